Background: an optimization exercise with open tools, aiming at small area. Do not read the settings as production practice. The RTL was checked by simulation tests, not by an equivalence proof against the original design. Order is by start time. A run may have started before the one above it ended, and the first run may already hold edits. The series may have gaps, and a smaller design here may also do less where the tests do not look. Power and IR drop assume default switching activity.

[config.mk]
export PLATFORM = sky130hd
export DESIGN_NAME = top
export DESIGN_NICKNAME = top
export VERILOG_FILES = /design/flow/design.v
export SDC_FILE = /design/flow/constraint.sdc
export NUM_CORES = 4
export LEC_CHECK = 0
export CAP_MARGIN = 20
export CORE_MARGIN = 2
export CORE_UTILIZATION = 40
export SLEW_MARGIN = 20
[constraint.sdc]
create_clock -name core_clock -period 6.5 [get_ports {clk}]
set_input_delay 1.3000 -clock core_clock [delete_from_list [all_inputs] [get_ports {clk}]]
set_output_delay 1.3000 -clock core_clock [all_outputs]
set_load 0.01 [all_outputs]
[design.v]
`timescale 1ns / 1ps
module one_bit_comparator(prev_less, prev_greater, prev_eq, a, b,
                          this_less, this_greater, this_eq);
	input prev_less, prev_greater, prev_eq, a, b;
	output this_less, this_greater, this_eq;
	wire this_less, this_greater, this_eq;
	assign this_less = prev_less | (prev_eq & ~a & b);
	assign this_greater = prev_greater | (prev_eq & a & ~b);
	assign this_eq = prev_eq & ((~a & ~b) | (a & b));
endmodule
module comp( A,B,out
    );
	 input [15:0] A,B;
    output wire [15:0] out;
	 wire less, greater, equality;
	 wire [14:0] less_array;
	 wire [14:0] greater_array;
	 wire [14:0] equality_array;
	 assign out[15:1] = 0;
	 one_bit_comparator COMP15 (1'b0, 1'b0, 1'b1, A[15], B[15],
						less_array[14], greater_array[14], equality_array[14]);
	 one_bit_comparator COMP14 (less_array[14], greater_array[14], equality_array[14],
						A[14], B[14], less_array[13], greater_array[13], equality_array[13]);
	 one_bit_comparator COMP13 (less_array[13], greater_array[13], equality_array[13],
						A[13], B[13], less_array[12], greater_array[12], equality_array[12]);
	 one_bit_comparator COMP12 (less_array[12], greater_array[12], equality_array[12],
						A[12], B[12], less_array[11], greater_array[11], equality_array[11]);
	 one_bit_comparator COMP11 (less_array[11], greater_array[11], equality_array[11],
						A[11], B[11], less_array[10], greater_array[10], equality_array[10]);
	 one_bit_comparator COMP10 (less_array[10], greater_array[10], equality_array[10],
						A[10], B[10], less_array[9], greater_array[9], equality_array[9]);
	 one_bit_comparator COMP9 (less_array[9], greater_array[9], equality_array[9],
						A[9], B[9], less_array[8], greater_array[8], equality_array[8]);
	 one_bit_comparator COMP8 (less_array[8], greater_array[8], equality_array[8],
						A[8], B[8], less_array[7], greater_array[7], equality_array[7]);
	 one_bit_comparator COMP7 (less_array[7], greater_array[7], equality_array[7],
						A[7], B[7], less_array[6], greater_array[6], equality_array[6]);
	 one_bit_comparator COMP6 (less_array[6], greater_array[6], equality_array[6],
						A[6], B[6], less_array[5], greater_array[5], equality_array[5]);
	 one_bit_comparator COMP5 (less_array[5], greater_array[5], equality_array[5],
						A[5], B[5], less_array[4], greater_array[4], equality_array[4]);
	 one_bit_comparator COMP4 (less_array[4], greater_array[4], equality_array[4],
						A[4], B[4], less_array[3], greater_array[3], equality_array[3]);
	 one_bit_comparator COMP3 (less_array[3], greater_array[3], equality_array[3],
						A[3], B[3], less_array[2], greater_array[2], equality_array[2]);
	 one_bit_comparator COMP2 (less_array[2], greater_array[2], equality_array[2],
						A[2], B[2], less_array[1], greater_array[1], equality_array[1]);
	 one_bit_comparator COMP1 (less_array[1], greater_array[1], equality_array[1],
						A[1], B[1], less_array[0], greater_array[0], equality_array[0]);
	 one_bit_comparator COMP0 (less_array[0], greater_array[0], equality_array[0],
						A[0], B[0], less, greater, equality);	 
    assign out[0]=less;
endmodule
`timescale 1ns / 1ps
module calc_xor(data1,data2,out
    );
	 input [15:0] data1,data2;
	 output wire [15:0]out;
	 assign out[0] = data1[0]^data2[0];
	 assign out[1] = data1[1]^data2[1];
	 assign out[2] = data1[2]^data2[2];
	 assign out[3] = data1[3]^data2[3];
	 assign out[4] = data1[4]^data2[4];
	 assign out[5] = data1[5]^data2[5];
	 assign out[6] = data1[6]^data2[6];
	 assign out[7] = data1[7]^data2[7];
	 assign out[8] = data1[8]^data2[8];
	 assign out[9] = data1[9]^data2[9];
	 assign out[10] = data1[10]^data2[10];
	 assign out[11] = data1[11]^data2[11];
	 assign out[12] = data1[12]^data2[12];
	 assign out[13] = data1[13]^data2[13];
	 assign out[14] = data1[14]^data2[14];
	 assign out[15] = data1[15]^data2[15];
endmodule
`timescale 1ns / 1ps
module right_shift(clk,A,shift,R
    );
        input clk; 
        input [15:0]A;
        input [3:0]shift;
        output [15:0]R;
        reg [15:0]R;
        always@(posedge clk) begin
                if(shift==0) begin
                        R<=A;
                end
                else if(shift==1) begin
                        R[14:0]<=A[15:1];
                        R[15]<=A[15];
                end
                else if(shift==2) begin
                        R[13:0]<=A[15:2];
                        R[15:14]<= {2{A[15]}};
                end
                else if(shift==3) begin
                        R[12:0]<=A[15:3];
                        R[15:13]<={3{A[15]}};
                end
                else if(shift==4) begin
                        R[11:0]<=A[15:4];
                        R[15:12]<={4{A[15]}};
                end
                else if(shift==5) begin
                        R[10:0]<=A[15:5];
                        R[15:11]<={5{A[15]}};
                end
                else if(shift==6) begin
                        R[9:0]<=A[15:6];
                        R[15:10]<={6{A[15]}};
                end
                else if(shift==7) begin
                        R[8:0]<=A[15:7];
                        R[15:9]<={7{A[15]}};
                end
                else if(shift==8) begin
                        R[7:0]<=A[15:8];
                        R[15:8]<={2{A[15]}};
                end
                else if(shift==9) begin
                        R[6:0]<=A[15:9];
                        R[15:7]<={8{A[15]}};
                end
                else if(shift==10) begin
                        R[5:0]<=A[15:10];
                        R[15:6]<={9{A[15]}};
                end
                else if(shift==11) begin
                        R[4:0]<=A[15:11];
                        R[15:5]<={10{A[15]}};
                end
                else if(shift==12) begin
                        R[3:0]<=A[15:12];
                        R[15:4]<={11{A[15]}};
                end
                else if(shift==13) begin
                        R[2:0]<=A[15:13];
                        R[15:3]<={12{A[15]}};
                end
                else if(shift==14) begin
                        R[1:0]<=A[15:14];
                        R[15:2]<={13{A[15]}};
                end
                else if(shift==15) begin
                        R[0]<=A[15];
                        R[15:1]<={14{A[15]}};
                end
        end
endmodule
`timescale 1ns / 1ps
module lcd_driver(line_a, line_b, clk, rst, LCD_RS, LCD_W, LCD_E, databits
    );
    input [127:0] line_a;
    input [127:0] line_b;
    input clk;
    input rst;
    output LCD_E;
    output LCD_W;
    output LCD_RS;
    output reg[3:0] databits;
    reg LCD_E;
    reg LCD_W;
    reg LCD_RS;
    reg [19:0] counter;
    reg [15:0] state;
    always @(posedge clk) begin
      if(rst) begin
        counter<=0;
        state<=0;
        LCD_E<=0;
        LCD_W<=0;
        LCD_RS<=0;
        databits<=0;
      end
      else begin
        if(counter==31) begin
            case(state)
                16'h0000: begin
                    LCD_E<=0;
                end
                16'h0001: begin
                    LCD_RS<=0;
                    LCD_W<=0;
                    databits <= 4'b0011;
                end
                16'h0002: begin
                    LCD_E<=1;
                end
                16'h0003: begin
                    LCD_E<=0;
                end
                16'h0004: begin
                    LCD_RS<=0;
                    LCD_W<=0;
                    databits <= 4'b0011;
                end
                16'h0005: begin
                    LCD_E<=1;
                end
                16'h0006: begin
                    LCD_E<=0;
                end
                16'h0007: begin
                    LCD_RS<=0;
                    LCD_W<=0;
                    databits <= 4'b0011;
                end
                16'h0008: begin
                    LCD_E<=1;
                end
                16'h0009: begin
                    LCD_E<=0;
                end
                16'h000A: begin
                    LCD_RS<=0;
                    LCD_W<=0;
                    databits <= 4'b0010;
                end
                16'h000B: begin
                    LCD_E<=1;
                end
                16'h000C: begin
                    LCD_E<=0;
                end
                16'h000D: begin
                    LCD_RS<=0;
                    LCD_W<=0;
                    databits <= 4'b0010;
                end
                16'h000E: begin
                    LCD_E<=1;
                end
                16'h000F: begin
                    LCD_E<=0;
                end
                16'h0010: begin
                    LCD_RS<=0;
                    LCD_W<=0;
                    databits <= 4'b1000;
                end
                16'h0011: begin
                    LCD_E<=1;
                end
                16'h0012: begin
                    LCD_E<=0;
                end
                16'h0013: begin
                    LCD_RS<=0;
                    LCD_W<=0;
                    databits <= 4'b0000;
                end
                16'h0014: begin
                    LCD_E<=1;
                end
                16'h0015: begin
                    LCD_E<=0;
                end
                16'h0016: begin
                    LCD_RS<=0;
                    LCD_W<=0;
                    databits <= 4'b0110;
                end
                16'h0017: begin
                    LCD_E<=1;
                end
                16'h0018: begin
                    LCD_E<=0;
                end
                16'h0019: begin
                    LCD_RS<=0;
                    LCD_W<=0;
                    databits <= 4'b0000;
                end
                16'h001A: begin
                    LCD_E<=1;
                end
                16'h001B: begin
                    LCD_E<=0;
                end
                16'h001C: begin
                    LCD_RS<=0;
                    LCD_W<=0;
                    databits <= 4'b1100;
                end
                16'h001D: begin
                    LCD_E<=1;
                end               
                16'h001E: begin
                    LCD_E<=0;
                end
                16'h001F: begin
                    LCD_RS<=0;
                    LCD_W<=0;
                    databits <= 4'b0000;
                end
                16'h0020: begin
                    LCD_E<=1;
                end
                16'h0021: begin
                    LCD_E<=0;
                end
                16'h0022: begin
                    LCD_RS<=0;
                    LCD_W<=0;
                    databits <= 4'b0001;
                end
                16'h0023: begin
                    LCD_E<=1;
                end     
                16'h0024: begin
                    LCD_E<=0;
                end
                16'h0025: begin
                    LCD_RS<=0;
                    LCD_W<=0;
                    databits <= 4'b1000;
                end
                16'h0026: begin
                    LCD_E<=1;
                end
                16'h0027: begin
                    LCD_E<=0;
                end
                16'h0028: begin
                    LCD_RS<=0;
                    LCD_W<=0;
                    databits <= 4'b0000;
                end
                16'h0029: begin
                    LCD_E<=1;
                end                
                16'h002A: begin
                    LCD_E<=0;
                end
                16'h002B: begin
                    LCD_RS<=1;
                    LCD_W<=0;
                    databits <= line_a[127:124];
                end
                16'h002C: begin
                    LCD_E<=1;
                end
                16'h002D: begin
                    LCD_E<=0;
                end
                16'h002E: begin
                    LCD_RS<=1;
                    LCD_W<=0;
                    databits <= line_a[123:120];
                end
                16'h002F: begin
                    LCD_E<=1;
                end
                16'h0030: begin
                    LCD_E<=0;
                end
                16'h0031: begin
                    LCD_RS<=1;
                    LCD_W<=0;
                    databits <= line_a[119:116];
                end
                16'h0032: begin
                    LCD_E<=1;
                end
                16'h0033: begin
                    LCD_E<=0;
                end
                16'h0034: begin
                    LCD_RS<=1;
                    LCD_W<=0;
                    databits <= line_a[115:112];
                end
                16'h0035: begin
                    LCD_E<=1;
                end
                16'h0036: begin
                    LCD_E<=0;
                end
                16'h0037: begin
                    LCD_RS<=1;
                    LCD_W<=0;
                    databits <= line_a[111:108];
                end
                16'h0038: begin
                    LCD_E<=1;
                end
                16'h0039: begin
                    LCD_E<=0;
                end
                16'h003A: begin
                    LCD_RS<=1;
                    LCD_W<=0;
                    databits <= line_a[107:104];
                end
                16'h003B: begin
                    LCD_E<=1;
                end
                16'h003C: begin
                    LCD_E<=0;
                end
                16'h003D: begin
                    LCD_RS<=1;
                    LCD_W<=0;
                    databits <= line_a[103:100];
                end
                16'h003E: begin
                    LCD_E<=1;
                end
                16'h003F: begin
                    LCD_E<=0;
                end
                16'h0040: begin
                    LCD_RS<=1;
                    LCD_W<=0;
                    databits <= line_a[99:96];
                end
                16'h0041: begin
                    LCD_E<=1;
                end  
                16'h0042: begin
                    LCD_E<=0;
                end
                16'h0043: begin
                    LCD_RS<=1;
                    LCD_W<=0;
                    databits <= line_a[95:92];
                end
                16'h0044: begin
                    LCD_E<=1;
                end
                16'h0045: begin
                    LCD_E<=0;
                end
                16'h0046: begin
                    LCD_RS<=1;
                    LCD_W<=0;
                    databits <= line_a[91:88];
                end
                16'h0047: begin
                    LCD_E<=1;
                end 
                16'h0048: begin
                    LCD_E<=0;
                end
                16'h0049: begin
                    LCD_RS<=1;
                    LCD_W<=0;
                    databits <= line_a[87:84];
                end
                16'h004A: begin
                    LCD_E<=1;
                end
                16'h004B: begin
                    LCD_E<=0;
                end
                16'h004C: begin
                    LCD_RS<=1;
                    LCD_W<=0;
                    databits <= line_a[83:80];
                end
                16'h004D: begin
                    LCD_E<=1;
                end 
                16'h004E: begin
                    LCD_E<=0;
                end
                16'h004F: begin
                    LCD_RS<=1;
                    LCD_W<=0;
                    databits <= line_a[79:76];
                end
                16'h0050: begin
                    LCD_E<=1;
                end
                16'h0051: begin
                    LCD_E<=0;
                end
                16'h0052: begin
                    LCD_RS<=1;
                    LCD_W<=0;
                    databits <= line_a[75:72];
                end
                16'h0053: begin
                    LCD_E<=1;
                end 
                16'h0054: begin
                    LCD_E<=0;
                end
                16'h0055: begin
                    LCD_RS<=1;
                    LCD_W<=0;
                    databits <= line_a[71:68];
                end
                16'h0056: begin
                    LCD_E<=1;
                end
                16'h0057: begin
                    LCD_E<=0;
                end
                16'h0058: begin
                    LCD_RS<=1;
                    LCD_W<=0;
                    databits <= line_a[67:64];
                end
                16'h0059: begin
                    LCD_E<=1;
                end 
                16'h005A: begin
                    LCD_E<=0;
                end
                16'h005B: begin
                    LCD_RS<=1;
                    LCD_W<=0;
                    databits <= line_a[63:60];
                end
                16'h005C: begin
                    LCD_E<=1;
                end
                16'h005D: begin
                    LCD_E<=0;
                end
                16'h005E: begin
                    LCD_RS<=1;
                    LCD_W<=0;
                    databits <= line_a[59:56];
                end
                16'h005F: begin
                    LCD_E<=1;
                end 
                16'h0060: begin
                    LCD_E<=0;
                end
                16'h0061: begin
                    LCD_RS<=1;
                    LCD_W<=0;
                    databits <= line_a[55:52];
                end
                16'h0062: begin
                    LCD_E<=1;
                end
                16'h0063: begin
                    LCD_E<=0;
                end
                16'h0064: begin
                    LCD_RS<=1;
                    LCD_W<=0;
                    databits <= line_a[51:48];
                end
                16'h0065: begin
                    LCD_E<=1;
                end 
                16'h0066: begin
                    LCD_E<=0;
                end
                16'h0067: begin
                    LCD_RS<=1;
                    LCD_W<=0;
                    databits <= line_a[47:44];
                end
                16'h0068: begin
                    LCD_E<=1;
                end
                16'h0069: begin
                    LCD_E<=0;
                end
                16'h006A: begin
                    LCD_RS<=1;
                    LCD_W<=0;
                    databits <= line_a[43:40];
                end
                16'h006B: begin
                    LCD_E<=1;
                end 
                16'h006C: begin
                    LCD_E<=0;
                end
                16'h006D: begin
                    LCD_RS<=1;
                    LCD_W<=0;
                    databits <= line_a[39:36];
                end
                16'h006E: begin
                    LCD_E<=1;
                end
                16'h006F: begin
                    LCD_E<=0;
                end
                16'h0070: begin
                    LCD_RS<=1;
                    LCD_W<=0;
                    databits <= line_a[35:32];
                end
                16'h0071: begin
                    LCD_E<=1;
                end
                16'h0072: begin
                    LCD_E<=0;
                end
                16'h0073: begin
                    LCD_RS<=1;
                    LCD_W<=0;
                    databits <= line_a[31:28];
                end
                16'h0074: begin
                    LCD_E<=1;
                end
                16'h0075: begin
                    LCD_E<=0;
                end
                16'h0076: begin
                    LCD_RS<=1;
                    LCD_W<=0;
                    databits <= line_a[27:24];
                end
                16'h0077: begin
                    LCD_E<=1;
                end
                16'h0078: begin
                    LCD_E<=0;
                end
                16'h0079: begin
                    LCD_RS<=1;
                    LCD_W<=0;
                    databits <= line_a[23:20];
                end
                16'h007A: begin
                    LCD_E<=1;
                end
                16'h007B: begin
                    LCD_E<=0;
                end
                16'h007C: begin
                    LCD_RS<=1;
                    LCD_W<=0;
                    databits <= line_a[19:16];
                end
                16'h007D: begin
                    LCD_E<=1;
                end
                16'h007E: begin
                    LCD_E<=0;
                end
                16'h007F: begin
                    LCD_RS<=1;
                    LCD_W<=0;
                    databits <= line_a[15:12];
                end
                16'h0080: begin
                    LCD_E<=1;
                end
                16'h0081: begin
                    LCD_E<=0;
                end
                16'h0082: begin
                    LCD_RS<=1;
                    LCD_W<=0;
                    databits <= line_a[11:8];
                end
                16'h0083: begin
                    LCD_E<=1;
                end
                16'h0084: begin
                    LCD_E<=0;
                end
                16'h0085: begin
                    LCD_RS<=1;
                    LCD_W<=0;
                    databits <= line_a[7:4];
                end
                16'h0086: begin
                    LCD_E<=1;
                end
                16'h0087: begin
                    LCD_E<=0;
                end
                16'h0088: begin
                    LCD_RS<=1;
                    LCD_W<=0;
                    databits <= line_a[3:0];
                end
                16'h0089: begin
                    LCD_E<=1;
                end
                16'h008A: begin
                    LCD_E<=0;
                end
                16'h008B: begin
                    LCD_RS<=0;
                    LCD_W<=0;
                    databits <= 4'b1100;
                end
                16'h008C: begin
                    LCD_E<=1;
                end
                16'h008D: begin
                    LCD_E<=0;
                end
                16'h008E: begin
                    LCD_RS<=0;
                    LCD_W<=0;
                    databits <= 4'b0000;
                end
                16'h008F: begin
                    LCD_E<=1;
                end      
                16'h0090: begin
                    LCD_E<=0;
                end
                16'h0091: begin
                    LCD_RS<=1;
                    LCD_W<=0;
                    databits <= line_b[127:124];
                end
                16'h0092: begin
                    LCD_E<=1;
                end
                16'h0093: begin
                    LCD_E<=0;
                end
                16'h0094: begin
                    LCD_RS<=1;
                    LCD_W<=0;
                    databits <= line_b[123:120];
                end
                16'h0095: begin
                    LCD_E<=1;
                end
                16'h0096: begin
                    LCD_E<=0;
                end
                16'h0097: begin
                    LCD_RS<=1;
                    LCD_W<=0;
                    databits <= line_b[119:116];
                end
                16'h0098: begin
                    LCD_E<=1;
                end
                16'h0099: begin
                    LCD_E<=0;
                end
                16'h009A: begin
                    LCD_RS<=1;
                    LCD_W<=0;
                    databits <= line_b[115:112];
                end
                16'h009B: begin
                    LCD_E<=1;
                end
                16'h009C: begin
                    LCD_E<=0;
                end
                16'h009D: begin
                    LCD_RS<=1;
                    LCD_W<=0;
                    databits <= line_b[111:108];
                end
                16'h009E: begin
                    LCD_E<=1;
                end
                16'h009F: begin
                    LCD_E<=0;
                end
                16'h00A0: begin
                    LCD_RS<=1;
                    LCD_W<=0;
                    databits <= line_b[107:104];
                end
                16'h00A1: begin
                    LCD_E<=1;
                end
                16'h00A2: begin
                    LCD_E<=0;
                end
                16'h00A3: begin
                    LCD_RS<=1;
                    LCD_W<=0;
                    databits <= line_b[103:100];
                end
                16'h00A4: begin
                    LCD_E<=1;
                end
                16'h00A5: begin
                    LCD_E<=0;
                end
                16'h00A6: begin
                    LCD_RS<=1;
                    LCD_W<=0;
                    databits <= line_b[99:96];
                end
                16'h00A7: begin
                    LCD_E<=1;
                end  
                16'h00A8: begin
                    LCD_E<=0;
                end
                16'h00A9: begin
                    LCD_RS<=1;
                    LCD_W<=0;
                    databits <= line_b[95:92];
                end
                16'h00AA: begin
                    LCD_E<=1;
                end
                16'h00AB: begin
                    LCD_E<=0;
                end
                16'h00AC: begin
                    LCD_RS<=1;
                    LCD_W<=0;
                    databits <= line_b[91:88];
                end
                16'h00AD: begin
                    LCD_E<=1;
                end 
                16'h00AE: begin
                    LCD_E<=0;
                end
                16'h00AF: begin
                    LCD_RS<=1;
                    LCD_W<=0;
                    databits <= line_b[87:84];
                end
                16'h00B0: begin
                    LCD_E<=1;
                end
                16'h00B1: begin
                    LCD_E<=0;
                end
                16'h00B2: begin
                    LCD_RS<=1;
                    LCD_W<=0;
                    databits <= line_b[83:80];
                end
                16'h00B3: begin
                    LCD_E<=1;
                end 
                16'h00B4: begin
                    LCD_E<=0;
                end
                16'h00B5: begin
                    LCD_RS<=1;
                    LCD_W<=0;
                    databits <= line_b[79:76];
                end
                16'h00B6: begin
                    LCD_E<=1;
                end
                16'h00B7: begin
                    LCD_E<=0;
                end
                16'h00B8: begin
                    LCD_RS<=1;
                    LCD_W<=0;
                    databits <= line_b[75:72];
                end
                16'h00B9: begin
                    LCD_E<=1;
                end 
                16'h00BA: begin
                    LCD_E<=0;
                end
                16'h00BB: begin
                    LCD_RS<=1;
                    LCD_W<=0;
                    databits <= line_b[71:68];
                end
                16'h00BC: begin
                    LCD_E<=1;
                end
                16'h00BD: begin
                    LCD_E<=0;
                end
                16'h00BE: begin
                    LCD_RS<=1;
                    LCD_W<=0;
                    databits <= line_b[67:64];
                end
                16'h00BF: begin
                    LCD_E<=1;
                end 
                16'h00C0: begin
                    LCD_E<=0;
                end
                16'h00C1: begin
                    LCD_RS<=1;
                    LCD_W<=0;
                    databits <= line_b[63:60];
                end
                16'h00C2: begin
                    LCD_E<=1;
                end
                16'h00C3: begin
                    LCD_E<=0;
                end
                16'h00C4: begin
                    LCD_RS<=1;
                    LCD_W<=0;
                    databits <= line_b[59:56];
                end
                16'h00C5: begin
                    LCD_E<=1;
                end 
                16'h00C6: begin
                    LCD_E<=0;
                end
                16'h00C7: begin
                    LCD_RS<=1;
                    LCD_W<=0;
                    databits <= line_b[55:52];
                end
                16'h00C8: begin
                    LCD_E<=1;
                end
                16'h00C9: begin
                    LCD_E<=0;
                end
                16'h00CA: begin
                    LCD_RS<=1;
                    LCD_W<=0;
                    databits <= line_b[51:48];
                end
                16'h00CB: begin
                    LCD_E<=1;
                end 
                16'h00CC: begin
                    LCD_E<=0;
                end
                16'h00CD: begin
                    LCD_RS<=1;
                    LCD_W<=0;
                    databits <= line_b[47:44];
                end
                16'h00CE: begin
                    LCD_E<=1;
                end
                16'h00CF: begin
                    LCD_E<=0;
                end
                16'h00D0: begin
                    LCD_RS<=1;
                    LCD_W<=0;
                    databits <= line_b[43:40];
                end
                16'h00D1: begin
                    LCD_E<=1;
                end 
                16'h00D2: begin
                    LCD_E<=0;
                end
                16'h00D3: begin
                    LCD_RS<=1;
                    LCD_W<=0;
                    databits <= line_b[39:36];
                end
                16'h00D4: begin
                    LCD_E<=1;
                end
                16'h00D5: begin
                    LCD_E<=0;
                end
                16'h00D6: begin
                    LCD_RS<=1;
                    LCD_W<=0;
                    databits <= line_b[35:32];
                end
                16'h00D7: begin
                    LCD_E<=1;
                end
                16'h00D8: begin
                    LCD_E<=0;
                end
                16'h00D9: begin
                    LCD_RS<=1;
                    LCD_W<=0;
                    databits <= line_b[31:28];
                end
                16'h00DA: begin
                    LCD_E<=1;
                end
                16'h00DB: begin
                    LCD_E<=0;
                end
                16'h00DC: begin
                    LCD_RS<=1;
                    LCD_W<=0;
                    databits <= line_b[27:24];
                end
                16'h00DD: begin
                    LCD_E<=1;
                end
                16'h00DE: begin
                    LCD_E<=0;
                end
                16'h00DF: begin
                    LCD_RS<=1;
                    LCD_W<=0;
                    databits <= line_b[23:20];
                end
                16'h00E0: begin
                    LCD_E<=1;
                end
                16'h00E1: begin
                    LCD_E<=0;
                end
                16'h00E2: begin
                    LCD_RS<=1;
                    LCD_W<=0;
                    databits <= line_b[19:16];
                end
                16'h00E3: begin
                    LCD_E<=1;
                end
                16'h00E4: begin
                    LCD_E<=0;
                end
                16'h00E5: begin
                    LCD_RS<=1;
                    LCD_W<=0;
                    databits <= line_b[15:12];
                end
                16'h00E6: begin
                    LCD_E<=1;
                end
                16'h00E7: begin
                    LCD_E<=0;
                end
                16'h00E8: begin
                    LCD_RS<=1;
                    LCD_W<=0;
                    databits <= line_b[11:8];
                end
                16'h00E9: begin
                    LCD_E<=1;
                end
                16'h00EA: begin
                    LCD_E<=0;
                end
                16'h00EB: begin
                    LCD_RS<=1;
                    LCD_W<=0;
                    databits <= line_b[7:4];
                end
                16'h00EC: begin
                    LCD_E<=1;
                end
                16'h00ED: begin
                    LCD_E<=0;
                end
                16'h00EE: begin
                    LCD_RS<=1;
                    LCD_W<=0;
                    databits <= line_b[3:0];
                end
                16'h00EF: begin
                    LCD_E<=1;
                end
					 endcase
            if(state == 16'h00EF) begin
					state <= 0;
				end
				else begin
					state<=state+1;
				end  
            counter<=0;
        end
        else begin
            counter <=counter+1;
        end
      end
    end
endmodule
`timescale 1ns / 1ps
module calc_interface(bits,clk,rst,rot,reset,line1,line2
    );
        input [3:0]bits;
        input clk,rst,rot,reset;
        output [127:0]line1;
        output [127:0]line2;
        reg [127:0]line1;
        reg [127:0]line2;
        reg prev;
        reg [4:0]state;
        reg [3:0]count;
        reg [15:0]r_data1;
        reg [15:0]r_data2;
        reg [15:0]w_data;
        reg [4:0]r_addr1;
        reg [4:0]r_addr2;
        reg [4:0]w_addr;
        reg [3:0]shift;
        reg [15:0]mem_block[0:31];
        wire [15:0]comp_res;
		  wire [15:0]xor_res;
        wire [15:0]s_result;
        integer k;
        always@(posedge clk) begin
            if(rst) begin
                prev<=1;
                state<=0;
                count<=0;
                r_data1<=0;
                r_data2<=0;
                w_data<=0;
                r_addr1<=0;
                r_addr2<=0;
                w_addr<=0;
                shift<=0;
                line1<=0;
                line2<=0;
                for(k=0;k<32;k=k+1) mem_block[k]<=0;
            end
            else begin
                prev<=rot;
                if(reset==1) begin
                        count<=0;
                        state<=0;
                end
                if(prev==0 & rot==1) begin
                        if(state==0) begin
                                if(bits[2:0]==0) begin
                                        state<=1;
                                end
                                else if(bits[2:0]==1) begin
                                        state<=2;
                                end
                                else if(bits[2:0]==2) begin
                                        state<=3;
                                end
                                else if(bits[2:0]==3) begin
                                        state<=4;
                                end
                                else if(bits[2:0]==4) begin
                                        state<=5;
                                end
                                else if(bits[2:0]==5) begin
                                        state<=6;
                                end
                                else if(bits[2:0]==6) begin
                                        state<=7;
                                end
                                else if(bits[2:0]==7) begin
                                        state<=8;
                                end
                        end
                        else if(state==1) begin
                                if(count==0) begin
                                        w_addr[3:0]<=bits[3:0];
                                        count<=1;
                                end
                                else if(count==1) begin
                                        w_addr[4]<=bits[0];
                                        count<=2;
                                end
                                else if(count==2) begin
                                        w_data[3:0]<=bits[3:0];
                                        count<=3;
                                end
                                else if(count==3) begin
                                        w_data[7:4]<=bits[3:0];
                                        count<=4;
                                end
                                else if(count==4) begin
                                        w_data[11:8]<=bits[3:0];
                                        count<=5;
                                end
                                else if(count==5) begin
                                        w_data[15:12]<=bits[3:0];
                                        count<=0;
                                        state<=9;
                                end
                        end
                        else if(state==2) begin
                                if(count==0) begin
                                        r_addr1[3:0]<=bits[3:0];
                                        count<=1;
                                end
                                if(count==1) begin
                                        r_addr1[4]<=bits[0];
                                        count<=0;
                                        state<=10;
                                end
                        end
                        else if(state==3) begin
                                if(count==0) begin
                                        r_addr1[3:0]<=bits[3:0];
                                        count<=1;
                                end
                                if(count==1) begin
                                        r_addr1[4]<=bits[0];
                                        count<=2;
                                end
                                if(count==2) begin
                                        r_addr2[3:0]<=bits[3:0];
                                        count<=3;
                                end
                                if(count==3) begin
                                        r_addr2[4]<=bits[0];
                                        count<=0;
                                        state<=11;
                                end
                        end
                        else if(state==4) begin
                                if(count==0) begin
                                        r_addr1[3:0]<=bits[3:0];
                                        count<=1;
                                end
                                if(count==1) begin
                                        r_addr1[4]<=bits[0];
                                        count<=2;
                                end
                                if(count==2) begin
                                        w_addr[3:0]<=bits[3:0];
                                        count<=3;
                                end
                                if(count==3) begin
                                        w_addr[4]<=bits[0];
                                        count<=4;
                                end
                                if(count==4) begin
                                        w_data[3:0]<=bits[3:0];
                                        count<=5;
                                end
                                if(count==5) begin
                                        w_data[7:4]<=bits[3:0];
                                        count<=6;
                                end
                                if(count==6) begin
                                        w_data[11:8]<=bits[3:0];
                                        count<=7;
                                end
                                if(count==7) begin
                                        w_data[15:12]<=bits[3:0];
                                        count<=0;
                                        state<=12;
                                end
                        end
                        else if(state==5) begin
                                if(count==0) begin
                                        r_addr1[3:0]<=bits[3:0];
                                        count<=1;
                                end
                                if(count==1) begin
                                        r_addr1[4]<=bits[0];
                                        count<=2;
                                end
                                if(count==2) begin
                                        r_addr2[3:0]<=bits[3:0];
                                        count<=3;
                                end
                                if(count==3) begin
                                        r_addr2[4]<=bits[0];
                                        count<=4;
                                end
                                if(count==4) begin
                                        w_addr[3:0]<=bits[3:0];
                                        count<=5;
                                end
                                if(count==5) begin
                                        w_addr[4]<=bits[0];
                                        count<=6;
                                end
                                if(count==6) begin
                                        w_data[3:0]<=bits[3:0];
                                        count<=7;
                                end
                                if(count==7) begin
                                        w_data[7:4]<=bits[3:0];
                                        count<=8;
                                end
                                if(count==8) begin
                                        w_data[11:8]<=bits[3:0];
                                        count<=9;
                                end
                                if(count==9) begin
                                        w_data[15:12]<=bits[3:0];
                                        count<=0;
                                        state<=13;
                                end
                        end
                        else if(state==6) begin
                                if(count==0) begin
                                        r_addr1[3:0]<=bits[3:0];
                                        count<=1;
                                end
                                if(count==1) begin
                                        r_addr1[4]<=bits[0];
                                        count<=2;
                                end
                                if(count==2) begin
                                        r_addr2[3:0]<=bits[3:0];
                                        count<=3;
                                end
                                if(count==3) begin
                                        r_addr2[4]<=bits[0];
                                        count<=4;
                                end
                                if(count==4) begin
                                        w_addr[3:0]<=bits[3:0];
                                        count<=5;
                                end
                                if(count==5) begin
                                        w_addr[4]<=bits[0];
                                        count<=0;
                                        state<=14;
                                end
                        end
                        else if(state==7) begin
                                if(count==0) begin
                                        r_addr1[3:0]<=bits[3:0];
                                        count<=1;
                                end
                                if(count==1) begin
                                        r_addr1[4]<=bits[0];
                                        count<=2;
                                end
                                if(count==2) begin
                                        r_addr2[3:0]<=bits[3:0];
                                        count<=3;
                                end
                                if(count==3) begin
                                        r_addr2[4]<=bits[0];
                                        count<=4;
                                end
                                if(count==4) begin
                                        w_addr[3:0]<=bits[3:0];
                                        count<=5;
                                end
                                if(count==5) begin
                                        w_addr[4]<=bits[0];
                                        count<=0;
                                        state<=15;
                                end
                        end
                        else if(state==8) begin
                                if(count==0) begin
                                        r_addr1[3:0]<=bits[3:0];
                                        count<=1;
                                end
                                if(count==1) begin
                                        r_addr1[4]<=bits[0];
                                        count<=2;
                                end
                                if(count==2) begin
                                        w_addr[3:0]<=bits[3:0];
                                        count<=3;
                                end
                                if(count==3) begin
                                        w_addr[4]<=bits[0];
                                        count<=4;
                                end
                                if(count==4) begin
                                        shift[3:0]<=bits[3:0];
                                        count<=0;
                                        state<=16;
                                end
                        end
                        else if(state==9) begin
                                mem_block[w_addr]<=w_data;
                                state<=17;
                        end
                        else if(state==10) begin
                                r_data1<=mem_block[r_addr1];
                                state<=18;
                        end
                        else if(state==11) begin
                                r_data1<=mem_block[r_addr1];
                                r_data2<=mem_block[r_addr2];
                                state<=19;
                        end
                        else if(state==12) begin
                                r_data1<=mem_block[r_addr1];
                                mem_block[w_addr]<=w_data;
                                state<=20;
                        end
                        else if(state==13) begin
                                r_data1<=mem_block[r_addr1];
                                r_data2<=mem_block[r_addr2];
                                mem_block[w_addr]<=w_data;
                                state<=21;
                        end
                        else if(state==14) begin
                                r_data1<=mem_block[r_addr1];
                                r_data2<=mem_block[r_addr2];
                                state<=22;
                        end
                        else if(state==15) begin
                                r_data1<=mem_block[r_addr1];
                                r_data2<=mem_block[r_addr2];
                                state<=23;
                        end
                        else if(state==16) begin
                                r_data1<=mem_block[r_addr1];
                                state<=24;
                        end
                        else if(state==17) begin
                                line1[127:40]<=88'h3030303030303030303030;
                                line1[39:32]<=w_addr[4]?8'b00110001:8'b00110000;
                                line1[31:24]<=w_addr[3]?8'b00110001:8'b00110000;
                                line1[23:16]<=w_addr[2]?8'b00110001:8'b00110000;
                                line1[15:8]<=w_addr[1]?8'b00110001:8'b00110000;
                                line1[7:0]<=w_addr[0]?8'b00110001:8'b00110000;
                                line2[127:120]<=w_data[15]?8'b00110001:8'b00110000;
                                line2[119:112]<=w_data[14]?8'b00110001:8'b00110000;
                                line2[111:104]<=w_data[13]?8'b00110001:8'b00110000;
                                line2[103:96]<=w_data[12]?8'b00110001:8'b00110000;
                                line2[95:88]<=w_data[11]?8'b00110001:8'b00110000;
                                line2[87:80]<=w_data[10]?8'b00110001:8'b00110000;
                                line2[79:72]<=w_data[9]?8'b00110001:8'b00110000;
                                line2[71:64]<=w_data[8]?8'b00110001:8'b00110000;
                                line2[63:56]<=w_data[7]?8'b00110001:8'b00110000;
                                line2[55:48]<=w_data[6]?8'b00110001:8'b00110000;
                                line2[47:40]<=w_data[5]?8'b00110001:8'b00110000;
                                line2[39:32]<=w_data[4]?8'b00110001:8'b00110000;
                                line2[31:24]<=w_data[3]?8'b00110001:8'b00110000;
                                line2[23:16]<=w_data[2]?8'b00110001:8'b00110000;
                                line2[15:8]<=w_data[1]?8'b00110001:8'b00110000;
                                line2[7:0]<=w_data[0]?8'b00110001:8'b00110000;
                                state<=0;
                        end
                        else if(state==18) begin
                                line1[127:40]<=88'h3030303030303030303030;
                                line1[39:32]<=r_addr1[4]?8'b00110001:8'b00110000;
                                line1[31:24]<=r_addr1[3]?8'b00110001:8'b00110000;
                                line1[23:16]<=r_addr1[2]?8'b00110001:8'b00110000;
                                line1[15:8]<=r_addr1[1]?8'b00110001:8'b00110000;
                                line1[7:0]<=r_addr1[0]?8'b00110001:8'b00110000;
                                line2[127:120]<=r_data1[15]?8'b00110001:8'b00110000;
                                line2[119:112]<=r_data1[14]?8'b00110001:8'b00110000;
                                line2[111:104]<=r_data1[13]?8'b00110001:8'b00110000;
                                line2[103:96]<=r_data1[12]?8'b00110001:8'b00110000;
                                line2[95:88]<=r_data1[11]?8'b00110001:8'b00110000;
                                line2[87:80]<=r_data1[10]?8'b00110001:8'b00110000;
                                line2[79:72]<=r_data1[9]?8'b00110001:8'b00110000;
                                line2[71:64]<=r_data1[8]?8'b00110001:8'b00110000;
                                line2[63:56]<=r_data1[7]?8'b00110001:8'b00110000;
                                line2[55:48]<=r_data1[6]?8'b00110001:8'b00110000;
                                line2[47:40]<=r_data1[5]?8'b00110001:8'b00110000;
                                line2[39:32]<=r_data1[4]?8'b00110001:8'b00110000;
                                line2[31:24]<=r_data1[3]?8'b00110001:8'b00110000;
                                line2[23:16]<=r_data1[2]?8'b00110001:8'b00110000;
                                line2[15:8]<=r_data1[1]?8'b00110001:8'b00110000;
                                line2[7:0]<=r_data1[0]?8'b00110001:8'b00110000;
                                state<=0;
                        end
                        else if(state==19) begin
                                line1[127:120]<=r_data1[15]?8'b00110001:8'b00110000;
                                line1[119:112]<=r_data1[14]?8'b00110001:8'b00110000;
                                line1[111:104]<=r_data1[13]?8'b00110001:8'b00110000;
                                line1[103:96]<=r_data1[12]?8'b00110001:8'b00110000;
                                line1[95:88]<=r_data1[11]?8'b00110001:8'b00110000;
                                line1[87:80]<=r_data1[10]?8'b00110001:8'b00110000;
                                line1[79:72]<=r_data1[9]?8'b00110001:8'b00110000;
                                line1[71:64]<=r_data1[8]?8'b00110001:8'b00110000;
                                line1[63:56]<=r_data1[7]?8'b00110001:8'b00110000;
                                line1[55:48]<=r_data1[6]?8'b00110001:8'b00110000;
                                line1[47:40]<=r_data1[5]?8'b00110001:8'b00110000;
                                line1[39:32]<=r_data1[4]?8'b00110001:8'b00110000;
                                line1[31:24]<=r_data1[3]?8'b00110001:8'b00110000;
                                line1[23:16]<=r_data1[2]?8'b00110001:8'b00110000;
                                line1[15:8]<=r_data1[1]?8'b00110001:8'b00110000;
                                line1[7:0]<=r_data1[0]?8'b00110001:8'b00110000;
                                line2[127:120]<=r_data2[15]?8'b00110001:8'b00110000;
                                line2[119:112]<=r_data2[14]?8'b00110001:8'b00110000;
                                line2[111:104]<=r_data2[13]?8'b00110001:8'b00110000;
                                line2[103:96]<=r_data2[12]?8'b00110001:8'b00110000;
                                line2[95:88]<=r_data2[11]?8'b00110001:8'b00110000;
                                line2[87:80]<=r_data2[10]?8'b00110001:8'b00110000;
                                line2[79:72]<=r_data2[9]?8'b00110001:8'b00110000;
                                line2[71:64]<=r_data2[8]?8'b00110001:8'b00110000;
                                line2[63:56]<=r_data2[7]?8'b00110001:8'b00110000;
                                line2[55:48]<=r_data2[6]?8'b00110001:8'b00110000;
                                line2[47:40]<=r_data2[5]?8'b00110001:8'b00110000;
                                line2[39:32]<=r_data2[4]?8'b00110001:8'b00110000;
                                line2[31:24]<=r_data2[3]?8'b00110001:8'b00110000;
                                line2[23:16]<=r_data2[2]?8'b00110001:8'b00110000;
                                line2[15:8]<=r_data2[1]?8'b00110001:8'b00110000;
                                line2[7:0]<=r_data2[0]?8'b00110001:8'b00110000;
                                state<=0;
                        end
                        else if(state==20) begin
                                line1[127:40]<=88'h3030303030303030303030;
                                line1[39:32]<=r_addr1[4]?8'b00110001:8'b00110000;
                                line1[31:24]<=r_addr1[3]?8'b00110001:8'b00110000;
                                line1[23:16]<=r_addr1[2]?8'b00110001:8'b00110000;
                                line1[15:8]<=r_addr1[1]?8'b00110001:8'b00110000;
                                line1[7:0]<=r_addr1[0]?8'b00110001:8'b00110000;
                                line2[127:120]<=r_data1[15]?8'b00110001:8'b00110000;
                                line2[119:112]<=r_data1[14]?8'b00110001:8'b00110000;
                                line2[111:104]<=r_data1[13]?8'b00110001:8'b00110000;
                                line2[103:96]<=r_data1[12]?8'b00110001:8'b00110000;
                                line2[95:88]<=r_data1[11]?8'b00110001:8'b00110000;
                                line2[87:80]<=r_data1[10]?8'b00110001:8'b00110000;
                                line2[79:72]<=r_data1[9]?8'b00110001:8'b00110000;
                                line2[71:64]<=r_data1[8]?8'b00110001:8'b00110000;
                                line2[63:56]<=r_data1[7]?8'b00110001:8'b00110000;
                                line2[55:48]<=r_data1[6]?8'b00110001:8'b00110000;
                                line2[47:40]<=r_data1[5]?8'b00110001:8'b00110000;
                                line2[39:32]<=r_data1[4]?8'b00110001:8'b00110000;
                                line2[31:24]<=r_data1[3]?8'b00110001:8'b00110000;
                                line2[23:16]<=r_data1[2]?8'b00110001:8'b00110000;
                                line2[15:8]<=r_data1[1]?8'b00110001:8'b00110000;
                                line2[7:0]<=r_data1[0]?8'b00110001:8'b00110000;
                                state<=0;
                        end
                        else if(state==21) begin
                                line1[127:120]<=r_data1[15]?8'b00110001:8'b00110000;
                                line1[119:112]<=r_data1[14]?8'b00110001:8'b00110000;
                                line1[111:104]<=r_data1[13]?8'b00110001:8'b00110000;
                                line1[103:96]<=r_data1[12]?8'b00110001:8'b00110000;
                                line1[95:88]<=r_data1[11]?8'b00110001:8'b00110000;
                                line1[87:80]<=r_data1[10]?8'b00110001:8'b00110000;
                                line1[79:72]<=r_data1[9]?8'b00110001:8'b00110000;
                                line1[71:64]<=r_data1[8]?8'b00110001:8'b00110000;
                                line1[63:56]<=r_data1[7]?8'b00110001:8'b00110000;
                                line1[55:48]<=r_data1[6]?8'b00110001:8'b00110000;
                                line1[47:40]<=r_data1[5]?8'b00110001:8'b00110000;
                                line1[39:32]<=r_data1[4]?8'b00110001:8'b00110000;
                                line1[31:24]<=r_data1[3]?8'b00110001:8'b00110000;
                                line1[23:16]<=r_data1[2]?8'b00110001:8'b00110000;
                                line1[15:8]<=r_data1[1]?8'b00110001:8'b00110000;
                                line1[7:0]<=r_data1[0]?8'b00110001:8'b00110000;
                                line2[127:120]<=r_data2[15]?8'b00110001:8'b00110000;
                                line2[119:112]<=r_data2[14]?8'b00110001:8'b00110000;
                                line2[111:104]<=r_data2[13]?8'b00110001:8'b00110000;
                                line2[103:96]<=r_data2[12]?8'b00110001:8'b00110000;
                                line2[95:88]<=r_data2[11]?8'b00110001:8'b00110000;
                                line2[87:80]<=r_data2[10]?8'b00110001:8'b00110000;
                                line2[79:72]<=r_data2[9]?8'b00110001:8'b00110000;
                                line2[71:64]<=r_data2[8]?8'b00110001:8'b00110000;
                                line2[63:56]<=r_data2[7]?8'b00110001:8'b00110000;
                                line2[55:48]<=r_data2[6]?8'b00110001:8'b00110000;
                                line2[47:40]<=r_data2[5]?8'b00110001:8'b00110000;
                                line2[39:32]<=r_data2[4]?8'b00110001:8'b00110000;
                                line2[31:24]<=r_data2[3]?8'b00110001:8'b00110000;
                                line2[23:16]<=r_data2[2]?8'b00110001:8'b00110000;
                                line2[15:8]<=r_data2[1]?8'b00110001:8'b00110000;
                                line2[7:0]<=r_data2[0]?8'b00110001:8'b00110000;
                                state<=0;
                        end
                        else if(state==22) begin
                                mem_block[w_addr]<=comp_res;
                                line1[127:40]<=88'h3030303030303030303030;
                                line1[39:32]<=w_addr[4]?8'b00110001:8'b00110000;
                                line1[31:24]<=w_addr[3]?8'b00110001:8'b00110000;
                                line1[23:16]<=w_addr[2]?8'b00110001:8'b00110000;
                                line1[15:8]<=w_addr[1]?8'b00110001:8'b00110000;
                                line1[7:0]<=w_addr[0]?8'b00110001:8'b00110000;
                                line2[127:120]<=comp_res[15]?8'b00110001:8'b00110000;
                                line2[119:112]<=comp_res[14]?8'b00110001:8'b00110000;
                                line2[111:104]<=comp_res[13]?8'b00110001:8'b00110000;
                                line2[103:96]<=comp_res[12]?8'b00110001:8'b00110000;
                                line2[95:88]<=comp_res[11]?8'b00110001:8'b00110000;
                                line2[87:80]<=comp_res[10]?8'b00110001:8'b00110000;
                                line2[79:72]<=comp_res[9]?8'b00110001:8'b00110000;
                                line2[71:64]<=comp_res[8]?8'b00110001:8'b00110000;
                                line2[63:56]<=comp_res[7]?8'b00110001:8'b00110000;
                                line2[55:48]<=comp_res[6]?8'b00110001:8'b00110000;
                                line2[47:40]<=comp_res[5]?8'b00110001:8'b00110000;
                                line2[39:32]<=comp_res[4]?8'b00110001:8'b00110000;
                                line2[31:24]<=comp_res[3]?8'b00110001:8'b00110000;
                                line2[23:16]<=comp_res[2]?8'b00110001:8'b00110000;
                                line2[15:8]<=comp_res[1]?8'b00110001:8'b00110000;
                                line2[7:0]<=comp_res[0]?8'b00110001:8'b00110000;
                                state<=0;
                        end
                        else if(state==23) begin
                                mem_block[w_addr]<=xor_res;
                                line1[127:40]<=88'h3030303030303030303030;
                                line1[39:32]<=w_addr[4]?8'b00110001:8'b00110000;
                                line1[31:24]<=w_addr[3]?8'b00110001:8'b00110000;
                                line1[23:16]<=w_addr[2]?8'b00110001:8'b00110000;
                                line1[15:8]<=w_addr[1]?8'b00110001:8'b00110000;
                                line1[7:0]<=w_addr[0]?8'b00110001:8'b00110000;
                                line2[127:120]<=xor_res[15]?8'b00110001:8'b00110000;
                                line2[119:112]<=xor_res[14]?8'b00110001:8'b00110000;
                                line2[111:104]<=xor_res[13]?8'b00110001:8'b00110000;
                                line2[103:96]<=xor_res[12]?8'b00110001:8'b00110000;
                                line2[95:88]<=xor_res[11]?8'b00110001:8'b00110000;
                                line2[87:80]<=xor_res[10]?8'b00110001:8'b00110000;
                                line2[79:72]<=xor_res[9]?8'b00110001:8'b00110000;
                                line2[71:64]<=xor_res[8]?8'b00110001:8'b00110000;
                                line2[63:56]<=xor_res[7]?8'b00110001:8'b00110000;
                                line2[55:48]<=xor_res[6]?8'b00110001:8'b00110000;
                                line2[47:40]<=xor_res[5]?8'b00110001:8'b00110000;
                                line2[39:32]<=xor_res[4]?8'b00110001:8'b00110000;
                                line2[31:24]<=xor_res[3]?8'b00110001:8'b00110000;
                                line2[23:16]<=xor_res[2]?8'b00110001:8'b00110000;
                                line2[15:8]<=xor_res[1]?8'b00110001:8'b00110000;
                                line2[7:0]<=xor_res[0]?8'b00110001:8'b00110000;
                                state<=0;
                        end
                        else if(state==24) begin
                                mem_block[w_addr]<=s_result;
                                line1[127:40]<=88'h3030303030303030303030;
                                line1[39:32]<=w_addr[4]?8'b00110001:8'b00110000;
                                line1[31:24]<=w_addr[3]?8'b00110001:8'b00110000;
                                line1[23:16]<=w_addr[2]?8'b00110001:8'b00110000;
                                line1[15:8]<=w_addr[1]?8'b00110001:8'b00110000;
                                line1[7:0]<=w_addr[0]?8'b00110001:8'b00110000;
                                line2[127:120]<=s_result[15]?8'b00110001:8'b00110000;
                                line2[119:112]<=s_result[14]?8'b00110001:8'b00110000;
                                line2[111:104]<=s_result[13]?8'b00110001:8'b00110000;
                                line2[103:96]<=s_result[12]?8'b00110001:8'b00110000;
                                line2[95:88]<=s_result[11]?8'b00110001:8'b00110000;
                                line2[87:80]<=s_result[10]?8'b00110001:8'b00110000;
                                line2[79:72]<=s_result[9]?8'b00110001:8'b00110000;
                                line2[71:64]<=s_result[8]?8'b00110001:8'b00110000;
                                line2[63:56]<=s_result[7]?8'b00110001:8'b00110000;
                                line2[55:48]<=s_result[6]?8'b00110001:8'b00110000;
                                line2[47:40]<=s_result[5]?8'b00110001:8'b00110000;
                                line2[39:32]<=s_result[4]?8'b00110001:8'b00110000;
                                line2[31:24]<=s_result[3]?8'b00110001:8'b00110000;
                                line2[23:16]<=s_result[2]?8'b00110001:8'b00110000;
                                line2[15:8]<=s_result[1]?8'b00110001:8'b00110000;
                                line2[7:0]<=s_result[0]?8'b00110001:8'b00110000;
                                state<=0;
                        end
                end
        end
            end
        comp  COMP(r_data1,r_data2,comp_res); 
		  calc_xor C_XOR(r_data1,r_data2,xor_res);
        right_shift RIGHT(clk,r_data1,shift,s_result);
endmodule
`timescale 1ns / 1ps
module detector(clk,rst,rot_a,rot_b,rot
    );
        input clk,rst,rot_a,rot_b;
        output rot;
        reg rot;
        always@(posedge clk) begin
                if(rst) begin
                        rot <= 1'b0;
                end
                else if(rot_a==1'b1 & rot_b==1'b1) begin
                        rot <= 1'b1;
                end
                else if(rot_a==1'b0 & rot_b==1'b0)      begin
                        rot <= 1'b0;
                end
        end
endmodule
`timescale 1ns / 1ps
module top(bits,clk,rst,rot_a,rot_b,reset,lcd_rs,lcd_w,lcd_e,databits
    );
        input [3:0]bits;
        input clk,rot_a,rot_b,reset;
        input rst;  
        output lcd_rs,lcd_w,lcd_e;
        output [3:0]databits;
        wire lcd_rs,lcd_w,lcd_e;
        wire [3:0]databits;
        wire rot;
        wire [127:0]line1;
        wire [127:0]line2;
        detector D0(clk,rst,rot_a,rot_b,rot);
        calc_interface I0(bits,clk,rst,rot,reset,line1,line2);
        lcd_driver L0(line1,line2,clk,rst,lcd_rs,lcd_w,lcd_e,databits);
endmodule
[run.sh]
#!/bin/bash
# synth_recipe.tcl (not shown) runs the flow's synth.tcl, then flattens the netlist and writes it again
# the make line also repeats each setting of config.mk as NAME=value (left out here)
make -C /OpenROAD-flow-scripts/flow DESIGN_CONFIG=/design/flow/config.mk WORK_HOME=/design/flow/orfs CLKGATE_MAP_FILE= SYNTH_SCRIPT=/design/flow/synth_recipe.tcl finish
==> flow_metrics.env, run 1 <==
export IMPL_hold_end="I0.line1[88]$_SDFFE_PP0P_"
export IMPL_synth_edf_count=528
export IMPL_max_slew_margin_rel_pct=24.49
export IMPL_nets=3189
export IMPL_hp_start="I0.line1[88]$_SDFFE_PP0P_"
export IMPL_start_util_pct=40.17
export IMPL_cts_root_buf="clkbuf_16"
export IMPL_post_route_period_util_pct=67.93
export IMPL_final_layout_size_suffix_gt1_share_pct=17.49
export IMPL_r2r_end="I0.mem_block[7][12]$_SDFFCE_PN0P_"
export IMPL_die_x_um=314.9
export IMPL_die_area_mm2=0.09919
export IMPL_grt_pass1_vias=26760
export IMPL_required_ns=6.79
export IMPL_cts_buffers=78
export IMPL_place_congestion=1.021
export IMPL_cts_tree="yes"
export IMPL_cap_violations=0
export IMPL_grt_setup_unrepaired="false"
export IMPL_grt_pass1_wl_mm=181.5
export IMPL_tns_ns=0
export IMPL_area_growth_pct=9.230
export IMPL_ios=16
export IMPL_worst_slack_ns=2.085
export IMPL_grt_overflow=0
export IMPL_num_vias=28490
export IMPL_ys_flop_type="edfxtp_1"
export IMPL_whs_path_depth=2
export IMPL_cts_setup_buffers=0
export IMPL_place_ws_ns=1.897
export IMPL_htreeDepth=3
export IMPL_grt_usage_pct=24.65
export IMPL_synth_cells=3324
export IMPL_r2r_cells=8
export IMPL_drc=0
export IMPL_worst_setup_path_end_kind="flip-flop"
export IMPL_antenna_found_initial=6
export IMPL_slew_violations=0
export IMPL_dpl_hpwl_mm=81.73
export IMPL_syn_area_per_cell_um2=11.63
export IMPL_cts_buffer_depth=3
export IMPL_drtIter0Drc=4231
export IMPL_clock_sinks=691
export IMPL_synthArstFlopShare_pct=0
export IMPL_hold_violations=0
export IMPL_cts_resized=0
export IMPL_yosysUniqueCellTypes=95
export IMPL_clkTransAtPathRegs_ns=0.06
export IMPL_path_class="reg -> reg"
export IMPL_finalSetupViolCount=0
export IMPL_clkLatencyLatePin_ns=0.68
export IMPL_fin_skew_ns=0.05851
export IMPL_max_freq_mhz=226.5
export IMPL_synthesis_area_mm2=0.03867
export IMPL_coreArea_mm2=0.09628
export IMPL_fillCellCount=8811
export IMPL_timing_reg2reg_setup_slack_ns=2.08
export IMPL_cp_start_kind="flip-flop"
export IMPL_grt_start_max_net_pins=95
export IMPL_worst_pin_slew_ns=1.130
export IMPL_seq_area_frac_synth_pct=49.44
export IMPL_p_per_area_mw_per_mm2=229.0
export IMPL_drtAntennaViolNets=0
export IMPL_hp_class="reg -> reg"
export IMPL_yosys_warnings=4
export IMPL_drt_first_pass_iters=6
export IMPL_rows=114
export IMPL_ys_ff_latch=691
export IMPL_ir_drop_mv=0.1761
export IMPL_viasPerCell=6.320
export IMPL_ctsHoldBuffers=0
export IMPL_status="no timing/DRC/antenna violations"
export IMPL_totalWireLength_mm=122.3
export IMPL_portBuffers=14
export IMPL_critPathArrivalTime_ns=4.70
export IMPL_finalCriticalPeriod_ns=4.415
export IMPL_worstReg2RegStart="I0.state[0]$_SDFF_PP0_"
export IMPL_leakage_nw=13.08
export IMPL_crit_fanout=21
export IMPL_route_detailed_wl_per_inst_um=27.12
export IMPL_fp_dieH_um=314.9
-- worst max-delay path, stage by stage (launching register included) --
cell	delay [ns]
dfxtp_1	0.57
buf_4	0.35
nor2_1	0.11
nor3_1	0.14
a22oi_1	0.14
nor3_1	0.34
and3_1	0.89
nand2_1	0.67
nand2b_1	0.85
-- registers in the layout (all words and copies together) (netlist names), named ones only --
signal        count
I0.mem_block    512
L0.counter       20
I0.line2         17
I0.RIGHT.R       16
I0.line1         16
I0.r_data1       16
I0.r_data2       16
I0.w_data        16
L0.state         16
I0.r_addr1        5
I0.r_addr2        5
I0.state          5
I0.w_addr         5
I0.count          4
I0.shift          4
L0.databits       4
D0.rot            1
I0.prev           1
L0.LCD_E          1
L0.LCD_RS         1
-- power breakdown --
part	switching, W	internal, W
logic	0.000201	0.000125
clock network	0.00188	0.00252
registers	0.0000820	0.00487
total	0.00216	0.00751
-- placed cells by master (no fill, tap or decap), types with 9 or more instances in the layout --
master / instances
nor4_1: 34
clkbuf_1: 18
conb_1: 17
nand4_1: 20
xnor2_1: 15
nand3b_1: 9
nand2b_1: 61
nor3b_1: 14
mux4_2: 322
a21oi_1: 129
a221o_1: 13
nor2_1: 745
a21o_1: 12
a31oi_1: 9
nor2b_1: 37
a22oi_1: 19
dfxtp_1: 153
a221oi_1: 31
o21ai_4: 10
and2_1: 9
o22ai_1: 14
buf_4: 65
xor2_1: 31
o221ai_1: 10
a2111oi_0: 9
edfxtp_1: 528
inv_1: 35
a211oi_1: 32
nand2_1: 165
and3_1: 27
mux2i_1: 86
o21ai_0: 107
clkinv_1: 10
o211ai_1: 17
or3_1: 9
clkdlybuf4s50_1: 13
clkinv_2: 11
clkbuf_16: 81
nor3_1: 50
nand3_1: 61
-- how the worst max path moves through the flow --
| stage | slack [ns] | from | end | cells past startpoint |
|---|---|---|---|---|
| after floorplan | 3.43 | rst | I0.mem_block[16][0]$_SDFFCE_PN0P_ | 6 |
| after global placement | 1.98 | rst | I0.mem_block[1][0]$_SDFFCE_PN0P_ | 8 |
| after detailed placement | 1.90 | rst | I0.mem_block[6][0]$_SDFFCE_PN0P_ | 8 |
| after CTS | 2.26 | I0.state[0]$_SDFF_PP0_ | I0.mem_block[2][0]$_SDFFCE_PN0P_ | 8 |
| after global routing | 1.93 | I0.state[0]$_SDFF_PP0_ | I0.mem_block[7][13]$_SDFFCE_PN0P_ | 8 |
| final | 2.08 | I0.state[0]$_SDFF_PP0_ | I0.mem_block[7][12]$_SDFFCE_PN0P_ | 8 |
-- synthesized netlist by cell type, types with 50 or more instances --
| master | n | area share (%) |
|---|---|---|
| a21oi_1 | 129 | 1.7 |
| buf_2 | 117 | 1.5 |
| clkbuf_1 | 178 | 1.7 |
| dfxtp_1 | 163 | 8.4 |
| edfxtp_1 | 528 | 41 |
| mux2i_1 | 86 | 2.2 |
| mux4_2 | 322 | 19 |
| nand2_1 | 165 | 1.6 |
| nand2b_1 | 61 | 0.99 |
| nand3_1 | 61 | 0.79 |
| nor2_1 | 746 | 7.2 |
| nor3_1 | 50 | 0.65 |
| o21ai_0 | 107 | 1.4 |
-- cells by family (layout without fill, tap and decap cells) --
kind of cell             after synthesis  in the layout  synth area share, %
AND/OR/NAND/NOR                     1298           1298                15.36
flip-flops                           691            691                49.44
AO/OA/AOI/OAI                        502            502                8.642
multiplexers                         413            413                21.12
buffers and inverters                364            256                4.125
XOR/XNOR                              46             46                1.042
adder cells (fa/ha/maj)                8              8               0.2523
other                                  2             18              0.01942
-- routing by layer --
layer | share of wire [%] | GRT usage, % | up-vias | routed length [um]
met1 | 41 | 35.92 | 14350 | 49820
met4 | 3.9 | 9.026 | 6 | 4796
met3 | 12 | 5.624 | 215 | 14130
li1 | - | - | 12260 | -
met2 | 44 | 35.93 | 1660 | 53480
met5 | 0.032 | 0 | - | 39
-- through the flow --
stage	total power [W]	instance area (um2)	std cells	utilization [%]	hold WS (ns)
2_1_floorplan	0.005205	38730	3339	-	0.4271
3_3_place_gp	0.005347	39680	4368	41.21	0.4413
3_5_place_dp	0.005357	39690	4368	41.22	0.4504
4_1_cts	0.009705	42190	4506	43.82	0.4594
5_1_grt	0.009920	42240	4507	43.87	0.4761
6_report	0.009675	42240	4508	43.88	0.4522
-- area by class of cell --
class                           count  area [um2]  share of cell area, %
Multi-Input combinational cell   2284       18160                  43.00
Sequential cell                   691       19140                  45.31
Clock buffer                      101        2122                  5.023
Antenna cell                        1       2.502               0.005924
Inverter                           36       135.1                 0.3199
Timing Repair Buffer               82       696.9                  1.650
Clock inverter                     37       385.4                 0.9123
Tap cell                         1276        1597                  3.779
==> run 2, diff against run 1 <==
==> design.v (replaced) <==
module comp(A,B,lt);
        input [15:0] A,B;
        output lt;
        assign lt = A < B;
endmodule
module calc_xor(data1,data2,out);
        input [15:0] data1,data2;
        output [15:0] out;
        assign out = data1 ^ data2;
endmodule
module right_shift(A,shift,R);
        input [15:0] A;
        input [3:0] shift;
        output [15:0] R;
        wire [15:0] lo = A >> shift;
        wire [15:0] fill = ~(16'hffff >> shift);
        wire [15:0] mask = (shift == 4'd8) ? 16'h0300 : shift[3] ? 16'h7fff : 16'hffff;
        assign R = lo | (fill & mask & {16{A[15]}});
endmodule
module lcd_driver(l1,l2,shown,clk,rst,LCD_RS,LCD_W,LCD_E,databits);
    input [15:0] l1, l2;
    input shown, clk, rst;
    output reg LCD_E, LCD_RS;
    output LCD_W;
    output reg [3:0] databits;
    assign LCD_W = 1'b0;
    reg [4:0] counter;
    reg [1:0] sub;
    reg [6:0] nib;
    reg [3:0] cmd;
    reg iscmd, hi, bitv;
    wire [6:0] k1 = nib - 7'd14;
    wire [6:0] k2 = nib - 7'd48;
    always @* begin
        iscmd = 1'b1; cmd = 4'h0; hi = 1'b0; bitv = 1'b0;
        case (nib)
          7'd0: cmd = 4'h3; 7'd1: cmd = 4'h3; 7'd2: cmd = 4'h3; 7'd3: cmd = 4'h2;
          7'd4: cmd = 4'h2; 7'd5: cmd = 4'h8; 7'd6: cmd = 4'h0; 7'd7: cmd = 4'h6;
          7'd8: cmd = 4'h0; 7'd9: cmd = 4'hC; 7'd10: cmd = 4'h0; 7'd11: cmd = 4'h1;
          7'd12: cmd = 4'h8; 7'd13: cmd = 4'h0; 7'd46: cmd = 4'hC; 7'd47: cmd = 4'h0;
          default: iscmd = 1'b0;
        endcase
        if (nib < 7'd48) begin hi = ~k1[0]; bitv = l1[~k1[4:1]]; end
        else begin hi = ~k2[0]; bitv = l2[~k2[4:1]]; end
    end
    always @(posedge clk) begin
      if (rst) begin
        counter <= 0; sub <= 0; nib <= 0;
        LCD_E <= 0; LCD_RS <= 0; databits <= 0;
      end else begin
        counter <= counter + 1'b1;
        if (counter == 5'd31) begin
            if (sub == 2'd0) LCD_E <= 1'b0;
            if (sub == 2'd2) LCD_E <= 1'b1;
            if (sub == 2'd1) begin
                LCD_RS <= ~iscmd;
                databits <= iscmd ? cmd : hi ? {2'b00, shown, shown} : {3'b000, bitv};
            end
            if (sub == 2'd2) begin
                sub <= 2'd0;
                nib <= (nib == 7'd79) ? 7'd0 : nib + 1'b1;
            end else sub <= sub + 1'b1;
        end
      end
    end
endmodule
module calc_interface(bits,clk,rst,rot,reset,l1,l2,shown);
        input [3:0]bits;
        input clk,rst,rot,reset;
        output reg [15:0] l1, l2;
        output reg shown;
        reg prev;
        reg [4:0]state;
        reg [3:0]count;
        reg [15:0]w_data;
        reg [4:0]r_addr1, r_addr2, w_addr;
        reg [3:0]shift;
        reg [15:0] rb;
        reg [15:0] mem [0:31];
        wire click = ~prev & rot;
        wire [15:0] ra = mem[click ? r_addr1 : r_addr2];
        wire [15:0] cmp_res, xor_res, s_res;
        comp C0(ra, rb, cmp_res[0]);
        assign cmp_res[15:1] = 15'd0;
        calc_xor X0(ra, rb, xor_res);
        right_shift S0(ra, shift, s_res);
        always@(posedge clk) rb <= ra;
        reg [15:0] n1, n2;
        always @* begin
            n1 = {11'd0, w_addr};
            n2 = w_data;
            case (state)
              5'd18, 5'd20: begin n1 = {11'd0, r_addr1}; n2 = ra; end
              5'd19, 5'd21: begin n1 = ra; n2 = rb; end
              5'd22: n2 = cmp_res;
              5'd23: n2 = xor_res;
              5'd24: n2 = s_res;
              default: ;
            endcase
        end
        wire disp = click & (state >= 5'd17);
        always @(posedge clk) begin
            if (rst) begin l1 <= 0; l2 <= 0; shown <= 0; end
            else if (disp) begin l1 <= n1; l2 <= n2; shown <= 1'b1; end
        end
        wire we = (click & ((state == 5'd9) | (state >= 5'd22))) |
                  ((click | reset) & ((state == 5'd20) | (state == 5'd21)));
        wire [15:0] wd = (state >= 5'd22) ? n2 : w_data;
        integer k;
        always @(posedge clk) begin
            for (k = 0; k < 32; k = k + 1)
                if (rst | (we & (w_addr == k))) mem[k] <= rst ? 16'd0 : wd;
        end
        always@(posedge clk) begin
            if(rst) begin
                prev<=1; state<=0; count<=0; w_data<=0;
                r_addr1<=0; r_addr2<=0; w_addr<=0; shift<=0;
            end
            else begin
                prev<=rot;
                if(reset) begin count<=0; state<=0; end
                if(click) begin
                    case (state)
                      5'd0: state <= {2'b00, bits[2:0]} + 5'd1;
                      5'd1: case (count)
                              4'd0: begin w_addr[3:0]<=bits; count<=1; end
                              4'd1: begin w_addr[4]<=bits[0]; count<=2; end
                              4'd2: begin w_data[3:0]<=bits; count<=3; end
                              4'd3: begin w_data[7:4]<=bits; count<=4; end
                              4'd4: begin w_data[11:8]<=bits; count<=5; end
                              4'd5: begin w_data[15:12]<=bits; count<=0; state<=9; end
                              default: ;
                            endcase
                      5'd2: case (count)
                              4'd0: begin r_addr1[3:0]<=bits; count<=1; end
                              4'd1: begin r_addr1[4]<=bits[0]; count<=0; state<=10; end
                              default: ;
                            endcase
                      5'd3: case (count)
                              4'd0: begin r_addr1[3:0]<=bits; count<=1; end
                              4'd1: begin r_addr1[4]<=bits[0]; count<=2; end
                              4'd2: begin r_addr2[3:0]<=bits; count<=3; end
                              4'd3: begin r_addr2[4]<=bits[0]; count<=0; state<=11; end
                              default: ;
                            endcase
                      5'd4: case (count)
                              4'd0: begin r_addr1[3:0]<=bits; count<=1; end
                              4'd1: begin r_addr1[4]<=bits[0]; count<=2; end
                              4'd2: begin w_addr[3:0]<=bits; count<=3; end
                              4'd3: begin w_addr[4]<=bits[0]; count<=4; end
                              4'd4: begin w_data[3:0]<=bits; count<=5; end
                              4'd5: begin w_data[7:4]<=bits; count<=6; end
                              4'd6: begin w_data[11:8]<=bits; count<=7; end
                              4'd7: begin w_data[15:12]<=bits; count<=0; state<=12; end
                              default: ;
                            endcase
                      5'd5: case (count)
                              4'd0: begin r_addr1[3:0]<=bits; count<=1; end
                              4'd1: begin r_addr1[4]<=bits[0]; count<=2; end
                              4'd2: begin r_addr2[3:0]<=bits; count<=3; end
                              4'd3: begin r_addr2[4]<=bits[0]; count<=4; end
                              4'd4: begin w_addr[3:0]<=bits; count<=5; end
                              4'd5: begin w_addr[4]<=bits[0]; count<=6; end
                              4'd6: begin w_data[3:0]<=bits; count<=7; end
                              4'd7: begin w_data[7:4]<=bits; count<=8; end
                              4'd8: begin w_data[11:8]<=bits; count<=9; end
                              4'd9: begin w_data[15:12]<=bits; count<=0; state<=13; end
                              default: ;
                            endcase
                      5'd6, 5'd7: case (count)
                              4'd0: begin r_addr1[3:0]<=bits; count<=1; end
                              4'd1: begin r_addr1[4]<=bits[0]; count<=2; end
                              4'd2: begin r_addr2[3:0]<=bits; count<=3; end
                              4'd3: begin r_addr2[4]<=bits[0]; count<=4; end
                              4'd4: begin w_addr[3:0]<=bits; count<=5; end
                              4'd5: begin w_addr[4]<=bits[0]; count<=0; state<=state+5'd8; end
                              default: ;
                            endcase
                      5'd8: case (count)
                              4'd0: begin r_addr1[3:0]<=bits; count<=1; end
                              4'd1: begin r_addr1[4]<=bits[0]; count<=2; end
                              4'd2: begin w_addr[3:0]<=bits; count<=3; end
                              4'd3: begin w_addr[4]<=bits[0]; count<=4; end
                              4'd4: begin shift<=bits; count<=0; state<=16; end
                              default: ;
                            endcase
                      default: state <= (state >= 5'd17) ? 5'd0 : state + 5'd8;
                    endcase
                end
            end
        end
endmodule
module detector(clk,rst,rot_a,rot_b,rot);
        input clk,rst,rot_a,rot_b;
        output reg rot;
        always@(posedge clk) begin
                if(rst) rot <= 1'b0;
                else if(rot_a & rot_b) rot <= 1'b1;
                else if(~rot_a & ~rot_b) rot <= 1'b0;
        end
endmodule
module top(bits,clk,rst,rot_a,rot_b,reset,lcd_rs,lcd_w,lcd_e,databits);
        input [3:0]bits;
        input clk,rot_a,rot_b,reset;
        input rst;  
        output lcd_rs,lcd_w,lcd_e;
        output [3:0]databits;
        wire rot;
        wire [15:0] l1, l2;
        wire shown;
        detector D0(clk,rst,rot_a,rot_b,rot);
        calc_interface I0(bits,clk,rst,rot,reset,l1,l2,shown);
        lcd_driver L0(l1,l2,shown,clk,rst,lcd_rs,lcd_w,lcd_e,databits);
endmodule
--- a/config.mk
+++ b/config.mk
@@ -6,6 +6,7 @@
 export NUM_CORES = 4
 export LEC_CHECK = 0
+export ABC_AREA = 1
 export CAP_MARGIN = 20
 export CORE_MARGIN = 2
-export CORE_UTILIZATION = 40
+export CORE_UTILIZATION = 55
 export SLEW_MARGIN = 20
==> flow_metrics.env, run 2 <==
export IMPL_switching_power_w=0.002063
export IMPL_ys_flop_type="edfxtp_1"
export IMPL_rows=82
export IMPL_power_frac_seq_pct=50.6
export IMPL_ios=16
export IMPL_cpPeakStageDelay_ns=0.68
export IMPL_nets=2930
export IMPL_syn_area_per_cell_um2=9.858
export IMPL_viasPerCell=5.794
export IMPL_area_growth_pct=12.32
export IMPL_synth_largest_area_cell="edfxtp_1"
export IMPL_place_congestion=0.9931
export IMPL_synthTopCellsByArea="edfxtp_1 (55%), nand2_1 (12%), dfxtp_1 (8.5%)"
export IMPL_synth_cells=2859
export IMPL_top_register="I0.mem"
export IMPL_instances_no_fill=3615
export IMPL_final_common_cell="nand2_1"
export IMPL_path_class="reg -> reg"
export IMPL_coreArea_mm2=0.05038
export IMPL_hp_class="reg -> reg"
export IMPL_finalSetupViolCount=0
export IMPL_cts_buffer_depth=3
export IMPL_fillCellCount=4127
export IMPL_cap_violations=0
export IMPL_worst_pin_slew_ns=1.119
export IMPL_cpMostUsedCell="nand2_1"
export IMPL_clkTransAtPathRegs_ns=0.06
export IMPL_grt_pass1_vias=19760
export IMPL_cts_buffers=67
export IMPL_cts_root_buf="clkbuf_16"
export IMPL_ctsHoldBuffers=0
export IMPL_yosys_warnings=4
export IMPL_crit_fanout=32
export IMPL_synthesis_area_mm2=0.02818
export IMPL_power_clock_fraction_pct=43.0
export IMPL_cts_tree="yes"
export IMPL_grt_usage_pct=31.35
export IMPL_worst_setup_path_end_kind="flip-flop"
export IMPL_fp_dieH_um=230.4
export IMPL_ir_drop_mv=0.2425
export IMPL_num_vias=20940
export IMPL_required_ns=6.80
export IMPL_p_comb_share_pct=6.4
export IMPL_largest_reg_flops=512
export IMPL_sw_frac_of_total_pct=22.96
export IMPL_clkLatencyLatePin_ns=0.62
export IMPL_finalCriticalPeriod_ns=5.268
export IMPL_grt_overflow=0
export IMPL_totalWireLength_mm=82.28
export IMPL_synthTopCellsByCount="nand2_1 (873), edfxtp_1 (512), nor2_1 (294), nand3_1 (222), inv_1 (176)"
export IMPL_synth_top_area_share_pct=54.55
export IMPL_tns_ns=0
export IMPL_yosysUniqueCellTypes=57
export IMPL_post_route_period_util_pct=81.05
export IMPL_p_int_w=0.006924
export IMPL_slowest_stage="nor2_2"
export IMPL_leakage_nw=12.80
export IMPL_hold_violations=0
export IMPL_status="no timing/DRC/antenna violations"
export IMPL_seq_area_mm2=0.01778
export IMPL_antenna_found_initial=4
export IMPL_placed_cells=3494
export IMPL_n_antenna_cell=0
export IMPL_portBuffers=14
export IMPL_max_freq_mhz=189.8
export IMPL_drtIter0Drc=2300
export IMPL_critPathArrivalTime_ns=5.57
export IMPL_hold_slack_ns=0.4503
export IMPL_clock_sinks=632
export IMPL_multiInputGateArea_mm2=0.009564
export IMPL_drt_first_pass_iters=6
export IMPL_grt_pass1_wl_mm=123.6
export IMPL_synthArstFlopShare_pct=0
export IMPL_grt_start_max_net_pins=78
export IMPL_grt_setup_unrepaired="false"
export IMPL_synth_edf_count=512
export IMPL_htreeDepth=3
export IMPL_mostFrequentLayoutCells="nand2_1 (873), edfxtp_1 (512), nor2_1 (294)"
export IMPL_synth_most_common_cell="nand2_1"
export IMPL_cts_setup_buffers=0
export IMPL_slew_violations=0
export IMPL_seq_area_frac_synth_pct=63.07
export IMPL_crit_chain="nand2_4 > nand2_1 > nand2_2 > nor2_4 > nand2_4 > nor2_2 > nand2_1 > nand4_1 > nor2_1 > nand4_1 > o21ai_0 > ha_1 > o21bai_1 > nand3_1 > a2111oi_0 > o21ai_0 > o211ai_1 > a21oi_1 > nor4_1 > nand2_1 > nand2_1 > a21oi_2 > buf_4"
export IMPL_final_layout_size_suffix_gt1_share_pct=9.956
export IMPL_fin_skew_ns=0.03278
export IMPL_dpl_hpwl_mm=53.66
export IMPL_cts_resized=0
export IMPL_drtAntennaViolNets=0
export IMPL_ys_ff_latch=632
export IMPL_max_slew_margin_rel_pct=25.25
export IMPL_start_util_pct=55.95
export IMPL_drc=0
export IMPL_die_x_um=230.4
export IMPL_route_detailed_wl_per_inst_um=22.76
export IMPL_p_per_area_mw_per_mm2=283.9
export IMPL_cp_start_kind="flip-flop"
export IMPL_timing_reg2reg_setup_slack_ns=1.23
export IMPL_die_area_mm2=0.05307
-- run 2: through the flow --
step                total power (W)  utilization, %  cell area, um2  setup WS, ns
finish                     0.008988           62.84           31660         1.232
global placement           0.005183           58.38           29410         1.482
CTS                        0.009008           62.77           31620         1.379
detailed placement         0.005189           58.39           29420         1.385
floorplan                  0.004985               -           28180         2.365
global route               0.009250           62.84           31660        0.9477
-- run 2: power by group through the flow --
stage	Clock [W]	Combinational, W	Sequential [W]
3_3_place_gp	0	0.000554	0.00463
3_5_place_dp	0	0.000556	0.00463
2_1_floorplan	0	0.000361	0.00462
5_1_grt	0.00406	0.000626	0.00456
4_1_cts	0.00390	0.000560	0.00455
6_report	0.00387	0.000572	0.00455
-- run 2: path summary, 6_finish.rpt --
| check | start | to | depth (start not counted) |
|---|---|---|---|
| setup / recovery | D0.rot$_SDFFE_PP0P_ | I0.mem[27][0]$_DFFE_PP_ | 23 |
| setup reg to reg | D0.rot$_SDFFE_PP0P_ | I0.mem[27][0]$_DFFE_PP_ | 23 |
| hold / removal | L0.counter[0]$_SDFF_PP0_ | L0.counter[0]$_SDFF_PP0_ | 1 |
| hold reg to reg | L0.counter[0]$_SDFF_PP0_ | L0.counter[0]$_SDFF_PP0_ | 1 |
-- run 2: final cells by class --
type	count	share of cell area, %
tap	672	2.656
sequential	632	56.16
timing repair buffer	67	1.763
multi-input combinational	1936	30.21
clock inverter	35	1.237
inverter	189	2.245
clock buffer	84	5.731
-- run 2: per-layer routing --
layer | up-vias | part of all wire (%) | track usage, %
met5 | - | 0 | 0
met4 | 0 | 3.2 | 10.65
met3 | 153 | 8.9 | 5.459
met2 | 989 | 45 | 48.04
met1 | 9978 | 43 | 45.51
li1 | 9824 | - | -
-- run 2: logic make-up (layout without fill, tap and decap cells) --
family          count (synthesis)  in the layout  share of synthesized area [%]
mux                             2              2                        0.07103
other cells                     1              1                        0.01331
simple gates                 1517           1517                          23.01
buf+inv                       291            375                          4.417
compound gates                383            383                          8.017
xor+xnor                        5              5                         0.1554
fa+ha+maj                      28             28                          1.243
flops                         632            632                          63.07
-- run 2: worst max-delay path: cells and delay by family, from the launching register on --
kind                       cells  cell delay [ns]
adders and majority gates      1             0.27
AOI/OAI and AO/OA              7             1.28
DFF                            1             0.51
and+or+nand+nor               14             2.64
buffers and inverters          1             0.26
==> run 3, diff against run 2 <==
--- a/design.v
+++ b/design.v
@@ -18,7 +18,8 @@
         assign R = lo | (fill & mask & {16{A[15]}});
 endmodule
-module lcd_driver(l1,l2,shown,clk,rst,LCD_RS,LCD_W,LCD_E,databits);
+module lcd_driver(l1,l2,shown,clk,rst,ph,LCD_RS,LCD_W,LCD_E,databits);
     input [15:0] l1, l2;
     input shown, clk, rst;
+    output [1:0] ph;
     output reg LCD_E, LCD_RS;
     output LCD_W;
@@ -26,4 +27,5 @@
     assign LCD_W = 1'b0;
     reg [4:0] counter;
+    assign ph = counter[1:0];
     reg [1:0] sub;
     reg [6:0] nib;
@@ -65,7 +67,8 @@
     end
 endmodule
-module calc_interface(bits,clk,rst,rot,reset,l1,l2,shown);
+module calc_interface(bits,clk,rst,rot,reset,ph,l1,l2,shown);
         input [3:0]bits;
         input clk,rst,rot,reset;
+        input [1:0] ph;
         output reg [15:0] l1, l2;
         output reg shown;
@@ -76,8 +79,45 @@
         reg [4:0]r_addr1, r_addr2, w_addr;
         reg [3:0]shift;
-        reg [15:0] rb;
-        reg [15:0] mem [0:31];
         wire click = ~prev & rot;
-        wire [15:0] ra = mem[click ? r_addr1 : r_addr2];
+        reg [15:0] word [0:31];
+        reg clr;                  
+        reg wact, wsel;           
+        reg [1:0] wcnt;
+        wire trig_a = (click & (state == 5'd9)) |
+                      ((click | reset) & ((state == 5'd20) | (state == 5'd21)));
+        wire trig_b = click & (state >= 5'd22);
+        wire wr = trig_a | wact;
+        wire [15:0] wsrc = (wsel & ~trig_a) ? l2 : w_data;
+        wire [3:0] wnib = (rst | clr) ? 4'd0 : wsrc[{ph, 2'b00} +: 4];
+        integer k;
+        always @(posedge clk) begin
+            for (k = 0; k < 32; k = k + 1)
+                word[k] <= {((rst | clr | (wr & (w_addr == k))) ? wnib : word[k][3:0]), word[k][15:4]};
+        end
+        always @(posedge clk) begin
+            if (rst) begin clr <= 1'b1; wact <= 1'b0; wsel <= 1'b0; wcnt <= 2'd0; end
+            else begin
+                if (ph == 2'd3) clr <= 1'b0;
+                if (trig_a) begin wact <= 1'b1; wsel <= 1'b0; wcnt <= 2'd2; end
+                else if (trig_b) begin wact <= 1'b1; wsel <= 1'b1; wcnt <= 2'd3; end
+                else if (wact) begin
+                    if (wcnt == 2'd0) wact <= 1'b0;
+                    wcnt <= wcnt - 1'b1;
+                end
+            end
+        end
+        wire [3:0] a_cur = word[r_addr1][3:0];
+        wire [3:0] b_cur = word[r_addr2][3:0];
+        reg [11:0] a_cap, b_cap;
+        always @(posedge clk) begin
+            a_cap <= {a_cur, a_cap[11:4]};
+            b_cap <= {b_cur, b_cap[11:4]};
+        end
+        wire [15:0] a_raw = {a_cur, a_cap};
+        wire [15:0] b_raw = {b_cur, b_cap};
+        wire [31:0] a_dbl = {a_raw, a_raw} << {ph, 2'b00};
+        wire [31:0] b_dbl = {b_raw, b_raw} << {ph, 2'b00};
+        wire [15:0] ra = a_dbl[27:12];
+        wire [15:0] rb = b_dbl[27:12];
         wire [15:0] cmp_res, xor_res, s_res;
         comp C0(ra, rb, cmp_res[0]);
@@ -85,5 +125,4 @@
         calc_xor X0(ra, rb, xor_res);
         right_shift S0(ra, shift, s_res);
-        always@(posedge clk) rb <= ra;
         reg [15:0] n1, n2;
         always @* begin
@@ -103,12 +142,4 @@
             if (rst) begin l1 <= 0; l2 <= 0; shown <= 0; end
             else if (disp) begin l1 <= n1; l2 <= n2; shown <= 1'b1; end
-        end
-        wire we = (click & ((state == 5'd9) | (state >= 5'd22))) |
-                  ((click | reset) & ((state == 5'd20) | (state == 5'd21)));
-        wire [15:0] wd = (state >= 5'd22) ? n2 : w_data;
-        integer k;
-        always @(posedge clk) begin
-            for (k = 0; k < 32; k = k + 1)
-                if (rst | (we & (w_addr == k))) mem[k] <= rst ? 16'd0 : wd;
         end
         always@(posedge clk) begin
@@ -210,5 +241,6 @@
         wire shown;
         detector D0(clk,rst,rot_a,rot_b,rot);
-        calc_interface I0(bits,clk,rst,rot,reset,l1,l2,shown);
-        lcd_driver L0(l1,l2,shown,clk,rst,lcd_rs,lcd_w,lcd_e,databits);
-endmodule
+        wire [1:0] ph;
+        calc_interface I0(bits,clk,rst,rot,reset,ph,l1,l2,shown);
+        lcd_driver L0(l1,l2,shown,clk,rst,ph,lcd_rs,lcd_w,lcd_e,databits);
+endmodule
==> flow_metrics.env, run 3 <==
export IMPL_clkLatencyLatePin_ns=0.65
export IMPL_yosys_warnings=4
export IMPL_cp_start_kind="flip-flop"
export IMPL_coreArea_mm2=0.04176
export IMPL_max_freq_mhz=223.9
export IMPL_seq_area_frac_synth_pct=55.64
export IMPL_tns_ns=0
export IMPL_cts_resized=0
export IMPL_synthTopCellsByArea="dfxtp_1 (56%), nand2_1 (10%), nand3_1 (5.0%)"
export IMPL_ys_flop_type="dfxtp_1"
export IMPL_start_util_pct=55.58
export IMPL_ir_drop_mv=0.2735
export IMPL_p_comb_share_pct=4.5
export IMPL_drc=0
export IMPL_portBuffers=14
export IMPL_die_area_mm2=0.04386
export IMPL_grt_pass1_vias=18870
export IMPL_clock_sinks=645
export IMPL_rows=75
export IMPL_area_growth_pct=12.17
export IMPL_grt_overflow=0
export IMPL_ios=16
export IMPL_cap_violations=0
export IMPL_antenna_found_initial=2
export IMPL_final_common_cell="nand2_1"
export IMPL_drt_first_pass_iters=6
export IMPL_power_frac_seq_pct=49.5
export IMPL_hold_violations=0
export IMPL_leakage_nw=10.45
export IMPL_hp_class="reg -> reg"
export IMPL_cts_setup_buffers=0
export IMPL_synthTopCellsByCount="nand2_1 (646), dfxtp_1 (645), inv_1 (271), nor2_1 (252), nand3_1 (232)"
export IMPL_placed_cells=3314
export IMPL_cts_buffer_depth=3
export IMPL_worst_pin_slew_ns=1.057
export IMPL_power_clock_fraction_pct=46.0
export IMPL_top_register="I0.word"
export IMPL_syn_area_per_cell_um2=8.204
export IMPL_power_w=0.008106
export IMPL_grt_setup_unrepaired="false"
export IMPL_yosysUniqueCellTypes=48
export IMPL_place_congestion=1.064
export IMPL_cts_root_buf="clkbuf_16"
export IMPL_fin_skew_ns=0.03890
export IMPL_switching_power_w=0.001822
export IMPL_synth_edf_count=0
export IMPL_required_ns=7.05
export IMPL_p_per_area_mw_per_mm2=311.4
export IMPL_num_vias=20090
export IMPL_synth_largest_area_cell="dfxtp_1"
export IMPL_max_slew_margin_rel_pct=29.11
export IMPL_drtAntennaViolNets=0
export IMPL_synth_top_area_share_pct=55.64
export IMPL_grt_pass1_wl_mm=115.2
export IMPL_route_detailed_wl_per_inst_um=22.66
export IMPL_clkTransAtPathRegs_ns=0.06
export IMPL_fillCellCount=3618
export IMPL_dpl_hpwl_mm=56.14
export IMPL_grt_start_max_net_pins=58
export IMPL_grt_usage_pct=35.02
export IMPL_instances_no_fill=3428
export IMPL_synthesis_area_mm2=0.02321
export IMPL_cts_tree="yes"
export IMPL_path_class="reg -> reg"
export IMPL_synth_cells=2829
export IMPL_slew_violations=0
export IMPL_fp_dieH_um=209.4
export IMPL_viasPerCell=5.861
export IMPL_p_int_w=0.006284
export IMPL_totalWireLength_mm=77.68
export IMPL_post_route_period_util_pct=68.71
export IMPL_nets=2875
export IMPL_worst_setup_path_end_kind="flip-flop"
export IMPL_sw_frac_of_total_pct=22.48
export IMPL_synthArstFlopShare_pct=0
export IMPL_finalCriticalPeriod_ns=4.466
export IMPL_status="no timing/DRC/antenna violations"
export IMPL_final_util_pct=62.34
export IMPL_cts_buffers=60
export IMPL_finalSetupViolCount=0
export IMPL_mostFrequentLayoutCells="nand2_1 (646), dfxtp_1 (643), inv_1 (271)"
export IMPL_critPathArrivalTime_ns=5.02
export IMPL_ctsHoldBuffers=0
export IMPL_final_layout_size_suffix_gt1_share_pct=6.960
export IMPL_synth_most_common_cell="nand2_1"
export IMPL_drtIter0Drc=2478
export IMPL_crit_fanout=6
export IMPL_htreeDepth=2
export IMPL_ys_ff_latch=645
export IMPL_die_x_um=209.4
export IMPL_largest_reg_flops=512
run 3: metal layers:
metal	vias up	GRT usage [%]	part of all wire [%]
met5	-	0	0
met4	0	14.61	4.2
met3	206	6.928	9.0
met2	1062	53.86	44
met1	9472	48.35	43
li1	9351	-	-
run 3: cell type report:
cell class	instances	area, um2	share of cell area (%)
diodes	1	2.502	0.009613
clock buffers	81	1720	6.609
clock inverters	32	424.2	1.629
inverters	282	1059	4.066
multi-input cells	1809	8915	34.24
flip-flops and latches	645	12910	49.61
well taps	539	674.4	2.591
repair buffers	39	322.8	1.240
run 3: worst paths after layout:
| check | endpoint | slack [ns] | from | depth (start not counted) |
|---|---|---|---|---|
| hold reg to reg | I0.word[1][8]$_DFF_P_ | 0.30 | I0.word[1][12]$_DFF_P_ | 0 |
| setup / recovery | I0.l2[0]$_SDFFE_PP0P_ | 2.03 | I0.r_addr1[0]$_SDFFE_PP0P_ | 25 |
| setup reg to reg | I0.l2[0]$_SDFFE_PP0P_ | 2.03 | I0.r_addr1[0]$_SDFFE_PP0P_ | 25 |
| hold / removal | I0.word[1][8]$_DFF_P_ | 0.30 | I0.word[1][12]$_DFF_P_ | 0 |
run 3: logic make-up after synthesis:
logic type               share of synthesized area, %
other                                         0.01616
buffers and inverters                           6.211
flip-flops                                      55.64
multiplexers                                    1.741
adder cells (fa/ha/maj)                         1.563
XOR/XNOR                                       0.2264
AND/OR/NAND/NOR                                 22.90
AO/OA/AOI/OAI                                   11.70
run 3: power groups by stage:
stage / clock, W / combinational [W] / sequential, W
floorplan: 0 / 0.000240 / 0.00409
global placement: 0 / 0.000350 / 0.00410
detailed placement: 0 / 0.000352 / 0.00410
CTS: 0.00377 / 0.000354 / 0.00402
global route: 0.00392 / 0.000399 / 0.00402
finish: 0.00373 / 0.000362 / 0.00402
run 3: critical path, stage by stage (launching register included):
cell and delay (ns):
dfxtp_1 0.38, nor2_1 0.50, nand2_1 0.29, nor2_1 0.46, nand2_1 0.22, nand2_1 0.10, nor2_1 0.08, nand2_1 0.11
nor2_1 0.08, nand2_1 0.19, nand3_1 0.14, nand3_1 0.15, nand2_1 0.16, inv_1 0.12, ha_1 0.26, a21oi_1 0.14
a211oi_1 0.09, a211oi_1 0.20, o21ai_0 0.11, nand4_1 0.07, a21oi_1 0.07, nor3_1 0.15, nor2_1 0.06, nand2_1 0.07
nand2_1 0.05, a21oi_1 0.11
run 3: metrics by stage:
stage | hold WS (ns) | worst slack (ns) | cell area [um2]
2_1_floorplan | 0.3096 | 3.308 | 23210
5_1_grt | 0.3029 | 1.761 | 26030
3_3_place_gp | 0.3097 | 1.842 | 23870
6_report | 0.3001 | 2.034 | 26030
4_1_cts | 0.2884 | 2.254 | 26030
3_5_place_dp | 0.3121 | 1.810 | 23880
==> run 4, diff against run 3 <==
--- a/config.mk
+++ b/config.mk
@@ -10,3 +10,6 @@
 export CORE_MARGIN = 2
 export CORE_UTILIZATION = 55
+export CTS_BUF_LIST = sky130_fd_sc_hd__clkbuf_16
+export CTS_CLUSTER_DIAMETER = 100
+export CTS_CLUSTER_SIZE = 30
 export SLEW_MARGIN = 20
==> flow_metrics.env, run 4 <==
export IMPL_status="no timing/DRC/antenna violations"
export IMPL_synth_edf_count=0
export IMPL_clkLatencyLatePin_ns=0.61
export IMPL_cts_resized=0
export IMPL_rows=75
export IMPL_synthArstFlopShare_pct=0
export IMPL_power_clock_fraction_pct=30.1
export IMPL_final_common_cell="nand2_1"
export IMPL_dpl_hpwl_mm=56.14
export IMPL_cpPeakStageDelay_ns=0.50
export IMPL_ys_ff_latch=645
export IMPL_place_congestion=1.064
export IMPL_coreArea_mm2=0.04176
export IMPL_max_slew_margin_rel_pct=12.29
export IMPL_fp_dieH_um=209.4
export IMPL_sw_frac_of_total_pct=22.76
export IMPL_grt_start_max_net_pins=58
export IMPL_mostFrequentLayoutCells="nand2_1 (646), dfxtp_1 (643), inv_1 (272)"
export IMPL_start_util_pct=55.58
export IMPL_clkTransAtPathRegs_ns=0.12
export IMPL_synth_cells=2829
export IMPL_tns_ns=0
export IMPL_grt_usage_pct=33.76
export IMPL_worst_pin_slew_ns=1.311
export IMPL_synth_top_area_share_pct=55.64
export IMPL_synthesis_area_mm2=0.02321
export IMPL_muxShareOfSynthArea_pct=1.741
export IMPL_antenna_found_initial=0
export IMPL_drt_first_pass_iters=6
export IMPL_top_register="I0.word"
export IMPL_finalSetupViolCount=0
export IMPL_clock_sinks=645
export IMPL_cts_buffers=25
export IMPL_path_class="reg -> reg"
export IMPL_ctsHoldBuffers=0
export IMPL_yosysUniqueCellTypes=48
export IMPL_synth_top_family_by_area="simple AND/OR/NAND/NOR gates"
export IMPL_synth_largest_area_cell="dfxtp_1"
export IMPL_cap_violations=0
export IMPL_cts_setup_buffers=0
export IMPL_die_x_um=209.4
export IMPL_slowest_stage="nor2_1"
export IMPL_ios=16
export IMPL_cp_start_kind="flip-flop"
export IMPL_largest_reg_flops=512
export IMPL_hp_class="reg -> reg"
export IMPL_route_detailed_wl_per_inst_um=22.59
export IMPL_synth_most_common_cell="nand2_1"
export IMPL_drtAntennaViolNets=0
export IMPL_power_frac_seq_pct=64.1
export IMPL_grt_setup_unrepaired="false"
export IMPL_hold_violations=0
export IMPL_synthTopCellsByCount="nand2_1 (646), dfxtp_1 (645), inv_1 (271), nor2_1 (252), nand3_1 (232)"
export IMPL_max_freq_mhz=224.3
export IMPL_synth_xor_area_share_pct=0.2264
export IMPL_worst_setup_path_end_kind="flip-flop"
export IMPL_required_ns=7.04
export IMPL_worst_slack_ns=2.042
export IMPL_p_comb_share_pct=5.8
export IMPL_totalWireLength_mm=75.49
export IMPL_fillCellCount=3803
export IMPL_grt_overflow=0
export IMPL_die_area_mm2=0.04386
export IMPL_nets=2840
export IMPL_crit_fanout=6
export IMPL_p_per_area_mw_per_mm2=255.0
export IMPL_place_ws_ns=1.810
export IMPL_cts_buffer_depth=3
export IMPL_grt_pass1_vias=18070
export IMPL_grt_pass1_wl_mm=111.6
export IMPL_n_antenna_cell=0
export IMPL_p_int_w=0.004837
export IMPL_drtIter0Drc=2412
export IMPL_synth_compound_area_share_pct=11.70
export IMPL_area_growth_pct=5.795
export IMPL_seq_area_frac_synth_pct=55.64
export IMPL_cpMostUsedCell="nand2_1"
export IMPL_yosys_warnings=4
export IMPL_finalCriticalPeriod_ns=4.458
export IMPL_crit_family="simple AND/OR/NAND/NOR gates"
export IMPL_htreeDepth=1
export IMPL_num_vias=19710
export IMPL_path_buf_inv=1
export IMPL_slew_violations=0
export IMPL_switching_power_w=0.001425
export IMPL_instances_no_fill=3342
export IMPL_ir_drop_mv=0.3155
export IMPL_portBuffers=14
export IMPL_cts_root_buf="clkbuf_16"
export IMPL_power_w=0.006262
export IMPL_viasPerCell=5.898
export IMPL_cts_tree="yes"
export IMPL_fin_skew_ns=0.04238
export IMPL_final_layout_size_suffix_gt1_share_pct=4.317
export IMPL_synthTopCellsByArea="dfxtp_1 (56%), nand2_1 (10%), nand3_1 (5.0%)"
export IMPL_drc=0
export IMPL_synthSimpleGateAreaFrac_pct=22.90
export IMPL_leakage_nw=9.735
export IMPL_post_route_period_util_pct=68.58
export IMPL_placed_cells=3314
export IMPL_synthAdderAreaFrac_pct=1.563
export IMPL_syn_area_per_cell_um2=8.204
export IMPL_ys_flop_type="dfxtp_1"
export IMPL_critPathArrivalTime_ns=4.99
## run 4: cell types whose count changed in the layout (fill, tap and decap cells not counted), moves of 2 or more
cell | before | now
clkinv_4 | 5 | 0
clkinvlp_4 | 5 | 0
inv_6 | 2 | 0
clkbuf_8 | 14 | 0
clkbuf_16 | 60 | 25
clkinv_2 | 11 | 0
bufinv_16 | 8 | 1
clkbuf_1 | 7 | 0
## run 4: cell families after synthesis
| kind of cell | Yosys count |
|---|---|
| and+or+nand+nor | 1258 |
| AOI/OAI and AO/OA | 478 |
| muxes | 37 |
| other | 1 |
| adders and majority gates | 29 |
| DFF | 645 |
| xor gates and xnor gates | 6 |
| buffers and inverters | 375 |
## run 4: final timing paths
| path | from | to | slack, ns | cells after the start |
|---|---|---|---|---|
| max | I0.r_addr1[0]$_SDFFE_PP0P_ | I0.l2[0]$_SDFFE_PP0P_ | 2.04 | 25 |
| min | I0.word[27][11]$_DFF_P_ | I0.word[27][7]$_DFF_P_ | 0.32 | 0 |
| max reg2reg | I0.r_addr1[0]$_SDFFE_PP0P_ | I0.l2[0]$_SDFFE_PP0P_ | 2.04 | 25 |
| min reg2reg | I0.word[27][11]$_DFF_P_ | I0.word[27][7]$_DFF_P_ | 0.32 | 0 |
## run 4: metrics by stage
stage / instance area (um2) / util [%] / hold WS [ns]
after floorplan: 23210 / - / 0.3096
after global placement: 23870 / 57.16 / 0.3097
after detailed placement: 23880 / 57.19 / 0.3121
after CTS: 24550 / 58.80 / 0.3205
after global routing: 24550 / 58.80 / 0.3321
final: 24550 / 58.80 / 0.3151
## run 4: area by class of cell
| type | count | area [um2] | area share (%) |
|---|---|---|---|
| Inverter | 282 | 1059 | 4.311 |
| Sequential cell | 645 | 12910 | 52.60 |
| Clock inverter | 3 | 45.04 | 0.1834 |
| Clock buffer | 25 | 625.6 | 2.548 |
| Tap cell | 539 | 674.4 | 2.747 |
| Timing Repair Buffer | 39 | 322.8 | 1.315 |
| Multi-Input combinational cell | 1809 | 8912 | 36.30 |
## run 4: routing by layer
metal  track usage, %  part of all wire (%)  vias to the layer above  wire [um]
met3            5.043                   8.9                      194       6755
met4            12.66                   4.4                        0       3338
met2            51.46                    43                     1050      32130
li1                 -                     -                     9228          -
met5                0                     0                        -          0
met1            48.64                    44                     9238      33260
## run 4: power by group through the flow
stage / Clock [W] / Combinational (W) / Sequential [W]
floorplan: 0 / 0.000240 / 0.00409
detailed placement: 0 / 0.000352 / 0.00410
global placement: 0 / 0.000350 / 0.00410
finish: 0.00189 / 0.000361 / 0.00401
global route: 0.00204 / 0.000398 / 0.00402
CTS: 0.00191 / 0.000353 / 0.00401
==> run 5, diff against run 4 <==
--- a/config.mk
+++ b/config.mk
@@ -10,6 +10,6 @@
 export CORE_MARGIN = 2
 export CORE_UTILIZATION = 55
-export CTS_BUF_LIST = sky130_fd_sc_hd__clkbuf_16
-export CTS_CLUSTER_DIAMETER = 100
-export CTS_CLUSTER_SIZE = 30
+export CTS_BUF_LIST = sky130_fd_sc_hd__clkbuf_8
+export CTS_CLUSTER_DIAMETER = 60
+export CTS_CLUSTER_SIZE = 20
 export SLEW_MARGIN = 20
==> flow_metrics.env, run 5 <==
export IMPL_final_layout_size_suffix_gt1_share_pct=5.497
export IMPL_yosysUniqueCellTypes=48
export IMPL_fin_skew_ns=0.05570
export IMPL_max_slew_margin_rel_pct=31.44
export IMPL_route_detailed_wl_per_inst_um=22.35
export IMPL_nets=2861
export IMPL_hold_end="I0.word[22][10]$_DFF_P_"
export IMPL_max_freq_mhz=221.4
export IMPL_cpMostUsedCell="nand2_1"
export IMPL_hp_start="I0.word[22][14]$_DFF_P_"
export IMPL_synthArstFlopShare_pct=0
export IMPL_seq_area_frac_synth_pct=55.64
export IMPL_drc=0
export IMPL_clkTransAtPathRegs_ns=0.11
export IMPL_worst_setup_path_end_kind="flip-flop"
export IMPL_leakage_nw=9.843
export IMPL_place_ws_ns=1.810
export IMPL_htreeDepth=2
export IMPL_clkLatencyLatePin_ns=0.71
export IMPL_synth_top_area_share_pct=55.64
export IMPL_synth_edf_count=0
export IMPL_grt_pass1_wl_mm=111.9
export IMPL_ctsHoldBuffers=0
export IMPL_rows=75
export IMPL_crit_family="simple AND/OR/NAND/NOR gates"
export IMPL_mostFrequentLayoutCells="nand2_1 (646), dfxtp_1 (643), inv_1 (272)"
export IMPL_n_antenna_cell=0
export IMPL_drt_first_pass_iters=8
export IMPL_grt_usage_pct=34.03
export IMPL_finalSetupViolCount=0
export IMPL_grt_pass1_vias=18150
export IMPL_cts_root_buf="clkbuf_8"
export IMPL_timing_reg2reg_setup_slack_ns=1.98
export IMPL_synth_cells=2829
export IMPL_dpl_hpwl_mm=56.14
export IMPL_fillCellCount=3792
export IMPL_p_per_area_mw_per_mm2=260.4
export IMPL_totalWireLength_mm=75.47
export IMPL_ir_drop_mv=0.2508
export IMPL_synthesis_area_mm2=0.02321
export IMPL_hp_class="reg -> reg"
export IMPL_clock_sinks=645
export IMPL_whs_path_depth=0
export IMPL_area_growth_pct=6.610
export IMPL_worst_pin_slew_ns=1.022
export IMPL_synth_most_common_cell="nand2_1"
export IMPL_cts_buffer_depth=3
export IMPL_ys_ff_latch=645
export IMPL_drtIter0Drc=2436
export IMPL_path_buf_inv=1
export IMPL_hold_violations=0
export IMPL_cts_tree="yes"
export IMPL_slowest_stage="nor2_1"
export IMPL_worst_slack_ns=1.983
export IMPL_crit_fanout=6
export IMPL_fp_dieH_um=209.4
export IMPL_cap_violations=0
export IMPL_post_route_period_util_pct=69.49
export IMPL_worstReg2RegStart="I0.r_addr1[0]$_SDFFE_PP0P_"
export IMPL_cts_buffers=45
export IMPL_grt_overflow=0
export IMPL_status="no timing/DRC/antenna violations"
export IMPL_synthTopCellsByCount="nand2_1 (646), dfxtp_1 (645), inv_1 (271), nor2_1 (252), nand3_1 (232)"
export IMPL_cpPeakStageDelay_ns=0.53
export IMPL_start_util_pct=55.58
export IMPL_antenna_found_initial=1
export IMPL_finalCriticalPeriod_ns=4.517
export IMPL_hold_slack_ns=0.3090
export IMPL_coreArea_mm2=0.04176
export IMPL_drtAntennaViolNets=0
export IMPL_die_x_um=209.4
export IMPL_top_register="I0.word"
export IMPL_cp_start_kind="flip-flop"
export IMPL_final_common_cell="nand2_1"
export IMPL_grt_setup_unrepaired="false"
export IMPL_slew_violations=0
export IMPL_path_class="reg -> reg"
export IMPL_cts_setup_buffers=0
export IMPL_final_util_pct=59.25
export IMPL_synthTopCellsByArea="dfxtp_1 (56%), nand2_1 (10%), nand3_1 (5.0%)"
export IMPL_grt_start_max_net_pins=58
export IMPL_syn_area_per_cell_um2=8.204
export IMPL_num_vias=19800
export IMPL_place_congestion=1.064
export IMPL_yosys_warnings=4
export IMPL_synth_largest_area_cell="dfxtp_1"
export IMPL_cts_resized=0
export IMPL_critPathArrivalTime_ns=5.13
export IMPL_required_ns=7.11
export IMPL_ios=16
export IMPL_largest_reg_flops=512
export IMPL_portBuffers=14
export IMPL_r2r_end="I0.l2[0]$_SDFFE_PP0P_"
export IMPL_die_area_mm2=0.04386
export IMPL_tns_ns=0
export IMPL_viasPerCell=5.863
export IMPL_ys_flop_type="dfxtp_1"
export IMPL_r2r_cells=25
## run 5: stage by stage
| step | cell area [um2] | std cells | power, W |
|---|---|---|---|
| finish | 24740 | 3377 | 0.006442 |
| global route | 24740 | 3377 | 0.006639 |
| CTS | 24740 | 3376 | 0.006456 |
| detailed placement | 23880 | 3314 | 0.004455 |
| global placement | 23870 | 3313 | 0.004451 |
| floorplan | 23210 | 2829 | 0.004333 |
## run 5: final cells by class
class | instances | area (um2) | share of cell area [%]
Sequential cell | 645 | 12910 | 52.20
Tap cell | 539 | 674.4 | 2.726
Multi-Input combinational cell | 1809 | 8912 | 36.02
Inverter | 282 | 1059 | 4.278
Clock buffer | 47 | 646.9 | 2.614
Clock inverter | 15 | 205.2 | 0.8293
Timing Repair Buffer | 40 | 330.3 | 1.335
## run 5: worst max-delay path by stage
stage,start,endpoint,slack (ns),cells after the start
finish,I0.r_addr1[0]$_SDFFE_PP0P_,I0.l2[0]$_SDFFE_PP0P_,1.98,25
global route,I0.r_addr1[4]$_SDFFE_PP0P_,I0.l2[0]$_SDFFE_PP0P_,1.79,25
CTS,I0.r_addr1[0]$_SDFFE_PP0P_,I0.l2[0]$_SDFFE_PP0P_,2.27,25
detailed placement,reset,I0.word[4][12]$_DFF_P_,1.81,14
global placement,reset,I0.word[17][12]$_DFF_P_,1.84,13
floorplan,reset,I0.word[17][15]$_DFF_P_,3.31,14
## run 5: cells by family (layout without fill, tap and decap cells)
| kind of cell | Yosys count | in the layout | share of synthesized area [%] |
|---|---|---|---|
| buffers and inverters | 375 | 384 | 6.211 |
| adder cells (fa/ha/maj) | 29 | 29 | 1.563 |
| XOR/XNOR | 6 | 6 | 0.2264 |
| AND/OR/NAND/NOR | 1258 | 1258 | 22.90 |
| AO/OA/AOI/OAI | 478 | 478 | 11.70 |
| other | 1 | 1 | 0.01616 |
| multiplexers | 37 | 37 | 1.741 |
| flip-flops | 645 | 645 | 55.64 |
## run 5: per-layer routing
layer / part of all wire [%] / track usage (%)
met4: 4.3 / 13.57
met5: 0 / 0
met2: 43 / 51.75
met3: 9.1 / 5.432
met1: 44 / 48.58
## run 5: worst reg2reg max path, delay by kind of cell (launching register included)
| family | cells | cell delay, ns |
|---|---|---|
| and+or+nand+nor | 17 | 2.92 |
| AOI/OAI and AO/OA | 6 | 0.70 |
| DFF | 1 | 0.39 |
| adders and majority gates | 1 | 0.26 |
| buffers and inverters | 1 | 0.12 |
## run 5: where the power goes
part | switching [W] | internal (W) | leakage, nW
combinational | 0.000256 | 0.000104 | 4.21
clock | 0.00131 | 0.000754 | 0.437
sequential | 0.0000214 | 0.00399 | 5.20
==> run 6, diff against run 5 <==
==> design.v (replaced) <==
module comp(A,B,lt);
        input [15:0] A,B;
        output lt;
        assign lt = A < B;
endmodule
module calc_xor(data1,data2,out);
        input [15:0] data1,data2;
        output [15:0] out;
        assign out = data1 ^ data2;
endmodule
module right_shift(A,shift,R);
        input [15:0] A;
        input [3:0] shift;
        output [15:0] R;
        wire [15:0] lo = A >> shift;
        wire [15:0] fill = ~(16'hffff >> shift);
        wire [15:0] mask = (shift == 4'd8) ? 16'h0300 : shift[3] ? 16'h7fff : 16'hffff;
        assign R = lo | (fill & mask & {16{A[15]}});
endmodule
module lcd_driver(l1,l2,shown,clk,rst,ph,LCD_RS,LCD_W,LCD_E,databits);
    input [15:0] l1, l2;
    input shown, clk, rst;
    output [1:0] ph;
    output reg LCD_E, LCD_RS;
    output LCD_W;
    output reg [3:0] databits;
    assign LCD_W = 1'b0;
    reg [4:0] counter;
    reg [1:0] sub;
    reg [6:0] m;
    assign ph = counter[1:0];
    wire ischar = m[5];
    wire [31:0] lbits = {l2, l1};
    wire bitv = lbits[{m[6], ~m[4:1]}];
    reg [3:0] cmd;
    always @* begin
        case ({m[6], m[3:0]})
          5'd0, 5'd1, 5'd2: cmd = 4'h3;
          5'd3, 5'd4: cmd = 4'h2;
          5'd5, 5'd12: cmd = 4'h8;
          5'd7: cmd = 4'h6;
          5'd9: cmd = 4'hC;
          5'd11: cmd = 4'h1;
          5'd16: cmd = 4'hC;
          default: cmd = 4'h0;
        endcase
    end
    wire [6:0] m_next = (m == 7'd13) ? 7'd32 : (m == 7'd65) ? 7'd96 : m + 1'b1;
    always @(posedge clk) begin
      if (rst) begin
        counter <= 0; sub <= 0; m <= 0;
        LCD_E <= 0; LCD_RS <= 0; databits <= 0;
      end else begin
        counter <= counter + 1'b1;
        if (counter == 5'd31) begin
            if (sub == 2'd0) LCD_E <= 1'b0;
            if (sub == 2'd2) LCD_E <= 1'b1;
            if (sub == 2'd1) begin
                LCD_RS <= ischar;
                databits <= ~ischar ? cmd : m[0] ? {3'b000, bitv & shown} : {2'b00, shown, shown};
            end
            if (sub == 2'd2) begin
                sub <= 2'd0;
                m <= m_next;
            end else sub <= sub + 1'b1;
        end
      end
    end
endmodule
module calc_interface(bits,clk,rst,rot,reset,ph,l1,l2,shown);
        input [3:0]bits;
        input clk,rst,rot,reset;
        input [1:0] ph;
        output reg [15:0] l1, l2;
        output reg shown;
        reg prev;
        reg [1:0] phs;
        reg [2:0] op;
        reg [3:0] count;
        reg [15:0] w_data;
        reg [4:0] r_addr1, r_addr2, w_addr;
        reg [3:0] shift;
        wire click = ~prev & rot;
        wire idle = (phs == 2'd0), opnd = (phs == 2'd1), exec = (phs == 2'd2), disp = (phs == 2'd3);
        reg [15:0] word [0:31];
        reg clr;                  
        reg wact, wsel;           
        reg [1:0] wcnt;
        wire trig_a = (click & exec & (op == 3'd0)) |
                      ((click | reset) & disp & ((op == 3'd3) | (op == 3'd4)));
        wire trig_b = click & disp & (op >= 3'd5);
        wire wr = trig_a | wact;
        wire [15:0] wsrc = (wsel & ~trig_a) ? l2 : w_data;
        wire [3:0] wnib = (rst | clr) ? 4'd0 : wsrc[{ph, 2'b00} +: 4];
        integer k;
        always @(posedge clk) begin
            for (k = 0; k < 32; k = k + 1)
                word[k] <= {((rst | clr | (wr & (w_addr == k))) ? wnib : word[k][3:0]), word[k][15:4]};
        end
        always @(posedge clk) begin
            if (rst) begin clr <= 1'b1; wact <= 1'b0; wsel <= 1'b0; wcnt <= 2'd0; end
            else begin
                if (ph == 2'd3) clr <= 1'b0;
                if (trig_a) begin wact <= 1'b1; wsel <= 1'b0; wcnt <= 2'd2; end
                else if (trig_b) begin wact <= 1'b1; wsel <= 1'b1; wcnt <= 2'd3; end
                else if (wact) begin
                    if (wcnt == 2'd0) wact <= 1'b0;
                    wcnt <= wcnt - 1'b1;
                end
            end
        end
        wire selb = (exec | disp) & ((op == 3'd2) | (op == 3'd4) | (op == 3'd5) | (op == 3'd6));
        wire [3:0] cur = word[selb ? r_addr2 : r_addr1][3:0];
        reg [15:0] a_hold;
        reg [11:0] b_cap;
        always @(posedge clk) begin
            if (~selb) a_hold[{ph, 2'b00} +: 4] <= cur;
            b_cap <= {cur, b_cap[11:4]};
        end
        reg [15:0] ra;
        always @* begin
            ra = a_hold;
            if (~selb) ra[{ph, 2'b00} +: 4] = cur;
        end
        wire [15:0] b_raw = {cur, b_cap};
        wire [31:0] b_dbl = {b_raw, b_raw} << {ph, 2'b00};
        wire [15:0] rb = b_dbl[27:12];
        wire [15:0] cmp_res, xor_res, s_res;
        comp C0(ra, rb, cmp_res[0]);
        assign cmp_res[15:1] = 15'd0;
        calc_xor X0(ra, rb, xor_res);
        right_shift S0(ra, shift, s_res);
        reg [15:0] n1, n2;
        always @* begin
            n1 = {11'd0, w_addr};
            n2 = w_data;
            case (op)
              3'd1, 3'd3: begin n1 = {11'd0, r_addr1}; n2 = ra; end
              3'd2, 3'd4: begin n1 = ra; n2 = rb; end
              3'd5: n2 = cmp_res;
              3'd6: n2 = xor_res;
              3'd7: n2 = s_res;
              default: ;
            endcase
        end
        wire show = click & disp;
        always @(posedge clk) begin
            if (show) begin l1 <= n1; l2 <= n2; end
            if (rst) shown <= 1'b0; else if (show) shown <= 1'b1;
        end
        reg f_r1lo, f_r1hi, f_r2lo, f_r2hi, f_wlo, f_whi, f_sh, fin;
        reg [3:0] f_d;    
        reg valid;
        always @* begin
            {f_r1lo, f_r1hi, f_r2lo, f_r2hi, f_wlo, f_whi, f_sh, fin} = 8'd0;
            f_d = 4'd0; valid = 1'b1;
            case (op)
              3'd0: case (count)
                      4'd0: f_wlo = 1'b1; 4'd1: f_whi = 1'b1;
                      4'd2: f_d[0] = 1'b1; 4'd3: f_d[1] = 1'b1; 4'd4: f_d[2] = 1'b1;
                      4'd5: begin f_d[3] = 1'b1; fin = 1'b1; end
                      default: valid = 1'b0;
                    endcase
              3'd1: case (count)
                      4'd0: f_r1lo = 1'b1;
                      4'd1: begin f_r1hi = 1'b1; fin = 1'b1; end
                      default: valid = 1'b0;
                    endcase
              3'd2: case (count)
                      4'd0: f_r1lo = 1'b1; 4'd1: f_r1hi = 1'b1; 4'd2: f_r2lo = 1'b1;
                      4'd3: begin f_r2hi = 1'b1; fin = 1'b1; end
                      default: valid = 1'b0;
                    endcase
              3'd3: case (count)
                      4'd0: f_r1lo = 1'b1; 4'd1: f_r1hi = 1'b1;
                      4'd2: f_wlo = 1'b1; 4'd3: f_whi = 1'b1;
                      4'd4: f_d[0] = 1'b1; 4'd5: f_d[1] = 1'b1; 4'd6: f_d[2] = 1'b1;
                      4'd7: begin f_d[3] = 1'b1; fin = 1'b1; end
                      default: valid = 1'b0;
                    endcase
              3'd4: case (count)
                      4'd0: f_r1lo = 1'b1; 4'd1: f_r1hi = 1'b1;
                      4'd2: f_r2lo = 1'b1; 4'd3: f_r2hi = 1'b1;
                      4'd4: f_wlo = 1'b1; 4'd5: f_whi = 1'b1;
                      4'd6: f_d[0] = 1'b1; 4'd7: f_d[1] = 1'b1; 4'd8: f_d[2] = 1'b1;
                      4'd9: begin f_d[3] = 1'b1; fin = 1'b1; end
                      default: valid = 1'b0;
                    endcase
              3'd5, 3'd6: case (count)
                      4'd0: f_r1lo = 1'b1; 4'd1: f_r1hi = 1'b1;
                      4'd2: f_r2lo = 1'b1; 4'd3: f_r2hi = 1'b1;
                      4'd4: f_wlo = 1'b1;
                      4'd5: begin f_whi = 1'b1; fin = 1'b1; end
                      default: valid = 1'b0;
                    endcase
              default: case (count)
                      4'd0: f_r1lo = 1'b1; 4'd1: f_r1hi = 1'b1;
                      4'd2: f_wlo = 1'b1; 4'd3: f_whi = 1'b1;
                      4'd4: begin f_sh = 1'b1; fin = 1'b1; end
                      default: valid = 1'b0;
                    endcase
            endcase
        end
        wire oc = click & opnd;           
        wire [3:0] bz = bits & {4{~rst}};
        wire ld_r1lo = rst | (oc & f_r1lo), ld_r1hi = rst | (oc & f_r1hi);
        wire ld_r2lo = rst | (oc & f_r2lo), ld_r2hi = rst | (oc & f_r2hi);
        wire ld_wlo = rst | (oc & f_wlo), ld_whi = rst | (oc & f_whi);
        wire [3:0] ld_d = {4{rst}} | ({4{oc}} & f_d);
        always @(posedge clk) begin
            if (ld_r1lo) r_addr1[3:0] <= bz;
            if (ld_r1hi) r_addr1[4] <= bz[0];
            if (ld_r2lo) r_addr2[3:0] <= bz;
            if (ld_r2hi) r_addr2[4] <= bz[0];
            if (ld_wlo) w_addr[3:0] <= bz;
            if (ld_whi) w_addr[4] <= bz[0];
            if (ld_d[0]) w_data[3:0] <= bz;
            if (ld_d[1]) w_data[7:4] <= bz;
            if (ld_d[2]) w_data[11:8] <= bz;
            if (ld_d[3]) w_data[15:12] <= bz;
            if (oc & f_sh) shift <= bits;   
        end
        always @(posedge clk) begin
            if (rst) begin
                prev <= 1'b1; phs <= 2'd0; count <= 4'd0;
            end else begin
                prev <= rot;
                if (reset) begin count <= 4'd0; phs <= 2'd0; end
                if (click) begin
                    if (idle) begin phs <= 2'd1; op <= bits[2:0]; end
                    else if (opnd) begin
                        if (valid) begin
                            count <= fin ? 4'd0 : count + 4'd1;
                            if (fin) phs <= 2'd2;
                        end
                    end
                    else if (exec) phs <= 2'd3;
                    else phs <= 2'd0;
                end
            end
        end
endmodule
module detector(clk,rst,rot_a,rot_b,rot);
        input clk,rst,rot_a,rot_b;
        output reg rot;
        always@(posedge clk) begin
                if(rst) rot <= 1'b0;
                else if(rot_a & rot_b) rot <= 1'b1;
                else if(~rot_a & ~rot_b) rot <= 1'b0;
        end
endmodule
module top(bits,clk,rst,rot_a,rot_b,reset,lcd_rs,lcd_w,lcd_e,databits);
        input [3:0]bits;
        input clk,rot_a,rot_b,reset;
        input rst;  
        output lcd_rs,lcd_w,lcd_e;
        output [3:0]databits;
        wire rot;
        wire [15:0] l1, l2;
        wire shown;
        detector D0(clk,rst,rot_a,rot_b,rot);
        wire [1:0] ph;
        calc_interface I0(bits,clk,rst,rot,reset,ph,l1,l2,shown);
        lcd_driver L0(l1,l2,shown,clk,rst,ph,lcd_rs,lcd_w,lcd_e,databits);
endmodule
--- a/config.mk
+++ b/config.mk
@@ -10,6 +10,6 @@
 export CORE_MARGIN = 2
 export CORE_UTILIZATION = 55
-export CTS_BUF_LIST = sky130_fd_sc_hd__clkbuf_8
-export CTS_CLUSTER_DIAMETER = 60
-export CTS_CLUSTER_SIZE = 20
+export CTS_BUF_LIST = sky130_fd_sc_hd__clkbuf_16
+export CTS_CLUSTER_DIAMETER = 100
+export CTS_CLUSTER_SIZE = 30
 export SLEW_MARGIN = 20
==> flow_metrics.env, run 6 <==
export IMPL_path_buf_inv=0
export IMPL_die_area_mm2=0.04250
export IMPL_synth_top_family_by_area="simple AND/OR/NAND/NOR gates"
export IMPL_cts_setup_buffers=0
export IMPL_final_layout_size_suffix_gt1_share_pct=11.27
export IMPL_antenna_found_initial=0
export IMPL_synth_compound_area_share_pct=6.937
export IMPL_grt_setup_unrepaired="false"
export IMPL_drc=0
export IMPL_multiInputGateArea_mm2=0.007430
export IMPL_synthArstFlopShare_pct=0
export IMPL_ios=16
export IMPL_clock_sinks=667
export IMPL_synthesis_area_mm2=0.02247
export IMPL_muxShareOfSynthArea_pct=6.302
export IMPL_use_met2_pct=39.63
export IMPL_grt_usage_pct=26.13
export IMPL_top_register="I0.word"
export IMPL_synthSimpleGateAreaFrac_pct=17.58
export IMPL_yosysUniqueCellTypes=58
export IMPL_grt_start_max_net_pins=40
export IMPL_final_common_cell="dfxtp_1"
export IMPL_ir_drop_mv=0.2588
export IMPL_grt_busiest_layer="met1"
export IMPL_rows=74
export IMPL_hold_violations=0
export IMPL_drtAntennaViolNets=0
export IMPL_hold_slack_ns=0.3285
export IMPL_num_vias=15010
export IMPL_cpMostUsedCell="nand2_1"
export IMPL_met3_usage_pct=2.759
export IMPL_seq_area_frac_synth_pct=62.53
export IMPL_cpPeakStageDelay_ns=0.68
export IMPL_place_congestion=0.9335
export IMPL_slowest_stage="nor2_4"
export IMPL_totalWireLength_mm=55.29
export IMPL_fin_skew_ns=0.02442
export IMPL_fillCellCount=3534
export IMPL_nets=2209
export IMPL_synthTopCellsByCount="dfxtp_1 (597), nand2_1 (339), nand3_1 (216), nor2_1 (200), inv_1 (145)"
export IMPL_largest_reg_flops=512
export IMPL_p_per_area_mw_per_mm2=282.7
export IMPL_seq_area_mm2=0.01405
export IMPL_grt_pass1_wl_mm=84.23
export IMPL_synth_most_common_cell="dfxtp_1"
export IMPL_cts_buffers=26
export IMPL_crit_fanout=32
export IMPL_finalCriticalPeriod_ns=5.058
export IMPL_ys_ff_latch=667
export IMPL_coreArea_mm2=0.04055
export IMPL_portBuffers=14
export IMPL_cts_root_buf="clkbuf_16"
export IMPL_cts_resized=0
export IMPL_worst_pin_slew_ns=1.154
export IMPL_critPathArrivalTime_ns=5.42
export IMPL_synth_largest_area_cell="dfxtp_1"
export IMPL_cp_start_kind="flip-flop"
export IMPL_post_route_period_util_pct=77.81
export IMPL_synth_top_area_share_pct=53.18
export IMPL_start_util_pct=55.42
export IMPL_clkTransAtPathRegs_ns=0.12
export IMPL_slew_violations=0
export IMPL_max_slew_margin_rel_pct=22.76
export IMPL_synth_xor_area_share_pct=0.07794
export IMPL_cts_tree="yes"
export IMPL_max_freq_mhz=197.7
export IMPL_status="no timing/DRC/antenna violations"
export IMPL_cts_buffer_depth=3
export IMPL_drt_first_pass_iters=6
export IMPL_yosys_warnings=4
export IMPL_die_x_um=206.1
export IMPL_fp_dieH_um=206.1
export IMPL_area_growth_pct=5.829
export IMPL_synthAdderAreaFrac_pct=1.837
export IMPL_dpl_hpwl_mm=39.10
export IMPL_worst_setup_path_end_kind="flip-flop"
export IMPL_synth_edf_count=70
export IMPL_hp_class="reg -> reg"
export IMPL_syn_area_per_cell_um2=10.22
export IMPL_synthTopCellsByArea="dfxtp_1 (53%), edfxtp_1 (9.4%), mux2_2 (6.2%)"
export IMPL_route_detailed_wl_per_inst_um=20.44
export IMPL_ctsHoldBuffers=0
export IMPL_leakage_nw=9.840
export IMPL_ys_flop_type="dfxtp_1"
export IMPL_drtIter0Drc=1619
export IMPL_grt_pass1_vias=14010
export IMPL_n_antenna_cell=0
export IMPL_required_ns=6.87
export IMPL_mostFrequentLayoutCells="dfxtp_1 (597), nand2_1 (339), nand3_1 (216)"
export IMPL_viasPerCell=5.548
export IMPL_tns_ns=0
export IMPL_clkLatencyLatePin_ns=0.60
export IMPL_global_route_usage_met1_pct=39.86
export IMPL_path_class="reg -> reg"
export IMPL_cap_violations=0
export IMPL_htreeDepth=1
export IMPL_crit_family="simple AND/OR/NAND/NOR gates"
export IMPL_synth_cells=2199
export IMPL_finalSetupViolCount=0
export IMPL_grt_overflow=0
run 6: cell types whose count changed after synthesis, moves of 16 or more:
cell / before / now
a21oi_1: 100 / 52
dfxtp_1: 645 / 597
edfxtp_1: 0 / 70
inv_1: 271 / 145
mux2_2: 27 / 124
nand2_1: 646 / 339
nand2_2: 1 / 21
nand3_1: 232 / 216
nand4_1: 67 / 41
nor2_1: 252 / 200
nor2_4: 0 / 17
o21ai_0: 223 / 93
o22ai_1: 49 / 11
run 6: path summary, 6_finish.rpt:
check | start | to | slack, ns | cells after the start
max reg2reg | I0.op[1]$_DFFE_PP_ | I0.l2[0]$_DFFE_PP_ | 1.44 | 30
min reg2reg | I0.word[10][5]$_DFF_P_ | I0.word[10][1]$_DFF_P_ | 0.33 | 0
max | I0.op[1]$_DFFE_PP_ | I0.l2[0]$_DFFE_PP_ | 1.44 | 30
min | I0.word[10][5]$_DFF_P_ | I0.word[10][1]$_DFF_P_ | 0.33 | 0
run 6: stage by stage:
stage | power (W) | util [%] | cells | worst slack [ns] | instance area [um2]
6_report | 0.006723 | 58.65 | 2705 | 1.442 | 23780
5_1_grt | 0.006954 | 58.65 | 2705 | 0.9898 | 23780
4_1_cts | 0.006759 | 58.58 | 2704 | 1.530 | 23760
3_5_place_dp | 0.004837 | 56.77 | 2670 | 1.569 | 23020
3_3_place_gp | 0.004833 | 56.64 | 2668 | 1.748 | 22970
2_1_floorplan | 0.004691 | - | 2199 | 2.796 | 22470
run 6: area by class of cell:
| cell class | count | area share (%) |
|---|---|---|
| clock inverter | 7 | 0.2420 |
| clock buffer | 27 | 2.841 |
| inverter | 157 | 2.478 |
| sequential | 667 | 59.09 |
| tap | 532 | 2.799 |
| timing repair buffer | 29 | 1.315 |
| multi-input combinational | 1286 | 31.24 |
run 6: power by group:
part | switching, W | internal (W)
Sequential | 0.0000462 | 0.00427
Combinational | 0.000311 | 0.000129
Clock | 0.00119 | 0.000781
Total | 0.00155 | 0.00518
run 6: layer usage:
| metal | routed length (um) | vias to the layer above |
|---|---|---|
| li1 | - | 7297 |
| met1 | 26850 | 7133 |
| met2 | 23640 | 497 |
| met3 | 3377 | 80 |
| met4 | 1415 | 0 |
| met5 | 0 | - |
run 6: cell families (layout without fill, tap and decap cells):
logic type / Yosys count / after routing
compound gates: 253 / 253
xor+xnor: 2 / 2
fa+ha+maj: 33 / 33
buf+inv: 246 / 220
flops: 667 / 667
mux: 126 / 126
other cells: 1 / 1
simple gates: 871 / 871
==> run 7, diff against run 6 <==
--- a/config.mk
+++ b/config.mk
@@ -9,5 +9,5 @@
 export CAP_MARGIN = 20
 export CORE_MARGIN = 2
-export CORE_UTILIZATION = 55
+export CORE_UTILIZATION = 70
 export CTS_BUF_LIST = sky130_fd_sc_hd__clkbuf_16
 export CTS_CLUSTER_DIAMETER = 100
==> flow_metrics.env, run 7 <==
export IMPL_totalWireLength_mm=55.30
export IMPL_r2r_end="I0.l2[0]$_DFFE_PP_"
export IMPL_antenna_found_initial=2
export IMPL_viasPerCell=6.022
export IMPL_power_frac_seq_pct=64.3
export IMPL_ir_drop_mv=0.2986
export IMPL_ys_ff_latch=667
export IMPL_yosysUniqueCellTypes=58
export IMPL_drtAntennaViolNets=0
export IMPL_dpl_hpwl_mm=37.77
export IMPL_synthAdderAreaFrac_pct=1.837
export IMPL_cpMostUsedCell="nand2_1"
export IMPL_synthTopCellsByArea="dfxtp_1 (53%), edfxtp_1 (9.4%), mux2_2 (6.2%)"
export IMPL_place_ws_ns=1.316
export IMPL_synthTopCellsByCount="dfxtp_1 (597), nand2_1 (339), nand3_1 (216), nor2_1 (200), inv_1 (145)"
export IMPL_r2r_cells=31
export IMPL_n_antenna_cell=0
export IMPL_synth_cells=2199
export IMPL_max_freq_mhz=196.6
export IMPL_area_growth_pct=4.977
export IMPL_ys_flop_type="dfxtp_1"
export IMPL_final_layout_size_suffix_gt1_share_pct=11.14
export IMPL_muxShareOfSynthArea_pct=6.302
export IMPL_start_util_pct=71.22
export IMPL_largest_reg_flops=512
export IMPL_timing_reg2reg_setup_slack_ns=1.41
export IMPL_post_route_period_util_pct=78.24
export IMPL_path_class="reg -> reg"
export IMPL_fin_skew_ns=0.03414
export IMPL_synth_xor_area_share_pct=0.07794
export IMPL_cap_violations=0
export IMPL_mostFrequentLayoutCells="dfxtp_1 (597), nand2_1 (339), nand3_1 (216)"
export IMPL_synthSimpleGateAreaFrac_pct=17.58
export IMPL_synth_edf_count=70
export IMPL_top_register="I0.word"
export IMPL_cts_buffer_depth=3
export IMPL_portBuffers=14
export IMPL_grt_pass1_wl_mm=85.19
export IMPL_hold_violations=0
export IMPL_cts_root_buf="clkbuf_16"
export IMPL_required_ns=6.86
export IMPL_ios=16
export IMPL_hp_start="I0.word[12][12]$_DFF_P_"
export IMPL_grt_setup_unrepaired="false"
export IMPL_synth_top_family_by_area="simple AND/OR/NAND/NOR gates"
export IMPL_num_vias=15500
export IMPL_worst_setup_path_end_kind="flip-flop"
export IMPL_sw_frac_of_total_pct=23.18
export IMPL_nets=2206
export IMPL_worst_pin_slew_ns=1.140
export IMPL_cp_start_kind="flip-flop"
export IMPL_grt_overflow=0
export IMPL_cts_setup_buffers=0
export IMPL_status="no timing/DRC/antenna violations"
export IMPL_coreArea_mm2=0.03156
export IMPL_finalSetupViolCount=0
export IMPL_route_detailed_wl_per_inst_um=21.48
export IMPL_slowest_stage="nor2_4"
export IMPL_synth_largest_area_cell="dfxtp_1"
export IMPL_yosys_warnings=4
export IMPL_max_slew_margin_rel_pct=24.01
export IMPL_cts_tree="yes"
export IMPL_power_clock_fraction_pct=29.2
export IMPL_cts_buffers=26
export IMPL_switching_power_w=0.001556
export IMPL_synth_top_area_share_pct=53.18
export IMPL_htreeDepth=1
export IMPL_hold_end="I0.word[12][8]$_DFF_P_"
export IMPL_drtIter0Drc=1728
export IMPL_clock_sinks=667
export IMPL_synth_compound_area_share_pct=6.937
export IMPL_grt_start_max_net_pins=41
export IMPL_synth_most_common_cell="dfxtp_1"
export IMPL_worst_slack_ns=1.414
export IMPL_grt_usage_pct=32.89
export IMPL_rows=65
export IMPL_grt_pass1_vias=15020
export IMPL_place_congestion=0.9837
export IMPL_final_util_pct=74.77
export IMPL_synthesis_area_mm2=0.02247
export IMPL_drc=0
export IMPL_p_per_area_mw_per_mm2=284.6
export IMPL_ctsHoldBuffers=0
export IMPL_p_int_w=0.005158
export IMPL_p_comb_share_pct=6.5
export IMPL_drt_first_pass_iters=6
export IMPL_clkLatencyLatePin_ns=0.59
export IMPL_die_area_mm2=0.03355
export IMPL_syn_area_per_cell_um2=10.22
export IMPL_whs_path_depth=0
export IMPL_finalCriticalPeriod_ns=5.086
export IMPL_leakage_nw=9.831
export IMPL_crit_fanout=29
export IMPL_clkTransAtPathRegs_ns=0.12
export IMPL_tns_ns=0
export IMPL_cts_resized=0
export IMPL_hp_class="reg -> reg"
export IMPL_cpPeakStageDelay_ns=0.65
export IMPL_worstReg2RegStart="I0.op[2]$_DFFE_PP_"
export IMPL_slew_violations=0
export IMPL_synthArstFlopShare_pct=0
export IMPL_die_x_um=183.2
export IMPL_critPathArrivalTime_ns=5.45
export IMPL_seq_area_frac_synth_pct=62.53
export IMPL_fp_dieH_um=183.2
export IMPL_final_common_cell="dfxtp_1"
-- run 7: through the flow --
| step | instances | total power (W) | instance area (um2) | hold slack [ns] |
|---|---|---|---|---|
| final | 2574 | 0.006715 | 23590 | 0.3214 |
| after global routing | 2574 | 0.006912 | 23590 | 0.3319 |
| after CTS | 2571 | 0.006707 | 23510 | 0.3291 |
| after detailed placement | 2535 | 0.004827 | 22780 | 0.3121 |
| after global placement | 2535 | 0.004816 | 22780 | 0.3096 |
| after floorplan | 2199 | 0.004691 | 22470 | 0.3096 |
-- run 7: per-layer routing --
layer / routed length, um / global-route usage [%]
met1: 23870 / 47.17
met2: 25290 / 52.56
met3: 4629 / 4.607
met4: 1477 / 9.440
met5: 38 / 0
-- run 7: worst max path at each step --
stage                        from                endpoint  slack (ns)
3_5_place_dp                reset  I0.word[8][13]$_DFF_P_        1.32
4_1_cts        I0.op[1]$_DFFE_PP_      I0.l2[0]$_DFFE_PP_        1.50
5_1_grt        I0.op[1]$_DFFE_PP_      I0.l2[0]$_DFFE_PP_        0.91
6_report       I0.op[2]$_DFFE_PP_      I0.l2[0]$_DFFE_PP_        1.41
2_1_floorplan  I0.op[1]$_DFFE_PP_      I0.l2[0]$_DFFE_PP_        2.80
3_3_place_gp                reset  I0.word[1][13]$_DFF_P_        1.37
-- run 7: cell type report --
cell class / count / area [um2]
Sequential cell: 667 / 14050
Fill cell: 2195 / 7963
Multi-Input combinational cell: 1286 / 7430
Clock buffer: 27 / 675.6
Inverter: 157 / 589.3
Tap cell: 402 / 503.0
Timing Repair Buffer: 26 / 290.3
Clock inverter: 9 / 51.30
-- run 7: power by group through the flow --
stage	registers (W)	clock network (W)	logic, W
after global routing	0.00433	0.00211	0.000470
final	0.00432	0.00196	0.000435
after floorplan	0.00439	0	0.000305
after detailed placement	0.00441	0	0.000417
after CTS	0.00432	0.00197	0.000420
after global placement	0.00440	0	0.000413
-- run 7: cell families after synthesis --
group,count (synthesis)
AOI/OAI and AO/OA,253
muxes,126
other,1
buffers and inverters,246
and+or+nand+nor,871
DFF,667
adders and majority gates,33
xor gates and xnor gates,2
-- run 7: critical path: cells and delay by family, from the launching register on --
| family | cells | cell delay [ns] |
|---|---|---|
| simple gates | 19 | 2.75 |
| compound gates | 10 | 1.13 |
| flops | 1 | 0.49 |
| fa+ha+maj | 1 | 0.36 |
| buf+inv | 1 | 0.11 |
==> run 8, diff against run 7 <==
--- a/design.v
+++ b/design.v
@@ -33,17 +33,10 @@
     wire [31:0] lbits = {l2, l1};
     wire bitv = lbits[{m[6], ~m[4:1]}];
-    reg [3:0] cmd;
-    always @* begin
-        case ({m[6], m[3:0]})
-          5'd0, 5'd1, 5'd2: cmd = 4'h3;
-          5'd3, 5'd4: cmd = 4'h2;
-          5'd5, 5'd12: cmd = 4'h8;
-          5'd7: cmd = 4'h6;
-          5'd9: cmd = 4'hC;
-          5'd11: cmd = 4'h1;
-          5'd16: cmd = 4'hC;
-          default: cmd = 4'h0;
-        endcase
-    end
+    wire [3:0] ci = m[3:0];
+    wire [3:0] cmd;
+    assign cmd[3] = m[6] ? (ci == 4'd0) : ((ci == 4'd5) | (ci == 4'd9) | (ci == 4'd12));
+    assign cmd[2] = m[6] ? (ci == 4'd0) : ((ci == 4'd7) | (ci == 4'd9));
+    assign cmd[1] = ~m[6] & ((ci <= 4'd4) | (ci == 4'd7));
+    assign cmd[0] = ~m[6] & ((ci <= 4'd2) | (ci == 4'd11));
     wire [6:0] m_next = (m == 7'd13) ? 7'd32 : (m == 7'd65) ? 7'd96 : m + 1'b1;
     always @(posedge clk) begin
@@ -149,57 +142,21 @@
             if (rst) shown <= 1'b0; else if (show) shown <= 1'b1;
         end
-        reg f_r1lo, f_r1hi, f_r2lo, f_r2hi, f_wlo, f_whi, f_sh, fin;
-        reg [3:0] f_d;    
-        reg valid;
-        always @* begin
-            {f_r1lo, f_r1hi, f_r2lo, f_r2hi, f_wlo, f_whi, f_sh, fin} = 8'd0;
-            f_d = 4'd0; valid = 1'b1;
-            case (op)
-              3'd0: case (count)
-                      4'd0: f_wlo = 1'b1; 4'd1: f_whi = 1'b1;
-                      4'd2: f_d[0] = 1'b1; 4'd3: f_d[1] = 1'b1; 4'd4: f_d[2] = 1'b1;
-                      4'd5: begin f_d[3] = 1'b1; fin = 1'b1; end
-                      default: valid = 1'b0;
-                    endcase
-              3'd1: case (count)
-                      4'd0: f_r1lo = 1'b1;
-                      4'd1: begin f_r1hi = 1'b1; fin = 1'b1; end
-                      default: valid = 1'b0;
-                    endcase
-              3'd2: case (count)
-                      4'd0: f_r1lo = 1'b1; 4'd1: f_r1hi = 1'b1; 4'd2: f_r2lo = 1'b1;
-                      4'd3: begin f_r2hi = 1'b1; fin = 1'b1; end
-                      default: valid = 1'b0;
-                    endcase
-              3'd3: case (count)
-                      4'd0: f_r1lo = 1'b1; 4'd1: f_r1hi = 1'b1;
-                      4'd2: f_wlo = 1'b1; 4'd3: f_whi = 1'b1;
-                      4'd4: f_d[0] = 1'b1; 4'd5: f_d[1] = 1'b1; 4'd6: f_d[2] = 1'b1;
-                      4'd7: begin f_d[3] = 1'b1; fin = 1'b1; end
-                      default: valid = 1'b0;
-                    endcase
-              3'd4: case (count)
-                      4'd0: f_r1lo = 1'b1; 4'd1: f_r1hi = 1'b1;
-                      4'd2: f_r2lo = 1'b1; 4'd3: f_r2hi = 1'b1;
-                      4'd4: f_wlo = 1'b1; 4'd5: f_whi = 1'b1;
-                      4'd6: f_d[0] = 1'b1; 4'd7: f_d[1] = 1'b1; 4'd8: f_d[2] = 1'b1;
-                      4'd9: begin f_d[3] = 1'b1; fin = 1'b1; end
-                      default: valid = 1'b0;
-                    endcase
-              3'd5, 3'd6: case (count)
-                      4'd0: f_r1lo = 1'b1; 4'd1: f_r1hi = 1'b1;
-                      4'd2: f_r2lo = 1'b1; 4'd3: f_r2hi = 1'b1;
-                      4'd4: f_wlo = 1'b1;
-                      4'd5: begin f_whi = 1'b1; fin = 1'b1; end
-                      default: valid = 1'b0;
-                    endcase
-              default: case (count)
-                      4'd0: f_r1lo = 1'b1; 4'd1: f_r1hi = 1'b1;
-                      4'd2: f_wlo = 1'b1; 4'd3: f_whi = 1'b1;
-                      4'd4: begin f_sh = 1'b1; fin = 1'b1; end
-                      default: valid = 1'b0;
-                    endcase
-            endcase
-        end
+        wire c0 = (count == 4'd0), c1 = (count == 4'd1), c2 = (count == 4'd2), c3 = (count == 4'd3),
+             c4 = (count == 4'd4), c5 = (count == 4'd5), c6 = (count == 4'd6), c7 = (count == 4'd7),
+             c8 = (count == 4'd8), c9 = (count == 4'd9);
+        wire o0 = (op == 3'd0), o1 = (op == 3'd1), o2 = (op == 3'd2), o3 = (op == 3'd3),
+             o4 = (op == 3'd4), o56 = (op == 3'd5) | (op == 3'd6), o7 = (op == 3'd7);
+        wire f_r1lo = ~o0 & c0;
+        wire f_r1hi = ~o0 & c1;
+        wire f_r2lo = (o2 | o4 | o56) & c2;
+        wire f_r2hi = (o2 | o4 | o56) & c3;
+        wire f_wlo = (o0 & c0) | ((o3 | o7) & c2) | ((o4 | o56) & c4);
+        wire f_whi = (o0 & c1) | ((o3 | o7) & c3) | ((o4 | o56) & c5);
+        wire f_sh = o7 & c4;
+        wire [3:0] f_d = o0 ? {c5, c4, c3, c2} : o3 ? {c7, c6, c5, c4} : o4 ? {c9, c8, c7, c6} : 4'd0;
+        wire fin = (o0 & c5) | (o1 & c1) | (o2 & c3) | (o3 & c7) | (o4 & c9) | (o56 & c5) | (o7 & c4);
+        wire valid = (o0 & (count <= 4'd5)) | (o1 & (count <= 4'd1)) | (o2 & (count <= 4'd3)) |
+                     (o3 & (count <= 4'd7)) | (o4 & (count <= 4'd9)) | (o56 & (count <= 4'd5)) |
+                     (o7 & (count <= 4'd4));
         wire oc = click & opnd;           
         wire [3:0] bz = bits & {4{~rst}};
--- a/config.mk
+++ b/config.mk
@@ -9,7 +9,7 @@
 export CAP_MARGIN = 20
 export CORE_MARGIN = 2
-export CORE_UTILIZATION = 70
+export CORE_UTILIZATION = 55
 export CTS_BUF_LIST = sky130_fd_sc_hd__clkbuf_16
-export CTS_CLUSTER_DIAMETER = 100
+export CTS_CLUSTER_DIAMETER = 60
 export CTS_CLUSTER_SIZE = 30
 export SLEW_MARGIN = 20
==> flow_metrics.env, run 8 <==
export IMPL_yosys_warnings=4
export IMPL_portBuffers=14
export IMPL_hold_violations=0
export IMPL_finalCriticalPeriod_ns=4.949
export IMPL_cp_start_kind="flip-flop"
export IMPL_grt_pass1_wl_mm=81.81
export IMPL_ys_flop_type="dfxtp_1"
export IMPL_worst_slack_ns=1.551
export IMPL_synthTopCellsByArea="dfxtp_1 (53%), edfxtp_1 (9.7%), nand2_1 (6.5%)"
export IMPL_mostFrequentLayoutCells="dfxtp_1 (574), nand2_1 (373), nand3_1 (199)"
export IMPL_clkLatencyLatePin_ns=0.59
export IMPL_drtIter0Drc=1261
export IMPL_num_vias=14700
export IMPL_area_growth_pct=8.753
export IMPL_power_clock_fraction_pct=36.8
export IMPL_die_x_um=202.9
export IMPL_coreArea_mm2=0.03883
export IMPL_whs_path_depth=0
export IMPL_synth_largest_area_cell="dfxtp_1"
export IMPL_p_comb_share_pct=5.7
export IMPL_synthesis_area_mm2=0.02175
export IMPL_cts_root_buf="clkbuf_16"
export IMPL_largest_reg_flops=512
export IMPL_grt_usage_pct=25.92
export IMPL_drt_first_pass_iters=6
export IMPL_p_per_area_mw_per_mm2=306.7
export IMPL_ctsHoldBuffers=0
export IMPL_cpMostUsedCell="nand2_1"
export IMPL_max_slew_margin_rel_pct=29.90
export IMPL_crit_fanout=11
export IMPL_hold_end="I0.word[2][11]$_DFF_P_"
export IMPL_grt_pass1_vias=14130
export IMPL_grt_overflow=0
export IMPL_die_area_mm2=0.04116
export IMPL_place_ws_ns=1.667
export IMPL_tns_ns=0
export IMPL_syn_area_per_cell_um2=10.16
export IMPL_clock_sinks=644
export IMPL_synth_top_area_share_pct=52.82
export IMPL_leakage_nw=9.847
export IMPL_slowest_stage="nor2_1"
export IMPL_ys_ff_latch=644
export IMPL_worstReg2RegStart="I0.op[1]$_DFFE_PP_"
export IMPL_status="no timing/DRC/antenna violations"
export IMPL_yosysUniqueCellTypes=57
export IMPL_hp_start="I0.word[2][15]$_DFF_P_"
export IMPL_cts_buffers=37
export IMPL_critPathArrivalTime_ns=5.26
export IMPL_path_class="reg -> reg"
export IMPL_nets=2173
export IMPL_ir_drop_mv=0.3170
export IMPL_finalSetupViolCount=0
export IMPL_start_util_pct=56.03
export IMPL_hp_class="reg -> reg"
export IMPL_worst_setup_path_end_kind="flip-flop"
export IMPL_fillCellCount=3296
export IMPL_r2r_end="I0.l2[0]$_DFFE_PP_"
export IMPL_placed_cells=2611
export IMPL_cts_tree="yes"
export IMPL_synth_cells=2141
export IMPL_grt_setup_unrepaired="false"
export IMPL_drc=0
export IMPL_synth_most_common_cell="dfxtp_1"
export IMPL_final_common_cell="dfxtp_1"
export IMPL_seq_area_frac_synth_pct=62.48
export IMPL_n_antenna_cell=0
export IMPL_place_congestion=0.9453
export IMPL_final_util_pct=60.93
export IMPL_multiInputGateArea_mm2=0.007254
export IMPL_clkTransAtPathRegs_ns=0.11
export IMPL_cts_buffer_depth=3
export IMPL_fin_skew_ns=0.04506
export IMPL_htreeDepth=2
export IMPL_cpPeakStageDelay_ns=0.66
export IMPL_dpl_hpwl_mm=37.22
export IMPL_slew_violations=0
export IMPL_grt_start_max_net_pins=41
export IMPL_sw_frac_of_total_pct=24.65
export IMPL_fp_dieH_um=202.9
export IMPL_cts_resized=0
export IMPL_antenna_found_initial=2
export IMPL_seq_area_mm2=0.01359
export IMPL_rows=72
export IMPL_r2r_cells=25
export IMPL_cts_setup_buffers=0
export IMPL_synthArstFlopShare_pct=0
export IMPL_worst_pin_slew_ns=1.048
export IMPL_final_layout_size_suffix_gt1_share_pct=12.33
export IMPL_required_ns=6.81
export IMPL_power_frac_seq_pct=57.5
export IMPL_timing_reg2reg_setup_slack_ns=1.55
export IMPL_synthTopCellsByCount="dfxtp_1 (574), nand2_1 (374), nand3_1 (199), nor2_1 (162), inv_1 (151)"
export IMPL_route_detailed_wl_per_inst_um=19.66
export IMPL_post_route_period_util_pct=76.14
export IMPL_instances_no_fill=2676
export IMPL_path_buf_inv=2
export IMPL_totalWireLength_mm=52.62
export IMPL_viasPerCell=5.493
export IMPL_drtAntennaViolNets=0
export IMPL_cap_violations=0
export IMPL_ios=16
export IMPL_p_int_w=0.005468
export IMPL_top_register="I0.word"
export IMPL_crit_family="simple AND/OR/NAND/NOR gates"
export IMPL_switching_power_w=0.001789
export IMPL_synth_edf_count=70
export IMPL_max_freq_mhz=202.0
==> run 8: changes by cell type in the layout (fill, tap and decap cells not counted), sizes merged, moves of 6 or more <==
cell and delta:
nand2 +30, clkbuf +10, nand4 +7, nor2 -40, a21oi +12, nand3 -19, o221ai -8, mux2 -6
dfxtp -23, o21ai -8, or2 +6, clkinv +8, inv +13
==> run 8: logic make-up after synthesis <==
kind of cell / share of synthesized area, %
DFF: 62.48
AOI/OAI and AO/OA: 6.810
and+or+nand+nor: 18.03
xor gates and xnor gates: 0.04027
buffers and inverters: 4.492
adders and majority gates: 1.840
other: 0.01724
muxes: 6.292
==> run 8: per-stage QoR <==
stage	cell area, um2	hold WS [ns]	total power [W]
5_1_grt	23660	0.2960	0.007530
4_1_cts	23660	0.2940	0.007309
3_3_place_gp	22350	0.3098	0.004666
6_report	23660	0.2995	0.007257
2_1_floorplan	21750	0.3096	0.004531
3_5_place_dp	22350	0.3121	0.004672
==> run 8: how the worst max path moves through the flow <==
stage / slack, ns / from / end / depth (start not counted)
6_report: 1.55 / I0.op[1]$_DFFE_PP_ / I0.l2[0]$_DFFE_PP_ / 25
3_5_place_dp: 1.67 / I0.op[2]$_DFFE_PP_ / I0.l2[0]$_DFFE_PP_ / 25
5_1_grt: 1.15 / I0.op[2]$_DFFE_PP_ / I0.l2[0]$_DFFE_PP_ / 25
3_3_place_gp: 1.79 / reset / I0.word[25][13]$_DFF_P_ / 14
4_1_cts: 1.64 / I0.op[2]$_DFFE_PP_ / I0.l2[0]$_DFFE_PP_ / 25
2_1_floorplan: 2.83 / I0.op[1]$_DFFE_PP_ / I0.l2[0]$_DFFE_PP_ / 26
==> run 8: power groups by stage <==
stage	combinational (W)	sequential [W]	clock (W)
floorplan	0.000292	0.00424	0
global route	0.000459	0.00419	0.00288
detailed placement	0.000407	0.00426	0
finish	0.000416	0.00417	0.00267
CTS	0.000409	0.00417	0.00273
global placement	0.000405	0.00426	0
==> run 8: per-layer routing <==
layer  vias up  routed length (um)  global-route usage (%)
li1       7162                   -                       -
met1      6970               25120                   37.93
met2       480               22740                   38.98
met3        83                3503                   4.831
met4         4                1227                   8.107
met5         -                  23                       0
==> run 8: final cells by class <==
| cell class | instances | area share, % |
|---|---|---|
| tap | 518 | 2.739 |
| clock buffer | 37 | 3.913 |
| clock inverter | 28 | 1.608 |
| inverter | 161 | 2.554 |
| sequential | 644 | 57.45 |
| timing repair buffer | 29 | 1.068 |
| multi-input combinational | 1259 | 30.66 |
==> run 8: worst register-to-register path: cells and delay by family (launching register included) <==
family	cells	cell delay, ns
compound gates	6	0.88
fa+ha+maj	1	0.38
buf+inv	2	0.21
flops	1	0.52
simple gates	16	2.70
==> run 9, diff against run 8 <==
--- a/config.mk
+++ b/config.mk
@@ -11,5 +11,5 @@
 export CORE_UTILIZATION = 55
 export CTS_BUF_LIST = sky130_fd_sc_hd__clkbuf_16
-export CTS_CLUSTER_DIAMETER = 60
-export CTS_CLUSTER_SIZE = 30
+export CTS_CLUSTER_DIAMETER = 100
+export CTS_CLUSTER_SIZE = 24
 export SLEW_MARGIN = 20
==> flow_metrics.env, run 9 <==
export IMPL_syn_area_per_cell_um2=10.16
export IMPL_ys_flop_type="dfxtp_1"
export IMPL_drc=0
export IMPL_drtIter0Drc=1439
export IMPL_yosysUniqueCellTypes=57
export IMPL_switching_power_w=0.001501
export IMPL_ys_ff_latch=644
export IMPL_path_buf_inv=2
export IMPL_grt_start_max_net_pins=41
export IMPL_max_slew_margin_rel_pct=29.67
export IMPL_r2r_end="I0.l2[0]$_DFFE_PP_"
export IMPL_status="no timing/DRC/antenna violations"
export IMPL_cts_root_buf="clkbuf_16"
export IMPL_max_freq_mhz=204.6
export IMPL_htreeDepth=1
export IMPL_area_growth_pct=6.442
export IMPL_synth_largest_area_cell="dfxtp_1"
export IMPL_synth_cells=2141
export IMPL_hp_class="reg -> reg"
export IMPL_p_comb_share_pct=6.3
export IMPL_grt_setup_unrepaired="false"
export IMPL_fp_dieH_um=202.9
export IMPL_cts_buffer_depth=3
export IMPL_cpPeakStageDelay_ns=0.65
export IMPL_p_per_area_mw_per_mm2=285.0
export IMPL_viasPerCell=5.507
export IMPL_portBuffers=14
export IMPL_dpl_hpwl_mm=37.22
export IMPL_slowest_stage="nor2_1"
export IMPL_synthArstFlopShare_pct=0
export IMPL_slew_violations=0
export IMPL_hold_violations=0
export IMPL_worst_setup_path_end_kind="flip-flop"
export IMPL_grt_pass1_vias=14000
export IMPL_die_area_mm2=0.04116
export IMPL_nets=2166
export IMPL_cts_buffers=30
export IMPL_cts_setup_buffers=0
export IMPL_tns_ns=0
export IMPL_finalCriticalPeriod_ns=4.888
export IMPL_cpMostUsedCell="nand2_1"
export IMPL_route_detailed_wl_per_inst_um=19.74
export IMPL_ios=16
export IMPL_clkLatencyLatePin_ns=0.62
export IMPL_drtAntennaViolNets=0
export IMPL_worstReg2RegStart="I0.op[1]$_DFFE_PP_"
export IMPL_start_util_pct=56.03
export IMPL_cp_start_kind="flip-flop"
export IMPL_seq_area_frac_synth_pct=62.48
export IMPL_largest_reg_flops=512
export IMPL_synth_most_common_cell="dfxtp_1"
export IMPL_crit_fanout=11
export IMPL_worst_pin_slew_ns=1.055
export IMPL_hold_end="I0.word[26][7]$_DFF_P_"
export IMPL_power_clock_fraction_pct=30.5
export IMPL_r2r_cells=25
export IMPL_crit_family="simple AND/OR/NAND/NOR gates"
export IMPL_synthTopCellsByCount="dfxtp_1 (574), nand2_1 (374), nand3_1 (199), nor2_1 (162), inv_1 (151)"
export IMPL_top_register="I0.word"
export IMPL_place_congestion=0.9453
export IMPL_power_frac_seq_pct=63.2
export IMPL_clkTransAtPathRegs_ns=0.11
export IMPL_mostFrequentLayoutCells="dfxtp_1 (574), nand2_1 (373), nand3_1 (199)"
export IMPL_synthesis_area_mm2=0.02175
export IMPL_cap_violations=0
export IMPL_leakage_nw=9.624
export IMPL_finalSetupViolCount=0
export IMPL_sw_frac_of_total_pct=22.74
export IMPL_p_int_w=0.005098
export IMPL_cts_resized=0
export IMPL_n_antenna_cell=0
export IMPL_ctsHoldBuffers=0
export IMPL_ir_drop_mv=0.2795
export IMPL_grt_overflow=0
export IMPL_die_x_um=202.9
export IMPL_final_common_cell="dfxtp_1"
export IMPL_synth_edf_count=70
export IMPL_totalWireLength_mm=52.28
export IMPL_critPathArrivalTime_ns=5.27
export IMPL_path_class="reg -> reg"
export IMPL_synth_top_area_share_pct=52.82
export IMPL_yosys_warnings=4
export IMPL_post_route_period_util_pct=75.20
export IMPL_antenna_found_initial=1
export IMPL_drt_first_pass_iters=5
export IMPL_grt_usage_pct=25.53
export IMPL_num_vias=14590
export IMPL_cts_tree="yes"
export IMPL_power_w=0.006599
export IMPL_grt_pass1_wl_mm=81.13
export IMPL_synthTopCellsByArea="dfxtp_1 (53%), edfxtp_1 (9.7%), nand2_1 (6.5%)"
export IMPL_whs_path_depth=0
export IMPL_hp_start="I0.word[26][11]$_DFF_P_"
export IMPL_timing_reg2reg_setup_slack_ns=1.61
export IMPL_final_layout_size_suffix_gt1_share_pct=11.07
export IMPL_coreArea_mm2=0.03883
export IMPL_required_ns=6.88
export IMPL_rows=72
export IMPL_fin_skew_ns=0.03610
export IMPL_clock_sinks=644
==> run 9: cell counts after synthesis <==
Identical to the previous run, type by type.
==> run 9: layout make-up <==
type                            count  area [um2]
Clock inverter                      7       27.53
Clock buffer                       31       775.7
Tap cell                          518       648.1
Fill cell                        3351       15670
Timing Repair Buffer               29       252.7
Multi-Input combinational cell   1259        7254
Sequential cell                   644       13590
Inverter                          161       604.3
==> run 9: how the worst max path moves through the flow <==
| stage | startpoint | end | slack, ns | cells after the start |
|---|---|---|---|---|
| floorplan | I0.op[1]$_DFFE_PP_ | I0.l2[0]$_DFFE_PP_ | 2.83 | 26 |
| global placement | reset | I0.word[25][13]$_DFF_P_ | 1.79 | 14 |
| detailed placement | I0.op[2]$_DFFE_PP_ | I0.l2[0]$_DFFE_PP_ | 1.67 | 25 |
| CTS | I0.op[2]$_DFFE_PP_ | I0.l2[0]$_DFFE_PP_ | 1.67 | 25 |
| global route | I0.op[2]$_DFFE_PP_ | I0.l2[0]$_DFFE_PP_ | 1.19 | 28 |
| finish | I0.op[1]$_DFFE_PP_ | I0.l2[0]$_DFFE_PP_ | 1.61 | 25 |
==> run 9: cell families after synthesis <==
group	count (synthesis)	synth area share (%)
compound gates	248	6.810
xor+xnor	1	0.04027
fa+ha+maj	32	1.840
buf+inv	238	4.492
flops	644	62.48
mux	122	6.292
other cells	1	0.01724
simple gates	855	18.03
==> run 9: through the flow <==
stage	hold WS (ns)	cells	setup slack (ns)	utilization, %	cell area (um2)
floorplan	0.3096	2141	2.832	-	21750
finish	0.3158	2649	1.612	59.64	23160
global placement	0.3098	2611	1.786	57.56	22350
detailed placement	0.3121	2611	1.667	57.57	22350
global route	0.3276	2649	1.189	59.64	23160
CTS	0.3194	2649	1.668	59.64	23160
==> run 9: routing by layer <==
metal | global-route usage, % | up-vias | wire length [um]
li1 | - | 7124 | -
met5 | 0 | - | 11
met3 | 4.157 | 91 | 3470
met2 | 39.07 | 471 | 22670
met4 | 6.700 | 2 | 1266
met1 | 37.67 | 6900 | 24860
==> run 9: power by group through the flow <==
stage	logic (W)	registers [W]	clock network, W
floorplan	0.000292	0.00424	0
global placement	0.000405	0.00426	0
detailed placement	0.000407	0.00426	0
CTS	0.000409	0.00417	0.00207
global route	0.000459	0.00419	0.00221
finish	0.000415	0.00417	0.00201
==> run 10, diff against run 9 <==
--- a/design.v
+++ b/design.v
@@ -2,5 +2,11 @@
         input [15:0] A,B;
         output lt;
-        assign lt = A < B;
+        wire [16:0] c;
+        assign c[0] = 1'b0;
+        genvar i;
+        generate for (i = 0; i < 16; i = i + 1) begin : g
+            assign c[i+1] = (~A[i] & B[i]) | (~A[i] & c[i]) | (B[i] & c[i]);
+        end endgenerate
+        assign lt = c[16];
 endmodule
 module calc_xor(data1,data2,out);
@@ -9,12 +15,17 @@
         assign out = data1 ^ data2;
 endmodule
-module right_shift(A,shift,R);
-        input [15:0] A;
+module right_shift(X,shift,a15,R);
+        input [15:0] X;
         input [3:0] shift;
+        input a15;
         output [15:0] R;
-        wire [15:0] lo = A >> shift;
-        wire [15:0] fill = ~(16'hffff >> shift);
-        wire [15:0] mask = (shift == 4'd8) ? 16'h0300 : shift[3] ? 16'h7fff : 16'hffff;
-        assign R = lo | (fill & mask & {16{A[15]}});
+        wire [3:0] top = {shift[3] | shift[2], shift[3], shift[3] & shift[2], 1'b0};   
+        wire [15:0] xs = {top[3] ? {4{a15}} : X[15:12], top[2] ? {4{a15}} : X[11:8],
+                          top[1] ? {4{a15}} : X[7:4], X[3:0]};
+        wire s = xs[15];
+        wire [15:0] asr = shift[1] ? (shift[0] ? {{3{s}}, xs[15:3]} : {{2{s}}, xs[15:2]})
+                                   : (shift[0] ? {s, xs[15:1]} : xs);
+        wire [15:0] z = (shift == 4'd8) ? 16'hfc00 : shift[3] ? 16'h8000 : 16'h0000;
+        assign R = asr & ~z;
 endmodule
 module lcd_driver(l1,l2,shown,clk,rst,ph,LCD_RS,LCD_W,LCD_E,databits);
@@ -105,23 +116,25 @@
         wire selb = (exec | disp) & ((op == 3'd2) | (op == 3'd4) | (op == 3'd5) | (op == 3'd6));
         wire [3:0] cur = word[selb ? r_addr2 : r_addr1][3:0];
-        reg [15:0] a_hold;
-        reg [11:0] b_cap;
-        always @(posedge clk) begin
-            if (~selb) a_hold[{ph, 2'b00} +: 4] <= cur;
-            b_cap <= {cur, b_cap[11:4]};
-        end
-        reg [15:0] ra;
+        wire [1:0] noff = ((op == 3'd7) & ~idle) ? shift[3:2] : 2'd0;
+        wire [1:0] q = ph - noff;
+        reg [15:0] a_hold, b_hold;
+        always @(posedge clk) begin
+            if (~selb) a_hold[{q, 2'b00} +: 4] <= cur;
+            if (selb) b_hold[{ph, 2'b00} +: 4] <= cur;
+        end
+        reg [15:0] ra, rb;
         always @* begin
             ra = a_hold;
-            if (~selb) ra[{ph, 2'b00} +: 4] = cur;
-        end
-        wire [15:0] b_raw = {cur, b_cap};
-        wire [31:0] b_dbl = {b_raw, b_raw} << {ph, 2'b00};
-        wire [15:0] rb = b_dbl[27:12];
+            if (~selb) ra[{q, 2'b00} +: 4] = cur;
+            rb = b_hold;
+            if (selb) rb[{ph, 2'b00} +: 4] = cur;
+        end
+        wire [1:0] s3 = 2'd3 - noff;      
+        wire a15 = ra[{s3, 2'b11}];
         wire [15:0] cmp_res, xor_res, s_res;
         comp C0(ra, rb, cmp_res[0]);
         assign cmp_res[15:1] = 15'd0;
         calc_xor X0(ra, rb, xor_res);
-        right_shift S0(ra, shift, s_res);
+        right_shift S0(ra, shift, a15, s_res);
         reg [15:0] n1, n2;
         always @* begin
==> flow_metrics.env, run 10 <==
export IMPL_required_ns=6.94
export IMPL_yosysUniqueCellTypes=56
export IMPL_start_util_pct=55.87
export IMPL_cts_setup_buffers=0
export IMPL_yosys_warnings=4
export IMPL_ios=16
export IMPL_fillCellCount=3321
export IMPL_cts_root_buf="clkbuf_16"
export IMPL_hp_class="reg -> reg"
export IMPL_crit_fanout=23
export IMPL_cts_buffers=30
export IMPL_hp_start="I0.word[19][6]$_DFF_P_"
export IMPL_mostFrequentLayoutCells="dfxtp_1 (578), nand2_1 (545), inv_1 (223)"
export IMPL_coreArea_mm2=0.03776
export IMPL_viasPerCell=5.438
export IMPL_worst_setup_path_end_kind="flip-flop"
export IMPL_synth_edf_count=70
export IMPL_synthTopCellsByArea="dfxtp_1 (55%), edfxtp_1 (10%), nand2_1 (9.7%)"
export IMPL_leakage_nw=9.303
export IMPL_power_clock_fraction_pct=30.4
export IMPL_cpPeakStageDelay_ns=0.61
export IMPL_fp_dieH_um=199.8
export IMPL_area_growth_pct=7.065
export IMPL_critPathArrivalTime_ns=6.13
export IMPL_path_class="reg -> reg"
export IMPL_cpMostUsedCell="nand2_1"
export IMPL_num_vias=15000
export IMPL_cts_buffer_depth=3
export IMPL_final_layout_size_suffix_gt1_share_pct=3.872
export IMPL_nets=2288
export IMPL_clkTransAtPathRegs_ns=0.11
export IMPL_cap_violations=0
export IMPL_portBuffers=14
export IMPL_ir_drop_mv=0.2918
export IMPL_route_detailed_wl_per_inst_um=20.06
export IMPL_grt_start_max_net_pins=47
export IMPL_antenna_found_initial=1
export IMPL_synth_most_common_cell="dfxtp_1"
export IMPL_syn_area_per_cell_um2=9.425
export IMPL_clock_sinks=648
export IMPL_ctsHoldBuffers=0
export IMPL_post_route_period_util_pct=87.61
export IMPL_largest_reg_flops=512
export IMPL_ys_flop_type="dfxtp_1"
export IMPL_clkLatencyLatePin_ns=0.61
export IMPL_seq_area_frac_synth_pct=64.82
export IMPL_grt_pass1_vias=13730
export IMPL_grt_usage_pct=27.94
export IMPL_hold_end="I0.word[19][2]$_DFF_P_"
export IMPL_synth_cells=2238
export IMPL_grt_setup_unrepaired="false"
export IMPL_path_buf_inv=2
export IMPL_slew_violations=0
export IMPL_worst_pin_slew_ns=1.119
export IMPL_totalWireLength_mm=55.33
export IMPL_finalSetupViolCount=0
export IMPL_synthTopCellsByCount="dfxtp_1 (578), nand2_1 (545), inv_1 (216), o21ai_0 (185), nor2_1 (179)"
export IMPL_p_per_area_mw_per_mm2=289.1
export IMPL_synth_largest_area_cell="dfxtp_1"
export IMPL_synthArstFlopShare_pct=0
export IMPL_final_util_pct=59.81
export IMPL_worst_slack_ns=0.8051
export IMPL_cts_resized=0
export IMPL_r2r_end="I0.l2[0]$_DFFE_PP_"
export IMPL_ys_ff_latch=648
export IMPL_top_register="I0.word"
export IMPL_place_ws_ns=0.8335
export IMPL_r2r_cells=50
export IMPL_timing_reg2reg_setup_slack_ns=0.81
export IMPL_cp_start_kind="flip-flop"
export IMPL_worstReg2RegStart="I0.op[1]$_DFFE_PP_"
export IMPL_slowest_stage="a211oi_1"
export IMPL_synthesis_area_mm2=0.02109
export IMPL_final_common_cell="dfxtp_1"
export IMPL_place_congestion=0.9602
export IMPL_grt_pass1_wl_mm=83.26
export IMPL_fin_skew_ns=0.03986
export IMPL_drc=0
export IMPL_drtAntennaViolNets=0
export IMPL_cts_tree="yes"
export IMPL_htreeDepth=1
export IMPL_p_comb_share_pct=5.3
export IMPL_drtIter0Drc=1429
export IMPL_hold_violations=0
export IMPL_p_int_w=0.005072
export IMPL_die_x_um=199.8
export IMPL_drt_first_pass_iters=5
export IMPL_whs_path_depth=0
export IMPL_dpl_hpwl_mm=40.58
export IMPL_synth_top_area_share_pct=54.86
export IMPL_switching_power_w=0.001456
export IMPL_grt_overflow=0
export IMPL_max_freq_mhz=175.6
export IMPL_rows=71
export IMPL_sw_frac_of_total_pct=22.30
export IMPL_tns_ns=0
export IMPL_max_slew_margin_rel_pct=25.12
export IMPL_die_area_mm2=0.03993
export IMPL_finalCriticalPeriod_ns=5.695
export IMPL_n_antenna_cell=0
export IMPL_crit_family="simple AND/OR/NAND/NOR gates"
export IMPL_power_w=0.006528
export IMPL_status="no timing/DRC/antenna violations"
export IMPL_power_frac_seq_pct=64.4
## run 10: layout make-up
class                           instances  area, um2  area share (%)
Multi-Input combinational cell       1312       6394           28.31
Timing Repair Buffer                   27      250.2           1.108
Clock inverter                          8      42.54          0.1884
Clock buffer                           30      750.7           3.324
Sequential cell                       648      13670           60.55
Tap cell                              511      639.4           2.831
Inverter                              222      833.3           3.690
## run 10: worst max-delay path by stage
stage / endpoint / depth (start not counted) / startpoint
3_5_place_dp: I0.l2[0]$_DFFE_PP_ / 51 / I0.op[1]$_DFFE_PP_
3_3_place_gp: I0.l2[0]$_DFFE_PP_ / 51 / I0.op[1]$_DFFE_PP_
5_1_grt: I0.l2[0]$_DFFE_PP_ / 51 / I0.op[1]$_DFFE_PP_
6_report: I0.l2[0]$_DFFE_PP_ / 50 / I0.op[1]$_DFFE_PP_
2_1_floorplan: I0.l2[0]$_DFFE_PP_ / 48 / I0.op[1]$_DFFE_PP_
4_1_cts: I0.l2[0]$_DFFE_PP_ / 51 / I0.op[1]$_DFFE_PP_
## run 10: cell families (layout without fill, tap and decap cells)
group | count (synthesis) | count (layout) | share of synthesized area (%)
XOR/XNOR | 4 | 4 | 0.1661
adder cells (fa/ha/maj) | 38 | 38 | 2.254
other | 1 | 1 | 0.01778
AND/OR/NAND/NOR | 903 | 903 | 17.53
AO/OA/AOI/OAI | 354 | 354 | 9.556
flip-flops | 648 | 648 | 64.82
buffers and inverters | 278 | 287 | 5.030
multiplexers | 12 | 12 | 0.6169
## run 10: power groups by stage
stage | combinational [W] | clock (W) | sequential [W]
after detailed placement | 0.000334 | 0 | 0.00429
after global placement | 0.000333 | 0 | 0.00429
after floorplan | 0.000225 | 0 | 0.00427
final | 0.000345 | 0.00198 | 0.00420
after global routing | 0.000385 | 0.00216 | 0.00421
after CTS | 0.000336 | 0.00203 | 0.00420
## run 10: metal layers
| metal | track usage (%) | share of wire, % | vias to the layer above | wire length (um) |
|---|---|---|---|---|
| li1 | - | - | 7244 | - |
| met1 | 44.55 | 50 | 7135 | 27440 |
| met2 | 40.03 | 41 | 549 | 22530 |
| met3 | 4.368 | 7.9 | 71 | 4374 |
| met4 | 5.185 | 1.8 | 0 | 987 |
| met5 | 0 | 0 | - | 0 |
## run 10: through the flow
step / hold WS [ns] / cell area (um2) / std cells
floorplan: 0.3096 / 21090 / 2238
global placement: 0.3095 / 21780 / 2720
detailed placement: 0.3121 / 21780 / 2720
CTS: 0.3232 / 22570 / 2758
global route: 0.3359 / 22580 / 2758
finish: 0.3242 / 22580 / 2758
==> run 11, diff against run 10 <==
--- a/config.mk
+++ b/config.mk
@@ -10,5 +10,5 @@
 export CORE_MARGIN = 2
 export CORE_UTILIZATION = 55
-export CTS_BUF_LIST = sky130_fd_sc_hd__clkbuf_16
+export CTS_BUF_LIST = sky130_fd_sc_hd__clkbuf_8 sky130_fd_sc_hd__clkbuf_16
 export CTS_CLUSTER_DIAMETER = 100
 export CTS_CLUSTER_SIZE = 24
==> flow_metrics.env, run 11 <==
export IMPL_worst_pin_slew_ns=1.119
export IMPL_die_x_um=199.8
export IMPL_slew_violations=0
export IMPL_post_route_period_util_pct=87.61
export IMPL_crit_fanout=23
export IMPL_synthTopCellsByArea="dfxtp_1 (55%), edfxtp_1 (10%), nand2_1 (9.7%)"
export IMPL_start_util_pct=55.87
export IMPL_grt_pass1_vias=13730
export IMPL_coreArea_mm2=0.03776
export IMPL_clkLatencyLatePin_ns=0.61
export IMPL_clkTransAtPathRegs_ns=0.11
export IMPL_syn_area_per_cell_um2=9.425
export IMPL_grt_overflow=0
export IMPL_top_register="I0.word"
export IMPL_cts_root_buf="clkbuf_16"
export IMPL_sw_frac_of_total_pct=22.30
export IMPL_required_ns=6.94
export IMPL_n_antenna_cell=0
export IMPL_drtIter0Drc=1429
export IMPL_critPathArrivalTime_ns=6.13
export IMPL_hold_slack_ns=0.3242
export IMPL_cap_violations=0
export IMPL_totalWireLength_mm=55.33
export IMPL_status="no timing/DRC/antenna violations"
export IMPL_grt_setup_unrepaired="false"
export IMPL_rows=71
export IMPL_synth_compound_area_share_pct=9.556
export IMPL_mostFrequentLayoutCells="dfxtp_1 (578), nand2_1 (545), inv_1 (223)"
export IMPL_hp_class="reg -> reg"
export IMPL_finalCriticalPeriod_ns=5.695
export IMPL_power_frac_seq_pct=64.4
export IMPL_synthArstFlopShare_pct=0
export IMPL_max_freq_mhz=175.6
export IMPL_ys_flop_type="dfxtp_1"
export IMPL_p_int_w=0.005072
export IMPL_yosysUniqueCellTypes=56
export IMPL_synthTopCellsByCount="dfxtp_1 (578), nand2_1 (545), inv_1 (216), o21ai_0 (185), nor2_1 (179)"
export IMPL_synth_cells=2238
export IMPL_viasPerCell=5.438
export IMPL_seq_area_frac_synth_pct=64.82
export IMPL_synth_edf_count=70
export IMPL_synth_top_family_by_area="simple AND/OR/NAND/NOR gates"
export IMPL_switching_power_w=0.001456
export IMPL_cp_start_kind="flip-flop"
export IMPL_nets=2288
export IMPL_cts_setup_buffers=0
export IMPL_cts_buffer_depth=3
export IMPL_route_detailed_wl_per_inst_um=20.06
export IMPL_antenna_found_initial=1
export IMPL_dpl_hpwl_mm=40.58
export IMPL_drtAntennaViolNets=0
export IMPL_final_layout_size_suffix_gt1_share_pct=3.872
export IMPL_place_congestion=0.9602
export IMPL_p_per_area_mw_per_mm2=289.1
export IMPL_hold_violations=0
export IMPL_htreeDepth=1
export IMPL_synthAdderAreaFrac_pct=2.254
export IMPL_cts_buffers=30
export IMPL_finalSetupViolCount=0
export IMPL_ir_drop_mv=0.2918
export IMPL_drc=0
export IMPL_ys_ff_latch=648
export IMPL_slowest_stage="a211oi_1"
export IMPL_final_common_cell="dfxtp_1"
export IMPL_fp_dieH_um=199.8
export IMPL_power_clock_fraction_pct=30.4
export IMPL_synth_most_common_cell="dfxtp_1"
export IMPL_synth_xor_area_share_pct=0.1661
export IMPL_yosys_warnings=4
export IMPL_synthSimpleGateAreaFrac_pct=17.53
export IMPL_num_vias=15000
export IMPL_largest_reg_flops=512
export IMPL_cpMostUsedCell="nand2_1"
export IMPL_synthesis_area_mm2=0.02109
export IMPL_cts_tree="yes"
export IMPL_drt_first_pass_iters=5
export IMPL_muxShareOfSynthArea_pct=0.6169
export IMPL_fin_skew_ns=0.03986
export IMPL_leakage_nw=9.303
export IMPL_ios=16
export IMPL_synth_top_area_share_pct=54.86
export IMPL_area_growth_pct=7.065
export IMPL_cpPeakStageDelay_ns=0.61
export IMPL_clock_sinks=648
export IMPL_grt_start_max_net_pins=47
export IMPL_grt_usage_pct=27.94
export IMPL_p_comb_share_pct=5.3
export IMPL_final_util_pct=59.81
export IMPL_grt_pass1_wl_mm=83.26
export IMPL_worst_setup_path_end_kind="flip-flop"
export IMPL_max_slew_margin_rel_pct=25.12
export IMPL_path_class="reg -> reg"
export IMPL_portBuffers=14
export IMPL_tns_ns=0
export IMPL_die_area_mm2=0.03993
export IMPL_synth_largest_area_cell="dfxtp_1"
==> run 11: cell counts after synthesis <==
No cell type changed its count.
==> run 11: routing by layer <==
| metal | track usage (%) | wire length (um) | up-vias |
|---|---|---|---|
| met5 | 0 | 0 | - |
| li1 | - | - | 7244 |
| met4 | 5.185 | 987 | 0 |
| met3 | 4.368 | 4374 | 71 |
| met2 | 40.03 | 22530 | 549 |
| met1 | 44.55 | 27440 | 7135 |
==> run 11: cell families after synthesis <==
family	Yosys count
and+or+nand+nor	903
DFF	648
AOI/OAI and AO/OA	354
buffers and inverters	278
adders and majority gates	38
muxes	12
xor gates and xnor gates	4
other	1
==> run 11: critical path: cells and delay by family, from the launching register on <==
| family | cells | cell delay, ns |
|---|---|---|
| compound gates | 3 | 0.86 |
| flops | 1 | 0.46 |
| simple gates | 44 | 3.77 |
| fa+ha+maj | 1 | 0.18 |
| buf+inv | 2 | 0.23 |
==> run 11: per-stage QoR <==
step           setup WS (ns)  power [W]  cells  area [um2]
4_1_cts               0.7883   0.006566   2758       22570
2_1_floorplan          1.905   0.004492   2238       21090
3_3_place_gp          0.9646   0.004624   2720       21780
6_report              0.8051   0.006528   2758       22580
3_5_place_dp          0.8335   0.004629   2720       21780
5_1_grt               0.1062   0.006756   2758       22580
==> run 11: power by group through the flow <==
stage | Sequential [W] | Clock [W] | Combinational [W]
2_1_floorplan | 0.00427 | 0 | 0.000225
3_3_place_gp | 0.00429 | 0 | 0.000333
3_5_place_dp | 0.00429 | 0 | 0.000334
4_1_cts | 0.00420 | 0.00203 | 0.000336
5_1_grt | 0.00421 | 0.00216 | 0.000385
6_report | 0.00420 | 0.00198 | 0.000345
==> run 11: area by class of cell <==
cell class	instances	area, um2
fillers	3321	15170
flip-flops and latches	648	13670
multi-input cells	1312	6394
inverters	222	833.3
clock buffers	30	750.7
well taps	511	639.4
repair buffers	27	250.2
clock inverters	8	42.54
==> run 11: repair_timing <==
item,CTS,global route
endpoints found under the setup margin,0,1
endpoints found under the hold margin,0,0
resized for setup,0,2
hold buffers,0,0
==> run 11: final timing paths <==
| kind | start | endpoint | slack (ns) | depth (start not counted) |
|---|---|---|---|---|
| worst max register to register | I0.op[1]$_DFFE_PP_ | I0.l2[0]$_DFFE_PP_ | 0.81 | 50 |
| worst min register to register | I0.word[19][6]$_DFF_P_ | I0.word[19][2]$_DFF_P_ | 0.32 | 0 |
| worst min-delay path | I0.word[19][6]$_DFF_P_ | I0.word[19][2]$_DFF_P_ | 0.32 | 0 |
| worst max-delay path | I0.op[1]$_DFFE_PP_ | I0.l2[0]$_DFFE_PP_ | 0.81 | 50 |
==> run 12, diff against run 11 <==
--- a/config.mk
+++ b/config.mk
@@ -10,6 +10,7 @@
 export CORE_MARGIN = 2
 export CORE_UTILIZATION = 55
-export CTS_BUF_LIST = sky130_fd_sc_hd__clkbuf_8 sky130_fd_sc_hd__clkbuf_16
+export CTS_BUF_LIST = sky130_fd_sc_hd__clkbuf_8
 export CTS_CLUSTER_DIAMETER = 100
-export CTS_CLUSTER_SIZE = 24
+export CTS_CLUSTER_SIZE = 16
+export GPL_TIMING_DRIVEN = 0
 export SLEW_MARGIN = 20
==> flow_metrics.env, run 12 <==
export IMPL_final_util_pct=59.90
export IMPL_die_area_mm2=0.03993
export IMPL_cts_root_buf="clkbuf_8"
export IMPL_place_congestion=0.9437
export IMPL_p_per_area_mw_per_mm2=284.4
export IMPL_fp_dieH_um=199.8
export IMPL_cp_start_kind="flip-flop"
export IMPL_ys_flop_type="dfxtp_1"
export IMPL_cts_buffers=46
export IMPL_required_ns=6.91
export IMPL_drtAntennaViolNets=0
export IMPL_start_util_pct=55.87
export IMPL_grt_setup_unrepaired="false"
export IMPL_slew_violations=0
export IMPL_slowest_stage="nor2_1"
export IMPL_cap_violations=0
export IMPL_finalCriticalPeriod_ns=5.957
export IMPL_antenna_found_initial=2
export IMPL_grt_usage_pct=29.25
export IMPL_post_route_period_util_pct=91.65
export IMPL_rows=71
export IMPL_clkTransAtPathRegs_ns=0.11
export IMPL_viasPerCell=5.414
export IMPL_die_x_um=199.8
export IMPL_drtIter0Drc=1665
export IMPL_nets=2347
export IMPL_whs_path_depth=0
export IMPL_drt_first_pass_iters=6
export IMPL_status="no timing/DRC/antenna violations"
export IMPL_final_layout_size_suffix_gt1_share_pct=4.459
export IMPL_area_growth_pct=7.219
export IMPL_met3_usage_pct=5.612
export IMPL_fillCellCount=3314
export IMPL_portBuffers=13
export IMPL_use_met2_pct=41.13
export IMPL_instances_no_fill=2822
export IMPL_leakage_nw=9.312
export IMPL_clkLatencyLatePin_ns=0.67
export IMPL_worst_setup_path_end_kind="flip-flop"
export IMPL_cpMostUsedCell="nand2_1"
export IMPL_cts_setup_buffers=0
export IMPL_ctsHoldBuffers=0
export IMPL_ir_drop_mv=0.2425
export IMPL_cts_tree="yes"
export IMPL_multiInputGateArea_mm2=0.006385
export IMPL_clock_sinks=648
export IMPL_ios=16
export IMPL_seq_area_mm2=0.01367
export IMPL_top_register="I0.word"
export IMPL_synthArstFlopShare_pct=0
export IMPL_num_vias=15280
export IMPL_max_slew_margin_rel_pct=31.61
export IMPL_placed_cells=2763
export IMPL_worst_pin_slew_ns=1.026
export IMPL_cpPeakStageDelay_ns=0.62
export IMPL_synth_top_area_share_pct=54.86
export IMPL_path_class="reg -> reg"
export IMPL_synth_cells=2238
export IMPL_drc=0
export IMPL_finalSetupViolCount=0
export IMPL_synthTopCellsByArea="dfxtp_1 (55%), edfxtp_1 (10%), nand2_1 (9.7%)"
export IMPL_seq_area_frac_synth_pct=64.82
export IMPL_cts_buffer_depth=3
export IMPL_totalWireLength_mm=57.74
export IMPL_grt_busiest_layer="met1"
export IMPL_max_freq_mhz=167.9
export IMPL_grt_pass1_vias=14220
export IMPL_synthTopCellsByCount="dfxtp_1 (578), nand2_1 (545), inv_1 (216), o21ai_0 (185), nor2_1 (179)"
export IMPL_syn_area_per_cell_um2=9.425
export IMPL_yosys_warnings=4
export IMPL_synth_most_common_cell="dfxtp_1"
export IMPL_global_route_usage_met1_pct=45.20
export IMPL_synth_largest_area_cell="dfxtp_1"
export IMPL_coreArea_mm2=0.03776
export IMPL_grt_start_max_net_pins=28
export IMPL_hp_class="reg -> reg"
export IMPL_hold_violations=0
export IMPL_fin_skew_ns=0.05177
export IMPL_tns_ns=0
export IMPL_synthesis_area_mm2=0.02109
export IMPL_largest_reg_flops=512
export IMPL_grt_pass1_wl_mm=85.27
export IMPL_synth_edf_count=70
export IMPL_critPathArrivalTime_ns=6.37
export IMPL_htreeDepth=2
export IMPL_r2r_cells=53
export IMPL_route_detailed_wl_per_inst_um=20.46
export IMPL_dpl_hpwl_mm=43.25
export IMPL_mostFrequentLayoutCells="dfxtp_1 (578), nand2_1 (545), inv_1 (224)"
export IMPL_crit_fanout=9
export IMPL_ys_ff_latch=648
export IMPL_final_common_cell="dfxtp_1"
export IMPL_yosysUniqueCellTypes=56
export IMPL_grt_overflow=0
export IMPL_hold_slack_ns=0.2889
==> run 12: cell counts after synthesis <==
Identical to the previous run, type by type.
==> run 12: cells by family after synthesis <==
kind of cell / count (synthesis) / share of synthesized area, %
XOR/XNOR: 4 / 0.1661
AND/OR/NAND/NOR: 903 / 17.53
adder cells (fa/ha/maj): 38 / 2.254
flip-flops: 648 / 64.82
multiplexers: 12 / 0.6169
buffers and inverters: 278 / 5.030
AO/OA/AOI/OAI: 354 / 9.556
other: 1 / 0.01778
==> run 12: path summary, 6_finish.rpt <==
path	startpoint	to	slack (ns)
hold reg to reg	I0.word[29][7]$_DFF_P_	I0.word[29][3]$_DFF_P_	0.29
hold / removal	I0.word[29][7]$_DFF_P_	I0.word[29][3]$_DFF_P_	0.29
setup / recovery	I0.op[2]$_DFFE_PP_	I0.l2[0]$_DFFE_PP_	0.54
setup reg to reg	I0.op[2]$_DFFE_PP_	I0.l2[0]$_DFFE_PP_	0.54
==> run 12: power breakdown <==
part	internal (W)	total, W	switching (W)	leakage, nW
clock	0.000665	0.00187	0.00120	0.394
combinational	0.0000893	0.000369	0.000279	3.58
sequential	0.00415	0.00420	0.0000455	5.34
==> run 12: critical path: cells and delay by family, from the launching register on <==
kind | cells | cell delay, ns
and+or+nand+nor | 44 | 4.01
buffers and inverters | 6 | 0.86
DFF | 1 | 0.34
adders and majority gates | 1 | 0.24
AOI/OAI and AO/OA | 2 | 0.19
==> run 12: layout make-up <==
class	instances	area share, %
multi-input combinational	1312	28.23
tap	511	2.827
timing repair buffer	14	0.6639
clock buffer	47	2.860
antenna	1	0.01107
sequential	648	60.46
clock inverter	11	0.2490
inverter	222	3.685
buffer	56	1.012
==> run 12: per-stage QoR <==
stage | setup WS (ns) | area [um2] | total power (W)
floorplan | 1.905 | 21090 | 0.004492
global placement | 0.3153 | 21860 | 0.004641
detailed placement | 0.3089 | 21890 | 0.004647
CTS | 0.2765 | 22590 | 0.006455
global route | 0.02467 | 22610 | 0.006644
finish | 0.5429 | 22620 | 0.006432
==> run 12: what timing repair did <==
action / CTS / global route
gates resized for setup: 0 / 5
endpoints found under the setup margin: 0 / 1
endpoints found under the hold margin: 0 / 0
==> run 12: layer usage <==
| layer | part of all wire (%) | vias up |
|---|---|---|
| met5 | 0 | - |
| met2 | 40 | 626 |
| met4 | 2.8 | 0 |
| li1 | - | 7347 |
| met3 | 8.7 | 111 |
| met1 | 49 | 7195 |
==> run 13, diff against run 12 <==
--- a/config.mk
+++ b/config.mk
@@ -7,5 +7,5 @@
 export LEC_CHECK = 0
 export ABC_AREA = 1
-export CAP_MARGIN = 20
+export CAP_MARGIN = 5
 export CORE_MARGIN = 2
 export CORE_UTILIZATION = 55
@@ -13,4 +13,3 @@
 export CTS_CLUSTER_DIAMETER = 100
 export CTS_CLUSTER_SIZE = 16
-export GPL_TIMING_DRIVEN = 0
-export SLEW_MARGIN = 20
+export SLEW_MARGIN = 5
==> flow_metrics.env, run 13 <==
export IMPL_area_growth_pct=6.561
export IMPL_num_vias=14950
export IMPL_finalSetupViolCount=0
export IMPL_ys_ff_latch=648
export IMPL_portBuffers=14
export IMPL_max_freq_mhz=173.0
export IMPL_met3_usage_pct=6.132
export IMPL_hold_end="I0.word[20][6]$_DFF_P_"
export IMPL_place_congestion=0.9602
export IMPL_critPathArrivalTime_ns=6.20
export IMPL_cpPeakStageDelay_ns=0.59
export IMPL_htreeDepth=2
export IMPL_totalWireLength_mm=55.71
export IMPL_drc=0
export IMPL_required_ns=6.92
export IMPL_nets=2304
export IMPL_whs_path_depth=0
export IMPL_coreArea_mm2=0.03776
export IMPL_worst_setup_path_end_kind="flip-flop"
export IMPL_ios=16
export IMPL_die_area_mm2=0.03993
export IMPL_cts_buffer_depth=3
export IMPL_tns_ns=0
export IMPL_antenna_found_initial=2
export IMPL_slew_violations=0
export IMPL_grt_pass1_vias=13820
export IMPL_yosysUniqueCellTypes=56
export IMPL_syn_area_per_cell_um2=9.425
export IMPL_slowest_stage="nor2_2"
export IMPL_synth_edf_count=70
export IMPL_cp_start_kind="flip-flop"
export IMPL_cts_tree="yes"
export IMPL_synthArstFlopShare_pct=0
export IMPL_rows=71
export IMPL_grt_busiest_layer="met1"
export IMPL_grt_usage_pct=28.43
export IMPL_global_route_usage_met1_pct=44.33
export IMPL_max_slew_margin_rel_pct=29.84
export IMPL_cpMostUsedCell="nand2_1"
export IMPL_r2r_cells=51
export IMPL_post_route_period_util_pct=88.94
export IMPL_largest_reg_flops=512
export IMPL_final_layout_size_suffix_gt1_share_pct=4.722
export IMPL_hp_class="reg -> reg"
export IMPL_path_class="reg -> reg"
export IMPL_crit_fanout=23
export IMPL_final_common_cell="dfxtp_1"
export IMPL_ir_drop_mv=0.2559
export IMPL_drtIter0Drc=1486
export IMPL_synthTopCellsByCount="dfxtp_1 (578), nand2_1 (545), inv_1 (216), o21ai_0 (185), nor2_1 (179)"
export IMPL_finalCriticalPeriod_ns=5.781
export IMPL_clkTransAtPathRegs_ns=0.12
export IMPL_die_x_um=199.8
export IMPL_cts_buffers=46
export IMPL_grt_overflow=0
export IMPL_hp_start="I0.word[20][10]$_DFF_P_"
export IMPL_ctsHoldBuffers=0
export IMPL_clkLatencyLatePin_ns=0.69
export IMPL_grt_setup_unrepaired="false"
export IMPL_seq_area_frac_synth_pct=64.82
export IMPL_drtAntennaViolNets=0
export IMPL_synth_cells=2238
export IMPL_clock_sinks=648
export IMPL_use_met2_pct=40.23
export IMPL_leakage_nw=9.260
export IMPL_synth_most_common_cell="dfxtp_1"
export IMPL_mostFrequentLayoutCells="dfxtp_1 (578), nand2_1 (545), inv_1 (222)"
export IMPL_grt_pass1_wl_mm=83.81
export IMPL_fp_dieH_um=199.8
export IMPL_timing_reg2reg_setup_slack_ns=0.72
export IMPL_grt_start_max_net_pins=47
export IMPL_viasPerCell=5.385
export IMPL_cap_violations=0
export IMPL_p_per_area_mw_per_mm2=284.2
export IMPL_worst_pin_slew_ns=1.049
export IMPL_worstReg2RegStart="I0.op[1]$_DFFE_PP_"
export IMPL_cts_root_buf="clkbuf_8"
export IMPL_dpl_hpwl_mm=40.58
export IMPL_synthesis_area_mm2=0.02109
export IMPL_synthTopCellsByArea="dfxtp_1 (55%), edfxtp_1 (10%), nand2_1 (9.7%)"
export IMPL_start_util_pct=55.87
export IMPL_synth_top_area_share_pct=54.86
export IMPL_yosys_warnings=4
export IMPL_drt_first_pass_iters=7
export IMPL_n_antenna_cell=0
export IMPL_final_util_pct=59.53
export IMPL_route_detailed_wl_per_inst_um=20.06
export IMPL_r2r_end="I0.l2[0]$_DFFE_PP_"
export IMPL_top_register="I0.word"
export IMPL_hold_violations=0
export IMPL_ys_flop_type="dfxtp_1"
export IMPL_fin_skew_ns=0.06575
export IMPL_status="no timing/DRC/antenna violations"
export IMPL_synth_largest_area_cell="dfxtp_1"
run 13: worst max-delay path by stage:
stage / start / to
floorplan: I0.op[1]$_DFFE_PP_ / I0.l2[0]$_DFFE_PP_
finish: I0.op[1]$_DFFE_PP_ / I0.l2[0]$_DFFE_PP_
global placement: I0.op[1]$_DFFE_PP_ / I0.l2[0]$_DFFE_PP_
CTS: I0.op[1]$_DFFE_PP_ / I0.l2[0]$_DFFE_PP_
detailed placement: I0.op[1]$_DFFE_PP_ / I0.l2[0]$_DFFE_PP_
global route: I0.op[1]$_DFFE_PP_ / I0.l2[0]$_DFFE_PP_
run 13: where the power goes:
part	leakage (nW)	switching, W	internal, W
logic	3.55	0.000255	0.0000898
registers	5.34	0.0000509	0.00415
clock network	0.372	0.00119	0.000650
run 13: critical path, delay by kind of cell, from the launching register on:
family | cells | cell delay, ns
AO/OA/AOI/OAI | 2 | 0.18
buffers and inverters | 3 | 0.51
flip-flops | 1 | 0.46
AND/OR/NAND/NOR | 45 | 4.14
adder cells (fa/ha/maj) | 1 | 0.23
run 13: per-layer routing:
layer | part of all wire, % | routed length [um]
met1 | 49 | 27540
met3 | 8.6 | 4765
met5 | 0.018 | 10
met2 | 40 | 22460
met4 | 1.7 | 928
run 13: cell type report:
class	instances	area, um2
inverter	222	833.3
sequential	648	13670
multi-input combinational	1312	6389
clock buffer	46	633.1
timing repair buffer	27	250.2
tap	511	639.4
clock inverter	11	58.81
fill	3368	15280
run 13: logic make-up (layout without fill, tap and decap cells):
kind of cell | after synthesis | count (layout) | share of synthesized area (%)
AND/OR/NAND/NOR | 903 | 903 | 17.53
flip-flops | 648 | 648 | 64.82
AO/OA/AOI/OAI | 354 | 354 | 9.556
buffers and inverters | 278 | 306 | 5.030
adder cells (fa/ha/maj) | 38 | 38 | 2.254
multiplexers | 12 | 12 | 0.6169
XOR/XNOR | 4 | 4 | 0.1661
other | 1 | 1 | 0.01778
run 13: repair_timing:
| item | CTS | global route |
|---|---|---|
| setup buffers | 0 | 0 |
| endpoints found under the setup margin | 0 | 1 |
| gates resized for setup | 0 | 1 |
run 13: through the flow:
step	setup slack, ns	instance area (um2)	total power [W]	hold WS, ns	instances
after floorplan	1.905	21090	0.004492	0.3096	2238
after global placement	0.9646	21780	0.004624	0.3095	2720
after detailed placement	0.8335	21780	0.004629	0.3121	2720
after CTS	0.8205	22470	0.006429	0.3083	2777
after global routing	0.009497	22480	0.006631	0.3262	2777
final	0.7186	22480	0.006389	0.2990	2777
==> run 14, diff against run 13 <==
--- a/config.mk
+++ b/config.mk
@@ -7,9 +7,9 @@
 export LEC_CHECK = 0
 export ABC_AREA = 1
-export CAP_MARGIN = 5
+export CAP_MARGIN = 20
 export CORE_MARGIN = 2
 export CORE_UTILIZATION = 55
-export CTS_BUF_LIST = sky130_fd_sc_hd__clkbuf_8
+export CTS_BUF_LIST = sky130_fd_sc_hd__clkbuf_4 sky130_fd_sc_hd__clkbuf_8
 export CTS_CLUSTER_DIAMETER = 100
-export CTS_CLUSTER_SIZE = 16
-export SLEW_MARGIN = 5
+export CTS_CLUSTER_SIZE = 12
+export SLEW_MARGIN = 20
==> flow_metrics.env, run 14 <==
export IMPL_whs_path_depth=0
export IMPL_route_detailed_wl_per_inst_um=20.09
export IMPL_drc=0
export IMPL_power_w=0.006653
export IMPL_p_int_w=0.005115
export IMPL_rows=71
export IMPL_ios=16
export IMPL_cts_buffer_depth=3
export IMPL_synthesis_area_mm2=0.02109
export IMPL_critPathArrivalTime_ns=6.28
export IMPL_max_slew_margin_rel_pct=23.65
export IMPL_grt_pass1_vias=13920
export IMPL_synth_top_area_share_pct=54.86
export IMPL_max_freq_mhz=170.8
export IMPL_portBuffers=14
export IMPL_drtAntennaViolNets=0
export IMPL_cts_tree="yes"
export IMPL_fillCellCount=3331
export IMPL_yosysUniqueCellTypes=56
export IMPL_use_met2_pct=40.12
export IMPL_finalCriticalPeriod_ns=5.855
export IMPL_synth_xor_area_share_pct=0.1661
export IMPL_place_congestion=0.9602
export IMPL_n_antenna_cell=0
export IMPL_top_register="I0.word"
export IMPL_final_common_cell="dfxtp_1"
export IMPL_path_class="reg -> reg"
export IMPL_worst_pin_slew_ns=1.141
export IMPL_coreArea_mm2=0.03776
export IMPL_grt_usage_pct=28.55
export IMPL_synthTopCellsByArea="dfxtp_1 (55%), edfxtp_1 (10%), nand2_1 (9.7%)"
export IMPL_syn_area_per_cell_um2=9.425
export IMPL_grt_start_max_net_pins=47
export IMPL_viasPerCell=5.429
export IMPL_mostFrequentLayoutCells="dfxtp_1 (578), nand2_1 (545), inv_1 (216)"
export IMPL_p_comb_share_pct=5.2
export IMPL_dpl_hpwl_mm=40.58
export IMPL_nets=2317
export IMPL_synthTopCellsByCount="dfxtp_1 (578), nand2_1 (545), inv_1 (216), o21ai_0 (185), nor2_1 (179)"
export IMPL_area_growth_pct=7.587
export IMPL_status="no timing/DRC/antenna violations"
export IMPL_placed_cells=2720
export IMPL_power_clock_fraction_pct=31.7
export IMPL_start_util_pct=55.87
export IMPL_instances_no_fill=2791
export IMPL_sw_frac_of_total_pct=23.12
export IMPL_largest_reg_flops=512
export IMPL_final_layout_size_suffix_gt1_share_pct=5.570
export IMPL_totalWireLength_mm=56.07
export IMPL_cpMostUsedCell="nand2_1"
export IMPL_die_area_mm2=0.03993
export IMPL_power_frac_seq_pct=63.2
export IMPL_grt_pass1_wl_mm=84.24
export IMPL_synthSimpleGateAreaFrac_pct=17.53
export IMPL_leakage_nw=9.369
export IMPL_switching_power_w=0.001538
export IMPL_cap_violations=0
export IMPL_clock_sinks=648
export IMPL_ir_drop_mv=0.2302
export IMPL_clkTransAtPathRegs_ns=0.09
export IMPL_worst_setup_path_end_kind="flip-flop"
export IMPL_num_vias=15150
export IMPL_fp_dieH_um=199.8
export IMPL_grt_busiest_layer="met1"
export IMPL_crit_fanout=23
export IMPL_drt_first_pass_iters=5
export IMPL_tns_ns=0
export IMPL_synth_edf_count=70
export IMPL_fin_skew_ns=0.07914
export IMPL_antenna_found_initial=1
export IMPL_cts_setup_buffers=0
export IMPL_synth_compound_area_share_pct=9.556
export IMPL_yosys_warnings=4
export IMPL_cts_root_buf="clkbuf_8"
export IMPL_p_per_area_mw_per_mm2=293.2
export IMPL_synthAdderAreaFrac_pct=2.254
export IMPL_seq_area_frac_synth_pct=64.82
export IMPL_synthArstFlopShare_pct=0
export IMPL_synth_most_common_cell="dfxtp_1"
export IMPL_die_x_um=199.8
export IMPL_grt_setup_unrepaired="false"
export IMPL_met3_usage_pct=6.048
export IMPL_drtIter0Drc=1382
export IMPL_required_ns=6.93
export IMPL_global_route_usage_met1_pct=44.60
export IMPL_ys_flop_type="dfxtp_1"
export IMPL_cp_start_kind="flip-flop"
export IMPL_cts_buffers=59
export IMPL_ys_ff_latch=648
export IMPL_cpPeakStageDelay_ns=0.59
export IMPL_synth_top_family_by_area="simple AND/OR/NAND/NOR gates"
export IMPL_synth_cells=2238
export IMPL_hold_violations=0
export IMPL_slowest_stage="nor2_2"
export IMPL_hp_class="reg -> reg"
export IMPL_muxShareOfSynthArea_pct=0.6169
export IMPL_post_route_period_util_pct=90.08
export IMPL_slew_violations=0
export IMPL_finalSetupViolCount=0
export IMPL_clkLatencyLatePin_ns=0.72
export IMPL_htreeDepth=2
export IMPL_synth_largest_area_cell="dfxtp_1"
export IMPL_grt_overflow=0
export IMPL_r2r_cells=51
==> run 14: cell counts after synthesis <==
Identical to the previous run, type by type.
==> run 14: final timing paths <==
check / from / slack, ns / endpoint
hold / removal: I0.word[24][7]$_DFF_P_ / 0.28 / I0.word[24][3]$_DFF_P_
setup reg to reg: I0.op[1]$_DFFE_PP_ / 0.65 / I0.l2[0]$_DFFE_PP_
setup / recovery: I0.op[1]$_DFFE_PP_ / 0.65 / I0.l2[0]$_DFFE_PP_
hold reg to reg: I0.word[24][7]$_DFF_P_ / 0.28 / I0.word[24][3]$_DFF_P_
==> run 14: cells by family (layout without fill, tap and decap cells) <==
| kind of cell | after synthesis | count (layout) |
|---|---|---|
| AND/OR/NAND/NOR | 903 | 903 |
| flip-flops | 648 | 648 |
| AO/OA/AOI/OAI | 354 | 354 |
| buffers and inverters | 278 | 320 |
| adder cells (fa/ha/maj) | 38 | 38 |
| multiplexers | 12 | 12 |
| XOR/XNOR | 4 | 4 |
| other | 1 | 1 |
==> run 14: routing by layer <==
layer,wire length (um),vias to the layer above
li1,-,7293
met1,27730,7135
met2,22460,637
met3,4749,86
met4,1124,0
met5,0,-
==> run 14: repair_timing <==
action	CTS	global route
setup endpoints to repair	0	1
hold buffers	0	0
gates resized for setup	0	1
==> run 14: power by group through the flow <==
stage / Combinational [W] / Clock [W] / Sequential (W)
final: 0.000345 / 0.00211 / 0.00420
after global routing: 0.000385 / 0.00231 / 0.00421
after CTS: 0.000336 / 0.00217 / 0.00420
after detailed placement: 0.000334 / 0 / 0.00429
after global placement: 0.000333 / 0 / 0.00429
after floorplan: 0.000225 / 0 / 0.00427
==> run 14: metrics by stage <==
step | utilization, % | worst slack [ns] | cell area (um2) | hold slack, ns
after CTS | 60.09 | 0.8113 | 22690 | 0.2774
after detailed placement | 57.69 | 0.8335 | 21780 | 0.3121
final | 60.11 | 0.6451 | 22690 | 0.2846
after global placement | 57.69 | 0.9646 | 21780 | 0.3095
after global routing | 60.11 | 0.01008 | 22690 | 0.3098
after floorplan | - | 1.905 | 21090 | 0.3096
==> run 14: critical path: cells and delay by family, from the launching register on <==
kind	cells	cell delay [ns]
and+or+nand+nor	45	4.22
AOI/OAI and AO/OA	2	0.18
buffers and inverters	3	0.51
DFF	1	0.46
adders and majority gates	1	0.23
==> run 14: area by class of cell <==
type / count / area, um2 / area share, %
clock buffer: 68 / 879.6 / 3.876
timing repair buffer: 27 / 250.2 / 1.103
clock inverter: 3 / 28.78 / 0.1268
multi-input combinational: 1312 / 6389 / 28.15
sequential: 648 / 13670 / 60.25
inverter: 222 / 833.3 / 3.672
tap: 511 / 639.4 / 2.817
==> run 15, diff against run 14 <==
--- a/config.mk
+++ b/config.mk
@@ -10,6 +10,6 @@
 export CORE_MARGIN = 2
 export CORE_UTILIZATION = 55
-export CTS_BUF_LIST = sky130_fd_sc_hd__clkbuf_4 sky130_fd_sc_hd__clkbuf_8
+export CTS_BUF_LIST = sky130_fd_sc_hd__clkbuf_8
 export CTS_CLUSTER_DIAMETER = 100
-export CTS_CLUSTER_SIZE = 12
+export CTS_CLUSTER_SIZE = 16
 export SLEW_MARGIN = 20
==> flow_metrics.env, run 15 <==
export IMPL_p_per_area_mw_per_mm2=284.2
export IMPL_path_class="reg -> reg"
export IMPL_fp_dieH_um=199.8
export IMPL_design_area_mm2=0.02248
export IMPL_yosys_warnings=4
export IMPL_crit_fanout=23
export IMPL_synth_edf_count=70
export IMPL_status="no timing/DRC/antenna violations"
export IMPL_slew_violations=0
export IMPL_synthesis_area_mm2=0.02109
export IMPL_dpl_hpwl_mm=40.58
export IMPL_slowest_stage="nor2_2"
export IMPL_num_vias=14950
export IMPL_max_slew_margin_rel_pct=29.84
export IMPL_cts_tree="yes"
export IMPL_worst_setup_path_end_kind="flip-flop"
export IMPL_path_buf_inv=3
export IMPL_mostFrequentLayoutCells="dfxtp_1 (578), nand2_1 (545), inv_1 (222)"
export IMPL_start_util_pct=55.87
export IMPL_ys_flop_type="dfxtp_1"
export IMPL_crit_family="simple AND/OR/NAND/NOR gates"
export IMPL_post_route_period_util_pct=88.94
export IMPL_drt_first_pass_iters=7
export IMPL_yosysUniqueCellTypes=56
export IMPL_grt_pass1_vias=13820
export IMPL_critPathArrivalTime_ns=6.20
export IMPL_cts_buffers=46
export IMPL_route_detailed_wl_per_inst_um=20.06
export IMPL_largest_reg_flops=512
export IMPL_grt_overflow=0
export IMPL_required_ns=6.92
export IMPL_synthTopCellsByCount="dfxtp_1 (578), nand2_1 (545), inv_1 (216), o21ai_0 (185), nor2_1 (179)"
export IMPL_fin_skew_ns=0.06575
export IMPL_grt_start_max_net_pins=47
export IMPL_portBuffers=14
export IMPL_timing_reg2reg_setup_slack_ns=0.72
export IMPL_n_antenna_cell=0
export IMPL_synth_top_area_share_pct=54.86
export IMPL_htreeDepth=2
export IMPL_synth_most_common_cell="dfxtp_1"
export IMPL_cap_violations=0
export IMPL_final_common_cell="dfxtp_1"
export IMPL_leakage_nw=9.260
export IMPL_synth_cells=2238
export IMPL_grt_setup_unrepaired="false"
export IMPL_finalCriticalPeriod_ns=5.781
export IMPL_cts_buffer_depth=3
export IMPL_cts_root_buf="clkbuf_8"
export IMPL_drc=0
export IMPL_tns_ns=0
export IMPL_nets=2304
export IMPL_die_x_um=199.8
export IMPL_clock_sinks=648
export IMPL_top_register="I0.word"
export IMPL_antenna_found_initial=2
export IMPL_worst_pin_slew_ns=1.049
export IMPL_ir_drop_mv=0.2559
export IMPL_syn_area_per_cell_um2=9.425
export IMPL_power_w=0.006389
export IMPL_ys_ff_latch=648
export IMPL_hp_class="reg -> reg"
export IMPL_clkTransAtPathRegs_ns=0.12
export IMPL_grt_usage_pct=28.43
export IMPL_cpMostUsedCell="nand2_1"
export IMPL_drtIter0Drc=1486
export IMPL_drtAntennaViolNets=0
export IMPL_totalWireLength_mm=55.71
export IMPL_cpPeakStageDelay_ns=0.59
export IMPL_coreArea_mm2=0.03776
export IMPL_clkLatencyLatePin_ns=0.69
export IMPL_grt_pass1_wl_mm=83.81
export IMPL_ios=16
export IMPL_synthArstFlopShare_pct=0
export IMPL_cp_start_kind="flip-flop"
export IMPL_final_layout_size_suffix_gt1_share_pct=4.722
export IMPL_rows=71
export IMPL_viasPerCell=5.385
export IMPL_area_growth_pct=6.561
export IMPL_synthTopCellsByArea="dfxtp_1 (55%), edfxtp_1 (10%), nand2_1 (9.7%)"
export IMPL_cts_setup_buffers=0
export IMPL_synth_largest_area_cell="dfxtp_1"
export IMPL_post_dp_cell_area_mm2=0.02178
export IMPL_ctsHoldBuffers=0
export IMPL_seq_area_frac_synth_pct=64.82
export IMPL_finalSetupViolCount=0
export IMPL_max_freq_mhz=173.0
export IMPL_die_area_mm2=0.03993
export IMPL_hold_violations=0
export IMPL_place_congestion=0.9602
run 15: stage by stage:
| step | setup slack (ns) | hold slack (ns) | std cells | utilization [%] |
|---|---|---|---|---|
| floorplan | 1.905 | 0.3096 | 2238 | - |
| global placement | 0.9646 | 0.3095 | 2720 | 57.69 |
| detailed placement | 0.8335 | 0.3121 | 2720 | 57.69 |
| CTS | 0.8205 | 0.3083 | 2777 | 59.52 |
| global route | 0.009497 | 0.3262 | 2777 | 59.53 |
| finish | 0.7186 | 0.2990 | 2777 | 59.53 |
run 15: where the power goes:
| part | switching, W | leakage (nW) | internal (W) |
|---|---|---|---|
| clock | 0.00119 | 0.372 | 0.000650 |
| sequential | 0.0000509 | 5.34 | 0.00415 |
| combinational | 0.000255 | 3.55 | 0.0000898 |
| total | 0.00150 | 9.26 | 0.00489 |
run 15: repair_timing:
action / CTS / global route
hold endpoints to repair: 0 / 0
endpoints found under the setup margin: 0 / 1
gates resized for setup: 0 / 1
run 15: path summary, 6_finish.rpt:
check,from,endpoint,cells after the start
worst min-delay path,I0.word[20][10]$_DFF_P_,I0.word[20][6]$_DFF_P_,0
worst max register to register,I0.op[1]$_DFFE_PP_,I0.l2[0]$_DFFE_PP_,51
worst min register to register,I0.word[20][10]$_DFF_P_,I0.word[20][6]$_DFF_P_,0
worst max-delay path,I0.op[1]$_DFFE_PP_,I0.l2[0]$_DFFE_PP_,51
run 15: cell families (layout without fill, tap and decap cells):
kind of cell             count (synthesis)  count (layout)  share of synthesized area (%)
AND/OR/NAND/NOR                        903             903                          17.53
other                                    1               1                        0.01778
XOR/XNOR                                 4               4                         0.1661
multiplexers                            12              12                         0.6169
flip-flops                             648             648                          64.82
AO/OA/AOI/OAI                          354             354                          9.556
buffers and inverters                  278             306                          5.030
adder cells (fa/ha/maj)                 38              38                          2.254
run 15: cell type report:
type                    instances  area (um2)
clock inverters                11       58.81
clock buffers                  46       633.1
inverters                     222       833.3
fillers                      3368       15280
repair buffers                 27       250.2
flip-flops and latches        648       13670
well taps                     511       639.4
multi-input cells            1312        6389
run 15: layer usage:
| layer | track usage [%] | wire [um] | up-vias |
|---|---|---|---|
| met1 | 44.33 | 27540 | 7043 |
| met2 | 40.23 | 22460 | 570 |
| met5 | 0 | 10 | - |
| met4 | 6.118 | 928 | 2 |
| met3 | 6.132 | 4765 | 75 |
| li1 | - | - | 7264 |
==> run 16, diff against run 15 <==
--- a/config.mk
+++ b/config.mk
@@ -9,7 +9,8 @@
 export CAP_MARGIN = 20
 export CORE_MARGIN = 2
-export CORE_UTILIZATION = 55
+export CORE_UTILIZATION = 70
 export CTS_BUF_LIST = sky130_fd_sc_hd__clkbuf_8
 export CTS_CLUSTER_DIAMETER = 100
 export CTS_CLUSTER_SIZE = 16
+export PLACE_DENSITY = 0.75
 export SLEW_MARGIN = 20
==> flow_metrics.env, run 16 <==
export IMPL_grt_pass1_vias=14540
export IMPL_clkTransAtPathRegs_ns=0.11
export IMPL_cp_start_kind="flip-flop"
export IMPL_seq_area_mm2=0.01367
export IMPL_area_growth_pct=5.967
export IMPL_drc=0
export IMPL_cpMostUsedCell="nand2_1"
export IMPL_crit_fanout=11
export IMPL_synth_top_area_share_pct=54.86
export IMPL_route_detailed_wl_per_inst_um=19.78
export IMPL_coreArea_mm2=0.02964
export IMPL_critPathArrivalTime_ns=6.13
export IMPL_n_antenna_cell=0
export IMPL_mostFrequentLayoutCells="dfxtp_1 (578), nand2_1 (545), inv_1 (225)"
export IMPL_synth_largest_area_cell="dfxtp_1"
export IMPL_final_layout_size_suffix_gt1_share_pct=4.800
export IMPL_antenna_found_initial=2
export IMPL_ys_flop_type="dfxtp_1"
export IMPL_grt_setup_unrepaired="false"
export IMPL_worst_setup_path_end_kind="flip-flop"
export IMPL_synth_cells=2238
export IMPL_grt_pass1_wl_mm=80.41
export IMPL_cts_root_buf="clkbuf_8"
export IMPL_path_class="reg -> reg"
export IMPL_drt_first_pass_iters=8
export IMPL_post_route_period_util_pct=88.71
export IMPL_grt_overflow=0
export IMPL_leakage_nw=9.291
export IMPL_place_congestion=1.027
export IMPL_clkLatencyLatePin_ns=0.63
export IMPL_synthArstFlopShare_pct=0
export IMPL_cts_buffer_depth=3
export IMPL_fin_skew_ns=0.04030
export IMPL_synth_most_common_cell="dfxtp_1"
export IMPL_design_area_mm2=0.02235
export IMPL_status="no timing/DRC/antenna violations"
export IMPL_syn_area_per_cell_um2=9.425
export IMPL_fillCellCount=2092
export IMPL_viasPerCell=5.813
export IMPL_grt_usage_pct=33.57
export IMPL_largest_reg_flops=512
export IMPL_ios=16
export IMPL_hold_violations=0
export IMPL_cap_violations=0
export IMPL_seq_area_frac_synth_pct=64.82
export IMPL_multiInputGateArea_mm2=0.006386
export IMPL_max_freq_mhz=173.4
export IMPL_ir_drop_mv=0.2592
export IMPL_yosys_warnings=4
export IMPL_totalWireLength_mm=52.64
export IMPL_tns_ns=0
export IMPL_start_util_pct=71.17
export IMPL_top_register="I0.word"
export IMPL_portBuffers=14
export IMPL_nets=2307
export IMPL_slowest_stage="nor2_2"
export IMPL_post_dp_cell_area_mm2=0.02164
export IMPL_max_slew_margin_rel_pct=21.14
export IMPL_dpl_hpwl_mm=38.35
export IMPL_ys_ff_latch=648
export IMPL_hold_slack_ns=0.3097
export IMPL_htreeDepth=2
export IMPL_synth_edf_count=70
export IMPL_synthTopCellsByCount="dfxtp_1 (578), nand2_1 (545), inv_1 (216), o21ai_0 (185), nor2_1 (179)"
export IMPL_p_per_area_mw_per_mm2=285.4
export IMPL_finalCriticalPeriod_ns=5.766
export IMPL_worst_slack_ns=0.7340
export IMPL_place_ws_ns=0.6668
export IMPL_cts_setup_buffers=0
export IMPL_drtIter0Drc=1880
export IMPL_die_area_mm2=0.03154
export IMPL_cts_buffers=46
export IMPL_rows=63
export IMPL_cpPeakStageDelay_ns=0.49
export IMPL_yosysUniqueCellTypes=56
export IMPL_num_vias=15470
export IMPL_worst_pin_slew_ns=1.183
export IMPL_hp_class="reg -> reg"
export IMPL_clock_sinks=648
export IMPL_die_x_um=177.6
export IMPL_final_common_cell="dfxtp_1"
export IMPL_fp_dieH_um=177.6
export IMPL_finalSetupViolCount=0
export IMPL_grt_start_max_net_pins=41
export IMPL_required_ns=6.86
export IMPL_drtAntennaViolNets=0
export IMPL_synthesis_area_mm2=0.02109
export IMPL_synthTopCellsByArea="dfxtp_1 (55%), edfxtp_1 (10%), nand2_1 (9.7%)"
export IMPL_slew_violations=0
export IMPL_cts_tree="yes"
run 16: worst paths after layout:
check                    startpoint                     to  slack (ns)  cells after the start
min          I0.word[6][11]$_DFF_P_  I0.word[6][7]$_DFF_P_        0.31                      0
max              I0.op[2]$_DFFE_PP_     I0.l2[0]$_DFFE_PP_        0.73                     47
max reg2reg      I0.op[2]$_DFFE_PP_     I0.l2[0]$_DFFE_PP_        0.73                     47
min reg2reg  I0.word[6][11]$_DFF_P_  I0.word[6][7]$_DFF_P_        0.31                      0
run 16: metal layers:
metal | GRT usage (%) | wire length [um]
met1 | 49.69 | 22780
met4 | 10.01 | 1463
met3 | 8.976 | 6226
met5 | 0 | 9
met2 | 48.37 | 22160
run 16: where the power goes:
part,switching [W],leakage (nW),internal (W),total (W)
logic,0.000253,3.56,0.0000901,0.000343
clock network,0.00118,0.396,0.000657,0.00183
registers,0.0000513,5.34,0.00415,0.00420
total,0.00148,9.29,0.00490,0.00638
run 16: worst max-delay path: cells and delay by family, from the launching register on:
kind / cells / cell delay, ns
and+or+nand+nor: 35 / 3.10
adders and majority gates: 3 / 0.75
buffers and inverters: 5 / 0.73
DFF: 1 / 0.47
xor gates and xnor gates: 2 / 0.32
AOI/OAI and AO/OA: 2 / 0.18
run 16: kinds of logic after synthesis:
kind of cell	Yosys count	synth area share, %
AND/OR/NAND/NOR	903	17.53
XOR/XNOR	4	0.1661
other	1	0.01778
multiplexers	12	0.6169
flip-flops	648	64.82
adder cells (fa/ha/maj)	38	2.254
AO/OA/AOI/OAI	354	9.556
buffers and inverters	278	5.030
run 16: repair_timing:
item | in CTS | in global routing
endpoints found under the setup margin | 0 | 1
resized for setup | 0 | 1
hold buffers | 0 | 0
endpoints found under the hold margin | 0 | 0
run 16: metrics by stage:
stage               utilization [%]  total power [W]  std cells
finish                        75.41         0.006378       2661
global route                  75.41         0.006577       2661
CTS                           75.41         0.006393       2661
detailed placement            73.01         0.004623       2602
global placement              73.01         0.004606       2602
floorplan                         -         0.004492       2238
run 16: area by class of cell:
class | count | share of cell area, %
Inverter | 222 | 3.728
Sequential cell | 648 | 61.17
Clock buffer | 46 | 2.833
Clock inverter | 13 | 0.3471
Multi-Input combinational cell | 1312 | 28.57
Tap cell | 390 | 2.183
Timing Repair Buffer | 30 | 1.164

[separate check: timing with driven ports]
No port has a modelled driver above. Below, the same layouts with a new extraction and two added sets of constraints.
Step 1: set_driving_cell puts a clkbuf_16 on clk and a buf_2 on each other input, an assumption about the parent block.
Step 2 adds t to the input delays and takes it off the output delays; t is the mean of the earliest and latest rising clock arrival at the registers after step 1. Input paths then give back, and output paths get back, about the clock's delay inside the block.
Three values: no drivers, after step 1, after step 2; two values: the first two.
| run | shift t [ns] | setup slack, ns | worst setup path at the end | latest minus earliest clock arrival (ns) |
|---|---|---|---|---|
| run 1 | 0.713 | 2.085 / 2.085 / 1.767 | input to register | 0.058 / 0.059 |
| run 2 | 0.667 | 1.232 / 1.232 / 1.232 | register to register | 0.032 / 0.033 |
| run 3 | 0.699 | 2.034 / 2.034 / 1.616 | input to register | 0.040 / 0.039 |
| run 4 | 0.645 | 2.042 / 2.042 / 1.657 | input to register | 0.043 / 0.043 |
| run 5 | 0.734 | 1.983 / 1.983 / 1.638 | input to register | 0.059 / 0.059 |
| run 6 | 0.642 | 1.442 / 1.442 / 1.442 | register to register | 0.024 / 0.024 |
| run 7 | 0.629 | 1.414 / 1.414 / 1.204 | input to register | 0.034 / 0.035 |
| run 8 | 0.626 | 1.551 / 1.551 / 1.551 | register to register | 0.045 / 0.046 |
| run 9 | 0.655 | 1.612 / 1.612 / 1.612 | register to register | 0.036 / 0.037 |
| run 10 | 0.648 | 0.805 / 0.805 / 0.805 | register to register | 0.039 / 0.040 |
| run 11 | 0.648 | 0.805 / 0.805 / 0.805 | register to register | 0.039 / 0.040 |
| run 12 | 0.700 | 0.543 / 0.543 / 0.543 | register to register | 0.052 / 0.052 |
| run 13 | 0.707 | 0.719 / 0.719 / 0.719 | register to register | 0.066 / 0.066 |
| run 14 | 0.732 | 0.645 / 0.645 / 0.645 | register to register | 0.079 / 0.079 |
| run 15 | 0.707 | 0.719 / 0.719 / 0.719 | register to register | 0.066 / 0.066 |
| run 16 | 0.658 | 0.734 / 0.734 / 0.734 | register to register | 0.042 / 0.042 |
After both steps setup and hold are still met in every run listed. The setup slack of run 3, which loses most, moves by 0.000 ns with the drivers and by -0.418 ns with both steps.
